Source: an optimization exercise on an open RTL-to-GDS flow (aim: small area and a short achievable clock period). Production flows keep margins and buffers that such runs may drop.
Where RTL was checked, it was by simulation tests only, not by an equivalence proof against the original.
Runs are listed by start time; runs that overlapped did not see each other's results, and the first one shown may already differ from the original design.
The series may have gaps, and a smaller design here may also do less where the tests do not look.
The RTL of run 1 was laid out without a check of its function.
The flow treats the clock pin as an ideal source, which a real chip does not have.

==> flow/design.v <==
module mul32_top (
    input  wire               clk,
    input  wire signed [31:0] a,
    input  wire signed [31:0] b,
    output reg  signed [63:0] product
);
    reg signed [31:0] a_r;
    reg signed [31:0] b_r;
    wire signed [63:0] p;
    parallel_multiplier #(.WIDTH(32)) u_mul (
        .a(a_r),
        .b(b_r),
        .product(p)
    );
    always @(posedge clk) begin
        a_r     <= a;
        b_r     <= b;
        product <= p;
    end
endmodule

module parallel_multiplier #(
    parameter WIDTH = 8
) (
    input signed [WIDTH-1:0] a,
    input signed [WIDTH-1:0] b,
    output signed [2*WIDTH-1:0] product
);
    wire [WIDTH*2*WIDTH-1:0] partial_products;
    partial_product_generator #(.WIDTH(WIDTH)) pp_gen (
        .a(a),
        .b(b),
        .partial_products(partial_products)
    );
    adder_tree #(.WIDTH(WIDTH)) adder_tree_inst (
        .partial_products(partial_products),
        .sum(product)
    );
endmodule
module partial_product_generator #(
    parameter WIDTH = 8
) (
    input signed [WIDTH-1:0] a,
    input signed [WIDTH-1:0] b,
    output [WIDTH*2*WIDTH-1:0] partial_products
);
    wire signed [2*WIDTH-1:0] a_extended;
    assign a_extended = {{WIDTH{a[WIDTH-1]}}, a};
    genvar i;
    generate
        for (i = 0; i < WIDTH-1; i = i + 1) begin: gen_pp
            assign partial_products[i*2*WIDTH +: 2*WIDTH] = b[i] ? (a_extended << i) : {2*WIDTH{1'b0}};
        end
        assign partial_products[(WIDTH-1)*2*WIDTH +: 2*WIDTH] = b[WIDTH-1] ? (-(a_extended << (WIDTH-1))) : {2*WIDTH{1'b0}};
    endgenerate
endmodule
module adder_tree #(
    parameter WIDTH = 8,
    parameter STAGES = $clog2(WIDTH)
) (
    input [WIDTH*2*WIDTH-1:0] partial_products,
    output signed [2*WIDTH-1:0] sum
);
    wire [(STAGES+1)*WIDTH*2*WIDTH-1:0] stage_data;
    genvar stage, i;
    generate
        assign stage_data[0 +: WIDTH*2*WIDTH] = partial_products;
        for (stage = 1; stage <= STAGES; stage = stage + 1) begin: gen_stage
            localparam integer NUM_INPUTS = WIDTH >> (stage - 1);
            localparam integer NUM_OUTPUTS = (NUM_INPUTS + 1) >> 1;
            for (i = 0; i < WIDTH; i = i + 1) begin: gen_node
                if (i < NUM_OUTPUTS) begin: gen_out
                    if (i*2 + 1 < NUM_INPUTS) begin: gen_pair
                        assign stage_data[(stage*WIDTH+i)*2*WIDTH +: 2*WIDTH] =
                            stage_data[((stage-1)*WIDTH+i*2)*2*WIDTH +: 2*WIDTH] +
                            stage_data[((stage-1)*WIDTH+i*2+1)*2*WIDTH +: 2*WIDTH];
                    end else begin: gen_pass
                        assign stage_data[(stage*WIDTH+i)*2*WIDTH +: 2*WIDTH] =
                            stage_data[((stage-1)*WIDTH+i*2)*2*WIDTH +: 2*WIDTH];
                    end
                end else begin: gen_zero
                    assign stage_data[(stage*WIDTH+i)*2*WIDTH +: 2*WIDTH] = {2*WIDTH{1'b0}};
                end
            end
        end
    endgenerate
    assign sum = stage_data[STAGES*WIDTH*2*WIDTH +: 2*WIDTH];
endmodule
==> flow/run.sh <==
#!/bin/bash
# synth_recipe.tcl (not shown) runs the flow's synth.tcl, then flattens the netlist and writes it again
# the make line also repeats each setting of config.mk as NAME=value (left out here)
make -C /OpenROAD-flow-scripts/flow DESIGN_CONFIG=/design/flow/config.mk WORK_HOME=/design/flow/orfs CLKGATE_MAP_FILE= SYNTH_SCRIPT=/design/flow/synth_recipe.tcl finish
==> flow/config.mk <==
export PLATFORM = sky130hd
export DESIGN_NAME = mul32_top
export DESIGN_NICKNAME = mul32_top
export VERILOG_FILES = /design/flow/design.v
export SDC_FILE = /design/flow/constraint.sdc
export NUM_CORES = 4
export LEC_CHECK = 0
export CAP_MARGIN = 20
export CORE_MARGIN = 2
export CORE_UTILIZATION = 40
export SLEW_MARGIN = 20
==> flow/constraint.sdc <==
create_clock -name core_clock -period 8.0 [get_ports {clk}]
set_input_delay 1.6000 -clock core_clock [delete_from_list [all_inputs] [get_ports {clk}]]
set_output_delay 1.6000 -clock core_clock [all_outputs]
set_load 0.01 [all_outputs]
==> results.cfg, run 1 <==
[placed_design]
portBuffers = 128
dp.final_hpwl_mm = 88.40
placed_cell_area_um2 = 41150
gp_congestion = 0.9146

[synth]
yosys-top-cells-count = fa_1 (1,049), inv_1 (1,006), nand2_1 (771)
syn_inst = 4079
synth_area_per_cell_um2 = 9.240
synth_area_leaders = fa_1 (56%), inv_1 (10%), nand2_1 (7.7%)
yosysMostFrequentCell = fa_1
yosys.area.top_type = fa_1
synth_edf_count = 0
synth-seq-cells = 128
syn-cell-area_um2 = 37690
synth_seq_area_share = 0.06799
async_flop_share = 0
synth-warning-count = 1
synth_ff_type = dfxtp_1
synth_top_area_share = 0.5572
synth_cell_type_count = 55

[route]
routed_wl_mm = 101.5
final_antenna_net_count = 0
drt_iter0_drc = 1551
first_pass_iters = 6
via_per_inst = 4.945
drt-wirelength-per-cell_um = 18.70
dr_total_vias = 26840
drc = 0

[critical_path]
r2r_start = a_r[2]
r2r_cells = 24
crit_start = a_r[2]
cp_cell_sequence = buf_4 > buf_4 > nand2_1 > fa_1 > inv_1 > fa_1 > inv_1 > fa_1 > fa_1 > fa_1 > inv_1 > fa_1 > ha_1 > ha_1 > ha_1 > o21ai_0 > a21oi_1 > nand4_1 > a31o_2 > a211oi_1 > buf_4 > o21ai_1 > and4_1 > or3_1
cp_max_fo = 20
critPathSlowestCell = dfxtp_1
crit_top_cell = fa_1
critPathKind = register to register
startpoint_type = register
slowest_delay_ps = 540
end_kind = register
worst_ep_arrival_time_ps = 8160
worstPathRequired_ps = 8390

[floorplanning]
dieArea_um2 = 96700
die_h_um = 311.0
coreArea_um2 = 93330
die_x_um = 311.0
ioPinCount = 129
start_util = 0.4039
num_rows = 112

[finish]
seqCellArea_um2 = 2582
drive_gt1_frac = 0.05847
area_growth_pct = 11.15
fin_area_um2 = 41890
multiInputGateArea_um2 = 30500
nets = 5427
n_fill_cell = 9104
fin_util = 0.4489

[grt]
antenna_found_initial = 6
grt_pass1_wl_mm = 165.9
first_global_vias = 29230
groute.usage.overall = 0.2218
overflow = 0
grt_max_degree = 39

[hold_path]
whs_path_depth = 2
hold_start = b_r[0]
hp-class = register to register

[sta]
fin_crit_ps = 7766
slew_headroom = 0.5146
drv_slew = 0
fmax_mhz = 128.8
setup_violations = 0
hold_viol_final = 0
worst_pin_slew_ps = 720.5
period_share = 0.9708
skew_ps = 23.89

[outcome]
status = timing/DRC/antenna clean

[clocking]
clock_path_buffers = 2
clk_root_buffer_cell = clkbuf_16
ctsHtreeMaxLevel = 4
cts_buffers = 17
cts_tree = done
clk_pin_slew_ps = 80
post_cts_buffers = 0
worstSkewPairLatency_ps = 530
hold_buffers = 0
cts.sinks = 128
cts_resized = 2

[flow_run]
cap_violations = 0
## final timing paths
path	endpoint	slack (ps)
setup / recovery	product[50]	230
hold / removal	product[0]	870
setup reg to reg	product[50]	230
hold reg to reg	product[0]	870
## per-layer routing
metal / vias to the layer above / track usage / share of wire
li1: 11760 / - / -
met1: 14250 / 0.2949 / 0.42
met2: 716 / 0.3861 / 0.52
met3: 115 / 0.02593 / 0.048
met4: 2 / 0.05545 / 0.022
met5: - / 0 / 0.00011
## worst max-delay path: cells and delay by family (launching register included)
family | cells | cell delay [ps]
compound gates | 5 | 1370
buf+inv | 6 | 900
flops | 1 | 540
fa+ha+maj | 9 | 3920
simple gates | 4 | 890
## layout by cell type, fill, tap and decap left out, types with 4 or more instances in the layout
cell / synthesis / final
o21ai_0: 50 / 46
and2_1: 279 / 279
a211oi_1: 6 / 5
ha_1: 153 / 153
nand4_1: 17 / 17
xnor2_1: 51 / 51
a21oi_1: 69 / 68
a21o_1: 20 / 20
o21a_1: 6 / 6
dfxtp_2: 0 / 16
xor2_1: 30 / 30
inv_1: 1006 / 1006
nand2b_1: 9 / 9
fa_2: 0 / 4
buf_6: 1 / 12
nor2b_1: 8 / 7
o21ai_1: 2 / 6
or3_1: 11 / 11
o21bai_1: 10 / 10
buf_12: 0 / 17
nand3_1: 17 / 17
a31oi_1: 10 / 10
clkdlybuf4s50_1: 0 / 128
fa_1: 1049 / 1045
dfxtp_1: 128 / 112
clkbuf_16: 0 / 17
o211ai_1: 8 / 8
nor4_1: 9 / 8
o31ai_1: 4 / 4
inv_6: 0 / 7
and3_1: 6 / 6
or4_1: 6 / 4
buf_4: 0 / 145
nor2_1: 51 / 51
nand2_1: 771 / 771
nor3_1: 22 / 21
## layout make-up
cell class	count	share of cell area
Inverter	1006	0.09014
Multi-Input combinational cell	2704	0.7281
Timing Repair Buffer	303	0.06827
Sequential cell	128	0.06164
Clock buffer	17	0.01015
Tap cell	1254	0.03745
Clock inverter	15	0.004181
Antenna cell	1	0.00005973
## through the flow
| stage | hold WS (ps) | setup WS, ps | TNS, ps | std cells |
|---|---|---|---|---|
| after detailed placement | 823.1 | -28.03 | -34.75 | 5395 |
| after floorplan | 486.9 | 667.4 | 0 | 4079 |
| final | 868.3 | 233.7 | 0 | 5428 |
| after CTS | 846.6 | 23.40 | 0 | 5427 |
| after global placement | 812.5 | -42.42 | -73.05 | 5395 |
| after global routing | 904.9 | -27.32 | -48.72 | 5427 |
## flip-flops by register name, summed over array words and instances, names as in the netlist
name,count
a_r,32
product,64
b_r,32
## cells by family (layout without fill, tap and decap cells)
family,Yosys count,count (layout),share of synthesized area
buffers and inverters,1247,1341,0.1244
DFF,128,128,0.06799
and+or+nand+nor,1213,1213,0.1467
xor gates and xnor gates,82,82,0.01925
adders and majority gates,1202,1202,0.6080
other,0,1,0
AOI/OAI and AO/OA,207,207,0.03373
Power of run 1 is not shown: default switching activity piles up to over one toggle a cycle in this logic, so the estimate is an artifact.
--- run 2: outline of the changes from run 1 ---
flow/design.v: 88 -> 3844 lines; modules unchanged: 1
  parallel_multiplier: edited, 18 -> 15 lines
  booth_mul32: new, 3760 lines, shown in part
  mul_benc: new, 4 lines
  mul_bsel: new, 3 lines
  mul_bsel0: new, 3 lines
  mul_bseln: new, 3 lines
  mul_fa: new, 4 lines
  mul_ha: new, 4 lines
  mul_fa1: new, 4 lines
  mul_inv: new, 3 lines
  mul_xor: new, 3 lines
  mul_xnor: new, 3 lines
  mul_pgp: new, 4 lines
  mul_gp: new, 3 lines
  mul_pgn: new, 4 lines
  mul_gn: new, 3 lines
  removed: partial_product_generator, adder_tree
==> module parallel_multiplier as of run 2 <==
module parallel_multiplier #(
    parameter WIDTH = 8
) (
    input signed [WIDTH-1:0] a,
    input signed [WIDTH-1:0] b,
    output signed [2*WIDTH-1:0] product
);
    generate
        if (WIDTH == 32) begin : g32
            booth_mul32 u_mul (.a(a), .b(b), .product(product));
        end else begin : ggen
            assign product = a * b;
        end
    endgenerate
endmodule
==> module booth_mul32 as of run 2, first 118 of 3760 lines <==
module booth_mul32 (
    input [31:0] a,
    input [31:0] b,
    output [63:0] product
);
    wire one1;
    wire two2;
    wire pp3;
    wire pp4;
    wire pp5;
    wire pp6;
    wire pp7;
    wire pp8;
    wire pp9;
    wire pp10;
    wire pp11;
    wire pp12;
    wire pp13;
    wire pp14;
    wire pp15;
    wire pp16;
    wire pp17;
    wire pp18;
    wire pp19;
    wire pp20;
    wire pp21;
    wire pp22;
    wire pp23;
    wire pp24;
    wire pp25;
    wire pp26;
    wire pp27;
    wire pp28;
    wire pp29;
    wire pp30;
    wire pp31;
    wire pp32;
    wire pp33;
    wire pp34;
    wire pp35;
    wire one36;
    wire two37;
    wire pp38;
    wire pp39;
    wire pp40;
    wire pp41;
    wire pp42;
    wire pp43;
    wire pp44;
    wire pp45;
    wire pp46;
    wire pp47;
    wire pp48;
    wire pp49;
    wire pp50;
    wire pp51;
    wire pp52;
    wire pp53;
    wire pp54;
    wire pp55;
    wire pp56;
    wire pp57;
    wire pp58;
    wire pp59;
    wire pp60;
    wire pp61;
    wire pp62;
    wire pp63;
    wire pp64;
    wire pp65;
    wire pp66;
    wire pp67;
    wire pp68;
    wire pp69;
    wire pp70;
    wire one71;
    wire two72;
    wire pp73;
    wire pp74;
    wire pp75;
    wire pp76;
    wire pp77;
    wire pp78;
    wire pp79;
    wire pp80;
    wire pp81;
    wire pp82;
    wire pp83;
    wire pp84;
    wire pp85;
    wire pp86;
    wire pp87;
    wire pp88;
    wire pp89;
    wire pp90;
    wire pp91;
    wire pp92;
    wire pp93;
    wire pp94;
    wire pp95;
    wire pp96;
    wire pp97;
    wire pp98;
    wire pp99;
    wire pp100;
    wire pp101;
    wire pp102;
    wire pp103;
    wire pp104;
    wire pp105;
    wire one106;
    wire two107;
    wire pp108;
    wire pp109;
    wire pp110;
    wire pp111;
    wire pp112;
    wire pp113;
==> module mul_benc as of run 2 <==
module mul_benc (input b2, input b1, input b0, output one, output two);
    assign one = b1 ^ b0;
    assign two = (b2 & ~b1 & ~b0) | (~b2 & b1 & b0);
endmodule
==> module mul_bsel as of run 2 <==
module mul_bsel (input aj, input ajm, input one, input two, input neg, output y);
    assign y = ((one & aj) | (two & ajm)) ^ neg;
endmodule
==> module mul_bsel0 as of run 2 <==
module mul_bsel0 (input aj, input one, input neg, output y);
    assign y = (one & aj) ^ neg;
endmodule
==> module mul_bseln as of run 2 <==
module mul_bseln (input aj, input ajm, input one, input two, input neg, output y);
    assign y = ~(((one & aj) | (two & ajm)) ^ neg);
endmodule
==> module mul_fa as of run 2 <==
module mul_fa (input a, input b, input c, output s, output co);
    assign s = a ^ b ^ c;
    assign co = (a & b) | (a & c) | (b & c);
endmodule
==> module mul_ha as of run 2 <==
module mul_ha (input a, input b, output s, output co);
    assign s = a ^ b;
    assign co = a & b;
endmodule
==> module mul_fa1 as of run 2 <==
module mul_fa1 (input a, input b, output s, output co);
    assign s = ~(a ^ b);
    assign co = a | b;
endmodule
==> module mul_inv as of run 2 <==
module mul_inv (input a, output y);
    assign y = ~a;
endmodule
==> module mul_xor as of run 2 <==
module mul_xor (input a, input b, output y);
    assign y = a ^ b;
endmodule
==> module mul_xnor as of run 2 <==
module mul_xnor (input a, input b, output y);
    assign y = ~(a ^ b);
endmodule
==> module mul_pgp as of run 2 <==
module mul_pgp (input g1, input p1, input g0, input p0, output gn, output pn);
    assign gn = ~(g1 | (p1 & g0));
    assign pn = ~(p1 & p0);
endmodule
==> module mul_gp as of run 2 <==
module mul_gp (input g1, input p1, input g0, output gn);
    assign gn = ~(g1 | (p1 & g0));
endmodule
==> module mul_pgn as of run 2 <==
module mul_pgn (input gn1, input pn1, input gn0, input pn0, output g, output p);
    assign g = ~(gn1 & (pn1 | gn0));
    assign p = ~(pn1 | pn0);
endmodule
==> module mul_gn as of run 2 <==
module mul_gn (input gn1, input pn1, input gn0, output g);
    assign g = ~(gn1 & (pn1 | gn0));
endmodule
--- a/flow/config.mk
+++ b/flow/config.mk
@@ -10,2 +10,4 @@
 export CORE_UTILIZATION = 40
+export SETUP_SLACK_MARGIN = 2.5
 export SLEW_MARGIN = 20
+export SYNTH_HIERARCHICAL = 1
==> run 2 against run 1 <==
Still clean on timing, DRC and antenna. Synthesized cell count is 39% lower. Flip-flop and latch count stayed put. Cell area is 5.8% lower. Via count is 11% lower. Fmax is 29% higher. Cell count is 26% lower. Routed wire length is 12% higher. Clock skew is 0.74 ps lower. Setup slack better by 1800 ps. Sequential share of layout area is 0.79 points higher. Critical path depth is 2 lower. Utilization is 11 points higher. Critical path type unchanged. Critical endpoint is now product[57]. Highest routed layer is now met4.
==> results.cfg, run 2 <==
[clocking]
clk_pin_slew_ps = 70
cts_tree = done
worstSkewPairLatency_ps = 490
cts.sinks = 128
ctsHtreeMaxLevel = 4
clk_root_buffer_cell = clkbuf_16
clock_path_buffers = 2
cts_buffers = 17

[critical_path]
r2r_cells = 22
end_kind = register
cp_cell_sequence = buf_12 > buf_16 > o22ai_4 > buf_6 > buf_12 > a22oi_2 > xnor2_2 > fa_2 > fa_1 > fa_2 > fa_2 > fa_1 > fa_2 > fa_1 > ha_4 > nand2_4 > nor2_4 > nand2_4 > nor2_4 > nand2_1 > o21ai_2 > xor2_2
path_delay_family = adder cells
worstPathRequired_ps = 8400
cp_max_fo = 6
worst_ep_arrival_time_ps = 6410
r2r_start = b_r[13]
slowest_delay_ps = 560
startpoint_type = register
timing.rr.end = product[57]
critPathSlowestCell = fa_1
crit_top_cell = fa_2
critPathKind = register to register
r2r_slack_ps = 1990
crit_buf_inv = 4

[synth]
synth_edf_count = 0
syn-cell-area_um2 = 28520
yosysMostFrequentCell = xnor2_1
synth_cell_type_count = 16
synth_area_leaders = fa_1 (29%), a22oi_2 (22%), xnor2_1 (16%)
synth-warning-count = 7
synth_seq_area_share = 0.08986
synth_top_area_share = 0.2949
synth-seq-cells = 128
synth_ff_type = dfxtp_1
yosys-top-cells-count = xnor2_1 (533), a22oi_2 (512), fa_1 (420)
async_flop_share = 0
yosys.area.top_type = fa_1
syn_inst = 2508
synth_area_per_cell_um2 = 11.37

[grt]
grt_pass1_wl_mm = 168.6
overflow = 0
first_global_vias = 25740
groute.usage.overall = 0.3058
grt_max_degree = 36
antenna_found_initial = 0

[route]
first_pass_iters = 5
dr.max_layer_used = met4
drt-wirelength-per-cell_um = 28.50
dr_total_vias = 23800
final_antenna_net_count = 0
drc = 0
met1_length_mm = 47.02
met2_length_mm = 52.99
routed_wl_mm = 113.8
via_per_inst = 5.964
drt_iter0_drc = 1844
met3_length_mm = 8.318

[hold_path]
hold_end = product[0]
hp-class = register to register
hold_start = b_r[1]
whs_path_depth = 2

[finish]
layout_common_cells = a22oi_2 (512), xnor2_1 (464), fa_1 (316)
antenna_cells = 0
drive_gt1_frac = 0.5628
mostFrequentLayoutCell = a22oi_2
top_regs = product x64, a_r x32, b_r x32
n_fill_cell = 5822
nets = 3645
largest_register_ffs = 64
regMostFlops = product
area_growth_pct = 38.44

[floorplanning]
num_rows = 97
start_util = 0.4058
die_x_um = 271
ioPinCount = 129
dieArea_um2 = 73440
die_h_um = 271
coreArea_um2 = 70270

[sta]
hold_viol_final = 0
setup_violations = 0
worst_pin_slew_ps = 861.6
skew_ps = 23.14
slew_headroom = 0.4256
fin_crit_ps = 6012
period_share = 0.7515
grt_setup_unrepaired = yes
fmax_mhz = 166.3
drv_slew = 0
fin_setup_tns_ps = 0

[placed_design]
gp_congestion = 0.9269
portBuffers = 128
dp.final_hpwl_mm = 82.99

[outcome]
status = timing/DRC/antenna clean

[flow_run]
cap_violations = 0
[run 2: changes by cell type after synthesis, sizes merged, moves of 20 or more]
cell    before  now
clkbuf     229    0
xnor2       52  533
nor3        22    0
and2       279    0
inv       1006   85
nor2        51  106
o21ai       52  147
fa        1049  420
a21o        20    0
a21oi       69  168
a22oi        2  512
nand2      771  179
xor2        30   74
ha         153  121
[run 2: how the worst max path moves through the flow]
stage	depth (start not counted)	end	startpoint
after global placement	19	product[41]	b_r[17]
after detailed placement	19	product[41]	b_r[17]
after CTS	23	product[41]	b_r[5]
after floorplan	18	product[57]	b_r[17]
final	22	product[57]	b_r[13]
after global routing	24	product[60]	b_r[13]
[run 2: final cells by class]
type	instances	area [µm²]	area share
tap	940	1176	0.02979
multi-input combinational	2300	29250	0.7410
inverter	85	319.1	0.008082
sequential	128	2746	0.06957
timing repair buffer	507	5378	0.1362
clock buffer	21	483.0	0.01223
clock inverter	10	122.6	0.003106
[run 2: logic make-up after synthesis]
| group | synth area share |
|---|---|
| AO/OA/AOI/OAI | 0.3230 |
| XOR/XNOR | 0.1864 |
| adder cells (fa/ha/maj) | 0.3479 |
| AND/OR/NAND/NOR | 0.04102 |
| flip-flops | 0.08986 |
| buffers and inverters | 0.01145 |
| other | 0.0002634 |
[run 2: per-layer routing]
metal / GRT usage / up-vias
met5: 0 / -
met4: 0.1320 / 0
met3: 0.04979 / 255
met2: 0.4909 / 1067
met1: 0.4067 / 12440
li1: - / 10040
[run 2: per-stage QoR]
stage,setup slack (ps),instances,util,cell area (µm²),hold slack (ps)
2_1_floorplan,1785,2514,-,30290,912.7
3_3_place_gp,949.2,3688,0.4779,33580,724.4
3_5_place_dp,954.6,3688,0.4779,33580,713.0
4_1_cts,2032,3926,0.5404,37970,784.9
5_1_grt,1895,3991,0.5618,39480,832.9
6_report,1988,3991,0.5618,39480,808.4
[run 2: worst register-to-register path, cell delays in order, from the launching register on]
cell,delay [ps]
dfxtp_4,370
buf_12,130
buf_16,120
o22ai_4,140
buf_6,160
buf_12,150
a22oi_2,80
xnor2_2,170
fa_2,380
fa_1,560
fa_2,410
fa_2,420
fa_1,460
fa_2,360
fa_1,510
ha_4,340
nand2_4,80
nor2_4,200
nand2_4,110
nor2_4,250
nand2_1,110
o21ai_2,230
xor2_2,210
[run 2: repair_timing]
item | in CTS | in global routing
setup buffers | 201 | 62
gates resized for setup | 340 | 179
cloned | 6 | 3
hold endpoints to repair | 0 | 0
pin swaps | 127 | 114
hold buffers | 0 | 0
setup endpoints to repair | 51 | 50
[run 2: Yosys stat by module (local to each module, per instance), excerpt]
module | copies in the design | area, µm²
mul_ha | 105 | 12.51
mul32_top | 1 | 2562
mul_xor | 42 | 8.758
mul_gn | 41 | 5.005
mul_bsel | 496 | 21.27
mul_inv | 21 | 3.754
mul_pgp | 147 | 12.51
Power of run 2 is left out for the same reason.
==> inputs of run 3 (changes only) <==
==> flow/flow/run.sh (new file) <==
#!/bin/bash
# Own layout flow: the standard flow (standard.sh) with two extra steps
# hooked into ORFS:
#  - before floorplanning (PRE_FLOORPLAN_TCL), flow/downsize.tcl gives every
#    combinational cell the smallest drive strength of its function, so the
#    timing repair sizes up only the cells on critical paths;
set -euo pipefail
export PRE_FLOORPLAN_TCL="$PWD/flow/downsize.tcl"
export POST_CTS_TCL="$PWD/flow/skew.tcl"
export SKEW_NS=1.8
bash standard.sh synth > synth.log 2>&1
bash standard.sh SKIP_CTS_REPAIR_TIMING=1 finish > layout.log 2>&1
grep -h "downsize:" orfs/logs/*/mul32_top/base/2_1_floorplan.log > downsize.log || true
grep -h "skew:" orfs/logs/*/mul32_top/base/4_1_cts.log > skew.log || true
==> flow/flow/downsize.tcl (new file) <==
# Before floorplanning: give every combinational cell the smallest drive
# strength of its function (name sky130_fd_sc_hd__<func>_<N>), so that the
# timing repair later sizes up only the cells that need it.  Registers keep
# the cell synthesis gave them.
set db [ord::get_db]
set block [ord::get_db_block]
set masters [dict create]
foreach lib [$db getLibs] {
  foreach m [$lib getMasters] {
    set n [$m getName]
    if {[regexp {^(sky130_fd_sc_hd__[a-z0-9]+)_([0-9]+)$} $n -> base sz]} {
      dict lappend masters $base [list $sz $n]
    }
  }
}
set dont_use {}
if {[info exists ::env(DONT_USE_CELLS)]} { set dont_use $::env(DONT_USE_CELLS) }
set changed 0
foreach inst [$block getInsts] {
  set m [$inst getMaster]
  set n [$m getName]
  if {![regexp {^(sky130_fd_sc_hd__[a-z0-9]+)_([0-9]+)$} $n -> base sz]} { continue }
  if {[regexp {^sky130_fd_sc_hd__(df|dl|sdf|edf|conb|tap|fill|decap|clk|lpflow|probe|diode)} $n]} { continue }
  set best ""
  set bestsz 1000
  foreach c [dict get $masters $base] {
    lassign $c csz cn
    if {[lsearch -exact $dont_use $cn] >= 0} { continue }
    if {$csz < $bestsz} { set bestsz $csz; set best $cn }
  }
  if {$best ne "" && $best ne $n} {
    set nm [$db findMaster $best]
    if {[$nm getWidth] <= [$m getWidth]} {
      $inst swapMaster $nm
      incr changed
    }
  }
}
puts "downsize: $changed cells set to their smallest drive strength"
==> flow/flow/skew.tcl (new file) <==

set skew_ns 1.5
if {[info exists ::env(SKEW_NS)]} { set skew_ns $::env(SKEW_NS) }

set block [ord::get_db_block]
set db [ord::get_db]
set buf_master [$db findMaster sky130_fd_sc_hd__clkbuf_1]
set end_master [$db findMaster sky130_fd_sc_hd__clkbuf_2]

proc pin_slack {name pin} {
  return [get_property [get_pins "$name/$pin"] slack_max]
}
proc ck_arrival {name} {
  return [get_property [get_pins "$name/CLK"] arrival_max_rise]
}

estimate_parasitics -placement

set regs {}
set worst 1e9
foreach inst [$block getInsts] {
  set n [$inst getName]
  if {![string match "product*" $n]} { continue }
  set s [pin_slack $n D]
  lappend regs [list $inst $n $s]
  if {$s < $worst} { set worst $s }
}
set tau [expr {$worst + $skew_ns}]
puts "skew: worst product setup slack $worst ns, skewing registers below $tau ns by $skew_ns ns"

# group the registers to skew by the clock net that feeds them
set groups [dict create]
foreach r $regs {
  lassign $r inst n s
  if {$s >= $tau} { continue }
  set net [[$inst findITerm CLK] getNet]
  dict lappend groups [$net getName] $inst
}

set nbuf 0
set gi 0
set chains {}
dict for {netname insts} $groups {
  incr gi
  set net [$block findNet $netname]
  # centroid of the group
  set sx 0; set sy 0
  foreach inst $insts {
    lassign [$inst getLocation] x y
    set sx [expr {$sx + $x}]; set sy [expr {$sy + $y}]
  }
  set cx [expr {int($sx / [llength $insts])}]
  set cy [expr {int($sy / [llength $insts])}]
  set ref [[lindex $insts 0] getName]
  set base [ck_arrival $ref]

  # move the group onto its own net behind one end buffer
  set endnet [odb::dbNet_create $block "skew_net_${gi}_end"]
  $endnet setSigType CLOCK
  foreach inst $insts {
    set it [$inst findITerm CLK]
    $it disconnect
    $it connect $endnet
  }
  set endbuf [odb::dbInst_create $block $end_master "skew_buf_${gi}_end"]
  $endbuf setLocation $cx $cy
  $endbuf setPlacementStatus PLACED
  [$endbuf findITerm X] connect $endnet
  [$endbuf findITerm A] connect $net
  incr nbuf

  # grow a chain in front of the end buffer until the delay is reached;
  # chain: buffers from the tree's net towards the end buffer
  set chain {}
  set k 0
  while {1} {
    set d [expr {[ck_arrival $ref] - $base}]
    if {$d >= $skew_ns || $k >= 60} { break }
    incr k
    set mid [odb::dbNet_create $block "skew_net_${gi}_$k"]
    $mid setSigType CLOCK
    set b [odb::dbInst_create $block $buf_master "skew_buf_${gi}_$k"]
    $b setLocation $cx $cy
    $b setPlacementStatus PLACED
    # insert b between the tree's net and the first buffer of the chain
    if {[llength $chain]} { set first [lindex $chain 0] } else { set first $endbuf }
    set fa [$first findITerm A]
    $fa disconnect
    $fa connect $mid
    [$b findITerm X] connect $mid
    [$b findITerm A] connect $net
    set chain [linsert $chain 0 $b]
    incr nbuf
    estimate_parasitics -placement
  }
  lappend chains [list $gi $net $ref $base $endbuf $chain]
  puts "skew: group $gi on $netname: [llength $insts] registers, $k chain buffers, clock delay +[format %.3f $d] ns"
}
puts "skew: $nbuf buffers inserted"

set_placement_padding -global \
  -left $::env(CELL_PAD_IN_SITES_DETAIL_PLACEMENT) \
  -right $::env(CELL_PAD_IN_SITES_DETAIL_PLACEMENT)
detailed_placement
estimate_parasitics -placement

# the legalized chains are longer: drop buffers from their front until the
# delay is back at SKEW_NS
foreach c $chains {
  lassign $c gi net ref base endbuf chain
  set removed 0
  while {[llength $chain] > 0} {
    set d [expr {[ck_arrival $ref] - $base}]
    if {$d <= $skew_ns + 0.04} { break }
    set b [lindex $chain 0]
    set chain [lrange $chain 1 end]
    if {[llength $chain]} { set next [lindex $chain 0] } else { set next $endbuf }
    set mid [[$b findITerm X] getNet]
    set na [$next findITerm A]
    $na disconnect
    [$b findITerm A] disconnect
    [$b findITerm X] disconnect
    odb::dbInst_destroy $b
    odb::dbNet_destroy $mid
    $na connect $net
    incr removed
    estimate_parasitics -placement
  }
  set d [expr {[ck_arrival $ref] - $base}]
  puts "skew: group $gi: removed $removed buffers, [llength $chain] left, clock delay +[format %.3f $d] ns"
}
detailed_placement
estimate_parasitics -placement
report_worst_slack -max
report_worst_slack -min

repair_timing_helper
detailed_placement
check_placement -verbose
estimate_parasitics -placement
report_worst_slack -max
report_worst_slack -min
==> flow/standard.sh (new file) <==
#!/bin/bash
# synth_recipe.tcl (not shown) runs the flow's synth.tcl, then flattens the netlist and writes it again
# the make line also repeats each setting of config.mk as NAME=value (left out here)
make -C /OpenROAD-flow-scripts/flow DESIGN_CONFIG=/design/flow/config.mk WORK_HOME=/design/flow/orfs CLKGATE_MAP_FILE= SYNTH_SCRIPT=/design/flow/synth_recipe.tcl "${@:-finish}"
--- a/flow/config.mk
+++ b/flow/config.mk
@@ -9,4 +9,5 @@
 export CORE_MARGIN = 2
-export CORE_UTILIZATION = 40
-export SETUP_SLACK_MARGIN = 2.5
+export CORE_UTILIZATION = 65
+export HOLD_SLACK_MARGIN = 0.05
+export SETUP_SLACK_MARGIN = 3.6
 export SLEW_MARGIN = 20
removed: flow/run.sh
==> run 3 against run 2 <==
The flow now stops in global routing. Synthesized cell count stayed put.
==> results.cfg, run 3 <==
[floorplanning]
ioPinCount = 129
die_x_um = 199.4
start_util = 0.6590
die_h_um = 199.4
num_rows = 71

[grt]
grt_max_degree = 35

[outcome]
error = [ERROR GRT-0232] Routing congestion too high. Check the congestion heatmap in the GUI.
status = aborted with a tool error
flow.stopped_at = global routing

[synth]
synth-warning-count = 7
syn_inst = 2508

[sta]
worstEndpointType = output port
worst_endpoint = product[21]

[placed_design]
dp.final_hpwl_mm = 71.52
gp_congestion = 1.022
portBuffers = 128
-- run 3: worst max path at each step --
stage,start,to,slack [ps]
3_3_place_gp,b_r[9],product[59],700
2_1_floorplan,b_r[9],product[55],2080
3_5_place_dp,b_r[9],product[59],690
-- run 3: metrics by stage --
| stage | cell area [µm²] | utilization | setup WS (ps) | std cells |
|---|---|---|---|---|
| floorplan | 26120 | - | 2083 | 2514 |
| global placement | 28780 | 0.7641 | 700.6 | 3244 |
| detailed placement | 28780 | 0.7641 | 694.3 | 3244 |
==> inputs of run 4 (changes only) <==
--- a/flow/design.v
+++ b/flow/design.v
@@ -1747,559 +1747,301 @@
     wire G1706;
-    wire P1707;
-    wire G1708;
-    wire P1709;
-    wire G1710;
-    wire P1711;
-    wire G1712;
-    wire P1713;
-    wire G1714;
-    wire P1715;
-    wire G1716;
-    wire P1717;
-    wire G1718;
-    wire P1719;
-    wire G1720;
-    wire P1721;
-    wire G1722;
-    wire P1723;
-    wire G1724;
-    wire P1725;
-    wire G1726;
-    wire P1727;
-    wire G1728;
-    wire P1729;
-    wire G1730;
-    wire P1731;
-    wire G1732;
-    wire P1733;
-    wire G1734;
-    wire P1735;
-    wire G1736;
-    wire P1737;
-    wire G1738;
-    wire P1739;
-    wire G1740;
-    wire P1741;
-    wire G1742;
-    wire P1743;
-    wire G1744;
-    wire P1745;
-    wire G1746;
-    wire P1747;
-    wire G1748;
-    wire P1749;
-    wire G1750;
-    wire P1751;
-    wire G1752;
-    wire P1753;
-    wire G1754;
-    wire P1755;
-    wire G1756;
-    wire P1757;
-    wire G1758;
-    wire P1759;
-    wire G1760;
-    wire P1761;
-    wire G1762;
-    wire P1763;
-    wire G1764;
-    wire P1765;
-    wire G1766;
-    wire P1767;
-    wire gi1768;
-    wire pi1769;
+    wire G1707;
+    wire P1708;
+    wire G1709;
+    wire P1710;
+    wire G1711;
+    wire P1712;
+    wire G1713;
+    wire P1714;
+    wire G1715;
+    wire P1716;
+    wire G1717;
+    wire P1718;
+    wire G1719;
+    wire P1720;
+    wire G1721;
+    wire P1722;
+    wire G1723;
+    wire P1724;
+    wire G1725;
+    wire P1726;
+    wire G1727;
+    wire P1728;
+    wire G1729;
+    wire P1730;
+    wire G1731;
+    wire P1732;
+    wire G1733;
+    wire P1734;
+    wire G1735;
+    wire P1736;
+    wire G1737;
+    wire P1738;
+    wire G1739;
+    wire P1740;
+    wire G1741;
+    wire P1742;
+    wire G1743;
+    wire P1744;
+    wire G1745;
+    wire P1746;
+    wire G1747;
+    wire P1748;
+    wire G1749;
+    wire P1750;
+    wire G1751;
+    wire P1752;
+    wire G1753;
+    wire P1754;
+    wire G1755;
+    wire P1756;
+    wire G1757;
+    wire P1758;
+    wire G1759;
+    wire P1760;
+    wire G1761;
+    wire P1762;
+    wire G1763;
+    wire P1764;
+    wire G1765;
+    wire P1766;
+    wire gi1767;
+    wire pi1768;
+    wire G1769;
     wire G1770;
     wire G1771;
-    wire G1772;
-    wire P1773;
-    wire G1774;
-    wire P1775;
-    wire G1776;
-    wire P1777;
-    wire G1778;
-    wire P1779;
-    wire G1780;
-    wire P1781;
-    wire G1782;
-    wire P1783;
-    wire G1784;
-    wire P1785;
-    wire G1786;
-    wire P1787;
-    wire G1788;
-    wire P1789;
-    wire G1790;
-    wire P1791;
-    wire G1792;
-    wire P1793;
-    wire G1794;
-    wire P1795;
-    wire G1796;
-    wire P1797;
-    wire G1798;
-    wire P1799;
-    wire G1800;
-    wire P1801;
-    wire G1802;
-    wire P1803;
-    wire G1804;
-    wire P1805;
-    wire G1806;
-    wire P1807;
-    wire G1808;
-    wire P1809;
-    wire G1810;
-    wire P1811;
-    wire G1812;
-    wire P1813;
-    wire G1814;
-    wire P1815;
-    wire G1816;
-    wire P1817;
-    wire G1818;
-    wire P1819;
-    wire G1820;
-    wire P1821;
-    wire G1822;
-    wire P1823;
-    wire G1824;
-    wire P1825;
-    wire G1826;
-    wire P1827;
-    wire G1828;
-    wire P1829;
+    wire P1772;
+    wire G1773;
+    wire P1774;
+    wire G1775;
+    wire P1776;
+    wire G1777;
+    wire P1778;
+    wire G1779;
+    wire P1780;
+    wire G1781;
+    wire P1782;
+    wire G1783;
+    wire P1784;
+    wire G1785;
+    wire P1786;
+    wire G1787;
+    wire P1788;
+    wire G1789;
+    wire P1790;
+    wire G1791;
+    wire P1792;
+    wire G1793;
+    wire P1794;
+    wire G1795;
+    wire P1796;
+    wire G1797;
+    wire P1798;
+    wire G1799;
+    wire P1800;
+    wire G1801;
+    wire P1802;
+    wire G1803;
+    wire P1804;
+    wire G1805;
+    wire P1806;
+    wire G1807;
+    wire P1808;
+    wire G1809;
+    wire P1810;
+    wire G1811;
+    wire P1812;
+    wire G1813;
+    wire P1814;
+    wire G1815;
+    wire P1816;
+    wire G1817;
+    wire P1818;
+    wire G1819;
+    wire P1820;
+    wire G1821;
+    wire P1822;
+    wire G1823;
+    wire P1824;
+    wire G1825;
+    wire P1826;
+    wire G1827;
+    wire gi1828;
+    wire pi1829;
     wire G1830;
-    wire P1831;
+    wire G1831;
     wire G1832;
-    wire P1833;
-    wire G1834;
-    wire P1835;
-    wire G1836;
-    wire P1837;
-    wire G1838;
-    wire P1839;
-    wire G1840;
-    wire P1841;
-    wire G1842;
-    wire P1843;
-    wire G1844;
-    wire P1845;
-    wire G1846;
-    wire P1847;
-    wire G1848;
-    wire P1849;
-    wire G1850;
-    wire P1851;
-    wire G1852;
-    wire P1853;
-    wire G1854;
-    wire P1855;
-    wire G1856;
-    wire P1857;
-    wire G1858;
-    wire P1859;
-    wire G1860;
-    wire P1861;
-    wire G1862;
-    wire P1863;
-    wire G1864;
-    wire P1865;
-    wire G1866;
-    wire P1867;
-    wire G1868;
-    wire P1869;
-    wire G1870;
-    wire P1871;
-    wire G1872;
-    wire P1873;
-    wire G1874;
-    wire P1875;
-    wire G1876;
-    wire P1877;
-    wire G1878;
-    wire P1879;
-    wire G1880;
-    wire P1881;
-    wire G1882;
-    wire P1883;
+    wire G1833;
+    wire P1834;
+    wire G1835;
+    wire P1836;
+    wire G1837;
+    wire P1838;
+    wire G1839;
+    wire P1840;
+    wire G1841;
+    wire P1842;
+    wire G1843;
+    wire P1844;
+    wire G1845;
+    wire P1846;
+    wire G1847;
+    wire P1848;
+    wire G1849;
+    wire P1850;
+    wire G1851;
+    wire P1852;
+    wire G1853;
+    wire P1854;
+    wire G1855;
+    wire P1856;
+    wire G1857;
+    wire P1858;
+    wire G1859;
+    wire P1860;
+    wire G1861;
+    wire P1862;
+    wire G1863;
+    wire P1864;
+    wire G1865;
+    wire P1866;
+    wire G1867;
+    wire P1868;
+    wire G1869;
+    wire P1870;
+    wire G1871;
+    wire P1872;
+    wire G1873;
+    wire P1874;
+    wire G1875;
+    wire P1876;
+    wire G1877;
+    wire P1878;
+    wire G1879;
+    wire P1880;
+    wire gi1881;
+    wire pi1882;
+    wire G1883;
     wire G1884;
-    wire P1885;
-    wire G1886;
-    wire P1887;
-    wire G1888;
-    wire P1889;
+    wire gi1885;
+    wire pi1886;
+    wire G1887;
+    wire gi1888;
+    wire pi1889;
     wire G1890;
-    wire P1891;
+    wire G1891;
     wire G1892;
-    wire gi1893;
-    wire pi1894;
+    wire G1893;
+    wire G1894;
     wire G1895;
-    wire G1896;
+    wire P1896;
     wire G1897;
-    wire G1898;
-    wire P1899;
-    wire G1900;
-    wire P1901;
-    wire G1902;
-    wire P1903;
-    wire G1904;
-    wire P1905;
-    wire G1906;
-    wire P1907;
-    wire G1908;
-    wire P1909;
-    wire G1910;
-    wire P1911;
-    wire G1912;
-    wire P1913;
-    wire G1914;
-    wire P1915;
-    wire G1916;
-    wire P1917;
-    wire G1918;
-    wire P1919;
-    wire G1920;
-    wire P1921;
-    wire G1922;
-    wire P1923;
-    wire G1924;
-    wire P1925;
-    wire G1926;
-    wire P1927;
-    wire G1928;
-    wire P1929;
+    wire P1898;
+    wire G1899;
+    wire P1900;
+    wire G1901;
+    wire P1902;
+    wire G1903;
+    wire P1904;
+    wire G1905;
+    wire P1906;
+    wire G1907;
+    wire P1908;
+    wire G1909;
+    wire P1910;
+    wire G1911;
+    wire P1912;
+    wire G1913;
+    wire P1914;
+    wire G1915;
+    wire P1916;
+    wire G1917;
+    wire P1918;
+    wire G1919;
+    wire P1920;
+    wire G1921;
+    wire P1922;
+    wire G1923;
+    wire P1924;
+    wire G1925;
+    wire P1926;
+    wire G1927;
+    wire gi1928;
+    wire pi1929;
     wire G1930;
-    wire P1931;
+    wire G1931;
     wire G1932;
-    wire P1933;
-    wire G1934;
-    wire P1935;
-    wire G1936;
-    wire P1937;
+    wire gi1933;
+    wire pi1934;
+    wire G1935;
+    wire gi1936;
+    wire pi1937;
     wire G1938;
-    wire P1939;
-    wire G1940;
-    wire P1941;
-    wire G1942;
-    wire P1943;
+    wire gi1939;
+    wire pi1940;
+    wire G1941;
+    wire gi1942;
+    wire pi1943;
     wire G1944;
-    wire P1945;
+    wire G1945;
     wire G1946;
-    wire P1947;
+    wire G1947;
     wire G1948;
-    wire P1949;
+    wire G1949;
     wire G1950;
-    wire P1951;
+    wire G1951;
     wire G1952;
-    wire P1953;
-    wire G1954;
-    wire P1955;
+    wire gi1953;
+    wire pi1954;
+    wire G1955;
     wire G1956;
-    wire P1957;
-    wire G1958;
-    wire P1959;
-    wire G1960;
-    wire P1961;
+    wire gi1957;
+    wire pi1958;
+    wire G1959;
+    wire gi1960;
+    wire pi1961;
     wire G1962;
-    wire P1963;
+    wire G1963;
     wire G1964;
-    wire P1965;
+    wire G1965;
     wire G1966;
-    wire P1967;
-    wire G1968;
-    wire P1969;
-    wire G1970;
-    wire P1971;
+    wire gi1967;
+    wire pi1968;
+    wire G1969;
+    wire gi1970;
+    wire pi1971;
     wire G1972;
-    wire P1973;
-    wire G1974;
-    wire P1975;
-    wire G1976;
-    wire P1977;
+    wire gi1973;
+    wire pi1974;
+    wire G1975;
+    wire gi1976;
+    wire pi1977;
     wire G1978;
-    wire P1979;
-    wire G1980;
-    wire P1981;
-    wire G1982;
-    wire P1983;
+    wire gi1979;
+    wire pi1980;
+    wire G1981;
+    wire gi1982;
+    wire pi1983;
     wire G1984;
-    wire P1985;
-    wire G1986;
-    wire P1987;
-    wire G1988;
-    wire P1989;
+    wire gi1985;
+    wire pi1986;
+    wire G1987;
+    wire gi1988;
+    wire pi1989;
     wire G1990;
-    wire P1991;
+    wire G1991;
     wire G1992;
-    wire P1993;
+    wire G1993;
     wire G1994;
-    wire P1995;
+    wire G1995;
     wire G1996;
-    wire P1997;
+    wire G1997;
     wire G1998;
-    wire P1999;
+    wire G1999;
     wire G2000;
-    wire P2001;
+    wire G2001;
     wire G2002;
-    wire P2003;
+    wire G2003;
     wire G2004;
-    wire P2005;
-    wire G2006;
-    wire P2007;
-    wire G2008;
-    wire P2009;
-    wire gi2010;
-    wire pi2011;
-    wire G2012;
-    wire G2013;
-    wire gi2014;
-    wire pi2015;
-    wire G2016;
-    wire gi2017;
-    wire pi2018;
-    wire G2019;
-    wire G2020;
-    wire G2021;
-    wire G2022;
-    wire G2023;
-    wire G2024;
-    wire P2025;
-    wire G2026;
-    wire P2027;
-    wire G2028;
-    wire P2029;
-    wire G2030;
-    wire P2031;
-    wire G2032;
-    wire P2033;
-    wire G2034;
-    wire P2035;
-    wire G2036;
-    wire P2037;
-    wire G2038;
-    wire P2039;
-    wire G2040;
-    wire P2041;
-    wire G2042;
-    wire P2043;
-    wire G2044;
-    wire P2045;
-    wire G2046;
-    wire P2047;
-    wire G2048;
-    wire P2049;
-    wire G2050;
-    wire P2051;
-    wire G2052;
-    wire P2053;
-    wire G2054;
-    wire P2055;
-    wire G2056;
-    wire P2057;
-    wire G2058;
-    wire P2059;
-    wire G2060;
-    wire P2061;
-    wire G2062;
-    wire P2063;
-    wire G2064;
-    wire P2065;
-    wire G2066;
-    wire P2067;
-    wire G2068;
-    wire P2069;
-    wire G2070;
-    wire P2071;
-    wire G2072;
-    wire P2073;
-    wire G2074;
-    wire P2075;
-    wire G2076;
-    wire P2077;
-    wire G2078;
-    wire P2079;
-    wire G2080;
-    wire P2081;
-    wire G2082;
-    wire P2083;
-    wire G2084;
-    wire P2085;
-    wire G2086;
-    wire P2087;
-    wire G2088;
-    wire P2089;
-    wire G2090;
-    wire P2091;
-    wire G2092;
-    wire P2093;
-    wire G2094;
-    wire P2095;
-    wire G2096;
-    wire P2097;
-    wire G2098;
-    wire P2099;
-    wire G2100;
-    wire P2101;
-    wire G2102;
-    wire P2103;
-    wire G2104;
-    wire P2105;
-    wire G2106;
-    wire P2107;
-    wire G2108;
-    wire P2109;
-    wire G2110;
-    wire P2111;
-    wire G2112;
-    wire P2113;
-    wire G2114;
-    wire P2115;
-    wire G2116;
-    wire P2117;
-    wire G2118;
-    wire P2119;
-    wire G2120;
-    wire gi2121;
-    wire pi2122;
-    wire G2123;
-    wire G2124;
-    wire G2125;
-    wire gi2126;
-    wire pi2127;
-    wire G2128;
-    wire gi2129;
-    wire pi2130;
-    wire G2131;
-    wire gi2132;
-    wire pi2133;
-    wire G2134;
-    wire gi2135;
-    wire pi2136;
-    wire G2137;
-    wire G2138;
-    wire G2139;
-    wire G2140;
-    wire G2141;
-    wire G2142;
-    wire G2143;
-    wire G2144;
-    wire G2145;
-    wire G2146;
-    wire P2147;
-    wire G2148;
-    wire P2149;
-    wire G2150;
-    wire P2151;
-    wire G2152;
-    wire P2153;
-    wire G2154;
-    wire P2155;
-    wire G2156;
-    wire P2157;
-    wire G2158;
-    wire P2159;
-    wire G2160;
-    wire P2161;
-    wire G2162;
-    wire P2163;
-    wire G2164;
-    wire P2165;
-    wire G2166;
-    wire P2167;
-    wire G2168;
-    wire P2169;
-    wire G2170;
-    wire P2171;
-    wire G2172;
-    wire P2173;
-    wire G2174;
-    wire P2175;
-    wire G2176;
-    wire P2177;
-    wire G2178;
-    wire P2179;
-    wire G2180;
-    wire P2181;
-    wire G2182;
-    wire P2183;
-    wire G2184;
-    wire P2185;
-    wire G2186;
-    wire P2187;
-    wire G2188;
-    wire P2189;
-    wire G2190;
-    wire P2191;
-    wire G2192;
-    wire P2193;
-    wire G2194;
-    wire P2195;
-    wire G2196;
-    wire P2197;
-    wire G2198;
-    wire P2199;
-    wire G2200;
-    wire P2201;
-    wire G2202;
-    wire P2203;
-    wire G2204;
-    wire P2205;
-    wire G2206;
-    wire P2207;
-    wire G2208;
-    wire P2209;
-    wire gi2210;
-    wire pi2211;
-    wire G2212;
-    wire G2213;
-    wire gi2214;
-    wire pi2215;
-    wire G2216;
-    wire gi2217;
-    wire pi2218;
-    wire G2219;
-    wire G2220;
-    wire G2221;
-    wire G2222;
-    wire G2223;
-    wire gi2224;
-    wire pi2225;
-    wire G2226;
-    wire gi2227;
-    wire pi2228;
-    wire G2229;
-    wire gi2230;
-    wire pi2231;
-    wire G2232;
-    wire gi2233;
-    wire pi2234;
-    wire G2235;
-    wire gi2236;
-    wire pi2237;
-    wire G2238;
-    wire gi2239;
-    wire pi2240;
-    wire G2241;
-    wire gi2242;
-    wire pi2243;
-    wire G2244;
-    wire gi2245;
-    wire pi2246;
-    wire G2247;
-    wire G2248;
-    wire G2249;
-    wire G2250;
-    wire G2251;
-    wire G2252;
-    wire G2253;
-    wire G2254;
-    wire G2255;
-    wire G2256;
-    wire G2257;
-    wire G2258;
-    wire G2259;
-    wire G2260;
-    wire G2261;
-    wire G2262;
-    wire G2263;
+    wire G2005;
     mul_benc u1 (.b2(b[1]), .b1(b[0]), .b0(1'b0), .one(one1), .two(two2));
@@ -3390,407 +3132,278 @@
     mul_gp u1086 (.g1(1'b0), .p1(pp4), .g0(g1521), .gn(G1643));
-    mul_pgp u1087 (.g1(g1523), .p1(x1524), .g0(1'b0), .p0(pp4), .gn(G1644), .pn(P1645));
-    mul_pgp u1088 (.g1(g1525), .p1(x1526), .g0(g1523), .p0(x1524), .gn(G1646), .pn(P1647));
-    mul_pgp u1089 (.g1(g1527), .p1(x1528), .g0(g1525), .p0(x1526), .gn(G1648), .pn(P1649));
-    mul_pgp u1090 (.g1(g1529), .p1(x1530), .g0(g1527), .p0(x1528), .gn(G1650), .pn(P1651));
-    mul_pgp u1091 (.g1(g1531), .p1(x1532), .g0(g1529), .p0(x1530), .gn(G1652), .pn(P1653));
-    mul_pgp u1092 (.g1(g1533), .p1(x1534), .g0(g1531), .p0(x1532), .gn(G1654), .pn(P1655));
-    mul_pgp u1093 (.g1(g1535), .p1(x1536), .g0(g1533), .p0(x1534), .gn(G1656), .pn(P1657));
-    mul_pgp u1094 (.g1(g1537), .p1(x1538), .g0(g1535), .p0(x1536), .gn(G1658), .pn(P1659));
-    mul_pgp u1095 (.g1(g1539), .p1(x1540), .g0(g1537), .p0(x1538), .gn(G1660), .pn(P1661));
-    mul_pgp u1096 (.g1(g1541), .p1(x1542), .g0(g1539), .p0(x1540), .gn(G1662), .pn(P1663));
-    mul_pgp u1097 (.g1(g1543), .p1(x1544), .g0(g1541), .p0(x1542), .gn(G1664), .pn(P1665));
-    mul_pgp u1098 (.g1(g1545), .p1(x1546), .g0(g1543), .p0(x1544), .gn(G1666), .pn(P1667));
-    mul_pgp u1099 (.g1(g1547), .p1(x1548), .g0(g1545), .p0(x1546), .gn(G1668), .pn(P1669));
-    mul_pgp u1100 (.g1(g1549), .p1(x1550), .g0(g1547), .p0(x1548), .gn(G1670), .pn(P1671));
-    mul_pgp u1101 (.g1(g1551), .p1(x1552), .g0(g1549), .p0(x1550), .gn(G1672), .pn(P1673));
-    mul_pgp u1102 (.g1(g1553), .p1(x1554), .g0(g1551), .p0(x1552), .gn(G1674), .pn(P1675));
-    mul_pgp u1103 (.g1(g1555), .p1(x1556), .g0(g1553), .p0(x1554), .gn(G1676), .pn(P1677));
-    mul_pgp u1104 (.g1(g1557), .p1(x1558), .g0(g1555), .p0(x1556), .gn(G1678), .pn(P1679));
-    mul_pgp u1105 (.g1(g1559), .p1(x1560), .g0(g1557), .p0(x1558), .gn(G1680), .pn(P1681));
-    mul_pgp u1106 (.g1(g1561), .p1(x1562), .g0(g1559), .p0(x1560), .gn(G1682), .pn(P1683));
-    mul_pgp u1107 (.g1(g1563), .p1(x1564), .g0(g1561), .p0(x1562), .gn(G1684), .pn(P1685));
-    mul_pgp u1108 (.g1(g1565), .p1(x1566), .g0(g1563), .p0(x1564), .gn(G1686), .pn(P1687));
-    mul_pgp u1109 (.g1(g1567), .p1(x1568), .g0(g1565), .p0(x1566), .gn(G1688), .pn(P1689));
-    mul_pgp u1110 (.g1(g1569), .p1(x1570), .g0(g1567), .p0(x1568), .gn(G1690), .pn(P1691));
-    mul_pgp u1111 (.g1(g1571), .p1(x1572), .g0(g1569), .p0(x1570), .gn(G1692), .pn(P1693));
-    mul_pgp u1112 (.g1(g1573), .p1(x1574), .g0(g1571), .p0(x1572), .gn(G1694), .pn(P1695));
-    mul_pgp u1113 (.g1(g1575), .p1(x1576), .g0(g1573), .p0(x1574), .gn(G1696), .pn(P1697));
-    mul_pgp u1114 (.g1(g1577), .p1(x1578), .g0(g1575), .p0(x1576), .gn(G1698), .pn(P1699));
-    mul_pgp u1115 (.g1(g1579), .p1(x1580), .g0(g1577), .p0(x1578), .gn(G1700), .pn(P1701));
-    mul_pgp u1116 (.g1(g1581), .p1(x1582), .g0(g1579), .p0(x1580), .gn(G1702), .pn(P1703));
-    mul_pgp u1117 (.g1(g1583), .p1(x1584), .g0(g1581), .p0(x1582), .gn(G1704), .pn(P1705));
-    mul_pgp u1118 (.g1(g1585), .p1(x1586), .g0(g1583), .p0(x1584), .gn(G1706), .pn(P1707));
-    mul_pgp u1119 (.g1(g1587), .p1(x1588), .g0(g1585), .p0(x1586), .gn(G1708), .pn(P1709));
-    mul_pgp u1120 (.g1(g1589), .p1(x1590), .g0(g1587), .p0(x1588), .gn(G1710), .pn(P1711));
-    mul_pgp u1121 (.g1(g1591), .p1(x1592), .g0(g1589), .p0(x1590), .gn(G1712), .pn(P1713));
-    mul_pgp u1122 (.g1(g1593), .p1(x1594), .g0(g1591), .p0(x1592), .gn(G1714), .pn(P1715));
-    mul_pgp u1123 (.g1(g1595), .p1(x1596), .g0(g1593), .p0(x1594), .gn(G1716), .pn(P1717));
-    mul_pgp u1124 (.g1(g1597), .p1(x1598), .g0(g1595), .p0(x1596), .gn(G1718), .pn(P1719));
-    mul_pgp u1125 (.g1(g1599), .p1(x1600), .g0(g1597), .p0(x1598), .gn(G1720), .pn(P1721));
-    mul_pgp u1126 (.g1(g1601), .p1(x1602), .g0(g1599), .p0(x1600), .gn(G1722), .pn(P1723));
-    mul_pgp u1127 (.g1(g1603), .p1(x1604), .g0(g1601), .p0(x1602), .gn(G1724), .pn(P1725));
-    mul_pgp u1128 (.g1(g1605), .p1(x1606), .g0(g1603), .p0(x1604), .gn(G1726), .pn(P1727));
-    mul_pgp u1129 (.g1(g1607), .p1(x1608), .g0(g1605), .p0(x1606), .gn(G1728), .pn(P1729));
-    mul_pgp u1130 (.g1(g1609), .p1(x1610), .g0(g1607), .p0(x1608), .gn(G1730), .pn(P1731));
-    mul_pgp u1131 (.g1(g1611), .p1(x1612), .g0(g1609), .p0(x1610), .gn(G1732), .pn(P1733));
-    mul_pgp u1132 (.g1(g1613), .p1(x1614), .g0(g1611), .p0(x1612), .gn(G1734), .pn(P1735));
-    mul_pgp u1133 (.g1(g1615), .p1(x1616), .g0(g1613), .p0(x1614), .gn(G1736), .pn(P1737));
-    mul_pgp u1134 (.g1(g1617), .p1(x1618), .g0(g1615), .p0(x1616), .gn(G1738), .pn(P1739));
-    mul_pgp u1135 (.g1(g1619), .p1(x1620), .g0(g1617), .p0(x1618), .gn(G1740), .pn(P1741));
-    mul_pgp u1136 (.g1(g1621), .p1(x1622), .g0(g1619), .p0(x1620), .gn(G1742), .pn(P1743));
-    mul_pgp u1137 (.g1(g1623), .p1(x1624), .g0(g1621), .p0(x1622), .gn(G1744), .pn(P1745));
-    mul_pgp u1138 (.g1(g1625), .p1(x1626), .g0(g1623), .p0(x1624), .gn(G1746), .pn(P1747));
-    mul_pgp u1139 (.g1(g1627), .p1(x1628), .g0(g1625), .p0(x1626), .gn(G1748), .pn(P1749));
-    mul_pgp u1140 (.g1(g1629), .p1(x1630), .g0(g1627), .p0(x1628), .gn(G1750), .pn(P1751));
-    mul_pgp u1141 (.g1(g1631), .p1(x1632), .g0(g1629), .p0(x1630), .gn(G1752), .pn(P1753));
-    mul_pgp u1142 (.g1(g1633), .p1(x1634), .g0(g1631), .p0(x1632), .gn(G1754), .pn(P1755));
-    mul_pgp u1143 (.g1(g1635), .p1(x1636), .g0(g1633), .p0(x1634), .gn(G1756), .pn(P1757));
-    mul_pgp u1144 (.g1(g1637), .p1(x1638), .g0(g1635), .p0(x1636), .gn(G1758), .pn(P1759));
-    mul_pgp u1145 (.g1(g1639), .p1(x1640), .g0(g1637), .p0(x1638), .gn(G1760), .pn(P1761));
-    mul_pgp u1146 (.g1(1'b0), .p1(s1519), .g0(g1639), .p0(x1640), .gn(G1762), .pn(P1763));
-    mul_pgp u1147 (.g1(g1641), .p1(x1642), .g0(1'b0), .p0(s1519), .gn(G1764), .pn(P1765));
-    mul_pgp u1148 (.g1(1'b0), .p1(1'b1), .g0(g1641), .p0(x1642), .gn(G1766), .pn(P1767));
-    mul_inv u1149 (.a(g1521), .y(gi1768));
-    mul_gn u1150 (.gn1(G1644), .pn1(P1645), .gn0(gi1768), .g(G1770));
-    mul_gn u1151 (.gn1(G1646), .pn1(P1647), .gn0(G1643), .g(G1771));
-    mul_pgn u1152 (.gn1(G1648), .pn1(P1649), .gn0(G1644), .pn0(P1645), .g(G1772), .p(P1773));
-    mul_pgn u1153 (.gn1(G1650), .pn1(P1651), .gn0(G1646), .pn0(P1647), .g(G1774), .p(P1775));
-    mul_pgn u1154 (.gn1(G1652), .pn1(P1653), .gn0(G1648), .pn0(P1649), .g(G1776), .p(P1777));
-    mul_pgn u1155 (.gn1(G1654), .pn1(P1655), .gn0(G1650), .pn0(P1651), .g(G1778), .p(P1779));
-    mul_pgn u1156 (.gn1(G1656), .pn1(P1657), .gn0(G1652), .pn0(P1653), .g(G1780), .p(P1781));
-    mul_pgn u1157 (.gn1(G1658), .pn1(P1659), .gn0(G1654), .pn0(P1655), .g(G1782), .p(P1783));
-    mul_pgn u1158 (.gn1(G1660), .pn1(P1661), .gn0(G1656), .pn0(P1657), .g(G1784), .p(P1785));
-    mul_pgn u1159 (.gn1(G1662), .pn1(P1663), .gn0(G1658), .pn0(P1659), .g(G1786), .p(P1787));
-    mul_pgn u1160 (.gn1(G1664), .pn1(P1665), .gn0(G1660), .pn0(P1661), .g(G1788), .p(P1789));
-    mul_pgn u1161 (.gn1(G1666), .pn1(P1667), .gn0(G1662), .pn0(P1663), .g(G1790), .p(P1791));
-    mul_pgn u1162 (.gn1(G1668), .pn1(P1669), .gn0(G1664), .pn0(P1665), .g(G1792), .p(P1793));
-    mul_pgn u1163 (.gn1(G1670), .pn1(P1671), .gn0(G1666), .pn0(P1667), .g(G1794), .p(P1795));
-    mul_pgn u1164 (.gn1(G1672), .pn1(P1673), .gn0(G1668), .pn0(P1669), .g(G1796), .p(P1797));
-    mul_pgn u1165 (.gn1(G1674), .pn1(P1675), .gn0(G1670), .pn0(P1671), .g(G1798), .p(P1799));
-    mul_pgn u1166 (.gn1(G1676), .pn1(P1677), .gn0(G1672), .pn0(P1673), .g(G1800), .p(P1801));
-    mul_pgn u1167 (.gn1(G1678), .pn1(P1679), .gn0(G1674), .pn0(P1675), .g(G1802), .p(P1803));
-    mul_pgn u1168 (.gn1(G1680), .pn1(P1681), .gn0(G1676), .pn0(P1677), .g(G1804), .p(P1805));
-    mul_pgn u1169 (.gn1(G1682), .pn1(P1683), .gn0(G1678), .pn0(P1679), .g(G1806), .p(P1807));
-    mul_pgn u1170 (.gn1(G1684), .pn1(P1685), .gn0(G1680), .pn0(P1681), .g(G1808), .p(P1809));
-    mul_pgn u1171 (.gn1(G1686), .pn1(P1687), .gn0(G1682), .pn0(P1683), .g(G1810), .p(P1811));
-    mul_pgn u1172 (.gn1(G1688), .pn1(P1689), .gn0(G1684), .pn0(P1685), .g(G1812), .p(P1813));
-    mul_pgn u1173 (.gn1(G1690), .pn1(P1691), .gn0(G1686), .pn0(P1687), .g(G1814), .p(P1815));
-    mul_pgn u1174 (.gn1(G1692), .pn1(P1693), .gn0(G1688), .pn0(P1689), .g(G1816), .p(P1817));
-    mul_pgn u1175 (.gn1(G1694), .pn1(P1695), .gn0(G1690), .pn0(P1691), .g(G1818), .p(P1819));
-    mul_pgn u1176 (.gn1(G1696), .pn1(P1697), .gn0(G1692), .pn0(P1693), .g(G1820), .p(P1821));
-    mul_pgn u1177 (.gn1(G1698), .pn1(P1699), .gn0(G1694), .pn0(P1695), .g(G1822), .p(P1823));
-    mul_pgn u1178 (.gn1(G1700), .pn1(P1701), .gn0(G1696), .pn0(P1697), .g(G1824), .p(P1825));
-    mul_pgn u1179 (.gn1(G1702), .pn1(P1703), .gn0(G1698), .pn0(P1699), .g(G1826), .p(P1827));
-    mul_pgn u1180 (.gn1(G1704), .pn1(P1705), .gn0(G1700), .pn0(P1701), .g(G1828), .p(P1829));
-    mul_pgn u1181 (.gn1(G1706), .pn1(P1707), .gn0(G1702), .pn0(P1703), .g(G1830), .p(P1831));
-    mul_pgn u1182 (.gn1(G1708), .pn1(P1709), .gn0(G1704), .pn0(P1705), .g(G1832), .p(P1833));
-    mul_pgn u1183 (.gn1(G1710), .pn1(P1711), .gn0(G1706), .pn0(P1707), .g(G1834), .p(P1835));
-    mul_pgn u1184 (.gn1(G1712), .pn1(P1713), .gn0(G1708), .pn0(P1709), .g(G1836), .p(P1837));
-    mul_pgn u1185 (.gn1(G1714), .pn1(P1715), .gn0(G1710), .pn0(P1711), .g(G1838), .p(P1839));
-    mul_pgn u1186 (.gn1(G1716), .pn1(P1717), .gn0(G1712), .pn0(P1713), .g(G1840), .p(P1841));
-    mul_pgn u1187 (.gn1(G1718), .pn1(P1719), .gn0(G1714), .pn0(P1715), .g(G1842), .p(P1843));
-    mul_pgn u1188 (.gn1(G1720), .pn1(P1721), .gn0(G1716), .pn0(P1717), .g(G1844), .p(P1845));
-    mul_pgn u1189 (.gn1(G1722), .pn1(P1723), .gn0(G1718), .pn0(P1719), .g(G1846), .p(P1847));
-    mul_pgn u1190 (.gn1(G1724), .pn1(P1725), .gn0(G1720), .pn0(P1721), .g(G1848), .p(P1849));
-    mul_pgn u1191 (.gn1(G1726), .pn1(P1727), .gn0(G1722), .pn0(P1723), .g(G1850), .p(P1851));
-    mul_pgn u1192 (.gn1(G1728), .pn1(P1729), .gn0(G1724), .pn0(P1725), .g(G1852), .p(P1853));
-    mul_pgn u1193 (.gn1(G1730), .pn1(P1731), .gn0(G1726), .pn0(P1727), .g(G1854), .p(P1855));
-    mul_pgn u1194 (.gn1(G1732), .pn1(P1733), .gn0(G1728), .pn0(P1729), .g(G1856), .p(P1857));
-    mul_pgn u1195 (.gn1(G1734), .pn1(P1735), .gn0(G1730), .pn0(P1731), .g(G1858), .p(P1859));
-    mul_pgn u1196 (.gn1(G1736), .pn1(P1737), .gn0(G1732), .pn0(P1733), .g(G1860), .p(P1861));
-    mul_pgn u1197 (.gn1(G1738), .pn1(P1739), .gn0(G1734), .pn0(P1735), .g(G1862), .p(P1863));
-    mul_pgn u1198 (.gn1(G1740), .pn1(P1741), .gn0(G1736), .pn0(P1737), .g(G1864), .p(P1865));
-    mul_pgn u1199 (.gn1(G1742), .pn1(P1743), .gn0(G1738), .pn0(P1739), .g(G1866), .p(P1867));
-    mul_pgn u1200 (.gn1(G1744), .pn1(P1745), .gn0(G1740), .pn0(P1741), .g(G1868), .p(P1869));
-    mul_pgn u1201 (.gn1(G1746), .pn1(P1747), .gn0(G1742), .pn0(P1743), .g(G1870), .p(P1871));
-    mul_pgn u1202 (.gn1(G1748), .pn1(P1749), .gn0(G1744), .pn0(P1745), .g(G1872), .p(P1873));
-    mul_pgn u1203 (.gn1(G1750), .pn1(P1751), .gn0(G1746), .pn0(P1747), .g(G1874), .p(P1875));
-    mul_pgn u1204 (.gn1(G1752), .pn1(P1753), .gn0(G1748), .pn0(P1749), .g(G1876), .p(P1877));
-    mul_pgn u1205 (.gn1(G1754), .pn1(P1755), .gn0(G1750), .pn0(P1751), .g(G1878), .p(P1879));
-    mul_pgn u1206 (.gn1(G1756), .pn1(P1757), .gn0(G1752), .pn0(P1753), .g(G1880), .p(P1881));
-    mul_pgn u1207 (.gn1(G1758), .pn1(P1759), .gn0(G1754), .pn0(P1755), .g(G1882), .p(P1883));
-    mul_pgn u1208 (.gn1(G1760), .pn1(P1761), .gn0(G1756), .pn0(P1757), .g(G1884), .p(P1885));
-    mul_pgn u1209 (.gn1(G1762), .pn1(P1763), .gn0(G1758), .pn0(P1759), .g(G1886), .p(P1887));
-    mul_pgn u1210 (.gn1(G1764), .pn1(P1765), .gn0(G1760), .pn0(P1761), .g(G1888), .p(P1889));
-    mul_pgn u1211 (.gn1(G1766), .pn1(P1767), .gn0(G1762), .pn0(P1763), .g(G1890), .p(P1891));
-    mul_gp u1212 (.g1(G1772), .p1(P1773), .g0(g1521), .gn(G1892));
-    mul_inv u1213 (.a(G1643), .y(gi1893));
-    mul_gp u1214 (.g1(G1774), .p1(P1775), .g0(gi1893), .gn(G1895));
-    mul_gp u1215 (.g1(G1776), .p1(P1777), .g0(G1770), .gn(G1896));
-    mul_gp u1216 (.g1(G1778), .p1(P1779), .g0(G1771), .gn(G1897));
-    mul_pgp u1217 (.g1(G1780), .p1(P1781), .g0(G1772), .p0(P1773), .gn(G1898), .pn(P1899));
-    mul_pgp u1218 (.g1(G1782), .p1(P1783), .g0(G1774), .p0(P1775), .gn(G1900), .pn(P1901));
-    mul_pgp u1219 (.g1(G1784), .p1(P1785), .g0(G1776), .p0(P1777), .gn(G1902), .pn(P1903));
-    mul_pgp u1220 (.g1(G1786), .p1(P1787), .g0(G1778), .p0(P1779), .gn(G1904), .pn(P1905));
-    mul_pgp u1221 (.g1(G1788), .p1(P1789), .g0(G1780), .p0(P1781), .gn(G1906), .pn(P1907));
-    mul_pgp u1222 (.g1(G1790), .p1(P1791), .g0(G1782), .p0(P1783), .gn(G1908), .pn(P1909));
-    mul_pgp u1223 (.g1(G1792), .p1(P1793), .g0(G1784), .p0(P1785), .gn(G1910), .pn(P1911));
-    mul_pgp u1224 (.g1(G1794), .p1(P1795), .g0(G1786), .p0(P1787), .gn(G1912), .pn(P1913));
-    mul_pgp u1225 (.g1(G1796), .p1(P1797), .g0(G1788), .p0(P1789), .gn(G1914), .pn(P1915));
-    mul_pgp u1226 (.g1(G1798), .p1(P1799), .g0(G1790), .p0(P1791), .gn(G1916), .pn(P1917));
-    mul_pgp u1227 (.g1(G1800), .p1(P1801), .g0(G1792), .p0(P1793), .gn(G1918), .pn(P1919));
-    mul_pgp u1228 (.g1(G1802), .p1(P1803), .g0(G1794), .p0(P1795), .gn(G1920), .pn(P1921));
-    mul_pgp u1229 (.g1(G1804), .p1(P1805), .g0(G1796), .p0(P1797), .gn(G1922), .pn(P1923));
-    mul_pgp u1230 (.g1(G1806), .p1(P1807), .g0(G1798), .p0(P1799), .gn(G1924), .pn(P1925));
-    mul_pgp u1231 (.g1(G1808), .p1(P1809), .g0(G1800), .p0(P1801), .gn(G1926), .pn(P1927));
-    mul_pgp u1232 (.g1(G1810), .p1(P1811), .g0(G1802), .p0(P1803), .gn(G1928), .pn(P1929));
-    mul_pgp u1233 (.g1(G1812), .p1(P1813), .g0(G1804), .p0(P1805), .gn(G1930), .pn(P1931));
-    mul_pgp u1234 (.g1(G1814), .p1(P1815), .g0(G1806), .p0(P1807), .gn(G1932), .pn(P1933));
-    mul_pgp u1235 (.g1(G1816), .p1(P1817), .g0(G1808), .p0(P1809), .gn(G1934), .pn(P1935));
-    mul_pgp u1236 (.g1(G1818), .p1(P1819), .g0(G1810), .p0(P1811), .gn(G1936), .pn(P1937));
-    mul_pgp u1237 (.g1(G1820), .p1(P1821), .g0(G1812), .p0(P1813), .gn(G1938), .pn(P1939));
-    mul_pgp u1238 (.g1(G1822), .p1(P1823), .g0(G1814), .p0(P1815), .gn(G1940), .pn(P1941));
-    mul_pgp u1239 (.g1(G1824), .p1(P1825), .g0(G1816), .p0(P1817), .gn(G1942), .pn(P1943));
-    mul_pgp u1240 (.g1(G1826), .p1(P1827), .g0(G1818), .p0(P1819), .gn(G1944), .pn(P1945));
-    mul_pgp u1241 (.g1(G1828), .p1(P1829), .g0(G1820), .p0(P1821), .gn(G1946), .pn(P1947));
-    mul_pgp u1242 (.g1(G1830), .p1(P1831), .g0(G1822), .p0(P1823), .gn(G1948), .pn(P1949));
-    mul_pgp u1243 (.g1(G1832), .p1(P1833), .g0(G1824), .p0(P1825), .gn(G1950), .pn(P1951));
-    mul_pgp u1244 (.g1(G1834), .p1(P1835), .g0(G1826), .p0(P1827), .gn(G1952), .pn(P1953));
-    mul_pgp u1245 (.g1(G1836), .p1(P1837), .g0(G1828), .p0(P1829), .gn(G1954), .pn(P1955));
-    mul_pgp u1246 (.g1(G1838), .p1(P1839), .g0(G1830), .p0(P1831), .gn(G1956), .pn(P1957));
-    mul_pgp u1247 (.g1(G1840), .p1(P1841), .g0(G1832), .p0(P1833), .gn(G1958), .pn(P1959));
-    mul_pgp u1248 (.g1(G1842), .p1(P1843), .g0(G1834), .p0(P1835), .gn(G1960), .pn(P1961));
-    mul_pgp u1249 (.g1(G1844), .p1(P1845), .g0(G1836), .p0(P1837), .gn(G1962), .pn(P1963));
-    mul_pgp u1250 (.g1(G1846), .p1(P1847), .g0(G1838), .p0(P1839), .gn(G1964), .pn(P1965));
-    mul_pgp u1251 (.g1(G1848), .p1(P1849), .g0(G1840), .p0(P1841), .gn(G1966), .pn(P1967));
-    mul_pgp u1252 (.g1(G1850), .p1(P1851), .g0(G1842), .p0(P1843), .gn(G1968), .pn(P1969));
-    mul_pgp u1253 (.g1(G1852), .p1(P1853), .g0(G1844), .p0(P1845), .gn(G1970), .pn(P1971));
-    mul_pgp u1254 (.g1(G1854), .p1(P1855), .g0(G1846), .p0(P1847), .gn(G1972), .pn(P1973));
-    mul_pgp u1255 (.g1(G1856), .p1(P1857), .g0(G1848), .p0(P1849), .gn(G1974), .pn(P1975));
-    mul_pgp u1256 (.g1(G1858), .p1(P1859), .g0(G1850), .p0(P1851), .gn(G1976), .pn(P1977));
-    mul_pgp u1257 (.g1(G1860), .p1(P1861), .g0(G1852), .p0(P1853), .gn(G1978), .pn(P1979));
-    mul_pgp u1258 (.g1(G1862), .p1(P1863), .g0(G1854), .p0(P1855), .gn(G1980), .pn(P1981));
-    mul_pgp u1259 (.g1(G1864), .p1(P1865), .g0(G1856), .p0(P1857), .gn(G1982), .pn(P1983));
-    mul_pgp u1260 (.g1(G1866), .p1(P1867), .g0(G1858), .p0(P1859), .gn(G1984), .pn(P1985));
-    mul_pgp u1261 (.g1(G1868), .p1(P1869), .g0(G1860), .p0(P1861), .gn(G1986), .pn(P1987));
-    mul_pgp u1262 (.g1(G1870), .p1(P1871), .g0(G1862), .p0(P1863), .gn(G1988), .pn(P1989));
-    mul_pgp u1263 (.g1(G1872), .p1(P1873), .g0(G1864), .p0(P1865), .gn(G1990), .pn(P1991));
-    mul_pgp u1264 (.g1(G1874), .p1(P1875), .g0(G1866), .p0(P1867), .gn(G1992), .pn(P1993));
-    mul_pgp u1265 (.g1(G1876), .p1(P1877), .g0(G1868), .p0(P1869), .gn(G1994), .pn(P1995));
-    mul_pgp u1266 (.g1(G1878), .p1(P1879), .g0(G1870), .p0(P1871), .gn(G1996), .pn(P1997));
-    mul_pgp u1267 (.g1(G1880), .p1(P1881), .g0(G1872), .p0(P1873), .gn(G1998), .pn(P1999));
-    mul_pgp u1268 (.g1(G1882), .p1(P1883), .g0(G1874), .p0(P1875), .gn(G2000), .pn(P2001));
-    mul_pgp u1269 (.g1(G1884), .p1(P1885), .g0(G1876), .p0(P1877), .gn(G2002), .pn(P2003));
-    mul_pgp u1270 (.g1(G1886), .p1(P1887), .g0(G1878), .p0(P1879), .gn(G2004), .pn(P2005));
-    mul_pgp u1271 (.g1(G1888), .p1(P1889), .g0(G1880), .p0(P1881), .gn(G2006), .pn(P2007));
-    mul_pgp u1272 (.g1(G1890), .p1(P1891), .g0(G1882), .p0(P1883), .gn(G2008), .pn(P2009));
-    mul_inv u1273 (.a(g1521), .y(gi2010));
-    mul_gn u1274 (.gn1(G1898), .pn1(P1899), .gn0(gi2010), .g(G2012));
-    mul_gn u1275 (.gn1(G1900), .pn1(P1901), .gn0(G1643), .g(G2013));
-    mul_inv u1276 (.a(G1770), .y(gi2014));
-    mul_gn u1277 (.gn1(G1902), .pn1(P1903), .gn0(gi2014), .g(G2016));
-    mul_inv u1278 (.a(G1771), .y(gi2017));
-    mul_gn u1279 (.gn1(G1904), .pn1(P1905), .gn0(gi2017), .g(G2019));
-    mul_gn u1280 (.gn1(G1906), .pn1(P1907), .gn0(G1892), .g(G2020));
-    mul_gn u1281 (.gn1(G1908), .pn1(P1909), .gn0(G1895), .g(G2021));
-    mul_gn u1282 (.gn1(G1910), .pn1(P1911), .gn0(G1896), .g(G2022));
-    mul_gn u1283 (.gn1(G1912), .pn1(P1913), .gn0(G1897), .g(G2023));
-    mul_pgn u1284 (.gn1(G1914), .pn1(P1915), .gn0(G1898), .pn0(P1899), .g(G2024), .p(P2025));
-    mul_pgn u1285 (.gn1(G1916), .pn1(P1917), .gn0(G1900), .pn0(P1901), .g(G2026), .p(P2027));
-    mul_pgn u1286 (.gn1(G1918), .pn1(P1919), .gn0(G1902), .pn0(P1903), .g(G2028), .p(P2029));
-    mul_pgn u1287 (.gn1(G1920), .pn1(P1921), .gn0(G1904), .pn0(P1905), .g(G2030), .p(P2031));
-    mul_pgn u1288 (.gn1(G1922), .pn1(P1923), .gn0(G1906), .pn0(P1907), .g(G2032), .p(P2033));
-    mul_pgn u1289 (.gn1(G1924), .pn1(P1925), .gn0(G1908), .pn0(P1909), .g(G2034), .p(P2035));
-    mul_pgn u1290 (.gn1(G1926), .pn1(P1927), .gn0(G1910), .pn0(P1911), .g(G2036), .p(P2037));
-    mul_pgn u1291 (.gn1(G1928), .pn1(P1929), .gn0(G1912), .pn0(P1913), .g(G2038), .p(P2039));
-    mul_pgn u1292 (.gn1(G1930), .pn1(P1931), .gn0(G1914), .pn0(P1915), .g(G2040), .p(P2041));
-    mul_pgn u1293 (.gn1(G1932), .pn1(P1933), .gn0(G1916), .pn0(P1917), .g(G2042), .p(P2043));
-    mul_pgn u1294 (.gn1(G1934), .pn1(P1935), .gn0(G1918), .pn0(P1919), .g(G2044), .p(P2045));
-    mul_pgn u1295 (.gn1(G1936), .pn1(P1937), .gn0(G1920), .pn0(P1921), .g(G2046), .p(P2047));
-    mul_pgn u1296 (.gn1(G1938), .pn1(P1939), .gn0(G1922), .pn0(P1923), .g(G2048), .p(P2049));
-    mul_pgn u1297 (.gn1(G1940), .pn1(P1941), .gn0(G1924), .pn0(P1925), .g(G2050), .p(P2051));
-    mul_pgn u1298 (.gn1(G1942), .pn1(P1943), .gn0(G1926), .pn0(P1927), .g(G2052), .p(P2053));
-    mul_pgn u1299 (.gn1(G1944), .pn1(P1945), .gn0(G1928), .pn0(P1929), .g(G2054), .p(P2055));
-    mul_pgn u1300 (.gn1(G1946), .pn1(P1947), .gn0(G1930), .pn0(P1931), .g(G2056), .p(P2057));
-    mul_pgn u1301 (.gn1(G1948), .pn1(P1949), .gn0(G1932), .pn0(P1933), .g(G2058), .p(P2059));
-    mul_pgn u1302 (.gn1(G1950), .pn1(P1951), .gn0(G1934), .pn0(P1935), .g(G2060), .p(P2061));
-    mul_pgn u1303 (.gn1(G1952), .pn1(P1953), .gn0(G1936), .pn0(P1937), .g(G2062), .p(P2063));
-    mul_pgn u1304 (.gn1(G1954), .pn1(P1955), .gn0(G1938), .pn0(P1939), .g(G2064), .p(P2065));
-    mul_pgn u1305 (.gn1(G1956), .pn1(P1957), .gn0(G1940), .pn0(P1941), .g(G2066), .p(P2067));
-    mul_pgn u1306 (.gn1(G1958), .pn1(P1959), .gn0(G1942), .pn0(P1943), .g(G2068), .p(P2069));
-    mul_pgn u1307 (.gn1(G1960), .pn1(P1961), .gn0(G1944), .pn0(P1945), .g(G2070), .p(P2071));
-    mul_pgn u1308 (.gn1(G1962), .pn1(P1963), .gn0(G1946), .pn0(P1947), .g(G2072), .p(P2073));
-    mul_pgn u1309 (.gn1(G1964), .pn1(P1965), .gn0(G1948), .pn0(P1949), .g(G2074), .p(P2075));
-    mul_pgn u1310 (.gn1(G1966), .pn1(P1967), .gn0(G1950), .pn0(P1951), .g(G2076), .p(P2077));
-    mul_pgn u1311 (.gn1(G1968), .pn1(P1969), .gn0(G1952), .pn0(P1953), .g(G2078), .p(P2079));
-    mul_pgn u1312 (.gn1(G1970), .pn1(P1971), .gn0(G1954), .pn0(P1955), .g(G2080), .p(P2081));
-    mul_pgn u1313 (.gn1(G1972), .pn1(P1973), .gn0(G1956), .pn0(P1957), .g(G2082), .p(P2083));
-    mul_pgn u1314 (.gn1(G1974), .pn1(P1975), .gn0(G1958), .pn0(P1959), .g(G2084), .p(P2085));
-    mul_pgn u1315 (.gn1(G1976), .pn1(P1977), .gn0(G1960), .pn0(P1961), .g(G2086), .p(P2087));
-    mul_pgn u1316 (.gn1(G1978), .pn1(P1979), .gn0(G1962), .pn0(P1963), .g(G2088), .p(P2089));
-    mul_pgn u1317 (.gn1(G1980), .pn1(P1981), .gn0(G1964), .pn0(P1965), .g(G2090), .p(P2091));
-    mul_pgn u1318 (.gn1(G1982), .pn1(P1983), .gn0(G1966), .pn0(P1967), .g(G2092), .p(P2093));
-    mul_pgn u1319 (.gn1(G1984), .pn1(P1985), .gn0(G1968), .pn0(P1969), .g(G2094), .p(P2095));
-    mul_pgn u1320 (.gn1(G1986), .pn1(P1987), .gn0(G1970), .pn0(P1971), .g(G2096), .p(P2097));
-    mul_pgn u1321 (.gn1(G1988), .pn1(P1989), .gn0(G1972), .pn0(P1973), .g(G2098), .p(P2099));
-    mul_pgn u1322 (.gn1(G1990), .pn1(P1991), .gn0(G1974), .pn0(P1975), .g(G2100), .p(P2101));
-    mul_pgn u1323 (.gn1(G1992), .pn1(P1993), .gn0(G1976), .pn0(P1977), .g(G2102), .p(P2103));
-    mul_pgn u1324 (.gn1(G1994), .pn1(P1995), .gn0(G1978), .pn0(P1979), .g(G2104), .p(P2105));
-    mul_pgn u1325 (.gn1(G1996), .pn1(P1997), .gn0(G1980), .pn0(P1981), .g(G2106), .p(P2107));
-    mul_pgn u1326 (.gn1(G1998), .pn1(P1999), .gn0(G1982), .pn0(P1983), .g(G2108), .p(P2109));
-    mul_pgn u1327 (.gn1(G2000), .pn1(P2001), .gn0(G1984), .pn0(P1985), .g(G2110), .p(P2111));
-    mul_pgn u1328 (.gn1(G2002), .pn1(P2003), .gn0(G1986), .pn0(P1987), .g(G2112), .p(P2113));
-    mul_pgn u1329 (.gn1(G2004), .pn1(P2005), .gn0(G1988), .pn0(P1989), .g(G2114), .p(P2115));
-    mul_pgn u1330 (.gn1(G2006), .pn1(P2007), .gn0(G1990), .pn0(P1991), .g(G2116), .p(P2117));
-    mul_pgn u1331 (.gn1(G2008), .pn1(P2009), .gn0(G1992), .pn0(P1993), .g(G2118), .p(P2119));
-    mul_gp u1332 (.g1(G2024), .p1(P2025), .g0(g1521), .gn(G2120));
-    mul_inv u1333 (.a(G1643), .y(gi2121));
-    mul_gp u1334 (.g1(G2026), .p1(P2027), .g0(gi2121), .gn(G2123));
-    mul_gp u1335 (.g1(G2028), .p1(P2029), .g0(G1770), .gn(G2124));
-    mul_gp u1336 (.g1(G2030), .p1(P2031), .g0(G1771), .gn(G2125));
-    mul_inv u1337 (.a(G1892), .y(gi2126));
-    mul_gp u1338 (.g1(G2032), .p1(P2033), .g0(gi2126), .gn(G2128));
-    mul_inv u1339 (.a(G1895), .y(gi2129));
-    mul_gp u1340 (.g1(G2034), .p1(P2035), .g0(gi2129), .gn(G2131));
-    mul_inv u1341 (.a(G1896), .y(gi2132));
-    mul_gp u1342 (.g1(G2036), .p1(P2037), .g0(gi2132), .gn(G2134));
-    mul_inv u1343 (.a(G1897), .y(gi2135));
-    mul_gp u1344 (.g1(G2038), .p1(P2039), .g0(gi2135), .gn(G2137));
-    mul_gp u1345 (.g1(G2040), .p1(P2041), .g0(G2012), .gn(G2138));
-    mul_gp u1346 (.g1(G2042), .p1(P2043), .g0(G2013), .gn(G2139));
-    mul_gp u1347 (.g1(G2044), .p1(P2045), .g0(G2016), .gn(G2140));
-    mul_gp u1348 (.g1(G2046), .p1(P2047), .g0(G2019), .gn(G2141));
-    mul_gp u1349 (.g1(G2048), .p1(P2049), .g0(G2020), .gn(G2142));
-    mul_gp u1350 (.g1(G2050), .p1(P2051), .g0(G2021), .gn(G2143));
-    mul_gp u1351 (.g1(G2052), .p1(P2053), .g0(G2022), .gn(G2144));
-    mul_gp u1352 (.g1(G2054), .p1(P2055), .g0(G2023), .gn(G2145));
-    mul_pgp u1353 (.g1(G2056), .p1(P2057), .g0(G2024), .p0(P2025), .gn(G2146), .pn(P2147));
-    mul_pgp u1354 (.g1(G2058), .p1(P2059), .g0(G2026), .p0(P2027), .gn(G2148), .pn(P2149));
-    mul_pgp u1355 (.g1(G2060), .p1(P2061), .g0(G2028), .p0(P2029), .gn(G2150), .pn(P2151));
-    mul_pgp u1356 (.g1(G2062), .p1(P2063), .g0(G2030), .p0(P2031), .gn(G2152), .pn(P2153));
-    mul_pgp u1357 (.g1(G2064), .p1(P2065), .g0(G2032), .p0(P2033), .gn(G2154), .pn(P2155));
-    mul_pgp u1358 (.g1(G2066), .p1(P2067), .g0(G2034), .p0(P2035), .gn(G2156), .pn(P2157));
-    mul_pgp u1359 (.g1(G2068), .p1(P2069), .g0(G2036), .p0(P2037), .gn(G2158), .pn(P2159));
-    mul_pgp u1360 (.g1(G2070), .p1(P2071), .g0(G2038), .p0(P2039), .gn(G2160), .pn(P2161));
-    mul_pgp u1361 (.g1(G2072), .p1(P2073), .g0(G2040), .p0(P2041), .gn(G2162), .pn(P2163));
-    mul_pgp u1362 (.g1(G2074), .p1(P2075), .g0(G2042), .p0(P2043), .gn(G2164), .pn(P2165));
-    mul_pgp u1363 (.g1(G2076), .p1(P2077), .g0(G2044), .p0(P2045), .gn(G2166), .pn(P2167));
-    mul_pgp u1364 (.g1(G2078), .p1(P2079), .g0(G2046), .p0(P2047), .gn(G2168), .pn(P2169));
-    mul_pgp u1365 (.g1(G2080), .p1(P2081), .g0(G2048), .p0(P2049), .gn(G2170), .pn(P2171));
-    mul_pgp u1366 (.g1(G2082), .p1(P2083), .g0(G2050), .p0(P2051), .gn(G2172), .pn(P2173));
-    mul_pgp u1367 (.g1(G2084), .p1(P2085), .g0(G2052), .p0(P2053), .gn(G2174), .pn(P2175));
-    mul_pgp u1368 (.g1(G2086), .p1(P2087), .g0(G2054), .p0(P2055), .gn(G2176), .pn(P2177));
-    mul_pgp u1369 (.g1(G2088), .p1(P2089), .g0(G2056), .p0(P2057), .gn(G2178), .pn(P2179));
-    mul_pgp u1370 (.g1(G2090), .p1(P2091), .g0(G2058), .p0(P2059), .gn(G2180), .pn(P2181));
-    mul_pgp u1371 (.g1(G2092), .p1(P2093), .g0(G2060), .p0(P2061), .gn(G2182), .pn(P2183));
-    mul_pgp u1372 (.g1(G2094), .p1(P2095), .g0(G2062), .p0(P2063), .gn(G2184), .pn(P2185));
-    mul_pgp u1373 (.g1(G2096), .p1(P2097), .g0(G2064), .p0(P2065), .gn(G2186), .pn(P2187));
-    mul_pgp u1374 (.g1(G2098), .p1(P2099), .g0(G2066), .p0(P2067), .gn(G2188), .pn(P2189));
-    mul_pgp u1375 (.g1(G2100), .p1(P2101), .g0(G2068), .p0(P2069), .gn(G2190), .pn(P2191));
-    mul_pgp u1376 (.g1(G2102), .p1(P2103), .g0(G2070), .p0(P2071), .gn(G2192), .pn(P2193));
-    mul_pgp u1377 (.g1(G2104), .p1(P2105), .g0(G2072), .p0(P2073), .gn(G2194), .pn(P2195));
-    mul_pgp u1378 (.g1(G2106), .p1(P2107), .g0(G2074), .p0(P2075), .gn(G2196), .pn(P2197));
-    mul_pgp u1379 (.g1(G2108), .p1(P2109), .g0(G2076), .p0(P2077), .gn(G2198), .pn(P2199));
-    mul_pgp u1380 (.g1(G2110), .p1(P2111), .g0(G2078), .p0(P2079), .gn(G2200), .pn(P2201));
-    mul_pgp u1381 (.g1(G2112), .p1(P2113), .g0(G2080), .p0(P2081), .gn(G2202), .pn(P2203));
-    mul_pgp u1382 (.g1(G2114), .p1(P2115), .g0(G2082), .p0(P2083), .gn(G2204), .pn(P2205));
-    mul_pgp u1383 (.g1(G2116), .p1(P2117), .g0(G2084), .p0(P2085), .gn(G2206), .pn(P2207));
-    mul_pgp u1384 (.g1(G2118), .p1(P2119), .g0(G2086), .p0(P2087), .gn(G2208), .pn(P2209));
-    mul_inv u1385 (.a(g1521), .y(gi2210));
-    mul_gn u1386 (.gn1(G2146), .pn1(P2147), .gn0(gi2210), .g(G2212));
-    mul_gn u1387 (.gn1(G2148), .pn1(P2149), .gn0(G1643), .g(G2213));
-    mul_inv u1388 (.a(G1770), .y(gi2214));
-    mul_gn u1389 (.gn1(G2150), .pn1(P2151), .gn0(gi2214), .g(G2216));
-    mul_inv u1390 (.a(G1771), .y(gi2217));
-    mul_gn u1391 (.gn1(G2152), .pn1(P2153), .gn0(gi2217), .g(G2219));
-    mul_gn u1392 (.gn1(G2154), .pn1(P2155), .gn0(G1892), .g(G2220));
-    mul_gn u1393 (.gn1(G2156), .pn1(P2157), .gn0(G1895), .g(G2221));
-    mul_gn u1394 (.gn1(G2158), .pn1(P2159), .gn0(G1896), .g(G2222));
-    mul_gn u1395 (.gn1(G2160), .pn1(P2161), .gn0(G1897), .g(G2223));
-    mul_inv u1396 (.a(G2012), .y(gi2224));
-    mul_gn u1397 (.gn1(G2162), .pn1(P2163), .gn0(gi2224), .g(G2226));
-    mul_inv u1398 (.a(G2013), .y(gi2227));
-    mul_gn u1399 (.gn1(G2164), .pn1(P2165), .gn0(gi2227), .g(G2229));
-    mul_inv u1400 (.a(G2016), .y(gi2230));
-    mul_gn u1401 (.gn1(G2166), .pn1(P2167), .gn0(gi2230), .g(G2232));
-    mul_inv u1402 (.a(G2019), .y(gi2233));
-    mul_gn u1403 (.gn1(G2168), .pn1(P2169), .gn0(gi2233), .g(G2235));
-    mul_inv u1404 (.a(G2020), .y(gi2236));
-    mul_gn u1405 (.gn1(G2170), .pn1(P2171), .gn0(gi2236), .g(G2238));
-    mul_inv u1406 (.a(G2021), .y(gi2239));
-    mul_gn u1407 (.gn1(G2172), .pn1(P2173), .gn0(gi2239), .g(G2241));
-    mul_inv u1408 (.a(G2022), .y(gi2242));
-    mul_gn u1409 (.gn1(G2174), .pn1(P2175), .gn0(gi2242), .g(G2244));
-    mul_inv u1410 (.a(G2023), .y(gi2245));
-    mul_gn u1411 (.gn1(G2176), .pn1(P2177), .gn0(gi2245), .g(G2247));
-    mul_gn u1412 (.gn1(G2178), .pn1(P2179), .gn0(G2120), .g(G2248));
-    mul_gn u1413 (.gn1(G2180), .pn1(P2181), .gn0(G2123), .g(G2249));
-    mul_gn u1414 (.gn1(G2182), .pn1(P2183), .gn0(G2124), .g(G2250));
-    mul_gn u1415 (.gn1(G2184), .pn1(P2185), .gn0(G2125), .g(G2251));
-    mul_gn u1416 (.gn1(G2186), .pn1(P2187), .gn0(G2128), .g(G2252));
-    mul_gn u1417 (.gn1(G2188), .pn1(P2189), .gn0(G2131), .g(G2253));
-    mul_gn u1418 (.gn1(G2190), .pn1(P2191), .gn0(G2134), .g(G2254));
-    mul_gn u1419 (.gn1(G2192), .pn1(P2193), .gn0(G2137), .g(G2255));
-    mul_gn u1420 (.gn1(G2194), .pn1(P2195), .gn0(G2138), .g(G2256));
-    mul_gn u1421 (.gn1(G2196), .pn1(P2197), .gn0(G2139), .g(G2257));
-    mul_gn u1422 (.gn1(G2198), .pn1(P2199), .gn0(G2140), .g(G2258));
-    mul_gn u1423 (.gn1(G2200), .pn1(P2201), .gn0(G2141), .g(G2259));
-    mul_gn u1424 (.gn1(G2202), .pn1(P2203), .gn0(G2142), .g(G2260));
-    mul_gn u1425 (.gn1(G2204), .pn1(P2205), .gn0(G2143), .g(G2261));
-    mul_gn u1426 (.gn1(G2206), .pn1(P2207), .gn0(G2144), .g(G2262));
-    mul_gn u1427 (.gn1(G2208), .pn1(P2209), .gn0(G2145), .g(G2263));
+    mul_pgp u1087 (.g1(g1525), .p1(x1526), .g0(g1523), .p0(x1524), .gn(G1644), .pn(P1645));
+    mul_pgp u1088 (.g1(g1529), .p1(x1530), .g0(g1527), .p0(x1528), .gn(G1646), .pn(P1647));
+    mul_pgp u1089 (.g1(g1533), .p1(x1534), .g0(g1531), .p0(x1532), .gn(G1648), .pn(P1649));
+    mul_pgp u1090 (.g1(g1537), .p1(x1538), .g0(g1535), .p0(x1536), .gn(G1650), .pn(P1651));
+    mul_pgp u1091 (.g1(g1541), .p1(x1542), .g0(g1539), .p0(x1540), .gn(G1652), .pn(P1653));
+    mul_pgp u1092 (.g1(g1545), .p1(x1546), .g0(g1543), .p0(x1544), .gn(G1654), .pn(P1655));
+    mul_pgp u1093 (.g1(g1549), .p1(x1550), .g0(g1547), .p0(x1548), .gn(G1656), .pn(P1657));
+    mul_pgp u1094 (.g1(g1553), .p1(x1554), .g0(g1551), .p0(x1552), .gn(G1658), .pn(P1659));
+    mul_pgp u1095 (.g1(g1557), .p1(x1558), .g0(g1555), .p0(x1556), .gn(G1660), .pn(P1661));
+    mul_pgp u1096 (.g1(g1561), .p1(x1562), .g0(g1559), .p0(x1560), .gn(G1662), .pn(P1663));
+    mul_pgp u1097 (.g1(g1565), .p1(x1566), .g0(g1563), .p0(x1564), .gn(G1664), .pn(P1665));
+    mul_pgp u1098 (.g1(g1569), .p1(x1570), .g0(g1567), .p0(x1568), .gn(G1666), .pn(P1667));
+    mul_pgp u1099 (.g1(g1573), .p1(x1574), .g0(g1571), .p0(x1572), .gn(G1668), .pn(P1669));
+    mul_pgp u1100 (.g1(g1577), .p1(x1578), .g0(g1575), .p0(x1576), .gn(G1670), .pn(P1671));
+    mul_pgp u1101 (.g1(g1581), .p1(x1582), .g0(g1579), .p0(x1580), .gn(G1672), .pn(P1673));
+    mul_pgp u1102 (.g1(g1585), .p1(x1586), .g0(g1583), .p0(x1584), .gn(G1674), .pn(P1675));
+    mul_pgp u1103 (.g1(g1589), .p1(x1590), .g0(g1587), .p0(x1588), .gn(G1676), .pn(P1677));
+    mul_pgp u1104 (.g1(g1593), .p1(x1594), .g0(g1591), .p0(x1592), .gn(G1678), .pn(P1679));
+    mul_pgp u1105 (.g1(g1597), .p1(x1598), .g0(g1595), .p0(x1596), .gn(G1680), .pn(P1681));
+    mul_pgp u1106 (.g1(g1601), .p1(x1602), .g0(g1599), .p0(x1600), .gn(G1682), .pn(P1683));
+    mul_pgp u1107 (.g1(g1605), .p1(x1606), .g0(g1603), .p0(x1604), .gn(G1684), .pn(P1685));
+    mul_pgp u1108 (.g1(g1609), .p1(x1610), .g0(g1607), .p0(x1608), .gn(G1686), .pn(P1687));
+    mul_pgp u1109 (.g1(g1613), .p1(x1614), .g0(g1611), .p0(x1612), .gn(G1688), .pn(P1689));
+    mul_pgp u1110 (.g1(g1617), .p1(x1618), .g0(g1615), .p0(x1616), .gn(G1690), .pn(P1691));
+    mul_pgp u1111 (.g1(g1621), .p1(x1622), .g0(g1619), .p0(x1620), .gn(G1692), .pn(P1693));
+    mul_pgp u1112 (.g1(g1625), .p1(x1626), .g0(g1623), .p0(x1624), .gn(G1694), .pn(P1695));
+    mul_pgp u1113 (.g1(g1629), .p1(x1630), .g0(g1627), .p0(x1628), .gn(G1696), .pn(P1697));
+    mul_pgp u1114 (.g1(g1633), .p1(x1634), .g0(g1631), .p0(x1632), .gn(G1698), .pn(P1699));
+    mul_pgp u1115 (.g1(g1637), .p1(x1638), .g0(g1635), .p0(x1636), .gn(G1700), .pn(P1701));
+    mul_pgp u1116 (.g1(1'b0), .p1(s1519), .g0(g1639), .p0(x1640), .gn(G1702), .pn(P1703));
+    mul_pgp u1117 (.g1(1'b0), .p1(1'b1), .g0(g1641), .p0(x1642), .gn(G1704), .pn(P1705));
+    mul_gn u1118 (.gn1(G1644), .pn1(P1645), .gn0(G1643), .g(G1706));
+    mul_pgn u1119 (.gn1(G1646), .pn1(P1647), .gn0(G1644), .pn0(P1645), .g(G1707), .p(P1708));
+    mul_pgn u1120 (.gn1(G1648), .pn1(P1649), .gn0(G1646), .pn0(P1647), .g(G1709), .p(P1710));
+    mul_pgn u1121 (.gn1(G1650), .pn1(P1651), .gn0(G1648), .pn0(P1649), .g(G1711), .p(P1712));
+    mul_pgn u1122 (.gn1(G1652), .pn1(P1653), .gn0(G1650), .pn0(P1651), .g(G1713), .p(P1714));
+    mul_pgn u1123 (.gn1(G1654), .pn1(P1655), .gn0(G1652), .pn0(P1653), .g(G1715), .p(P1716));
+    mul_pgn u1124 (.gn1(G1656), .pn1(P1657), .gn0(G1654), .pn0(P1655), .g(G1717), .p(P1718));
+    mul_pgn u1125 (.gn1(G1658), .pn1(P1659), .gn0(G1656), .pn0(P1657), .g(G1719), .p(P1720));
+    mul_pgn u1126 (.gn1(G1660), .pn1(P1661), .gn0(G1658), .pn0(P1659), .g(G1721), .p(P1722));
+    mul_pgn u1127 (.gn1(G1662), .pn1(P1663), .gn0(G1660), .pn0(P1661), .g(G1723), .p(P1724));
+    mul_pgn u1128 (.gn1(G1664), .pn1(P1665), .gn0(G1662), .pn0(P1663), .g(G1725), .p(P1726));
+    mul_pgn u1129 (.gn1(G1666), .pn1(P1667), .gn0(G1664), .pn0(P1665), .g(G1727), .p(P1728));
+    mul_pgn u1130 (.gn1(G1668), .pn1(P1669), .gn0(G1666), .pn0(P1667), .g(G1729), .p(P1730));
+    mul_pgn u1131 (.gn1(G1670), .pn1(P1671), .gn0(G1668), .pn0(P1669), .g(G1731), .p(P1732));
+    mul_pgn u1132 (.gn1(G1672), .pn1(P1673), .gn0(G1670), .pn0(P1671), .g(G1733), .p(P1734));
+    mul_pgn u1133 (.gn1(G1674), .pn1(P1675), .gn0(G1672), .pn0(P1673), .g(G1735), .p(P1736));
+    mul_pgn u1134 (.gn1(G1676), .pn1(P1677), .gn0(G1674), .pn0(P1675), .g(G1737), .p(P1738));
+    mul_pgn u1135 (.gn1(G1678), .pn1(P1679), .gn0(G1676), .pn0(P1677), .g(G1739), .p(P1740));
+    mul_pgn u1136 (.gn1(G1680), .pn1(P1681), .gn0(G1678), .pn0(P1679), .g(G1741), .p(P1742));
+    mul_pgn u1137 (.gn1(G1682), .pn1(P1683), .gn0(G1680), .pn0(P1681), .g(G1743), .p(P1744));
+    mul_pgn u1138 (.gn1(G1684), .pn1(P1685), .gn0(G1682), .pn0(P1683), .g(G1745), .p(P1746));
+    mul_pgn u1139 (.gn1(G1686), .pn1(P1687), .gn0(G1684), .pn0(P1685), .g(G1747), .p(P1748));
+    mul_pgn u1140 (.gn1(G1688), .pn1(P1689), .gn0(G1686), .pn0(P1687), .g(G1749), .p(P1750));
+    mul_pgn u1141 (.gn1(G1690), .pn1(P1691), .gn0(G1688), .pn0(P1689), .g(G1751), .p(P1752));
+    mul_pgn u1142 (.gn1(G1692), .pn1(P1693), .gn0(G1690), .pn0(P1691), .g(G1753), .p(P1754));
+    mul_pgn u1143 (.gn1(G1694), .pn1(P1695), .gn0(G1692), .pn0(P1693), .g(G1755), .p(P1756));
+    mul_pgn u1144 (.gn1(G1696), .pn1(P1697), .gn0(G1694), .pn0(P1695), .g(G1757), .p(P1758));
+    mul_pgn u1145 (.gn1(G1698), .pn1(P1699), .gn0(G1696), .pn0(P1697), .g(G1759), .p(P1760));
+    mul_pgn u1146 (.gn1(G1700), .pn1(P1701), .gn0(G1698), .pn0(P1699), .g(G1761), .p(P1762));
+    mul_pgn u1147 (.gn1(G1702), .pn1(P1703), .gn0(G1700), .pn0(P1701), .g(G1763), .p(P1764));
+    mul_pgn u1148 (.gn1(G1704), .pn1(P1705), .gn0(G1702), .pn0(P1703), .g(G1765), .p(P1766));
+    mul_inv u1149 (.a(G1643), .y(gi1767));
+    mul_gp u1150 (.g1(G1707), .p1(P1708), .g0(gi1767), .gn(G1769));
+    mul_gp u1151 (.g1(G1709), .p1(P1710), .g0(G1706), .gn(G1770));
+    mul_pgp u1152 (.g1(G1711), .p1(P1712), .g0(G1707), .p0(P1708), .gn(G1771), .pn(P1772));
+    mul_pgp u1153 (.g1(G1713), .p1(P1714), .g0(G1709), .p0(P1710), .gn(G1773), .pn(P1774));
+    mul_pgp u1154 (.g1(G1715), .p1(P1716), .g0(G1711), .p0(P1712), .gn(G1775), .pn(P1776));
+    mul_pgp u1155 (.g1(G1717), .p1(P1718), .g0(G1713), .p0(P1714), .gn(G1777), .pn(P1778));
+    mul_pgp u1156 (.g1(G1719), .p1(P1720), .g0(G1715), .p0(P1716), .gn(G1779), .pn(P1780));
+    mul_pgp u1157 (.g1(G1721), .p1(P1722), .g0(G1717), .p0(P1718), .gn(G1781), .pn(P1782));
+    mul_pgp u1158 (.g1(G1723), .p1(P1724), .g0(G1719), .p0(P1720), .gn(G1783), .pn(P1784));
+    mul_pgp u1159 (.g1(G1725), .p1(P1726), .g0(G1721), .p0(P1722), .gn(G1785), .pn(P1786));
+    mul_pgp u1160 (.g1(G1727), .p1(P1728), .g0(G1723), .p0(P1724), .gn(G1787), .pn(P1788));
+    mul_pgp u1161 (.g1(G1729), .p1(P1730), .g0(G1725), .p0(P1726), .gn(G1789), .pn(P1790));
+    mul_pgp u1162 (.g1(G1731), .p1(P1732), .g0(G1727), .p0(P1728), .gn(G1791), .pn(P1792));
+    mul_pgp u1163 (.g1(G1733), .p1(P1734), .g0(G1729), .p0(P1730), .gn(G1793), .pn(P1794));
+    mul_pgp u1164 (.g1(G1735), .p1(P1736), .g0(G1731), .p0(P1732), .gn(G1795), .pn(P1796));
+    mul_pgp u1165 (.g1(G1737), .p1(P1738), .g0(G1733), .p0(P1734), .gn(G1797), .pn(P1798));
+    mul_pgp u1166 (.g1(G1739), .p1(P1740), .g0(G1735), .p0(P1736), .gn(G1799), .pn(P1800));
+    mul_pgp u1167 (.g1(G1741), .p1(P1742), .g0(G1737), .p0(P1738), .gn(G1801), .pn(P1802));
+    mul_pgp u1168 (.g1(G1743), .p1(P1744), .g0(G1739), .p0(P1740), .gn(G1803), .pn(P1804));
+    mul_pgp u1169 (.g1(G1745), .p1(P1746), .g0(G1741), .p0(P1742), .gn(G1805), .pn(P1806));
+    mul_pgp u1170 (.g1(G1747), .p1(P1748), .g0(G1743), .p0(P1744), .gn(G1807), .pn(P1808));
+    mul_pgp u1171 (.g1(G1749), .p1(P1750), .g0(G1745), .p0(P1746), .gn(G1809), .pn(P1810));
+    mul_pgp u1172 (.g1(G1751), .p1(P1752), .g0(G1747), .p0(P1748), .gn(G1811), .pn(P1812));
+    mul_pgp u1173 (.g1(G1753), .p1(P1754), .g0(G1749), .p0(P1750), .gn(G1813), .pn(P1814));
+    mul_pgp u1174 (.g1(G1755), .p1(P1756), .g0(G1751), .p0(P1752), .gn(G1815), .pn(P1816));
+    mul_pgp u1175 (.g1(G1757), .p1(P1758), .g0(G1753), .p0(P1754), .gn(G1817), .pn(P1818));
+    mul_pgp u1176 (.g1(G1759), .p1(P1760), .g0(G1755), .p0(P1756), .gn(G1819), .pn(P1820));
+    mul_pgp u1177 (.g1(G1761), .p1(P1762), .g0(G1757), .p0(P1758), .gn(G1821), .pn(P1822));
+    mul_pgp u1178 (.g1(G1763), .p1(P1764), .g0(G1759), .p0(P1760), .gn(G1823), .pn(P1824));
+    mul_pgp u1179 (.g1(G1765), .p1(P1766), .g0(G1761), .p0(P1762), .gn(G1825), .pn(P1826));
+    mul_gn u1180 (.gn1(G1771), .pn1(P1772), .gn0(G1643), .g(G1827));
+    mul_inv u1181 (.a(G1706), .y(gi1828));
+    mul_gn u1182 (.gn1(G1773), .pn1(P1774), .gn0(gi1828), .g(G1830));
+    mul_gn u1183 (.gn1(G1775), .pn1(P1776), .gn0(G1769), .g(G1831));
+    mul_gn u1184 (.gn1(G1777), .pn1(P1778), .gn0(G1770), .g(G1832));
+    mul_pgn u1185 (.gn1(G1779), .pn1(P1780), .gn0(G1771), .pn0(P1772), .g(G1833), .p(P1834));
+    mul_pgn u1186 (.gn1(G1781), .pn1(P1782), .gn0(G1773), .pn0(P1774), .g(G1835), .p(P1836));
+    mul_pgn u1187 (.gn1(G1783), .pn1(P1784), .gn0(G1775), .pn0(P1776), .g(G1837), .p(P1838));
+    mul_pgn u1188 (.gn1(G1785), .pn1(P1786), .gn0(G1777), .pn0(P1778), .g(G1839), .p(P1840));
+    mul_pgn u1189 (.gn1(G1787), .pn1(P1788), .gn0(G1779), .pn0(P1780), .g(G1841), .p(P1842));
+    mul_pgn u1190 (.gn1(G1789), .pn1(P1790), .gn0(G1781), .pn0(P1782), .g(G1843), .p(P1844));
+    mul_pgn u1191 (.gn1(G1791), .pn1(P1792), .gn0(G1783), .pn0(P1784), .g(G1845), .p(P1846));
+    mul_pgn u1192 (.gn1(G1793), .pn1(P1794), .gn0(G1785), .pn0(P1786), .g(G1847), .p(P1848));
+    mul_pgn u1193 (.gn1(G1795), .pn1(P1796), .gn0(G1787), .pn0(P1788), .g(G1849), .p(P1850));
+    mul_pgn u1194 (.gn1(G1797), .pn1(P1798), .gn0(G1789), .pn0(P1790), .g(G1851), .p(P1852));
+    mul_pgn u1195 (.gn1(G1799), .pn1(P1800), .gn0(G1791), .pn0(P1792), .g(G1853), .p(P1854));
+    mul_pgn u1196 (.gn1(G1801), .pn1(P1802), .gn0(G1793), .pn0(P1794), .g(G1855), .p(P1856));
+    mul_pgn u1197 (.gn1(G1803), .pn1(P1804), .gn0(G1795), .pn0(P1796), .g(G1857), .p(P1858));
+    mul_pgn u1198 (.gn1(G1805), .pn1(P1806), .gn0(G1797), .pn0(P1798), .g(G1859), .p(P1860));
+    mul_pgn u1199 (.gn1(G1807), .pn1(P1808), .gn0(G1799), .pn0(P1800), .g(G1861), .p(P1862));
+    mul_pgn u1200 (.gn1(G1809), .pn1(P1810), .gn0(G1801), .pn0(P1802), .g(G1863), .p(P1864));
+    mul_pgn u1201 (.gn1(G1811), .pn1(P1812), .gn0(G1803), .pn0(P1804), .g(G1865), .p(P1866));
+    mul_pgn u1202 (.gn1(G1813), .pn1(P1814), .gn0(G1805), .pn0(P1806), .g(G1867), .p(P1868));
+    mul_pgn u1203 (.gn1(G1815), .pn1(P1816), .gn0(G1807), .pn0(P1808), .g(G1869), .p(P1870));
+    mul_pgn u1204 (.gn1(G1817), .pn1(P1818), .gn0(G1809), .pn0(P1810), .g(G1871), .p(P1872));
+    mul_pgn u1205 (.gn1(G1819), .pn1(P1820), .gn0(G1811), .pn0(P1812), .g(G1873), .p(P1874));
+    mul_pgn u1206 (.gn1(G1821), .pn1(P1822), .gn0(G1813), .pn0(P1814), .g(G1875), .p(P1876));
+    mul_pgn u1207 (.gn1(G1823), .pn1(P1824), .gn0(G1815), .pn0(P1816), .g(G1877), .p(P1878));
+    mul_pgn u1208 (.gn1(G1825), .pn1(P1826), .gn0(G1817), .pn0(P1818), .g(G1879), .p(P1880));
+    mul_inv u1209 (.a(G1643), .y(gi1881));
+    mul_gp u1210 (.g1(G1833), .p1(P1834), .g0(gi1881), .gn(G1883));
+    mul_gp u1211 (.g1(G1835), .p1(P1836), .g0(G1706), .gn(G1884));
+    mul_inv u1212 (.a(G1769), .y(gi1885));
+    mul_gp u1213 (.g1(G1837), .p1(P1838), .g0(gi1885), .gn(G1887));
+    mul_inv u1214 (.a(G1770), .y(gi1888));
+    mul_gp u1215 (.g1(G1839), .p1(P1840), .g0(gi1888), .gn(G1890));
+    mul_gp u1216 (.g1(G1841), .p1(P1842), .g0(G1827), .gn(G1891));
+    mul_gp u1217 (.g1(G1843), .p1(P1844), .g0(G1830), .gn(G1892));
+    mul_gp u1218 (.g1(G1845), .p1(P1846), .g0(G1831), .gn(G1893));
+    mul_gp u1219 (.g1(G1847), .p1(P1848), .g0(G1832), .gn(G1894));
+    mul_pgp u1220 (.g1(G1849), .p1(P1850), .g0(G1833), .p0(P1834), .gn(G1895), .pn(P1896));
+    mul_pgp u1221 (.g1(G1851), .p1(P1852), .g0(G1835), .p0(P1836), .gn(G1897), .pn(P1898));
+    mul_pgp u1222 (.g1(G1853), .p1(P1854), .g0(G1837), .p0(P1838), .gn(G1899), .pn(P1900));
+    mul_pgp u1223 (.g1(G1855), .p1(P1856), .g0(G1839), .p0(P1840), .gn(G1901), .pn(P1902));
+    mul_pgp u1224 (.g1(G1857), .p1(P1858), .g0(G1841), .p0(P1842), .gn(G1903), .pn(P1904));
+    mul_pgp u1225 (.g1(G1859), .p1(P1860), .g0(G1843), .p0(P1844), .gn(G1905), .pn(P1906));
+    mul_pgp u1226 (.g1(G1861), .p1(P1862), .g0(G1845), .p0(P1846), .gn(G1907), .pn(P1908));
+    mul_pgp u1227 (.g1(G1863), .p1(P1864), .g0(G1847), .p0(P1848), .gn(G1909), .pn(P1910));
+    mul_pgp u1228 (.g1(G1865), .p1(P1866), .g0(G1849), .p0(P1850), .gn(G1911), .pn(P1912));
+    mul_pgp u1229 (.g1(G1867), .p1(P1868), .g0(G1851), .p0(P1852), .gn(G1913), .pn(P1914));
+    mul_pgp u1230 (.g1(G1869), .p1(P1870), .g0(G1853), .p0(P1854), .gn(G1915), .pn(P1916));
+    mul_pgp u1231 (.g1(G1871), .p1(P1872), .g0(G1855), .p0(P1856), .gn(G1917), .pn(P1918));
+    mul_pgp u1232 (.g1(G1873), .p1(P1874), .g0(G1857), .p0(P1858), .gn(G1919), .pn(P1920));
+    mul_pgp u1233 (.g1(G1875), .p1(P1876), .g0(G1859), .p0(P1860), .gn(G1921), .pn(P1922));
+    mul_pgp u1234 (.g1(G1877), .p1(P1878), .g0(G1861), .p0(P1862), .gn(G1923), .pn(P1924));
+    mul_pgp u1235 (.g1(G1879), .p1(P1880), .g0(G1863), .p0(P1864), .gn(G1925), .pn(P1926));
+    mul_gn u1236 (.gn1(G1895), .pn1(P1896), .gn0(G1643), .g(G1927));
+    mul_inv u1237 (.a(G1706), .y(gi1928));
+    mul_gn u1238 (.gn1(G1897), .pn1(P1898), .gn0(gi1928), .g(G1930));
+    mul_gn u1239 (.gn1(G1899), .pn1(P1900), .gn0(G1769), .g(G1931));
+    mul_gn u1240 (.gn1(G1901), .pn1(P1902), .gn0(G1770), .g(G1932));
+    mul_inv u1241 (.a(G1827), .y(gi1933));
+    mul_gn u1242 (.gn1(G1903), .pn1(P1904), .gn0(gi1933), .g(G1935));
+    mul_inv u1243 (.a(G1830), .y(gi1936));
+    mul_gn u1244 (.gn1(G1905), .pn1(P1906), .gn0(gi1936), .g(G1938));
+    mul_inv u1245 (.a(G1831), .y(gi1939));
+    mul_gn u1246 (.gn1(G1907), .pn1(P1908), .gn0(gi1939), .g(G1941));
+    mul_inv u1247 (.a(G1832), .y(gi1942));
+    mul_gn u1248 (.gn1(G1909), .pn1(P1910), .gn0(gi1942), .g(G1944));
+    mul_gn u1249 (.gn1(G1911), .pn1(P1912), .gn0(G1883), .g(G1945));
+    mul_gn u1250 (.gn1(G1913), .pn1(P1914), .gn0(G1884), .g(G1946));
+    mul_gn u1251 (.gn1(G1915), .pn1(P1916), .gn0(G1887), .g(G1947));
+    mul_gn u1252 (.gn1(G1917), .pn1(P1918), .gn0(G1890), .g(G1948));
+    mul_gn u1253 (.gn1(G1919), .pn1(P1920), .gn0(G1891), .g(G1949));
+    mul_gn u1254 (.gn1(G1921), .pn1(P1922), .gn0(G1892), .g(G1950));
+    mul_gn u1255 (.gn1(G1923), .pn1(P1924), .gn0(G1893), .g(G1951));
+    mul_gn u1256 (.gn1(G1925), .pn1(P1926), .gn0(G1894), .g(G1952));
+    mul_inv u1257 (.a(G1643), .y(gi1953));
+    mul_gp u1258 (.g1(g1523), .p1(x1524), .g0(gi1953), .gn(G1955));
+    mul_gp u1259 (.g1(g1527), .p1(x1528), .g0(G1706), .gn(G1956));
+    mul_inv u1260 (.a(G1769), .y(gi1957));
+    mul_gp u1261 (.g1(g1531), .p1(x1532), .g0(gi1957), .gn(G1959));
+    mul_inv u1262 (.a(G1770), .y(gi1960));
+    mul_gp u1263 (.g1(g1535), .p1(x1536), .g0(gi1960), .gn(G1962));
+    mul_gp u1264 (.g1(g1539), .p1(x1540), .g0(G1827), .gn(G1963));
+    mul_gp u1265 (.g1(g1543), .p1(x1544), .g0(G1830), .gn(G1964));
+    mul_gp u1266 (.g1(g1547), .p1(x1548), .g0(G1831), .gn(G1965));
+    mul_gp u1267 (.g1(g1551), .p1(x1552), .g0(G1832), .gn(G1966));
+    mul_inv u1268 (.a(G1883), .y(gi1967));
+    mul_gp u1269 (.g1(g1555), .p1(x1556), .g0(gi1967), .gn(G1969));
+    mul_inv u1270 (.a(G1884), .y(gi1970));
+    mul_gp u1271 (.g1(g1559), .p1(x1560), .g0(gi1970), .gn(G1972));
+    mul_inv u1272 (.a(G1887), .y(gi1973));
+    mul_gp u1273 (.g1(g1563), .p1(x1564), .g0(gi1973), .gn(G1975));
+    mul_inv u1274 (.a(G1890), .y(gi1976));
+    mul_gp u1275 (.g1(g1567), .p1(x1568), .g0(gi1976), .gn(G1978));
+    mul_inv u1276 (.a(G1891), .y(gi1979));
+    mul_gp u1277 (.g1(g1571), .p1(x1572), .g0(gi1979), .gn(G1981));
+    mul_inv u1278 (.a(G1892), .y(gi1982));
+    mul_gp u1279 (.g1(g1575), .p1(x1576), .g0(gi1982), .gn(G1984));
+    mul_inv u1280 (.a(G1893), .y(gi1985));
+    mul_gp u1281 (.g1(g1579), .p1(x1580), .g0(gi1985), .gn(G1987));
+    mul_inv u1282 (.a(G1894), .y(gi1988));
+    mul_gp u1283 (.g1(g1583), .p1(x1584), .g0(gi1988), .gn(G1990));
+    mul_gp u1284 (.g1(g1587), .p1(x1588), .g0(G1927), .gn(G1991));
+    mul_gp u1285 (.g1(g1591), .p1(x1592), .g0(G1930), .gn(G1992));
+    mul_gp u1286 (.g1(g1595), .p1(x1596), .g0(G1931), .gn(G1993));
+    mul_gp u1287 (.g1(g1599), .p1(x1600), .g0(G1932), .gn(G1994));
+    mul_gp u1288 (.g1(g1603), .p1(x1604), .g0(G1935), .gn(G1995));
+    mul_gp u1289 (.g1(g1607), .p1(x1608), .g0(G1938), .gn(G1996));
+    mul_gp u1290 (.g1(g1611), .p1(x1612), .g0(G1941), .gn(G1997));
+    mul_gp u1291 (.g1(g1615), .p1(x1616), .g0(G1944), .gn(G1998));
+    mul_gp u1292 (.g1(g1619), .p1(x1620), .g0(G1945), .gn(G1999));
+    mul_gp u1293 (.g1(g1623), .p1(x1624), .g0(G1946), .gn(G2000));
+    mul_gp u1294 (.g1(g1627), .p1(x1628), .g0(G1947), .gn(G2001));
+    mul_gp u1295 (.g1(g1631), .p1(x1632), .g0(G1948), .gn(G2002));
+    mul_gp u1296 (.g1(g1635), .p1(x1636), .g0(G1949), .gn(G2003));
+    mul_gp u1297 (.g1(g1639), .p1(x1640), .g0(G1950), .gn(G2004));
+    mul_gp u1298 (.g1(g1641), .p1(x1642), .g0(G1951), .gn(G2005));
     assign product[0] = x1522;
-    mul_xor u1429 (.a(pp4), .b(g1521), .y(product[1]));
-    mul_xnor u1430 (.a(x1524), .b(G1643), .y(product[2]));
-    mul_xor u1431 (.a(x1526), .b(G1770), .y(product[3]));
-    mul_xor u1432 (.a(x1528), .b(G1771), .y(product[4]));
-    mul_xnor u1433 (.a(x1530), .b(G1892), .y(product[5]));
-    mul_xnor u1434 (.a(x1532), .b(G1895), .y(product[6]));
-    mul_xnor u1435 (.a(x1534), .b(G1896), .y(product[7]));
-    mul_xnor u1436 (.a(x1536), .b(G1897), .y(product[8]));
-    mul_xor u1437 (.a(x1538), .b(G2012), .y(product[9]));
-    mul_xor u1438 (.a(x1540), .b(G2013), .y(product[10]));
-    mul_xor u1439 (.a(x1542), .b(G2016), .y(product[11]));
-    mul_xor u1440 (.a(x1544), .b(G2019), .y(product[12]));
-    mul_xor u1441 (.a(x1546), .b(G2020), .y(product[13]));
-    mul_xor u1442 (.a(x1548), .b(G2021), .y(product[14]));
-    mul_xor u1443 (.a(x1550), .b(G2022), .y(product[15]));
-    mul_xor u1444 (.a(x1552), .b(G2023), .y(product[16]));
-    mul_xnor u1445 (.a(x1554), .b(G2120), .y(product[17]));
-    mul_xnor u1446 (.a(x1556), .b(G2123), .y(product[18]));
-    mul_xnor u1447 (.a(x1558), .b(G2124), .y(product[19]));
-    mul_xnor u1448 (.a(x1560), .b(G2125), .y(product[20]));
-    mul_xnor u1449 (.a(x1562), .b(G2128), .y(product[21]));
-    mul_xnor u1450 (.a(x1564), .b(G2131), .y(product[22]));
-    mul_xnor u1451 (.a(x1566), .b(G2134), .y(product[23]));
-    mul_xnor u1452 (.a(x1568), .b(G2137), .y(product[24]));
-    mul_xnor u1453 (.a(x1570), .b(G2138), .y(product[25]));
-    mul_xnor u1454 (.a(x1572), .b(G2139), .y(product[26]));
-    mul_xnor u1455 (.a(x1574), .b(G2140), .y(product[27]));
-    mul_xnor u1456 (.a(x1576), .b(G2141), .y(product[28]));
-    mul_xnor u1457 (.a(x1578), .b(G2142), .y(product[29]));
-    mul_xnor u1458 (.a(x1580), .b(G2143), .y(product[30]));
-    mul_xnor u1459 (.a(x1582), .b(G2144), .y(product[31]));
-    mul_xnor u1460 (.a(x1584), .b(G2145), .y(product[32]));
-    mul_xor u1461 (.a(x1586), .b(G2212), .y(product[33]));
-    mul_xor u1462 (.a(x1588), .b(G2213), .y(product[34]));
-    mul_xor u1463 (.a(x1590), .b(G2216), .y(product[35]));
-    mul_xor u1464 (.a(x1592), .b(G2219), .y(product[36]));
-    mul_xor u1465 (.a(x1594), .b(G2220), .y(product[37]));
-    mul_xor u1466 (.a(x1596), .b(G2221), .y(product[38]));
-    mul_xor u1467 (.a(x1598), .b(G2222), .y(product[39]));
-    mul_xor u1468 (.a(x1600), .b(G2223), .y(product[40]));
-    mul_xor u1469 (.a(x1602), .b(G2226), .y(product[41]));
-    mul_xor u1470 (.a(x1604), .b(G2229), .y(product[42]));
-    mul_xor u1471 (.a(x1606), .b(G2232), .y(product[43]));
-    mul_xor u1472 (.a(x1608), .b(G2235), .y(product[44]));
-    mul_xor u1473 (.a(x1610), .b(G2238), .y(product[45]));
-    mul_xor u1474 (.a(x1612), .b(G2241), .y(product[46]));
-    mul_xor u1475 (.a(x1614), .b(G2244), .y(product[47]));
-    mul_xor u1476 (.a(x1616), .b(G2247), .y(product[48]));
-    mul_xor u1477 (.a(x1618), .b(G2248), .y(product[49]));
-    mul_xor u1478 (.a(x1620), .b(G2249), .y(product[50]));
-    mul_xor u1479 (.a(x1622), .b(G2250), .y(product[51]));
-    mul_xor u1480 (.a(x1624), .b(G2251), .y(product[52]));
-    mul_xor u1481 (.a(x1626), .b(G2252), .y(product[53]));
-    mul_xor u1482 (.a(x1628), .b(G2253), .y(product[54]));
-    mul_xor u1483 (.a(x1630), .b(G2254), .y(product[55]));
-    mul_xor u1484 (.a(x1632), .b(G2255), .y(product[56]));
-    mul_xor u1485 (.a(x1634), .b(G2256), .y(product[57]));
-    mul_xor u1486 (.a(x1636), .b(G2257), .y(product[58]));
-    mul_xor u1487 (.a(x1638), .b(G2258), .y(product[59]));
-    mul_xor u1488 (.a(x1640), .b(G2259), .y(product[60]));
-    mul_xor u1489 (.a(s1519), .b(G2260), .y(product[61]));
-    mul_xor u1490 (.a(x1642), .b(G2261), .y(product[62]));
-    mul_xor u1491 (.a(1'b1), .b(G2262), .y(product[63]));
+    mul_xor u1300 (.a(pp4), .b(g1521), .y(product[1]));
+    mul_xnor u1301 (.a(x1524), .b(G1643), .y(product[2]));
+    mul_xnor u1302 (.a(x1526), .b(G1955), .y(product[3]));
+    mul_xor u1303 (.a(x1528), .b(G1706), .y(product[4]));
+    mul_xnor u1304 (.a(x1530), .b(G1956), .y(product[5]));
+    mul_xnor u1305 (.a(x1532), .b(G1769), .y(product[6]));
+    mul_xnor u1306 (.a(x1534), .b(G1959), .y(product[7]));
+    mul_xnor u1307 (.a(x1536), .b(G1770), .y(product[8]));
+    mul_xnor u1308 (.a(x1538), .b(G1962), .y(product[9]));
+    mul_xor u1309 (.a(x1540), .b(G1827), .y(product[10]));
+    mul_xnor u1310 (.a(x1542), .b(G1963), .y(product[11]));
+    mul_xor u1311 (.a(x1544), .b(G1830), .y(product[12]));
+    mul_xnor u1312 (.a(x1546), .b(G1964), .y(product[13]));
+    mul_xor u1313 (.a(x1548), .b(G1831), .y(product[14]));
+    mul_xnor u1314 (.a(x1550), .b(G1965), .y(product[15]));
+    mul_xor u1315 (.a(x1552), .b(G1832), .y(product[16]));
+    mul_xnor u1316 (.a(x1554), .b(G1966), .y(product[17]));
+    mul_xnor u1317 (.a(x1556), .b(G1883), .y(product[18]));
+    mul_xnor u1318 (.a(x1558), .b(G1969), .y(product[19]));
+    mul_xnor u1319 (.a(x1560), .b(G1884), .y(product[20]));
+    mul_xnor u1320 (.a(x1562), .b(G1972), .y(product[21]));
+    mul_xnor u1321 (.a(x1564), .b(G1887), .y(product[22]));
+    mul_xnor u1322 (.a(x1566), .b(G1975), .y(product[23]));
+    mul_xnor u1323 (.a(x1568), .b(G1890), .y(product[24]));
+    mul_xnor u1324 (.a(x1570), .b(G1978), .y(product[25]));
+    mul_xnor u1325 (.a(x1572), .b(G1891), .y(product[26]));
+    mul_xnor u1326 (.a(x1574), .b(G1981), .y(product[27]));
+    mul_xnor u1327 (.a(x1576), .b(G1892), .y(product[28]));
+    mul_xnor u1328 (.a(x1578), .b(G1984), .y(product[29]));
+    mul_xnor u1329 (.a(x1580), .b(G1893), .y(product[30]));
+    mul_xnor u1330 (.a(x1582), .b(G1987), .y(product[31]));
+    mul_xnor u1331 (.a(x1584), .b(G1894), .y(product[32]));
+    mul_xnor u1332 (.a(x1586), .b(G1990), .y(product[33]));
+    mul_xor u1333 (.a(x1588), .b(G1927), .y(product[34]));
+    mul_xnor u1334 (.a(x1590), .b(G1991), .y(product[35]));
+    mul_xor u1335 (.a(x1592), .b(G1930), .y(product[36]));
+    mul_xnor u1336 (.a(x1594), .b(G1992), .y(product[37]));
+    mul_xor u1337 (.a(x1596), .b(G1931), .y(product[38]));
+    mul_xnor u1338 (.a(x1598), .b(G1993), .y(product[39]));
+    mul_xor u1339 (.a(x1600), .b(G1932), .y(product[40]));
+    mul_xnor u1340 (.a(x1602), .b(G1994), .y(product[41]));
+    mul_xor u1341 (.a(x1604), .b(G1935), .y(product[42]));
+    mul_xnor u1342 (.a(x1606), .b(G1995), .y(product[43]));
+    mul_xor u1343 (.a(x1608), .b(G1938), .y(product[44]));
+    mul_xnor u1344 (.a(x1610), .b(G1996), .y(product[45]));
+    mul_xor u1345 (.a(x1612), .b(G1941), .y(product[46]));
+    mul_xnor u1346 (.a(x1614), .b(G1997), .y(product[47]));
+    mul_xor u1347 (.a(x1616), .b(G1944), .y(product[48]));
+    mul_xnor u1348 (.a(x1618), .b(G1998), .y(product[49]));
+    mul_xor u1349 (.a(x1620), .b(G1945), .y(product[50]));
+    mul_xnor u1350 (.a(x1622), .b(G1999), .y(product[51]));
+    mul_xor u1351 (.a(x1624), .b(G1946), .y(product[52]));
+    mul_xnor u1352 (.a(x1626), .b(G2000), .y(product[53]));
+    mul_xor u1353 (.a(x1628), .b(G1947), .y(product[54]));
+    mul_xnor u1354 (.a(x1630), .b(G2001), .y(product[55]));
+    mul_xor u1355 (.a(x1632), .b(G1948), .y(product[56]));
+    mul_xnor u1356 (.a(x1634), .b(G2002), .y(product[57]));
+    mul_xor u1357 (.a(x1636), .b(G1949), .y(product[58]));
+    mul_xnor u1358 (.a(x1638), .b(G2003), .y(product[59]));
+    mul_xor u1359 (.a(x1640), .b(G1950), .y(product[60]));
+    mul_xnor u1360 (.a(s1519), .b(G2004), .y(product[61]));
+    mul_xor u1361 (.a(x1642), .b(G1951), .y(product[62]));
+    mul_xnor u1362 (.a(1'b1), .b(G2005), .y(product[63]));
 endmodule
--- a/flow/flow/run.sh
+++ b/flow/flow/run.sh
@@ -1,3 +1,3 @@
 #!/bin/bash
-# Own layout flow: the standard flow (standard.sh) with two extra steps
+# Own layout flow: the standard flow (standard.sh) with these changes,
 # hooked into ORFS:
@@ -6,2 +6,4 @@
 #    timing repair sizes up only the cells on critical paths;
+#  - every input and output port still gets a buffer, but a plain buf_1
+#    (BUFFER_PORTS_ARGS) rather than the delay cell buffer_ports picks;
 set -euo pipefail
@@ -9,3 +11,5 @@
 export POST_CTS_TCL="$PWD/flow/skew.tcl"
-export SKEW_NS=1.8
+export BUFFER_PORTS_ARGS="-buffer_cell sky130_fd_sc_hd__buf_1"
+export SKEW_NS=2.0
+export SKEW_HOLD_KEEP=-0.3
 bash standard.sh synth > synth.log 2>&1
==> flow/flow/skew.tcl (replaced) <==

set skew_ns 1.8
if {[info exists ::env(SKEW_NS)]} { set skew_ns $::env(SKEW_NS) }
set step 0.2
if {[info exists ::env(SKEW_STEP)]} { set step $::env(SKEW_STEP) }

set hold_keep 0.1
if {[info exists ::env(SKEW_HOLD_KEEP)]} { set hold_keep $::env(SKEW_HOLD_KEEP) }

set block [ord::get_db_block]
set db [ord::get_db]
set buf_master [$db findMaster sky130_fd_sc_hd__clkbuf_1]
set end_small [$db findMaster sky130_fd_sc_hd__clkbuf_4]
set end_big [$db findMaster sky130_fd_sc_hd__clkbuf_8]
set site_w 460
set row_h 2720

proc ck_arrival {name} {
  return [get_property [get_pins "$name/CLK"] arrival_max_rise]
}
proc out_arrival {inst} {
  return [get_property [get_pins "[$inst getName]/X"] arrival_max_rise]
}

estimate_parasitics -placement

set regs {}
set worst 1e9
foreach inst [$block getInsts] {
  set n [$inst getName]
  if {![string match "product*" $n]} { continue }
  set s [get_property [get_pins "$n/D"] slack_max]
  set h [get_property [get_pins "$n/D"] slack_min]
  lappend regs [list $inst $n $s $h]
  if {$s < $worst} { set worst $s }
}
puts "skew: worst product setup slack $worst ns, up to $skew_ns ns of skew in steps of $step ns"

# per clock-tree net: delay class -> registers
set groups [dict create]
foreach r $regs {
  lassign $r inst n s h
  set want [expr {$skew_ns - ($s - $worst)}]
  # no more than the hold slack allows
  if {$want > $h - $hold_keep} { set want [expr {$h - $hold_keep}] }
  set cls [expr {int(round($want / $step))}]
  if {$cls < 1} { continue }
  set net [[$inst findITerm CLK] getNet]
  dict lappend groups [$net getName] [list $cls $inst]
}

set nbuf 0
set gi 0
dict for {netname members} $groups {
  incr gi
  set net [$block findNet $netname]
  set sx 0; set sy 0
  set maxcls 0
  set classes [dict create]
  foreach m $members {
    lassign $m cls inst
    lassign [$inst getLocation] x y
    set sx [expr {$sx + $x}]; set sy [expr {$sy + $y}]
    if {$cls > $maxcls} { set maxcls $cls }
    dict lappend classes $cls $inst
  }
  set cx [expr {int($sx / [llength $members])}]
  set cy [expr {int($sy / [llength $members])}]
  set ref [[lindex [dict get $classes $maxcls] 0] getName]
  set base [ck_arrival $ref]

  # one end buffer per delay class, fed from the tree's net for now
  set ends [dict create]
  foreach cls [lsort -integer -decreasing [dict keys $classes]] {
    set endnet [odb::dbNet_create $block "skew_net_${gi}_c${cls}"]
    $endnet setSigType CLOCK
    foreach inst [dict get $classes $cls] {
      set it [$inst findITerm CLK]
      $it disconnect
      $it connect $endnet
    }
    if {[llength [dict get $classes $cls]] > 4} { set em $end_big } else { set em $end_small }
    set eb [odb::dbInst_create $block $em "skew_buf_${gi}_c${cls}"]
    $eb setLocation $cx [expr {$cy + $row_h}]
    $eb setPlacementStatus PLACED
    [$eb findITerm X] connect $endnet
    [$eb findITerm A] connect $net
    dict set ends $cls $eb
    incr nbuf
  }
  estimate_parasitics -placement

  # grow the chain from the tree's net; each class follows the chain's end
  # until its registers see their delay, then stays on that tap
  set active [dict keys $ends]
  set still {}
  foreach cls $active {
    set r [[lindex [dict get $classes $cls] 0] getName]
    if {[ck_arrival $r] - $base < $cls * $step - 0.045} { lappend still $cls }
  }
  set active $still
  set prevnet $net
  set k 0
  while {[llength $active] && $k < 60} {
    incr k
    set mid [odb::dbNet_create $block "skew_net_${gi}_$k"]
    $mid setSigType CLOCK
    set b [odb::dbInst_create $block $buf_master "skew_buf_${gi}_$k"]
    $b setLocation [expr {$cx + ($k % 16) * 3 * $site_w}] [expr {$cy - ($k / 16) * $row_h}]
    $b setPlacementStatus PLACED
    [$b findITerm A] connect $prevnet
    [$b findITerm X] connect $mid
    foreach cls $active {
      set a [[dict get $ends $cls] findITerm A]
      $a disconnect
      $a connect $mid
    }
    incr nbuf
    estimate_parasitics -placement
    set still {}
    foreach cls $active {
      set r [[lindex [dict get $classes $cls] 0] getName]
      if {[ck_arrival $r] - $base < $cls * $step - 0.045} { lappend still $cls }
    }
    set active $still
    set prevnet $mid
  }
  set msg ""
  foreach cls [lsort -integer [dict keys $classes]] {
    set r [[lindex [dict get $classes $cls] 0] getName]
    append msg [format " %.1f:%d->+%.2f" [expr {$cls * $step}] [llength [dict get $classes $cls]] [expr {[ck_arrival $r] - $base}]]
  }
  puts "skew: group $gi on $netname: $k chain buffers;$msg"
}
puts "skew: $nbuf buffers inserted"

set_placement_padding -global \
  -left $::env(CELL_PAD_IN_SITES_DETAIL_PLACEMENT) \
  -right $::env(CELL_PAD_IN_SITES_DETAIL_PLACEMENT)
detailed_placement
estimate_parasitics -placement
report_worst_slack -max
report_worst_slack -min

repair_timing_helper
detailed_placement
check_placement -verbose
estimate_parasitics -placement
report_worst_slack -max
report_worst_slack -min
set worst_ck 0
foreach r $regs {
  set sl [get_property [get_pins "[lindex $r 1]/CLK"] slew_max]
  if {$sl > $worst_ck} { set worst_ck $sl }
}
puts "skew: worst product clock-pin slew (placement estimate) $worst_ck ns"
--- a/flow/config.mk
+++ b/flow/config.mk
@@ -9,5 +9,6 @@
 export CORE_MARGIN = 2
-export CORE_UTILIZATION = 65
-export HOLD_SLACK_MARGIN = 0.05
-export SETUP_SLACK_MARGIN = 3.6
+export CORE_UTILIZATION = 45
+export HOLD_SLACK_MARGIN = 0.08
+export PLACE_DENSITY = 0.5
+export SETUP_SLACK_MARGIN = 3.2
 export SLEW_MARGIN = 20
==> run 4 against run 3 <==
Synthesized cell count is 10% lower. The run now finishes clean.
==> results.cfg, run 4 <==
[critical_path]
slowest_delay_ps = 630
worst_ep_arrival_time_ps = 7120
startpoint_type = register
worstPathRequired_ps = 10120
path_delay_family = adder cells
critPathSlowestCell = dlygate4sd3_1
crit_buf_inv = 2
cp_max_fo = 19
cp_cell_sequence = dlygate4sd3_1 > buf_4 > xnor2_1 > fa_1 > fa_1 > fa_1 > fa_1 > fa_1 > fa_1 > ha_1 > a21oi_1 > o21ai_0 > a21oi_1 > o21ai_1 > a21oi_1 > o21ai_2 > a21oi_1 > xnor2_1
end_kind = register
critPathKind = register to register
crit_top_cell = fa_1

[finish]
antenna_cells = 0
mostFrequentLayoutCell = xnor2_1
layout_common_cells = xnor2_1 (552), a22oi_1 (476), fa_1 (387)
drive_gt1_frac = 0.1702
n_fill_cell = 4446
top_regs = product x64, a_r x32, b_r x32
nets = 3555
fin_util = 0.5961
largest_register_ffs = 64
regMostFlops = product

[sta]
setup_violations = 0
slew_headroom = 0.2322
worst_pin_slew_ps = 1148
skew_ps = 2128
fin_setup_tns_ps = 0
fmax_mhz = 200.1
hold_viol_final = 0
period_share = 0.6248
grt_setup_unrepaired = yes
setup_slack_ps = 3002
fin_crit_ps = 4998
drv_slew = 0

[route]
met2_length_mm = 50.05
met3_length_mm = 13.24
drt-wirelength-per-cell_um = 30.56
final_antenna_net_count = 0
met1_length_mm = 43.06
drt_iter0_drc = 2537
via_per_inst = 6.329
dr_total_vias = 23100
drc = 0
routed_wl_mm = 111.5
first_pass_iters = 6
dr.max_layer_used = met4

[floorplanning]
start_util = 0.4526
die_x_um = 233.5
coreArea_um2 = 52340
num_rows = 84
die_h_um = 233.5
ioPinCount = 129
dieArea_um2 = 54500

[clocking]
cts_tree = done
worstSkewPairLatency_ps = 2610
clk_pin_slew_ps = 60
cts.sinks = 128

[grt]
first_global_vias = 24320
grt_max_degree = 37
overflow = 0
grt_pass1_wl_mm = 157.3
antenna_found_initial = 0
groute.usage.overall = 0.4048

[placed_design]
dp.final_hpwl_mm = 72.60
place_ws_ps = 826.7
gp_congestion = 0.9709
portBuffers = 128

[hold_path]
hp-class = register to register

[flow_run]
cap_violations = 0

[outcome]
status = timing/DRC/antenna clean

[synth]
syn_inst = 2250
synth-warning-count = 7
-- run 4: worst register-to-register path: cells and delay by family, from the launching register on --
| family | cells | cell delay [ps] |
|---|---|---|
| buffers and inverters | 2 | 1050 |
| xor gates and xnor gates | 2 | 320 |
| adders and majority gates | 7 | 3080 |
| AOI/OAI and AO/OA | 7 | 1670 |
| DFF | 1 | 510 |
-- run 4: path summary, 6_finish.rpt --
check                              from          end  slack (ps)  cells past startpoint
worst max-delay path            b_r[17]  product[61]        3000                     18
worst min-delay path             a_r[0]  product[23]         220                     12
worst max register to register  b_r[17]  product[61]        3000                     18
worst min register to register   a_r[0]  product[23]         220                     12
-- run 4: layout make-up, without the clock buffers --
class / count / area (µm²) / share of cell area
Buffer: 246 / 1031 / 0.03305
Inverter: 85 / 319.1 / 0.01023
Timing Repair Buffer: 426 / 3396 / 0.1088
Multi-Input combinational cell: 2045 / 22360 / 0.7167
Sequential cell: 128 / 2644 / 0.08474
Clock inverter: 9 / 107.6 / 0.003449
Tap cell: 688 / 860.8 / 0.02759
-- run 4: stage by stage --
step	cells	hold slack (ps)	area, µm²
floorplan	2254	865.4	25180
global placement	3190	844.8	27510
detailed placement	3190	871.1	27510
global route	3650	80.22	31200
finish	3650	216.6	31200
-- run 4: routing by layer --
metal	up-vias	track usage
met2	1711	0.6228
li1	9485	-
met1	11610	0.5156
met5	-	0
met4	0	0.1905
met3	291	0.1316
Power of run 4 is left out for the same reason.
--- run 5: outline of the changes from run 4 ---
flow/design.v: 3457 -> 3392 lines; modules unchanged: 16
  booth_mul32: edited, 3373 -> 3308 lines, shown in part
==> module booth_mul32 as of run 5, first 118 of 3308 lines <==
module booth_mul32 (
    input [31:0] a,
    input [31:0] b,
    output [63:0] product
);
    wire one1;
    wire two2;
    wire pp3;
    wire pp4;
    wire pp5;
    wire pp6;
    wire pp7;
    wire pp8;
    wire pp9;
    wire pp10;
    wire pp11;
    wire pp12;
    wire pp13;
    wire pp14;
    wire pp15;
    wire pp16;
    wire pp17;
    wire pp18;
    wire pp19;
    wire pp20;
    wire pp21;
    wire pp22;
    wire pp23;
    wire pp24;
    wire pp25;
    wire pp26;
    wire pp27;
    wire pp28;
    wire pp29;
    wire pp30;
    wire pp31;
    wire pp32;
    wire pp33;
    wire pp34;
    wire pp35;
    wire one36;
    wire two37;
    wire pp38;
    wire pp39;
    wire pp40;
    wire pp41;
    wire pp42;
    wire pp43;
    wire pp44;
    wire pp45;
    wire pp46;
    wire pp47;
    wire pp48;
    wire pp49;
    wire pp50;
    wire pp51;
    wire pp52;
    wire pp53;
    wire pp54;
    wire pp55;
    wire pp56;
    wire pp57;
    wire pp58;
    wire pp59;
    wire pp60;
    wire pp61;
    wire pp62;
    wire pp63;
    wire pp64;
    wire pp65;
    wire pp66;
    wire pp67;
    wire pp68;
    wire pp69;
    wire pp70;
    wire one71;
    wire two72;
    wire pp73;
    wire pp74;
    wire pp75;
    wire pp76;
    wire pp77;
    wire pp78;
    wire pp79;
    wire pp80;
    wire pp81;
    wire pp82;
    wire pp83;
    wire pp84;
    wire pp85;
    wire pp86;
    wire pp87;
    wire pp88;
    wire pp89;
    wire pp90;
    wire pp91;
    wire pp92;
    wire pp93;
    wire pp94;
    wire pp95;
    wire pp96;
    wire pp97;
    wire pp98;
    wire pp99;
    wire pp100;
    wire pp101;
    wire pp102;
    wire pp103;
    wire pp104;
    wire pp105;
    wire one106;
    wire two107;
    wire pp108;
    wire pp109;
    wire pp110;
    wire pp111;
    wire pp112;
    wire pp113;
==> run 5 against run 4 <==
Clock skew shrank 33 ps. Synthesized cell count shrank 1.3%. Fmax grew 2.8%. Routed wire length shrank 6.2%. Register-to-register slack gained 140 ps. Die area shrank 0.50%. Worst hold slack lost 130 ps.
==> results.cfg, run 5 <==
[synth]
synth-warning-count = 7
syn_inst = 2221

[placed_design]
gp_congestion = 0.9439
portBuffers = 128
dp.final_hpwl_mm = 69.96

[sta]
grt_setup_unrepaired = yes
fin_crit_ps = 4862
drv_slew = 0
fmax_mhz = 205.7
worst_pin_slew_ps = 965.0
setup_violations = 0
fin_setup_tns_ps = 0
hold_viol_final = 0
period_share = 0.6078
slew_headroom = 0.3545
skew_ps = 2095

[clocking]
clk_pin_slew_ps = 70
cts.sinks = 128
cts_tree = done
worstSkewPairLatency_ps = 2560

[critical_path]
worstPathRequired_ps = 9770
path_delay_family = adder cells
critPathSlowestCell = fa_1
crit_top_cell = fa_1
end_kind = register
critPathKind = register to register
worst_ep_arrival_time_ps = 6630
cp_max_fo = 15
crit_buf_inv = 1
slowest_delay_ps = 610
startpoint_type = register
cp_cell_sequence = nand2b_1 > o22ai_4 > buf_6 > a22oi_1 > xnor2_1 > fa_1 > fa_2 > fa_1 > fa_1 > fa_1 > fa_2 > fa_1 > ha_4 > a21oi_2 > o21ai_1 > a21oi_1 > o21ai_1 > a21oi_2 > xnor2_1

[finish]
drive_gt1_frac = 0.1715
fin_util = 0.5838
nets = 3423
mostFrequentLayoutCell = xnor2_1
layout_common_cells = xnor2_1 (547), a22oi_1 (481), fa_1 (406)
seqCellArea_um2 = 2676
multiInputGateArea_um2 = 22120
regMostFlops = product
n_fill_cell = 4460
largest_register_ffs = 64
antenna_cells = 0
top_regs = product x64, a_r x32, b_r x32

[route]
dr_total_vias = 22130
drt-wirelength-per-cell_um = 29.78
drc = 0
first_pass_iters = 6
drt_iter0_drc = 2567
final_antenna_net_count = 0
via_per_inst = 6.296
routed_wl_mm = 104.6

[flow_run]
cap_violations = 0

[grt]
groute.usage.overall = 0.3921
antenna_found_initial = 0
grt_pass1_wl_mm = 153.7
overflow = 0
first_global_vias = 23780
grt_max_degree = 35

[floorplanning]
coreArea_um2 = 51510
die_h_um = 232.9
start_util = 0.4576
die_x_um = 232.9
ioPinCount = 129
num_rows = 83
dieArea_um2 = 54230

[hold_path]
hp-class = register to register

[outcome]
status = timing/DRC/antenna clean
==> run 5: worst reg2reg max path, stage by stage (launching register included) <==
cell      delay (ps)
dfxtp_1          370
nand2b_1         200
o22ai_4          320
buf_6            260
a22oi_1          130
xnor2_1          290
fa_1             510
fa_2             390
fa_1             440
fa_1             390
fa_1             460
fa_2             360
fa_1             610
ha_4             240
a21oi_2          150
o21ai_1          120
a21oi_1          210
o21ai_1          160
a21oi_2          280
xnor2_1          250
==> run 5: cell type report, without the clock buffers <==
type | count | share of cell area
clock inverters | 15 | 0.006075
plain buffers | 209 | 0.02967
inverters | 86 | 0.01074
well taps | 680 | 0.02829
flip-flops and latches | 128 | 0.08900
repair buffers | 357 | 0.08651
multi-input cells | 2022 | 0.7356
==> run 5: worst paths after layout <==
check                           startpoint          end  slack, ps  cells after the start
worst max-delay path                b_r[0]  product[35]       3140                     19
worst min-delay path               b_r[29]  product[62]         90                      9
worst max register to register      b_r[0]  product[35]       3140                     19
worst min register to register     b_r[29]  product[62]         90                      9
==> run 5: per-layer routing <==
| layer | wire length, µm | part of all wire | GRT usage | vias to the layer above |
|---|---|---|---|---|
| met3 | 12160 | 0.12 | 0.1237 | 309 |
| met4 | 4683 | 0.045 | 0.1823 | 2 |
| li1 | - | - | - | 9149 |
| met1 | 40760 | 0.39 | 0.5035 | 11170 |
| met5 | 77 | 0.00074 | 0.01103 | - |
| met2 | 46950 | 0.45 | 0.6009 | 1499 |
==> run 5: per-stage QoR <==
| stage | hold WS (ps) | instance area, µm² | setup WS [ps] | std cells |
|---|---|---|---|---|
| finish | 88.54 | 30070 | 3138 | 3514 |
| floorplan | 916.9 | 24780 | 1988 | 2234 |
| global placement | 810.4 | 26890 | 841.6 | 3140 |
| detailed placement | 806.5 | 26900 | 795.0 | 3140 |
| global route | 79.88 | 30070 | 3085 | 3514 |
Power of run 5 is left out for the same reason.
## Run 6: large edit since run 5, in outline
flow/design.v: 3392 -> 3362 lines; modules unchanged: 16
  booth_mul32: edited, 3308 -> 3278 lines, shown in part
==> module booth_mul32 as of run 6, first 118 of 3278 lines <==
module booth_mul32 (
    input [31:0] a,
    input [31:0] b,
    output [63:0] product
);
    wire one1;
    wire two2;
    wire pp3;
    wire pp4;
    wire pp5;
    wire pp6;
    wire pp7;
    wire pp8;
    wire pp9;
    wire pp10;
    wire pp11;
    wire pp12;
    wire pp13;
    wire pp14;
    wire pp15;
    wire pp16;
    wire pp17;
    wire pp18;
    wire pp19;
    wire pp20;
    wire pp21;
    wire pp22;
    wire pp23;
    wire pp24;
    wire pp25;
    wire pp26;
    wire pp27;
    wire pp28;
    wire pp29;
    wire pp30;
    wire pp31;
    wire pp32;
    wire pp33;
    wire pp34;
    wire pp35;
    wire one36;
    wire two37;
    wire pp38;
    wire pp39;
    wire pp40;
    wire pp41;
    wire pp42;
    wire pp43;
    wire pp44;
    wire pp45;
    wire pp46;
    wire pp47;
    wire pp48;
    wire pp49;
    wire pp50;
    wire pp51;
    wire pp52;
    wire pp53;
    wire pp54;
    wire pp55;
    wire pp56;
    wire pp57;
    wire pp58;
    wire pp59;
    wire pp60;
    wire pp61;
    wire pp62;
    wire pp63;
    wire pp64;
    wire pp65;
    wire pp66;
    wire pp67;
    wire pp68;
    wire pp69;
    wire pp70;
    wire one71;
    wire two72;
    wire pp73;
    wire pp74;
    wire pp75;
    wire pp76;
    wire pp77;
    wire pp78;
    wire pp79;
    wire pp80;
    wire pp81;
    wire pp82;
    wire pp83;
    wire pp84;
    wire pp85;
    wire pp86;
    wire pp87;
    wire pp88;
    wire pp89;
    wire pp90;
    wire pp91;
    wire pp92;
    wire pp93;
    wire pp94;
    wire pp95;
    wire pp96;
    wire pp97;
    wire pp98;
    wire pp99;
    wire pp100;
    wire pp101;
    wire pp102;
    wire pp103;
    wire pp104;
    wire pp105;
    wire one106;
    wire two107;
    wire pp108;
    wire pp109;
    wire pp110;
    wire pp111;
    wire pp112;
    wire pp113;
==> run 6 against run 5 <==
Still clean on timing, DRC and antenna. Flip-flop and latch count is the same. Via count grew 1.9%. Setup slack lost 53 ps. Routed wire length grew 2.9%. Global-route usage grew 0.56 points. Register-to-register slack lost 50 ps. Utilization grew 0.72 points. First-iteration DRC count grew 2.3%.
==> results.cfg, run 6 <==
[critical_path]
end_kind = register
startpoint_type = register
worst_ep_arrival_time_ps = 5640
cp_max_fo = 16
worstPathRequired_ps = 8720
critPathKind = register to register

[synth]
synth-warning-count = 7
syn_inst = 2206

[route]
first_pass_iters = 6
dr_total_vias = 22540
drt_iter0_drc = 2625
drc = 0
final_antenna_net_count = 0
drt-wirelength-per-cell_um = 30.14
via_per_inst = 6.311
routed_wl_mm = 107.7

[grt]
first_global_vias = 23950
overflow = 0
use_met1 = 0.5261
antenna_found_initial = 2
groute.usage.overall = 0.3977
grtUsageMet3 = 0.1243
grt_pass1_wl_mm = 154.9
met2_usage = 0.5847
busiest_layer = met2
grt_max_degree = 36

[sta]
grt_setup_unrepaired = yes
drv_slew = 0
setup_violations = 0
fmax_mhz = 203.4
setup_slack_ps = 3085
fin_crit_ps = 4915
slew_headroom = 0.3612
fin_setup_tns_ps = 0
period_share = 0.6144
hold_viol_final = 0
skew_ps = 2271
worst_pin_slew_ps = 955.1

[finish]
nets = 3478
antenna_cells = 0
top_regs = product x64, a_r x32, b_r x32
layout_common_cells = xnor2_1 (548), a22oi_1 (478), fa_1 (415)
drive_gt1_frac = 0.1712
fin_util = 0.5909
mostFrequentLayoutCell = xnor2_1
regMostFlops = product
largest_register_ffs = 64

[outcome]
status = timing/DRC/antenna clean

[clocking]
worstSkewPairLatency_ps = 2750
cts.sinks = 128
clk_pin_slew_ps = 70
cts_tree = done

[floorplanning]
coreArea_um2 = 51510
dieArea_um2 = 54180
start_util = 0.4572
die_x_um = 232.8
ioPinCount = 129
num_rows = 83
die_h_um = 232.8

[hold_path]
hp-class = register to register

[flow_run]
cap_violations = 0

[placed_design]
portBuffers = 128
dp.final_hpwl_mm = 71.28
gp_congestion = 0.9638
place_ws_ps = 937.5
[run 6: stage by stage]
stage          hold slack, ps  instances  instance area (µm²)
3_5_place_dp            973.3       3151                27050
5_1_grt                 42.83       3572                30440
3_3_place_gp            961.7       3151                27050
6_report                162.4       3572                30440
2_1_floorplan           916.9       2233                24820
[run 6: critical path: stages, from the launching register on]
cell and delay [ps]:
dfxtp_2 680, dlygate4sd3_1 820, a22oi_1 140, xnor2_1 180, fa_1 550, fa_1 420, ha_1 210, fa_1 410
fa_1 380, fa_1 420, ha_4 320, nand2_2 90, nor2_2 180, a21oi_2 100, xnor2_1 220
[run 6: final timing paths]
path,start,endpoint,slack [ps],cells past startpoint
max reg2reg,a_r[5],product[13],3080,14
min,b_r[31],product[34],160,9
min reg2reg,b_r[31],product[34],160,9
max,a_r[5],product[13],3080,14
[run 6: area by class of cell, without the clock buffers]
type	count	area [µm²]
Multi-Input combinational cell	2012	21930
Fill cell	4445	21070
Timing Repair Buffer	398	3059
Sequential cell	128	2659
Buffer	237	1031
Tap cell	680	850.8
Inverter	85	319.1
Clock inverter	14	155.1
[run 6: routing by layer]
layer,vias to the layer above,share of wire
met5,-,0.00029
met4,4,0.054
met3,339,0.12
met2,1671,0.43
met1,11330,0.39
li1,9204,-
Power of run 6 is left out for the same reason.
==> inputs of run 7 (changes only) <==
==> flow/design.v: back to that of run 5 <==
--- a/flow/flow/skew.tcl
+++ b/flow/flow/skew.tcl
@@ -12,2 +12,4 @@
 set buf_master [$db findMaster sky130_fd_sc_hd__clkbuf_1]
+# a delay cell gives more delay per area for the bulk of a chain
+set dly_master [$db findMaster sky130_fd_sc_hd__dlygate4sd3_1]
 set end_small [$db findMaster sky130_fd_sc_hd__clkbuf_4]
@@ -53,2 +55,3 @@
 set gi 0
+set all_ends {}
 dict for {netname members} $groups {
@@ -107,4 +110,12 @@
     $mid setSigType CLOCK
-    set b [odb::dbInst_create $block $buf_master "skew_buf_${gi}_$k"]
-    $b setLocation [expr {$cx + ($k % 16) * 3 * $site_w}] [expr {$cy - ($k / 16) * $row_h}]
+    # the delay still missing for the nearest class
+    set gap 1e9
+    foreach cls $active {
+      set r [[lindex [dict get $classes $cls] 0] getName]
+      set g [expr {$cls * $step - ([ck_arrival $r] - $base)}]
+      if {$g < $gap} { set gap $g }
+    }
+    if {$gap > 0.75} { set bm $dly_master } else { set bm $buf_master }
+    set b [odb::dbInst_create $block $bm "skew_buf_${gi}_$k"]
+    $b setLocation [expr {$cx + ($k % 8) * 8 * $site_w}] [expr {$cy - ($k / 8) * $row_h}]
     $b setPlacementStatus PLACED
@@ -133,2 +144,42 @@
   puts "skew: group $gi on $netname: $k chain buffers;$msg"
+  dict for {cls eb} $ends { lappend all_ends $eb }
+}
+
+# keep the registers' clock-pin slew well under the limit: a stronger end
+# buffer, or a stronger chain buffer in front of it
+set up_master [dict create \
+  sky130_fd_sc_hd__clkbuf_1 sky130_fd_sc_hd__clkbuf_2 \
+  sky130_fd_sc_hd__clkbuf_2 sky130_fd_sc_hd__clkbuf_4 \
+  sky130_fd_sc_hd__clkbuf_4 sky130_fd_sc_hd__clkbuf_8 \
+  sky130_fd_sc_hd__clkbuf_8 sky130_fd_sc_hd__clkbuf_16]
+for {set pass 0} {$pass < 3} {incr pass} {
+  set changed 0
+  foreach eb $all_ends {
+    set en [$eb getName]
+    set worst_sl 0
+    foreach it [[[$eb findITerm X] getNet] getITerms] {
+      if {[[$it getMTerm] getName] ne "CLK"} { continue }
+      set sl [get_property [get_pins "[[$it getInst] getName]/CLK"] slew_max]
+      if {$sl > $worst_sl} { set worst_sl $sl }
+    }
+    if {$worst_sl <= 0.07} { continue }
+    set in_sl [get_property [get_pins "$en/A"] slew_max]
+    if {$in_sl > 0.09} {
+      # strengthen the chain buffer that drives this end buffer
+      set drv ""
+      foreach it [[[$eb findITerm A] getNet] getITerms] {
+        if {[$it isOutputSignal]} { set drv [$it getInst] }
+      }
+      if {$drv ne "" && [dict exists $up_master [[$drv getMaster] getName]]} {
+        $drv swapMaster [$db findMaster [dict get $up_master [[$drv getMaster] getName]]]
+        incr changed
+      }
+    } elseif {[dict exists $up_master [[$eb getMaster] getName]]} {
+      $eb swapMaster [$db findMaster [dict get $up_master [[$eb getMaster] getName]]]
+      incr changed
+    }
+  }
+  estimate_parasitics -placement
+  puts "skew: slew pass $pass: $changed buffers sized up"
+  if {$changed == 0} { break }
 }
==> run 7 against run 6 <==
Worst hold slack got worse by 52 ps. Via count decreased by 2.8%. Fmax increased by 1.1%. Cell area decreased by 1.9%. Clock skew decreased by 310 ps. Utilization decreased by 1.1 points. Flip-flop and latch count unchanged. Critical path type unchanged.
==> results.cfg, run 7 <==
[floorplanning]
dieArea_um2 = 54230
start_util = 0.4576
die_h_um = 232.9
ioPinCount = 129
coreArea_um2 = 51510
die_x_um = 232.9
num_rows = 83

[grt]
grt_pass1_wl_mm = 153.5
grt_max_degree = 35
overflow = 0
groute.usage.overall = 0.3921
antenna_found_initial = 1
first_global_vias = 23600

[critical_path]
cp_cell_sequence = xor2_4 > a22oi_1 > xnor2_1 > fa_1 > fa_1 > fa_1 > fa_1 > fa_1 > ha_1 > ha_1 > a21oi_2 > o21ai_0 > a21oi_1 > o21ai_2 > a21oi_2 > inv_1 > a21oi_2 > xnor2_1
path_delay_family = adder cells
worst_ep_arrival_time_ps = 6590
startpoint_type = register
critPathSlowestCell = xor2_4
critPathKind = register to register
slowest_delay_ps = 650
end_kind = register
cp_max_fo = 10
crit_buf_inv = 1
worstPathRequired_ps = 9720
crit_top_cell = fa_1

[sta]
fmax_mhz = 205.7
hold_viol_final = 0
grt_setup_unrepaired = yes
drv_slew = 0
worst_pin_slew_ps = 1051
fin_crit_ps = 4862
setup_violations = 0
skew_ps = 1965
slew_headroom = 0.2972
fin_setup_tns_ps = 0
period_share = 0.6077

[finish]
drive_gt1_frac = 0.1798
multiInputGateArea_um2 = 22150
regMostFlops = product
largest_register_ffs = 64
mostFrequentLayoutCell = xnor2_1
nets = 3347
top_regs = product x64, a_r x32, b_r x32
antenna_cells = 0
layout_common_cells = xnor2_1 (545), a22oi_1 (481), fa_1 (405)
n_fill_cell = 4538
seqCellArea_um2 = 2670

[placed_design]
dp.final_hpwl_mm = 69.96
gp_congestion = 0.9439
portBuffers = 128

[route]
first_pass_iters = 6
routed_wl_mm = 104.6
drc = 0
final_antenna_net_count = 0
via_per_inst = 6.375
dr_total_vias = 21920
drt_iter0_drc = 2512
drt-wirelength-per-cell_um = 30.41

[hold_path]
hp-class = register to register

[synth]
synth-warning-count = 7
syn_inst = 2221

[clocking]
clk_pin_slew_ps = 60
cts_tree = done
cts.sinks = 128
worstSkewPairLatency_ps = 2440

[flow_run]
cap_violations = 0

[outcome]
status = timing/DRC/antenna clean
run 7: path summary, 6_finish.rpt:
kind / startpoint / depth (start not counted) / slack [ps] / end
min reg2reg: b_r[31] / 8 / 110 / product[44]
max reg2reg: b_r[15] / 18 / 3140 / product[32]
max: b_r[15] / 18 / 3140 / product[32]
min: b_r[31] / 8 / 110 / product[44]
run 7: worst reg2reg max path, cell delays in order (launching register included):
cell and delay [ps]:
dfxtp_4 520, xor2_4 650, a22oi_1 230, xnor2_1 180, fa_1 440, fa_1 500
fa_1 450, fa_1 540, fa_1 420, ha_1 300, ha_1 340, a21oi_2 300
o21ai_0 220, a21oi_1 250, o21ai_2 110, a21oi_2 210, inv_1 90, a21oi_2 130
xnor2_1 210
run 7: final cells by class, without the clock buffers:
class / count / share of cell area
buffer: 141 / 0.02410
clock inverter: 15 / 0.006120
inverter: 86 / 0.01081
multi-input combinational: 2022 / 0.7421
sequential: 128 / 0.08945
tap: 680 / 0.02850
timing repair buffer: 349 / 0.08467
run 7: layer usage:
layer  track usage  part of all wire  up-vias  wire [µm]
met2        0.5995              0.45     1526      46730
li1              -                 -     8991          -
met4        0.1969             0.048        4       4986
met1        0.5017              0.39    11090      40460
met5       0.01103           0.00087        -         91
met3        0.1196              0.12      304      12290
run 7: metrics by stage:
stage	setup WS [ps]	hold slack, ps	util	instance area [µm²]	std cells
2_1_floorplan	1988	916.9	-	24780	2234
3_3_place_gp	841.6	810.4	0.5221	26890	3140
3_5_place_dp	795.0	806.5	0.5222	26900	3140
5_1_grt	3106	86.71	0.5795	29850	3438
6_report	3138	109.9	0.5795	29850	3438
Power of run 7 is left out for the same reason.

[port drivers added, routing unchanged]
The results above use ideal ports. As a check the final layouts listed here were re-extracted and re-timed, cells and wires unchanged.
Step 1: set_driving_cell puts a clkbuf_16 on clk and a buf_2 on each other input, an assumption about the parent block.
Step 2, shift: input delay + t, output delay - t, t = (earliest + latest rising clock arrival at the registers) / 2. This alone moves slack from input paths to output paths.
Three values: ideal ports, drivers, drivers and shift; two values: the first two.
| run | shift t [ns] | setup slack, ns | hold WS [ns] | worst setup path at the end | latest minus earliest clock arrival (ns) | cell pins on the clock port's net |
|---|---|---|---|---|---|---|
| run 1 | 0.584 | 0.234 / 0.234 / 0.234 | 0.868 / 0.868 / 0.868 | register to register | 0.028 / 0.028 | 1 |
| run 2 | 0.548 | 1.988 / 1.988 / 1.988 | 0.808 / 0.808 / 0.808 | register to register | 0.024 / 0.023 | 1 |
| run 4 | 1.601 | 3.002 / 3.002 / 3.002 | 0.217 / 0.217 / 0.217 | register to register | 2.147 / 2.147 | 1 |
| run 5 | 1.571 | 3.138 / 3.138 / 3.138 | 0.089 / 0.089 / 0.089 | register to register | 2.099 / 2.099 | 1 |
| run 6 | 1.675 | 3.085 / 3.085 / 3.085 | 0.162 / 0.162 / 0.162 | register to register | 2.271 / 2.271 | 1 |
| run 7 | 1.509 | 3.138 / 3.138 / 3.138 | 0.110 / 0.110 / 0.110 | register to register | 1.964 / 1.964 | 1 |
Clock arrivals are far apart in run 4, run 5, run 6 and run 7, so t is only a midpoint there and step 2 fits no single register.
